What follows belongs to an exercise in optimizing a design on an open flow for small area and a short achievable clock period; a production flow would make more cautious choices.
RTL that was checked went through simulation tests only; none was proved equivalent to the original.
Runs are listed by start time; runs that overlapped did not see each other's results, and the first one shown may already differ from the original design.
The series may have gaps, and a smaller design here may also do less where the tests do not look.
Only the layout flow was run in runs 3 to 10; the RTL was not checked for function there.
The clock cells of runs 11 to 15 come from the design's own scripts or RTL, not from TritonCTS.
The clock input has no modelled driver; a real chip could not lean on it and would need a root buffer or a full tree.

### flow/config.mk
export PLATFORM = sky130hd
export DESIGN_NAME = axis_dwidth_upsizer
export DESIGN_NICKNAME = axis_dwidth_upsizer
export VERILOG_FILES = /design/flow/design.v
export SDC_FILE = /design/flow/constraint.sdc
export NUM_CORES = 4
export LEC_CHECK = 0
export CAP_MARGIN = 20
export CORE_MARGIN = 2
export CORE_UTILIZATION = 40
export SLEW_MARGIN = 20
### flow/design.v
module axis_dwidth_upsizer #(
  parameter WIDTH      = 32,  
  parameter NUM_REG    =  4  
)(
    input  logic aclk,                     
    input  logic aresetn,               
    input  logic s_axis_tvalid,   
    output logic s_axis_tready,   
    input  logic [WIDTH-1:0] s_axis_tdata,     
    input  logic s_axis_tlast,   
    output logic m_axis_tvalid,   
    input  logic m_axis_tready,   
    output logic [WIDTH*NUM_REG-1:0] m_axis_tdata,     
    output logic m_axis_tlast
);
    localparam READY = 0;
    localparam LOAD = 1;
    localparam WRTARRAY = 2;
  logic [NUM_REG*WIDTH - 1:0] s_reg;
  logic [32:0] cnt;
  logic [1:0] state_reg;
  logic m_axis_tlast_local;
  always @(posedge aclk) begin
    if (aresetn == 0) begin
      state_reg       <= READY;
      cnt             <=  0;
      s_axis_tready   <=  1;
      m_axis_tvalid   <=  0;
      m_axis_tlast    <=  0;
      m_axis_tlast_local <= 0;
      s_reg           <= '0;
    end else begin
      m_axis_tdata    <= s_reg;
      if (s_axis_tlast == 1) m_axis_tlast_local <= 1;
      case (state_reg)
        READY:
          begin
            cnt <=  0;
            if (s_axis_tvalid == 1) begin
              s_reg[WIDTH-1:0] <= s_axis_tdata;
              state_reg   <= LOAD;
              cnt           <= cnt + 1;
            end
          end
        LOAD:
          begin
            if (cnt < NUM_REG & m_axis_tlast_local == 1) begin
              s_reg <= (s_reg << WIDTH);
              cnt            <= cnt + 1;
              state_reg      <= LOAD;
            end else if (cnt < NUM_REG  & s_axis_tvalid == 1) begin
              s_reg <= (s_reg << WIDTH) | s_axis_tdata;
              cnt            <= cnt + 1;
              state_reg      <= LOAD;
            end else if (cnt < NUM_REG & s_axis_tvalid == 0) 
              state_reg <= LOAD;
            else begin
              state_reg       <= WRTARRAY;
              s_axis_tready   <= 0;
              m_axis_tvalid   <= 1;
              m_axis_tlast    <= m_axis_tlast_local;
              cnt <= 0;
            end
          end
        WRTARRAY:
          begin
            if (m_axis_tready == 1) begin
              state_reg       <= READY;
              m_axis_tvalid <= 0;
              s_axis_tready   <= 1;
              m_axis_tlast    <= 0;
              m_axis_tlast_local <= 0;
            end
          end
      endcase
    end
  end
endmodule
### flow/run.sh
#!/bin/bash
# synth_recipe.tcl (not shown) runs the flow's synth.tcl, then flattens the netlist and writes it again
# the make line also repeats each setting of config.mk as NAME=value (left out here)
make -C /OpenROAD-flow-scripts/flow DESIGN_CONFIG=/design/flow/config.mk WORK_HOME=/design/flow/orfs CLKGATE_MAP_FILE= SYNTH_SCRIPT=/design/flow/synth_recipe.tcl finish
### flow/constraint.sdc
create_clock -name core_clock -period 3.5 [get_ports {aclk}]
set_input_delay 0.7000 -clock core_clock [delete_from_list [all_inputs] [get_ports {aclk}]]
set_output_delay 0.7000 -clock core_clock [all_outputs]
set_load 0.01 [all_outputs]
==> flow_summary.json, run 1 <==
{
  "whs_path_depth": 0,
  "synth.cell_area_um2": 10400,
  "status": "no timing/DRC/antenna violations",
  "cp.required_ps": 3880,
  "setup_viol": 0,
  "drive_gt1_share_pct": 5.22,
  "hp-start": "s_reg[118]",
  "synth-compound-area-share_pct": 5.83,
  "synth_ff_type": "dfxtp_1",
  "fin_skew_ps": 6.77,
  "reg2reg_setup_slack_ps": 750,
  "clk_pin_slew_worst_paths_ps": 60,
  "grt_antenna_before_repair": 0,
  "drc": 0,
  "synth.most_common_cell": "nand2_1",
  "syn-num-nets": 957,
  "insertion_delay_ps": 530,
  "ant_nets": 0,
  "synth_top_family_by_area": "simple AND/OR/NAND/NOR gates",
  "crit_path_end_kind": "register",
  "relSlewSlack_pct": 40.2,
  "synthArstFlopShare_pct": 0,
  "cp_max_fo": 52,
  "period_minus_slack_ps": 2750,
  "max_cap_violations": 0,
  "grt_max_degree": 164,
  "cts_root_buf": "clkbuf_16",
  "path_cells": "nor4_1 > nand4_1 > or4_4 > buf_12 > nand2_1 > a21oi_1",
  "die_w_um": 165,
  "r2r-end": "s_reg[50]",
  "worst-path-buf-inv": 1,
  "synth_cell_types": 40,
  "slew_viol_final": 0,
  "synthXorXnorAreaFrac_pct": 2.62,
  "tns_ps": 0,
  "startpoint": "cnt[6]",
  "grt_pass1_wl_um": 35000,
  "avgSynthCellArea_um2": 11.3,
  "fmaxAchievable_mhz": 364,
  "yosys_warnings": 1,
  "post_drt_wl_per_cell_um": 15.9,
  "grt_overflow": 0,
  "synth-edff-count": 128,
  "io_pins": 168,
  "syn_to_final_growth_pct": 27.4,
  "hold_buffers": 0,
  "coreArea_um2": 25300,
  "htree_levels": 1,
  "ys_top_cells_by_area": "edfxtp_1 (37%), dfxtp_1 (32%), nand2_1 (9.6%)",
  "numCtsBuffers": 29,
  "rsz0062_at_grt": "false",
  "synth-adder-area-share_pct": 0.604,
  "reg2regPathDepth": 6,
  "core.rowCount": 58,
  "crit_slowest_cell": "or4_4",
  "dr.pass1.iters": 5,
  "crit_type": "register to register",
  "via_per_inst": 4.82,
  "port_buffers": 167,
  "start_util_pct": 40.9,
  "cp.arrival_ps": 3130,
  "grt_pass1_vias": 6321,
  "totalWireLength_um": 22600,
  "clock-sinks": 295,
  "max_slew.worst_pin.slew_ps": 890,
  "fill_cells": 2267,
  "slowest_delay_ps": 900,
  "postCtsSetupBuffers": 0,
  "track_usage_pct": 16.3,
  "clockBufferDepth": 3,
  "antennaDiodeCount": 0,
  "finalHoldViolations": 0,
  "critPathTopFamily": "simple AND/OR/NAND/NOR gates",
  "r2r-start": "cnt[6]",
  "ys_seq_elements": 295,
  "cts_tree": "built",
  "die_h_um": 165,
  "hp-class": "register to register",
  "synth.mux.area_fraction_pct": 3.19,
  "cp-start-kind": "register",
  "die_area_um2": 27200,
  "hpwl_um": 14300,
  "gp_congestion": 0.819,
  "dr_total_vias": 6860,
  "cts_resized": 0,
  "nets": 1113,
  "synth.top_cell.area_share_pct": 37.1,
  "period_share_pct": 78.6,
  "hold_path_end": "m_axis_tdata[118]",
  "synth_commonest_cells": "nand2_1 (266), dfxtp_1 (167), edfxtp_1 (128)",
  "synthSimpleGateAreaFrac_pct": 15.7,
  "synth_cells": 915,
  "drt-initial-drc-count": 443,
  "yosysTopAreaCell": "edfxtp_1",
  "ys_seq_area_share_pct": 69.4
}
==> layout by cell type, fill, tap and decap left out, types with 2 or more instances in the layout <==
cell type,n
a211oi_1,2
a21oi_1,98
and3_1,6
and4_1,7
buf_12,4
buf_4,2
buf_6,2
clkbuf_1,12
clkbuf_16,29
clkbuf_8,3
clkdlybuf4s50_1,166
clkinv_1,2
clkinv_2,7
dfxtp_1,167
edfxtp_1,128
ha_1,5
inv_1,6
mux2i_1,33
nand2_1,266
nand3_1,9
nand3b_1,2
nand4_1,14
nor2_1,44
nor2b_1,3
nor3_1,9
nor3b_1,2
nor4_1,9
nor4_2,2
o21ai_0,4
or2_2,2
or3_1,2
xnor2_1,19
xor2_1,12
==> layout make-up <==
class	count	area [um2]	area share, %
clock buffer	44	812	6.15
timing repair buffer	174	1780	13.5
tap	330	413	3.13
clock inverter	9	45.0	0.341
sequential	295	7190	54.4
inverter	7	27.5	0.209
multi-input combinational	564	2940	22.2
==> metal layers <==
layer	routed length (um)	up-vias	share of wire (%)	global-route usage, %
li1	-	3449	-	-
met1	10900	3209	48	24.3
met2	10100	173	45	24.8
met3	1240	29	5.5	2.84
met4	391	0	1.7	3.95
met5	0	-	0	0
==> per-stage QoR <==
step / setup slack [ps] / cells / instance area [um2] / hold WS [ps] / util (%)
2_1_floorplan: 1470 / 915 / 10400 / 408 / -
3_3_place_gp: 661 / 1369 / 12300 / 412 / 48.6
3_5_place_dp: 589 / 1369 / 12300 / 418 / 48.6
4_1_cts: 743 / 1422 / 13200 / 428 / 52.0
5_1_grt: 585 / 1423 / 13200 / 440 / 52.1
6_report: 750 / 1423 / 13200 / 429 / 52.1
==> worst register-to-register path: stages (launching register included) <==
cell	delay (ps)
dfxtp_1	370
nor4_1	470
nand4_1	350
or4_4	900
buf_12	310
nand2_1	120
a21oi_1	70
==> worst max-delay path by stage <==
stage                            end  cells past startpoint
after floorplan           s_reg[100]                      8
after global placement    s_reg[113]                      5
after detailed placement   s_reg[50]                      5
after CTS                 s_reg[118]                      5
after global routing       s_reg[45]                      6
final                      s_reg[50]                      6
==> logic make-up after synthesis <==
kind of cell | count (synthesis)
buf+inv | 56
flops | 295
mux | 33
simple gates | 381
compound gates | 114
fa+ha+maj | 5
xor+xnor | 31
Power of run 1 is not shown: the default activity estimate is doubtful for this run.
==> inputs of run 2 (changes only) <==
==> flow/design.v (replaced) <==
module axis_dwidth_upsizer #(
  parameter WIDTH      = 32,  
  parameter NUM_REG    =  4  
)(
    input  logic aclk,
    input  logic aresetn,
    input  logic s_axis_tvalid,
    output logic s_axis_tready,
    input  logic [WIDTH-1:0] s_axis_tdata,
    input  logic s_axis_tlast,
    output logic m_axis_tvalid,
    input  logic m_axis_tready,
    output logic [WIDTH*NUM_REG-1:0] m_axis_tdata,
    output logic m_axis_tlast
);
  logic [NUM_REG*WIDTH-1:0] s_reg;
  logic [2:0] cnt;
  logic       vld;
  logic       tl;    
  wire idle    = (cnt == 0) & ~vld;
  wire full    = (cnt == NUM_REG);
  wire loading = (cnt != 0) & ~full;
  wire fill    = loading & tl;
  wire shift   = (idle & s_axis_tvalid) | (loading & (tl | s_axis_tvalid));
  always @(posedge aclk) begin
    if (shift)
      s_reg <= {s_reg[(NUM_REG-1)*WIDTH-1:0], fill ? {WIDTH{1'b0}} : s_axis_tdata};
  end
  always @(posedge aclk) begin
    if (aresetn == 0) begin
      cnt <= 0;
      vld <= 0;
      tl  <= 0;
    end else begin
      if (vld) begin
        if (m_axis_tready) begin
          vld <= 0;
          tl  <= 0;
        end
      end else if (full) begin
        vld <= 1;
        cnt <= 0;
      end else begin
        if (s_axis_tlast) tl <= 1;
        if (shift) cnt <= cnt + 1;
      end
    end
  end
  assign s_axis_tready = ~vld;
  assign m_axis_tvalid = vld;
  assign m_axis_tdata  = s_reg;
  assign m_axis_tlast  = tl;
endmodule
==> run 2 against run 1 <==
Effect of this change: synthesized area is 58% lower; maximum frequency is 20% higher; clock-buffer cell count is 27 lower; largest cell class unchanged; critical path type is now register to primary output; flip-flop and latch count is 162 lower; register-to-register slack better by 910 ps; global-route usage is 2.2 points lower; synthesized cell count is 78% lower; highest routed layer unchanged; non-clock buffer count is 6 lower.
==> flow_summary.json, run 2 <==
{
  "yosys_warnings": 1,
  "ys_top_cells_by_area": "edfxtp_1 (88%), and2_1 (4.4%), dfxtp_1 (2.3%)",
  "final_common_cell": "clkdlybuf4s50_1",
  "finalHoldViolations": 0,
  "fill_cells": 834,
  "hpwl_um": 5610,
  "cts_resized": 0,
  "via_per_inst": 4.39,
  "max_cap_violations": 0,
  "drc": 0,
  "syn-num-nets": 236,
  "rsz0062_at_grt": "false",
  "hp-class": "register to register",
  "port_buffers": 167,
  "start_util_pct": 40.7,
  "final_area_um2": 6790,
  "die_h_um": 109,
  "coreArea_um2": 10700,
  "clk_pin_slew_worst_paths_ps": 60,
  "antennaDiodeCount": 0,
  "nets": 420,
  "totalWireLength_um": 8220,
  "drive_gt1_share_pct": 9.14,
  "status": "no timing/DRC/antenna violations",
  "clock-sinks": 133,
  "die_w_um": 109,
  "period_share_pct": 65.7,
  "syn_to_final_growth_pct": 55.3,
  "gp_congestion": 0.706,
  "crit_path_end_kind": "primary output",
  "setup_viol": 0,
  "cp-start-kind": "register",
  "hold_buffers": 0,
  "htree_levels": 4,
  "dr_total_vias": 2344,
  "post_drt_wl_per_cell_um": 15.4,
  "insertion_delay_ps": 500,
  "largest_reg_flops": 128,
  "cts_root_buf": "clkbuf_8",
  "fin_skew_ps": 5.24,
  "synth.top_cell.area_share_pct": 87.9,
  "synth_cell_types": 20,
  "grt_max_degree": 129,
  "final_cell_mix": "clkdlybuf4s50_1 (167), edfxtp_1 (128), and2_1 (31)",
  "track_usage_pct": 14.1,
  "synth.most_common_cell": "edfxtp_1",
  "dpl-instance-area_um2": 6230,
  "avgSynthCellArea_um2": 22.2,
  "worst_hold_slack_ps": 443,
  "cp_max_fo": 5,
  "numCtsBuffers": 17,
  "synthArstFlopShare_pct": 0,
  "ys_seq_area_share_pct": 90.2,
  "synth.cell_area_um2": 4370,
  "cp.required_ps": 2800,
  "drt-initial-drc-count": 111,
  "synth_cells": 197,
  "ys_seq_elements": 133,
  "io_pins": 168,
  "die_area_um2": 11800,
  "relSlewSlack_pct": 56.4,
  "ant_nets": 0,
  "slew_viol_final": 0,
  "cts_tree": "built",
  "clockBufferDepth": 2,
  "crit_type": "register to primary output",
  "synth_commonest_cells": "edfxtp_1 (128), and2_1 (31), dfxtp_1 (5)",
  "grt_pass1_vias": 2213,
  "dr.pass1.iters": 4,
  "synth-edff-count": 128,
  "tns_ps": 0,
  "max_slew.worst_pin.slew_ps": 654,
  "grt_pass1_wl_um": 11800,
  "grt_overflow": 0,
  "core.rowCount": 38,
  "synth_ff_type": "edfxtp_1",
  "postCtsSetupBuffers": 0,
  "period_minus_slack_ps": 2300,
  "cp.arrival_ps": 1600,
  "yosysTopAreaCell": "edfxtp_1",
  "grt_antenna_before_repair": 0,
  "fmaxAchievable_mhz": 435
}
[run 2: stage by stage]
stage	cells	util (%)	setup slack [ps]
after global placement	502	58.0	1040
after floorplan	197	-	229
after global routing	534	63.2	1120
after detailed placement	502	58.0	1000
after CTS	534	63.2	1160
final	534	63.2	1200
[run 2: kinds of logic after synthesis]
group	count (synthesis)	share of synthesized area (%)
muxes	2	0.458
and+or+nand+nor	44	6.18
DFF	133	90.2
AOI/OAI and AO/OA	9	1.86
adders and majority gates	2	0.572
buffers and inverters	7	0.687
[run 2: final cells by class]
cell class,count,area (um2),area share (%)
repair buffers,168,1690,24.9
flip-flops and latches,133,3940,58.1
clock inverters,15,139,2.05
multi-input cells,57,408,6.01
inverters,4,15.0,0.221
clock buffers,17,414,6.10
well taps,140,175,2.58
[run 2: critical path: stages (launching register included)]
cell             delay [ps]
dfxtp_1                 360
inv_1                   170
clkdlybuf4s50_1         560
[run 2: metal layers]
| layer | GRT usage, % | vias to the layer above | part of all wire, % |
|---|---|---|---|
| li1 | - | 1116 | - |
| met1 | 16.6 | 1106 | 41 |
| met2 | 21.7 | 109 | 48 |
| met3 | 6.15 | 13 | 8.9 |
| met4 | 7.97 | 0 | 2.1 |
| met5 | 0 | - | 0 |
[run 2: path summary, 6_finish.rpt]
kind	slack, ps	to	cells past startpoint	start
worst min register to register	440	s_reg[94]	0	s_reg[62]
worst min-delay path	440	s_reg[94]	0	s_reg[62]
worst max register to register	1660	s_reg[104]	4	cnt[0]
worst max-delay path	1200	s_axis_tready	2	vld
Power of run 2 is not shown: the default activity estimate is doubtful for this run.
==> inputs of run 3 (changes only) <==
==> flow/design.v (replaced) <==
module axis_dwidth_upsizer #(
  parameter WIDTH      = 32,  
  parameter NUM_REG    =  4  
)(
    input  logic aclk,
    input  logic aresetn,
    input  logic s_axis_tvalid,
    output logic s_axis_tready,
    input  logic [WIDTH-1:0] s_axis_tdata,
    input  logic s_axis_tlast,
    output logic m_axis_tvalid,
    input  logic m_axis_tready,
    output logic [WIDTH*NUM_REG-1:0] m_axis_tdata,
    output logic m_axis_tlast
);
  logic [NUM_REG*WIDTH-1:0] s_reg;
  logic [2:0] cnt;
  logic       vld;    
  logic       rdy;    
  logic       tl;     
  logic       fill;   
  wire full  = (cnt == NUM_REG);
  wire acc   = ~vld & ~full;           
  wire shift = (acc & s_axis_tvalid) | fill;
  always @(posedge aclk) begin
    if (shift)
      s_reg <= {s_reg[(NUM_REG-1)*WIDTH-1:0], s_axis_tdata & {WIDTH{~fill}}};
  end
  logic [2:0] cnt_n;
  logic       vld_n, tl_n;
  always @* begin
    cnt_n = cnt;
    vld_n = vld;
    tl_n  = tl;
    if (vld) begin
      if (m_axis_tready) begin
        vld_n = 0;
        tl_n  = 0;
      end
    end else if (full) begin
      vld_n = 1;
      cnt_n = 0;
    end else begin
      if (s_axis_tlast) tl_n = 1;
      if (shift) cnt_n = cnt + 1;
    end
  end
  always @(posedge aclk) begin
    if (aresetn == 0) begin
      cnt  <= 0;
      vld  <= 0;
      rdy  <= 1;
      tl   <= 0;
      fill <= 0;
    end else begin
      cnt  <= cnt_n;
      vld  <= vld_n;
      rdy  <= ~vld_n;
      tl   <= tl_n;
      fill <= tl_n & (cnt_n != 0) & (cnt_n != NUM_REG) & ~vld_n;
    end
  end
  assign s_axis_tready = rdy;
  assign m_axis_tvalid = vld;
  assign m_axis_tdata  = s_reg;
  assign m_axis_tlast  = tl;
endmodule
==> flow/flow/run.sh (new file) <==
#!/bin/bash
# Standard ORFS layout, with the port buffers made of the smallest buffer cell
# (buffer_ports otherwise picks a clock delay buffer for every port).
set -euo pipefail
bash standard.sh BUFFER_PORTS_ARGS="-buffer_cell sky130_fd_sc_hd__buf_1" finish > orfs_make.log 2>&1
==> flow/standard.sh (new file) <==
#!/bin/bash
# synth_recipe.tcl (not shown) runs the flow's synth.tcl, then flattens the netlist and writes it again
# the make line also repeats each setting of config.mk as NAME=value (left out here)
make -C /OpenROAD-flow-scripts/flow DESIGN_CONFIG=/design/flow/config.mk WORK_HOME=/design/flow/orfs CLKGATE_MAP_FILE= SYNTH_SCRIPT=/design/flow/synth_recipe.tcl "${@:-finish}"
removed: flow/run.sh
==> run 3 against run 2 <==
Effect of this change: still clean; highest routed layer unchanged; synthesized area up 0.77%; synthesized cell count grew 3.0%; global-route usage is 0.29 points lower; first-iteration DRC count down 9.9%; largest cell class unchanged; critical path depth up 3; clock skew increased by 3.2 ps; maximum frequency fell by 3.3%.
==> flow_summary.json, run 3 <==
{
  "insertion_delay_ps": 500,
  "grt_antenna_before_repair": 0,
  "relSlewSlack_pct": 64.2,
  "grt_overflow": 0,
  "fin_util_pct": 53.5,
  "crit_type": "register to register",
  "fmaxAchievable_mhz": 421,
  "drive_gt1_share_pct": 9.25,
  "crit_path_end_kind": "register",
  "core.rowCount": 38,
  "slew_viol_final": 0,
  "synth_ff_type": "edfxtp_1",
  "cts_root_buf": "clkbuf_8",
  "die_w_um": 109,
  "gp_congestion": 0.726,
  "hold_buffers": 0,
  "dr_wl_met2_um": 4100,
  "fin_skew_ps": 8.42,
  "synth.most_common_cell": "edfxtp_1",
  "io_pins": 168,
  "avgSynthCellArea_um2": 21.7,
  "dr_total_vias": 2424,
  "largest_reg_flops": 128,
  "yosys_warnings": 1,
  "nets": 427,
  "max_slew.worst_pin.slew_ps": 537,
  "htree_levels": 4,
  "setup_viol": 0,
  "clk_pin_slew_worst_paths_ps": 60,
  "final_cell_mix": "buf_1 (167), edfxtp_1 (128), nor2b_1 (29)",
  "totalWireLength_um": 7970,
  "synth.top_cell.area_share_pct": 87.3,
  "grt_max_degree": 61,
  "rsz0062_at_grt": "false",
  "coreArea_um2": 10800,
  "ys_seq_elements": 135,
  "antennaDiodeCount": 0,
  "ant_nets": 0,
  "yosysTopAreaCell": "edfxtp_1",
  "max_cap_violations": 0,
  "synth_cell_types": 24,
  "fill_cells": 897,
  "final_common_cell": "buf_1",
  "die_area_um2": 11900,
  "hpwl_um": 5560,
  "synth_commonest_cells": "edfxtp_1 (128), nor2b_1 (29), dfxtp_1 (7)",
  "cts_resized": 0,
  "post_drt_wl_per_cell_um": 14.8,
  "dr.pass1.iters": 4,
  "path_cells": "inv_1 > ha_1 > a21oi_1 > a21o_4 > buf_4",
  "status": "no timing/DRC/antenna violations",
  "worst-path-buf-inv": 2,
  "drt-met1-wl_um": 3160,
  "cp.arrival_ps": 2540,
  "cp.required_ps": 3660,
  "cp_max_fo": 41,
  "cts_tree": "built",
  "hp-class": "register to register",
  "start_util_pct": 40.8,
  "tns_ps": 0,
  "critPathTopFamily": "compound AO/OA/AOI/OAI gates",
  "syn-num-nets": 242,
  "grt_pass1_wl_um": 11800,
  "clock-sinks": 135,
  "ys_seq_area_share_pct": 90.5,
  "die_h_um": 109,
  "ys_top_cells_by_area": "edfxtp_1 (87%), nor2b_1 (4.1%), dfxtp_1 (3.2%)",
  "via_per_inst": 4.49,
  "slowest_delay_ps": 520,
  "synthArstFlopShare_pct": 0,
  "postCtsSetupBuffers": 0,
  "top_layer": "met4",
  "synth-edff-count": 128,
  "dr_wl_met3_um": 618,
  "cp-start-kind": "register",
  "drt-initial-drc-count": 100,
  "period_minus_slack_ps": 2380,
  "syn_to_final_growth_pct": 31.1,
  "port_buffers": 167,
  "drc": 0,
  "crit_slowest_cell": "a21o_4",
  "grt_pass1_vias": 2305,
  "clockBufferDepth": 2,
  "finalHoldViolations": 0,
  "period_share_pct": 67.9,
  "synth.cell_area_um2": 4400,
  "track_usage_pct": 13.8,
  "synth_cells": 203,
  "numCtsBuffers": 17
}
[run 3: changes by cell type after synthesis, sizes merged, moves of 2 or more]
cell | previous run | this run
a21oi | 0 | 2
and2 | 33 | 1
and2b | 0 | 3
dfxtp | 5 | 7
nand2 | 4 | 6
nor2b | 3 | 29
nor3 | 0 | 2
o21a | 2 | 0
[run 3: final timing paths]
path                            startpoint    endpoint  slack (ps)  depth (start not counted)
worst max-delay path                cnt[0]  s_reg[118]        1120                          5
worst min-delay path             s_reg[20]   s_reg[52]         440                          0
worst max register to register      cnt[0]  s_reg[118]        1120                          5
worst min register to register   s_reg[20]   s_reg[52]         440                          0
[run 3: layout make-up]
cell class / count / area (um2) / area share, %
sequential: 135 / 3980 / 69.0
timing repair buffer: 170 / 662 / 11.5
clock buffer: 17 / 414 / 7.17
multi-input combinational: 60 / 390 / 6.76
tap: 140 / 175 / 3.03
clock inverter: 14 / 133 / 2.30
inverter: 4 / 15.0 / 0.260
[run 3: metal layers]
metal | up-vias | track usage, %
li1 | 1148 | -
met1 | 1161 | 16.0
met2 | 107 | 22.4
met3 | 8 | 5.68
met4 | 0 | 6.50
met5 | - | 0
[run 3: cells by family after synthesis]
| group | share of synthesized area, % |
|---|---|
| flip-flops | 90.5 |
| multiplexers | 0.227 |
| adder cells (fa/ha/maj) | 0.568 |
| AO/OA/AOI/OAI | 1.82 |
| AND/OR/NAND/NOR | 6.08 |
| buffers and inverters | 0.852 |
[run 3: metrics by stage]
stage                     worst slack [ps]  hold WS (ps)  cell area [um2]  std cells
after floorplan                        680           476             4410        203
after global placement                1300           429             5230        509
after detailed placement              1140           432             5230        509
after CTS                             1120           434             5770        540
after global routing                   958           429             5770        540
final                                 1120           442             5770        540
Power of run 3 is not shown: the default activity estimate is doubtful for this run.
==> inputs of run 4 (changes only) <==
--- a/flow/config.mk
+++ b/flow/config.mk
@@ -8,4 +8,5 @@
 export CAP_MARGIN = 20
 export CORE_MARGIN = 2
-export CORE_UTILIZATION = 40
+export CORE_UTILIZATION = 60
+export CTS_BUF_LIST = sky130_fd_sc_hd__clkbuf_4 sky130_fd_sc_hd__clkbuf_8
 export SLEW_MARGIN = 20
==> run 4 against run 3 <==
Effect of this change: clock-buffer cell count rose by 1; worst setup slack better by 86 ps; core utilization up 25 points; global-route usage is 4.3 points higher; maximum frequency grew 3.7%; cell area decreased by 3.0%; flip-flop and latch count unchanged; wire length fell by 8.4%; die area decreased by 32%; non-clock buffer count up 1; critical path type unchanged; critical endpoint is now s_reg[117].
==> flow_summary.json, run 4 <==
{
  "numCtsBuffers": 17,
  "max_cap_violations": 0,
  "clock-sinks": 135,
  "start_util_pct": 61.4,
  "port_buffers": 167,
  "synth.cell_area_um2": 4400,
  "crit_slowest_cell": "a21o_4",
  "cp-start-kind": "register",
  "synth_cells": 203,
  "totalWireLength_um": 7300,
  "antennaDiodeCount": 0,
  "multi_input_area_um2": 390,
  "cp.required_ps": 3590,
  "cts_resized": 0,
  "cp.depth": 5,
  "core.rowCount": 31,
  "cts_root_buf": "clkbuf_8",
  "ys_seq_elements": 135,
  "cts_tree": "built",
  "grt_antenna_before_repair": 0,
  "die_w_um": 89.7,
  "clockBufferDepth": 2,
  "cp.arrival_ps": 2380,
  "post_drt_wl_per_cell_um": 14.6,
  "crit_type": "register to register",
  "nets": 428,
  "status": "no timing/DRC/antenna violations",
  "seqCellArea_um2": 3980,
  "cp_max_fo": 53,
  "crit_path_end_kind": "register",
  "fin_util_pct": 78.0,
  "layout_setup_ws_ps": 1210,
  "fill_cells": 425,
  "post-place-ws_ps": 1200,
  "relSlewSlack_pct": 57.2,
  "worst-path-buf-inv": 2,
  "slew_viol_final": 0,
  "track_usage_pct": 18.1,
  "grt_max_degree": 54,
  "hold_buffers": 0,
  "max_slew.worst_pin.slew_ps": 643,
  "synth.top_cell.area_share_pct": 87.3,
  "drt-initial-drc-count": 160,
  "hpwl_um": 5120,
  "yosysTopAreaCell": "edfxtp_1",
  "synth-edff-count": 128,
  "fin_skew_ps": 7.79,
  "htree_levels": 4,
  "final_cell_mix": "buf_1 (167), edfxtp_1 (128), nor2b_1 (29)",
  "slowest_delay_ps": 580,
  "synth_ff_type": "edfxtp_1",
  "clk_pin_slew_worst_paths_ps": 70,
  "insertion_delay_ps": 410,
  "die_area_um2": 8040,
  "drive_gt1_share_pct": 9.95,
  "gp_congestion": 0.714,
  "critPathTopFamily": "compound AO/OA/AOI/OAI gates",
  "period_minus_slack_ps": 2290,
  "period_share_pct": 65.5,
  "yosys_warnings": 1,
  "rsz0062_at_grt": "false",
  "whs_path_depth": 0,
  "syn-num-nets": 242,
  "ys_seq_area_share_pct": 90.5,
  "dr_total_vias": 2396,
  "setup_viol": 0,
  "synth.most_common_cell": "edfxtp_1",
  "grt_overflow": 0,
  "synthArstFlopShare_pct": 0,
  "r2r-start": "cnt[0]",
  "reg2reg_setup_slack_ps": 1210,
  "syn_to_final_growth_pct": 27.1,
  "final_common_cell": "buf_1",
  "r2r-end": "s_reg[117]",
  "tns_ps": 0,
  "fmaxAchievable_mhz": 436,
  "die_h_um": 89.7,
  "coreArea_um2": 7180,
  "synth_commonest_cells": "edfxtp_1 (128), nor2b_1 (29), dfxtp_1 (7)",
  "ant_nets": 0,
  "dr.pass1.iters": 5,
  "io_pins": 168,
  "reg2regPathDepth": 5,
  "postCtsSetupBuffers": 0,
  "hold_path_end": "s_reg[114]",
  "grt_pass1_vias": 2147,
  "avgSynthCellArea_um2": 21.7,
  "path_cells": "inv_1 > ha_1 > a21oi_1 > a21o_4 > buf_4",
  "largest_reg_flops": 128,
  "hp-start": "s_reg[82]",
  "startpoint": "cnt[0]",
  "grt_pass1_wl_um": 10300,
  "ys_top_cells_by_area": "edfxtp_1 (87%), nor2b_1 (4.1%), dfxtp_1 (3.2%)",
  "finalHoldViolations": 0,
  "via_per_inst": 4.78,
  "hp-class": "register to register",
  "drc": 0,
  "synth_cell_types": 24
}
==> run 4: worst max-delay path by stage <==
| stage | endpoint | slack, ps |
|---|---|---|
| after floorplan | s_reg[0] | 680 |
| after global placement | s_reg[14] | 1240 |
| after detailed placement | s_reg[14] | 1200 |
| after CTS | s_reg[81] | 1200 |
| after global routing | s_reg[81] | 1000 |
| final | s_reg[117] | 1210 |
==> run 4: worst reg2reg max path, delay by kind of cell, from the launching register on <==
family          cells  cell delay [ps]
compound gates      2              820
buf+inv             2              540
flops               1              370
fa+ha+maj           1              230
==> run 4: layer usage <==
metal	global-route usage (%)	vias up	part of all wire (%)
li1	-	1146	-
met5	0	-	0
met2	28.3	107	51
met3	9.51	10	9.6
met4	8.96	0	1.5
met1	20.6	1133	38
==> run 4: stage by stage <==
stage | hold slack (ps) | instance area, um2 | std cells
CTS | 443 | 5600 | 501
finish | 447 | 5600 | 501
global placement | 426 | 5180 | 469
floorplan | 476 | 4410 | 203
global route | 450 | 5600 | 501
detailed placement | 430 | 5180 | 469
==> run 4: layout make-up <==
class	count	share of cell area, %
clock inverters	14	3.11
clock buffers	18	4.31
multi-input cells	60	6.97
well taps	99	2.21
flip-flops and latches	135	71.2
inverters	4	0.268
repair buffers	171	12.0
==> run 4: cells by family after synthesis <==
kind of cell	count (synthesis)	synth area share (%)
adders and majority gates	2	0.568
DFF	135	90.5
buffers and inverters	8	0.852
and+or+nand+nor	45	6.08
muxes	1	0.227
AOI/OAI and AO/OA	12	1.82
Power of run 4 is not shown: the default activity estimate is doubtful for this run.
==> inputs of run 5 (changes only) <==
==> flow/design.v (replaced) <==
module axis_dwidth_upsizer #(
  parameter WIDTH      = 32,  
  parameter NUM_REG    =  4  
)(
    input  logic aclk,
    input  logic aresetn,
    input  logic s_axis_tvalid,
    output logic s_axis_tready,
    input  logic [WIDTH-1:0] s_axis_tdata,
    input  logic s_axis_tlast,
    output logic m_axis_tvalid,
    input  logic m_axis_tready,
    output logic [WIDTH*NUM_REG-1:0] m_axis_tdata,
    output logic m_axis_tlast
);
  localparam CW = $clog2(NUM_REG);
  logic [NUM_REG*WIDTH-1:0] s_reg;
  logic [CW-1:0] cnt;    
  logic       acc;       
  logic       full;      
  logic       vld;       
  logic       rdy;       
  logic       tl;        
  logic       fill;      
  wire shift = (acc & s_axis_tvalid) | fill;
  wire last  = shift & (cnt == NUM_REG - 1);
  always @(posedge aclk) begin
    if (shift)
      s_reg <= {s_reg[(NUM_REG-1)*WIDTH-1:0], s_axis_tdata & {WIDTH{~fill}}};
  end
  logic [CW-1:0] cnt_n;
  logic acc_n, full_n, vld_n, tl_n;
  always @* begin
    cnt_n  = shift ? cnt + 1'b1 : cnt;
    acc_n  = acc ? ~last : (vld & m_axis_tready);
    full_n = acc & last;
    vld_n  = full | (vld & ~m_axis_tready);
    if (acc)
      tl_n = tl | s_axis_tlast;
    else if (vld & m_axis_tready)
      tl_n = 0;
    else
      tl_n = tl;
  end
  always @(posedge aclk) begin
    if (aresetn == 0) begin
      cnt  <= 0;
      acc  <= 1;
      full <= 0;
      vld  <= 0;
      rdy  <= 1;
      tl   <= 0;
      fill <= 0;
    end else begin
      cnt  <= cnt_n;
      acc  <= acc_n;
      full <= full_n;
      vld  <= vld_n;
      rdy  <= ~vld_n;
      tl   <= tl_n;
      fill <= tl_n & acc_n & (cnt_n != 0);
    end
  end
  assign s_axis_tready = rdy;
  assign m_axis_tvalid = vld;
  assign m_axis_tdata  = s_reg;
  assign m_axis_tlast  = tl;
endmodule
--- a/flow/config.mk
+++ b/flow/config.mk
@@ -9,4 +9,4 @@
 export CORE_MARGIN = 2
 export CORE_UTILIZATION = 60
-export CTS_BUF_LIST = sky130_fd_sc_hd__clkbuf_4 sky130_fd_sc_hd__clkbuf_8
+export CTS_BUF_LIST = sky130_fd_sc_hd__clkbuf_8
 export SLEW_MARGIN = 20
==> run 5 against run 4 <==
Effect of this change: via count is 3.8% lower; hold slack about the same; synthesized cell count is 4.4% lower; flip-flop and latch count grew 1; register-to-register slack better by 540 ps; first-iteration DRC count is 16% lower; final cell count is 2.2% lower; critical endpoint is now s_reg[9]; highest routed layer unchanged; clock-buffer cell count fell by 1; still clean; wire length shrank 2.7%; worst setup slack better by 540 ps; global-route usage fell by 0.51 points.
==> flow_summary.json, run 5 <==
{
  "cts_tree": "built",
  "setup_viol": 0,
  "dr_total_vias": 2305,
  "numCtsBuffers": 17,
  "largest_reg_flops": 128,
  "gp_congestion": 0.811,
  "port_buffers": 167,
  "track_usage_pct": 17.6,
  "seqCellArea_um2": 4000,
  "final_cell_mix": "buf_1 (167), edfxtp_1 (128), nor2b_1 (34)",
  "period_minus_slack_ps": 1760,
  "synth_cell_types": 19,
  "drt-initial-drc-count": 135,
  "fmaxAchievable_mhz": 570,
  "fin_skew_ps": 8.60,
  "die_area_um2": 7990,
  "multi_input_area_um2": 348,
  "clockBufferDepth": 2,
  "max_slew.worst_pin.slew_ps": 634,
  "antennaDiodeCount": 0,
  "cp-start-kind": "register",
  "ys_seq_area_share_pct": 91.5,
  "synth_cells": 194,
  "cp.arrival_ps": 1790,
  "slowest_delay_ps": 490,
  "die_w_um": 89.4,
  "insertion_delay_ps": 410,
  "crit_type": "register to register",
  "grt_overflow": 0,
  "hpwl_um": 4730,
  "synth.cell_area_um2": 4370,
  "final_common_cell": "buf_1",
  "synth_commonest_cells": "edfxtp_1 (128), nor2b_1 (34), dfxtp_1 (8)",
  "synthArstFlopShare_pct": 0,
  "htree_levels": 4,
  "drc": 0,
  "die_h_um": 89.4,
  "drive_gt1_share_pct": 8.70,
  "grt_antenna_before_repair": 0,
  "avgSynthCellArea_um2": 22.5,
  "ant_nets": 0,
  "syn-num-nets": 232,
  "crit_slowest_cell": "buf_12",
  "grt_max_degree": 129,
  "path_cells": "buf_4 > a21oi_4 > clkinvlp_4 > buf_12",
  "cp.required_ps": 3540,
  "start_util_pct": 61.3,
  "dr.pass1.iters": 4,
  "tns_ps": 0,
  "cts_resized": 0,
  "max_cap_violations": 0,
  "post_drt_wl_per_cell_um": 14.5,
  "io_pins": 168,
  "yosys_warnings": 1,
  "synth.top_cell.area_share_pct": 87.9,
  "hold_buffers": 0,
  "yosysTopAreaCell": "edfxtp_1",
  "cp_max_fo": 128,
  "syn_to_final_growth_pct": 27.6,
  "hp-class": "register to register",
  "grt_pass1_vias": 2148,
  "coreArea_um2": 7140,
  "postCtsSetupBuffers": 0,
  "fill_cells": 423,
  "crit_path_end_kind": "register",
  "via_per_inst": 4.70,
  "synth_ff_type": "edfxtp_1",
  "totalWireLength_um": 7110,
  "final_area_um2": 5580,
  "clock-sinks": 136,
  "status": "no timing/DRC/antenna violations",
  "slew_viol_final": 0,
  "ys_top_cells_by_area": "edfxtp_1 (88%), nor2b_1 (4.9%), dfxtp_1 (3.7%)",
  "clk_pin_slew_worst_paths_ps": 70,
  "ys_seq_elements": 136,
  "finalHoldViolations": 0,
  "nets": 417,
  "core.rowCount": 31,
  "synth.most_common_cell": "edfxtp_1",
  "grt_pass1_wl_um": 10100,
  "dpl-instance-area_um2": 5140,
  "synth-edff-count": 128,
  "period_share_pct": 50.2,
  "cts_root_buf": "clkbuf_8",
  "rsz0062_at_grt": "false",
  "relSlewSlack_pct": 57.7
}
run 5: final timing paths:
check                           slack, ps  depth (start not counted)      start        end
worst min-delay path                  450                          0  s_reg[59]  s_reg[91]
worst min register to register        450                          0  s_reg[59]  s_reg[91]
worst max-delay path                 1740                          4       fill   s_reg[9]
worst max register to register       1740                          4       fill   s_reg[9]
run 5: routing by layer:
layer / GRT usage [%] / up-vias / wire [um]
li1: - / 1108 / -
met1: 19.8 / 1073 / 2660
met2: 27.7 / 111 / 3640
met3: 9.14 / 13 / 657
met4: 8.68 / 0 / 150
met5: 0 / - / 0
run 5: metrics by stage:
step	worst slack, ps	hold WS (ps)	util [%]	cells
2_1_floorplan	251	431	-	194
3_3_place_gp	1540	426	72.0	459
3_5_place_dp	1520	431	72.0	459
4_1_cts	1740	445	78.2	490
5_1_grt	1620	455	78.2	490
6_report	1740	447	78.2	490
run 5: layout make-up:
class,count,share of cell area [%]
clock inverters,14,3.70
flip-flops and latches,136,71.7
repair buffers,169,11.7
inverters,2,0.202
well taps,99,2.22
multi-input cells,53,6.23
clock buffers,17,4.19
run 5: critical path: cells and delay by family (launching register included):
kind / cells / cell delay [ps]
buffers and inverters: 3 / 920
DFF: 1 / 310
AOI/OAI and AO/OA: 1 / 110
run 5: cells by family after synthesis:
family,count (synthesis),share of synthesized area [%]
flops,136,91.5
simple gates,42,5.63
compound gates,8,1.60
buf+inv,5,0.515
xor+xnor,1,0.200
mux,1,0.229
fa+ha+maj,1,0.286
Power of run 5 is not shown: the default activity estimate is doubtful for this run.
==> inputs of run 6 (changes only) <==
--- a/flow/config.mk
+++ b/flow/config.mk
@@ -10,3 +10,4 @@
 export CORE_UTILIZATION = 60
 export CTS_BUF_LIST = sky130_fd_sc_hd__clkbuf_8
+export SETUP_SLACK_MARGIN = 2.0
 export SLEW_MARGIN = 20
==> run 6 against run 5 <==
Effect of this change: still clean on timing, DRC and antenna; non-clock buffer count increased by 62; synthesized area unchanged; clock-buffer cell count unchanged; die area unchanged; largest cell class unchanged; highest routed layer unchanged.
==> flow_summary.json, run 6 <==
{
  "max_slew.worst_pin.slew_ps": 364,
  "synth_commonest_cells": "edfxtp_1 (128), nor2b_1 (34), dfxtp_1 (8)",
  "crit_path_end_kind": "primary output",
  "synth.cell_area_um2": 4370,
  "cp.arrival_ps": 1010,
  "hp-class": "register to register",
  "drive_gt1_share_pct": 49.3,
  "fmaxAchievable_mhz": 586,
  "ys_seq_elements": 136,
  "reg2reg_setup_slack_ps": 2060,
  "grt_max_degree": 100,
  "syn_to_final_growth_pct": 41.1,
  "via_per_inst": 4.75,
  "nets": 479,
  "port_buffers": 167,
  "grt_pass1_vias": 2213,
  "antennaDiodeCount": 0,
  "totalWireLength_um": 8580,
  "synth_top_family_by_area": "simple AND/OR/NAND/NOR gates",
  "ys_seq_area_share_pct": 91.5,
  "ant_nets": 0,
  "yosys_warnings": 1,
  "period_share_pct": 48.7,
  "tns_ps": 0,
  "dr_total_vias": 2620,
  "final_common_cell": "edfxtp_1",
  "grt_pass1_wl_um": 10400,
  "die_w_um": 89.4,
  "synthXorXnorAreaFrac_pct": 0.200,
  "core.rowCount": 31,
  "crit_slowest_cell": "edfxtp_1",
  "setup_viol": 0,
  "numCtsBuffers": 17,
  "start_util_pct": 61.3,
  "gp_congestion": 0.778,
  "dr.pass1.iters": 4,
  "fill_cells": 367,
  "slew_viol_final": 0,
  "status": "no timing/DRC/antenna violations",
  "track_usage_pct": 18.7,
  "avgSynthCellArea_um2": 22.5,
  "die_h_um": 89.4,
  "syn-num-nets": 232,
  "largest_reg_flops": 128,
  "synth_ff_type": "edfxtp_1",
  "max_cap_violations": 0,
  "synth-edff-count": 128,
  "crit_type": "register to primary output",
  "grt_antenna_before_repair": 0,
  "cp.required_ps": 2800,
  "synthSimpleGateAreaFrac_pct": 5.64,
  "critPathTopFamily": "flip-flops",
  "fin_skew_ps": 7.15,
  "drc": 0,
  "synth-compound-area-share_pct": 1.60,
  "final_cell_mix": "edfxtp_1 (128), clkbuf_2 (99), buf_4 (62)",
  "ys_top_cells_by_area": "edfxtp_1 (88%), nor2b_1 (4.9%), dfxtp_1 (3.7%)",
  "relSlewSlack_pct": 75.7,
  "cp_max_fo": 2,
  "period_minus_slack_ps": 1710,
  "synth-adder-area-share_pct": 0.286,
  "synth.most_common_cell": "edfxtp_1",
  "seqCellArea_um2": 4010,
  "rsz0062_at_grt": "true",
  "hold_buffers": 0,
  "multi_input_area_um2": 348,
  "yosysTopAreaCell": "edfxtp_1",
  "synth.top_cell.area_share_pct": 87.9,
  "cp-start-kind": "register",
  "grt_overflow": 0,
  "cts_root_buf": "clkbuf_8",
  "clockBufferDepth": 2,
  "synth_cell_types": 19,
  "slowest_delay_ps": 420,
  "finalHoldViolations": 0,
  "cts_tree": "built",
  "coreArea_um2": 7140,
  "insertion_delay_ps": 420,
  "htree_levels": 4,
  "synth_cells": 194,
  "path_cells": "clkbuf_2",
  "clk_pin_slew_worst_paths_ps": 70,
  "post_drt_wl_per_cell_um": 15.6,
  "die_area_um2": 7990,
  "synthArstFlopShare_pct": 0,
  "drt-initial-drc-count": 159,
  "io_pins": 168,
  "clock-sinks": 136,
  "synth.mux.area_fraction_pct": 0.229,
  "worst-path-buf-inv": 1
}
[run 6: cell counts after synthesis]
No cell type changed its count.
[run 6: timing repair]
item / CTS / global route
cloned: 0 / 1
setup endpoints to repair: 131 / 230
endpoints found under the hold margin: 0 / 0
setup buffers: 28 / 32
resized for setup: 32 / 104
pin swaps: 0 / 1
[run 6: logic make-up (layout without fill, tap and decap cells)]
group,Yosys count,in the layout
AO/OA/AOI/OAI,8,8
XOR/XNOR,1,1
adder cells (fa/ha/maj),1,1
buffers and inverters,5,263
flip-flops,136,136
multiplexers,1,1
AND/OR/NAND/NOR,42,42
[run 6: worst paths after layout]
path | to | from | cells past startpoint
setup / recovery | m_axis_tdata[53] | s_reg[53] | 1
hold / removal | s_reg[123] | s_reg[91] | 0
setup reg to reg | s_reg[3] | acc | 3
hold reg to reg | s_reg[123] | s_reg[91] | 0
[run 6: per-stage QoR]
stage | instance area, um2 | std cells | hold slack (ps) | util, % | worst slack, ps
6_report | 6170 | 551 | 442 | 86.5 | 1790
5_1_grt | 6170 | 551 | 456 | 86.5 | 1760
4_1_cts | 5760 | 518 | 445 | 80.7 | 1790
3_5_place_dp | 5150 | 460 | 430 | 72.1 | 1600
3_3_place_gp | 5150 | 460 | 427 | 72.1 | 1630
2_1_floorplan | 4380 | 194 | 431 | - | 251
[run 6: cell type report]
| class | instances | area share (%) |
|---|---|---|
| inverter | 2 | 0.182 |
| sequential | 136 | 64.9 |
| clock inverter | 13 | 1.74 |
| clock buffer | 17 | 3.79 |
| timing repair buffer | 231 | 21.7 |
| tap | 99 | 2.01 |
| multi-input combinational | 53 | 5.64 |
[run 6: layer usage]
layer  global-route usage (%)  up-vias  part of all wire (%)
met5                        0        -                     0
met4                     9.63        0                   2.1
met3                     9.14       16                   7.4
met2                     30.5      115                    55
met1                     20.2     1258                    35
li1                         -     1231                     -
[run 6: worst reg2reg max path, cell delays in order (launching register included)]
cell and delay (ps):
dfxtp_1 440, a21oi_4 120, clkinvlp_4 160, buf_4 370
Power of run 6 is not shown: the default activity estimate is doubtful for this run.
==> inputs of run 7 (changes only) <==
==> flow/design.v (replaced) <==
module axis_dwidth_upsizer #(
  parameter WIDTH      = 32,  
  parameter NUM_REG    =  4  
)(
    input  logic aclk,
    input  logic aresetn,
    input  logic s_axis_tvalid,
    output logic s_axis_tready,
    input  logic [WIDTH-1:0] s_axis_tdata,
    input  logic s_axis_tlast,
    output logic m_axis_tvalid,
    input  logic m_axis_tready,
    output logic [WIDTH*NUM_REG-1:0] m_axis_tdata,
    output logic m_axis_tlast
);
  logic [NUM_REG*WIDTH-1:0] s_reg;
  logic [NUM_REG-1:0] pos;    
  logic       full;           
  logic       vld;            
  logic       rdy;            
  logic       tl;             
  logic       fill;           
  wire acc   = |pos;
  wire shift = (acc & s_axis_tvalid) | fill;    
  wire [WIDTH-1:0] din = s_axis_tdata & {WIDTH{~fill}};
  genvar k;
  generate
    for (k = 0; k < NUM_REG; k = k + 1) begin : g_slot
      always @(posedge aclk) begin
        if (pos[k] & (s_axis_tvalid | fill))
          s_reg[(NUM_REG-k)*WIDTH-1 -: WIDTH] <= din;
      end
    end
  endgenerate
  logic [NUM_REG-1:0] pos_n;
  logic full_n, vld_n, tl_n;
  always @* begin
    pos_n  = shift ? {pos[NUM_REG-2:0], 1'b0} : pos;
    pos_n[0] = pos_n[0] | (vld & m_axis_tready);
    full_n = pos[NUM_REG-1] & shift;
    vld_n  = full | (vld & ~m_axis_tready);
    if (acc)
      tl_n = tl | s_axis_tlast;
    else if (vld & m_axis_tready)
      tl_n = 0;
    else
      tl_n = tl;
  end
  always @(posedge aclk) begin
    if (aresetn == 0) begin
      pos  <= 1;
      full <= 0;
      vld  <= 0;
      rdy  <= 1;
      tl   <= 0;
      fill <= 0;
    end else begin
      pos  <= pos_n;
      full <= full_n;
      vld  <= vld_n;
      rdy  <= ~vld_n;
      tl   <= tl_n;
      fill <= tl_n & |pos_n[NUM_REG-1:1];
    end
  end
  assign s_axis_tready = rdy;
  assign m_axis_tvalid = vld;
  assign m_axis_tdata  = s_reg;
  assign m_axis_tlast  = tl;
endmodule
--- a/flow/config.mk
+++ b/flow/config.mk
@@ -10,4 +10,3 @@
 export CORE_UTILIZATION = 60
 export CTS_BUF_LIST = sky130_fd_sc_hd__clkbuf_8
-export SETUP_SLACK_MARGIN = 2.0
 export SLEW_MARGIN = 20
==> run 7 against run 6 <==
Effect of this change: global-route usage increased by 1.3 points; synthesized cell count increased by 1.0%; critical path depth increased by 2; critical path type is now register to register; highest routed layer unchanged.
==> flow_summary.json, run 7 <==
{
  "status": "no timing/DRC/antenna violations",
  "yosysTopAreaCell": "edfxtp_1",
  "hold_buffers": 0,
  "crit_path_end_kind": "register",
  "max_slew.worst_pin.slew_ps": 1030,
  "finalHoldViolations": 0,
  "clock-sinks": 137,
  "ys_seq_elements": 137,
  "via_per_inst": 4.88,
  "cp-start-kind": "register",
  "port_buffers": 167,
  "synthXorXnorAreaFrac_pct": 0,
  "antennaDiodeCount": 0,
  "drt-initial-drc-count": 188,
  "dr_total_vias": 2404,
  "start_util_pct": 61.0,
  "drc": 0,
  "die_w_um": 89.4,
  "gp_congestion": 0.793,
  "synth.most_common_cell": "edfxtp_1",
  "drt-met1-wl_um": 3230,
  "fin_skew_ps": 8.87,
  "final_cell_mix": "buf_1 (167), edfxtp_1 (128), nor2b_1 (34)",
  "synth_cells": 196,
  "ys_seq_area_share_pct": 91.9,
  "clockBufferDepth": 2,
  "postCtsSetupBuffers": 0,
  "tns_ps": 0,
  "max_cap_violations": 0,
  "period_minus_slack_ps": 2200,
  "relSlewSlack_pct": 31.2,
  "final_cells": 493,
  "slew_viol_final": 0,
  "yosys_warnings": 1,
  "die_h_um": 89.4,
  "nets": 419,
  "largest_reg_flops": 128,
  "core.rowCount": 31,
  "period_share_pct": 62.8,
  "synthArstFlopShare_pct": 0,
  "crit_type": "register to register",
  "final_common_cell": "buf_1",
  "fin_util_pct": 78.1,
  "cts_resized": 0,
  "synth.mux.area_fraction_pct": 0,
  "fmaxAchievable_mhz": 455,
  "synth_cell_types": 17,
  "post_drt_wl_per_cell_um": 16.4,
  "cp.required_ps": 3540,
  "fill_cells": 421,
  "htree_levels": 4,
  "cts_root_buf": "clkbuf_8",
  "numCtsBuffers": 17,
  "synth.top_cell.area_share_pct": 87.8,
  "die_area_um2": 8000,
  "totalWireLength_um": 8080,
  "grt_max_degree": 36,
  "synth.cell_area_um2": 4380,
  "dp_cells": 462,
  "grt_pass1_wl_um": 11000,
  "insertion_delay_ps": 430,
  "track_usage_pct": 20.0,
  "cts_tree": "built",
  "syn-num-nets": 233,
  "synth-compound-area-share_pct": 1.06,
  "cp.arrival_ps": 2240,
  "coreArea_um2": 7180,
  "hp-class": "register to register",
  "cp_max_fo": 35,
  "top_layer": "met4",
  "grt_pass1_vias": 2179,
  "synth_top_family_by_area": "simple AND/OR/NAND/NOR gates",
  "dr_wl_met3_um": 698,
  "grt_antenna_before_repair": 0,
  "drive_gt1_share_pct": 9.39,
  "synth_commonest_cells": "edfxtp_1 (128), nor2b_1 (37), dfxtp_1 (9)",
  "clk_pin_slew_worst_paths_ps": 70,
  "dr_wl_met2_um": 3960,
  "ant_nets": 0,
  "synth-edff-count": 128,
  "synth_ff_type": "edfxtp_1",
  "dr.pass1.iters": 4,
  "hpwl_um": 5200,
  "avgSynthCellArea_um2": 22.3,
  "grt_overflow": 0,
  "ys_top_cells_by_area": "edfxtp_1 (88%), nor2b_1 (5.3%), dfxtp_1 (4.1%)",
  "io_pins": 168,
  "synthSimpleGateAreaFrac_pct": 6.71,
  "syn_to_final_growth_pct": 27.9,
  "rsz0062_at_grt": "false",
  "synth-adder-area-share_pct": 0,
  "setup_viol": 0
}
[run 7: changes by cell type after synthesis, sizes merged, moves of 3 or more]
cell / delta
buf: -3
clkbuf: +3
nor2b: +3
o21a: +3
[run 7: kinds of logic (layout without fill, tap and decap cells)]
group                  count (synthesis)  in the layout
flip-flops                           137            137
AND/OR/NAND/NOR                       48             48
AO/OA/AOI/OAI                          7              7
buffers and inverters                  4            202
[run 7: critical path: stages (launching register included)]
cell and delay (ps):
dfxtp_1 310, buf_4 360, nor2_1 270, nor2b_4 860
[run 7: routing by layer]
layer,GRT usage [%],up-vias
li1,-,1113
met1,25.7,1136
met2,30.6,136
met3,8.40,19
met4,8.14,0
met5,0,-
[run 7: path summary, 6_finish.rpt]
check | from | to | slack (ps) | cells past startpoint
worst max-delay path | fill | s_reg[23] | 1300 | 3
worst min-delay path | full | rdy | 470 | 1
worst max register to register | fill | s_reg[23] | 1300 | 3
worst min register to register | full | rdy | 470 | 1
[run 7: cell type report]
type / instances / area [um2] / area share, %
clock buffers: 17 / 234 / 4.18
clock inverters: 14 / 205 / 3.66
inverters: 1 / 3.75 / 0.0670
multi-input cells: 55 / 363 / 6.48
flip-flops and latches: 137 / 4020 / 71.8
well taps: 99 / 124 / 2.21
repair buffers: 170 / 649 / 11.6
[run 7: per-stage QoR]
stage	setup slack, ps	instance area [um2]	hold WS (ps)
2_1_floorplan	805	4380	431
4_1_cts	1280	5600	483
3_5_place_dp	1230	5160	469
3_3_place_gp	1220	5160	465
6_report	1300	5600	475
5_1_grt	1150	5600	515
Power of run 7 is not shown: the default activity estimate is doubtful for this run.
==> inputs of run 8 (changes only) <==
--- a/flow/config.mk
+++ b/flow/config.mk
@@ -9,4 +9,6 @@
 export CORE_MARGIN = 2
 export CORE_UTILIZATION = 60
-export CTS_BUF_LIST = sky130_fd_sc_hd__clkbuf_8
+export CTS_BUF_LIST = sky130_fd_sc_hd__clkbuf_16
+export CTS_CLUSTER_DIAMETER = 100
+export CTS_CLUSTER_SIZE = 40
 export SLEW_MARGIN = 20
==> run 8 against run 7 <==
Effect of this change: still clean on timing, DRC and antenna; via count is 1.0% higher; worst setup slack better by 1.2 ps; core utilization is 2.7 points higher; non-clock buffer count stayed put; hold slack worse by 3.5 ps; synthesized area stayed put; maximum frequency hardly changed; flip-flop and latch count stayed put; critical endpoint is now s_reg[5].
==> flow_summary.json, run 8 <==
{
  "ys_top_cells_by_area": "edfxtp_1 (88%), nor2b_1 (5.3%), dfxtp_1 (4.1%)",
  "drc": 0,
  "fmaxAchievable_mhz": 455,
  "final_cell_mix": "buf_1 (167), edfxtp_1 (128), nor2b_1 (34)",
  "ant_nets": 0,
  "synth_cell_types": 17,
  "antennaDiodeCount": 0,
  "grt_antenna_before_repair": 0,
  "cts_root_buf": "clkbuf_16",
  "htree_levels": 4,
  "synth_cells": 196,
  "max_slew.worst_pin.slew_ps": 1020,
  "reg2regPathDepth": 3,
  "clockBufferDepth": 2,
  "grt_pass1_wl_um": 12000,
  "crit_path_end_kind": "register",
  "grt_pass1_vias": 2304,
  "hpwl_um": 5200,
  "slowest_delay_ps": 860,
  "synthArstFlopShare_pct": 0,
  "cp_max_fo": 35,
  "insertion_delay_ps": 410,
  "rsz0062_at_grt": "false",
  "critPathTopFamily": "simple AND/OR/NAND/NOR gates",
  "drt-initial-drc-count": 140,
  "gp_congestion": 0.793,
  "largest_reg_flops": 128,
  "nets": 419,
  "layout_setup_ws_ps": 1300,
  "startpoint": "fill",
  "postCtsSetupBuffers": 0,
  "syn_to_final_growth_pct": 32.3,
  "critPathCapture": "s_reg[5]",
  "cp.arrival_ps": 2220,
  "io_pins": 168,
  "die_h_um": 89.4,
  "grt_overflow": 0,
  "track_usage_pct": 22.3,
  "post-place-ws_ps": 1230,
  "core.rowCount": 31,
  "die_w_um": 89.4,
  "yosysTopAreaCell": "edfxtp_1",
  "syn-num-nets": 233,
  "cp.required_ps": 3520,
  "period_share_pct": 62.7,
  "avgSynthCellArea_um2": 22.3,
  "path_cells": "buf_4 > nor2_1 > nor2b_4",
  "final_common_cell": "buf_1",
  "grt_max_degree": 36,
  "r2r-start": "fill",
  "crit_type": "register to register",
  "reg2reg_setup_slack_ps": 1300,
  "synth-edff-count": 128,
  "start_util_pct": 61.0,
  "synth_ff_type": "edfxtp_1",
  "finalHoldViolations": 0,
  "cp-start-kind": "register",
  "post_drt_wl_per_cell_um": 17.6,
  "hp-class": "register to register",
  "synth.top_cell.area_share_pct": 87.8,
  "hold_buffers": 0,
  "clk_pin_slew_worst_paths_ps": 60,
  "relSlewSlack_pct": 31.8,
  "crit_slowest_cell": "nor2b_4",
  "clock-sinks": 137,
  "status": "no timing/DRC/antenna violations",
  "drive_gt1_share_pct": 9.39,
  "die_area_um2": 8000,
  "synth.cell_area_um2": 4380,
  "dr_total_vias": 2428,
  "synth_commonest_cells": "edfxtp_1 (128), nor2b_1 (37), dfxtp_1 (9)",
  "totalWireLength_um": 8690,
  "port_buffers": 167,
  "cp.depth": 3,
  "ys_seq_area_share_pct": 91.9,
  "tns_ps": 0,
  "worst-path-buf-inv": 1,
  "ys_seq_elements": 137,
  "dr.pass1.iters": 4,
  "slew_viol_final": 0,
  "cts_resized": 0,
  "yosys_warnings": 1,
  "numCtsBuffers": 17,
  "synth.most_common_cell": "edfxtp_1",
  "via_per_inst": 4.92,
  "cts_tree": "built",
  "period_minus_slack_ps": 2200,
  "setup_viol": 0,
  "max_cap_violations": 0,
  "fin_skew_ps": 8.71,
  "r2r-end": "s_reg[5]",
  "coreArea_um2": 7180
}
-- run 8: cells by family (layout without fill, tap and decap cells) --
group | after synthesis | in the layout | share of synthesized area (%)
buffers and inverters | 4 | 202 | 0.343
AND/OR/NAND/NOR | 48 | 48 | 6.71
AO/OA/AOI/OAI | 7 | 7 | 1.06
flip-flops | 137 | 137 | 91.9
-- run 8: metrics by stage --
step | cells | hold WS (ps) | instance area [um2] | util [%]
floorplan | 196 | 431 | 4380 | -
global placement | 462 | 465 | 5160 | 72.0
detailed placement | 462 | 469 | 5160 | 72.0
CTS | 493 | 480 | 5790 | 80.7
global route | 493 | 539 | 5790 | 80.7
finish | 493 | 471 | 5790 | 80.7
-- run 8: area by class of cell --
class | instances | area [um2]
Clock buffer | 17 | 425
Clock inverter | 14 | 205
Fill cell | 385 | 1380
Inverter | 1 | 3.75
Multi-Input combinational cell | 55 | 363
Sequential cell | 137 | 4020
Tap cell | 99 | 124
Timing Repair Buffer | 170 | 649
-- run 8: worst min path at each step --
stage / startpoint / end / slack (ps) / depth (start not counted)
after floorplan: full / rdy / 430 / 1
after global placement: full / rdy / 460 / 1
after detailed placement: full / rdy / 470 / 1
after CTS: full / rdy / 480 / 1
after global routing: full / rdy / 540 / 1
final: full / rdy / 470 / 1
-- run 8: worst reg2reg max path: cells and delay by family (launching register included) --
family | cells | cell delay [ps]
simple gates | 2 | 1140
buf+inv | 1 | 360
flops | 1 | 300
-- run 8: layer usage --
metal / GRT usage [%] / vias up / part of all wire [%]
met2: 33.9 / 152 / 49
met5: 0 / - / 0
met3: 8.49 / 20 / 8.9
li1: - / 1123 / -
met4: 14.4 / 0 / 2.8
met1: 27.1 / 1133 / 39
Power of run 8 is not shown: the default activity estimate is doubtful for this run.
==> inputs of run 9 (changes only) <==
==> flow/flow/run.sh (replaced) <==
#!/bin/bash
# Standard ORFS layout with: the smallest buffer cell for the port buffers
# (buffer_ports otherwise picks a clock delay buffer), and a shallow clock tree
# of large clock buffers without dummy loads.
set -euo pipefail
CTS="-sink_clustering_enable -repair_clock_nets -dont_use_dummy_load -sink_clustering_size 36 -sink_clustering_max_diameter 100 -buf_list sky130_fd_sc_hd__clkbuf_16 -root_buf sky130_fd_sc_hd__clkbuf_16"
bash standard.sh BUFFER_PORTS_ARGS="-buffer_cell sky130_fd_sc_hd__buf_1" CTS_ARGS="$CTS" finish > orfs_make.log 2>&1
--- a/flow/config.mk
+++ b/flow/config.mk
@@ -9,6 +9,3 @@
 export CORE_MARGIN = 2
 export CORE_UTILIZATION = 60
-export CTS_BUF_LIST = sky130_fd_sc_hd__clkbuf_16
-export CTS_CLUSTER_DIAMETER = 100
-export CTS_CLUSTER_SIZE = 40
 export SLEW_MARGIN = 20
==> run 9 against run 8 <==
Effect of this change: clock-buffer cell count did not move; sequential share of layout area rose by 2.5 points; critical path depth did not move; via count fell by 1.8%; global-route usage fell by 2.0 points; synthesized cell count did not move; register-to-register slack barely moved; first-iteration DRC count rose by 15%; synthesized area did not move; core utilization fell by 2.9 points; non-clock buffer count did not move; worst setup slack got worse by 7.0 ps; critical path type unchanged.
==> flow_summary.json, run 9 <==
{
  "via_per_inst": 4.98,
  "synth.top_cell.area_share_pct": 87.8,
  "period_share_pct": 62.9,
  "synth_commonest_cells": "edfxtp_1 (128), nor2b_1 (37), dfxtp_1 (9)",
  "drc": 0,
  "syn-num-nets": 233,
  "cp-start-kind": "register",
  "cts_tree": "built",
  "max_cap_violations": 0,
  "numCtsBuffers": 17,
  "die_area_um2": 8000,
  "post_drt_wl_per_cell_um": 16.9,
  "ys_top_cells_by_area": "edfxtp_1 (88%), nor2b_1 (5.3%), dfxtp_1 (4.1%)",
  "die_h_um": 89.4,
  "finalHoldViolations": 0,
  "io_pins": 168,
  "period_minus_slack_ps": 2200,
  "synth_cells": 196,
  "nets": 419,
  "grt_pass1_wl_um": 11200,
  "worst-path-buf-inv": 1,
  "port_buffers": 167,
  "max_slew.worst_pin.slew_ps": 1040,
  "track_usage_pct": 20.3,
  "fmaxAchievable_mhz": 454,
  "synth_cell_types": 17,
  "ant_nets": 0,
  "cp.required_ps": 3490,
  "grt_antenna_before_repair": 0,
  "postCtsSetupBuffers": 0,
  "drive_gt1_share_pct": 6.58,
  "dr_total_vias": 2384,
  "hold_buffers": 0,
  "start_util_pct": 61.0,
  "ys_seq_elements": 137,
  "drt-initial-drc-count": 161,
  "hold_path_end": "rdy",
  "yosys_warnings": 1,
  "relSlewSlack_pct": 30.8,
  "die_w_um": 89.4,
  "synth-edff-count": 128,
  "crit_slowest_cell": "nor2b_4",
  "crit_type": "register to register",
  "synth.cell_area_um2": 4380,
  "synthArstFlopShare_pct": 0,
  "dr.pass1.iters": 4,
  "gp_congestion": 0.793,
  "clockBufferDepth": 2,
  "core.rowCount": 31,
  "slowest_delay_ps": 860,
  "coreArea_um2": 7180,
  "cp_max_fo": 35,
  "avgSynthCellArea_um2": 22.3,
  "clk_pin_slew_worst_paths_ps": 50,
  "crit_path_end_kind": "register",
  "final_cell_mix": "buf_1 (167), edfxtp_1 (128), nor2b_1 (34)",
  "largest_reg_flops": 128,
  "synth.most_common_cell": "edfxtp_1",
  "grt_pass1_vias": 2194,
  "syn_to_final_growth_pct": 27.6,
  "hp-class": "register to register",
  "clock-sinks": 137,
  "path_cells": "buf_4 > nor2_1 > nor2b_4",
  "reg2regPathDepth": 3,
  "grt_overflow": 0,
  "cp.arrival_ps": 2200,
  "setup_viol": 0,
  "cts_resized": 0,
  "htree_levels": 4,
  "r2r-start": "fill",
  "status": "no timing/DRC/antenna violations",
  "reg2reg_setup_slack_ps": 1300,
  "slew_viol_final": 0,
  "critPathTopFamily": "simple AND/OR/NAND/NOR gates",
  "cp.depth": 3,
  "rsz0062_at_grt": "false",
  "ys_seq_area_share_pct": 91.9,
  "insertion_delay_ps": 390,
  "r2r-end": "s_reg[23]",
  "fin_skew_ps": 14.5,
  "yosysTopAreaCell": "edfxtp_1",
  "grt_max_degree": 36,
  "final_common_cell": "buf_1",
  "synth_ff_type": "edfxtp_1",
  "totalWireLength_um": 8090,
  "tns_ps": 0,
  "hpwl_um": 5200,
  "hp-start": "full",
  "cts_root_buf": "clkbuf_16",
  "antennaDiodeCount": 0,
  "whs_path_depth": 1
}
run 9: layout make-up:
| cell class | instances | area [um2] |
|---|---|---|
| flip-flops and latches | 137 | 4020 |
| fillers | 433 | 1590 |
| repair buffers | 170 | 649 |
| clock buffers | 17 | 425 |
| multi-input cells | 55 | 363 |
| well taps | 99 | 124 |
| inverters | 1 | 3.75 |
run 9: kinds of logic after synthesis:
family                 share of synthesized area (%)
buffers and inverters                          0.343
flip-flops                                      91.9
AO/OA/AOI/OAI                                   1.06
AND/OR/NAND/NOR                                 6.71
run 9: worst max path at each step:
stage,start,end
floorplan,s_axis_tvalid,s_reg[32]
finish,fill,s_reg[23]
global route,fill,s_reg[23]
CTS,fill,s_reg[23]
detailed placement,s_axis_tvalid,s_reg[24]
global placement,s_axis_tvalid,s_reg[30]
run 9: stage by stage:
step	instances	area [um2]	hold slack (ps)	utilization [%]	setup WS [ps]
6_report	479	5590	471	77.9	1300
5_1_grt	479	5590	538	77.9	1170
4_1_cts	479	5590	480	77.9	1270
3_5_place_dp	462	5160	469	72.0	1230
3_3_place_gp	462	5160	465	72.0	1220
2_1_floorplan	196	4380	431	-	805
run 9: metal layers:
layer | global-route usage (%) | share of wire, %
met1 | 26.2 | 40
met2 | 31.5 | 50
met3 | 8.68 | 9.6
met4 | 7.06 | 0.67
met5 | 0 | 0
Power of run 9 is not shown: the default activity estimate is doubtful for this run.
==> inputs of run 10 (changes only) <==
==> flow/flow/run.sh (replaced) <==
#!/bin/bash
# Standard ORFS layout with: the smallest buffer cell for the port buffers
# (buffer_ports otherwise picks a clock delay buffer), and a shallow clock tree
# of large clock buffers without dummy loads.
set -euo pipefail
CTS="-sink_clustering_enable -repair_clock_nets -dont_use_dummy_load -sink_clustering_size 20 -sink_clustering_max_diameter 60 -buf_list sky130_fd_sc_hd__clkbuf_8"
bash standard.sh BUFFER_PORTS_ARGS="-buffer_cell sky130_fd_sc_hd__buf_1" CTS_ARGS="$CTS" finish > orfs_make.log 2>&1
==> run 10 against run 9 <==
Effect of this change: worst setup slack improved by 24 ps; flip-flop and latch count unchanged; via count is 1.7% lower; register-to-register slack better by 20 ps; final cell count is the same; cell area is 3.4% lower; critical path depth unchanged; critical path type unchanged.
==> flow_summary.json, run 10 <==
{
  "synth.most_common_cell": "edfxtp_1",
  "core.rowCount": 31,
  "drive_gt1_share_pct": 6.58,
  "synth_cells": 196,
  "die_area_um2": 8000,
  "cp.required_ps": 3500,
  "coreArea_um2": 7180,
  "setup_viol": 0,
  "ys_seq_area_share_pct": 91.9,
  "synth.top_cell.area_share_pct": 87.8,
  "tns_ps": 0,
  "totalWireLength_um": 7940,
  "crit_type": "register to register",
  "grt_max_degree": 36,
  "hold_buffers": 0,
  "cp_max_fo": 35,
  "largest_reg_flops": 128,
  "fin_skew_ps": 24.0,
  "fin_util_pct": 75.2,
  "synth_ff_type": "edfxtp_1",
  "yosys_warnings": 1,
  "track_usage_pct": 19.9,
  "yosysTopAreaCell": "edfxtp_1",
  "max_cap_violations": 0,
  "cts_tree": "built",
  "hpwl_um": 5200,
  "grt_overflow": 0,
  "antennaDiodeCount": 0,
  "syn_to_final_growth_pct": 23.3,
  "clock-sinks": 137,
  "fill_cells": 450,
  "finalHoldViolations": 0,
  "nets": 419,
  "drt-initial-drc-count": 181,
  "grt_antenna_before_repair": 0,
  "via_per_inst": 4.89,
  "io_pins": 168,
  "cp.arrival_ps": 2180,
  "ys_seq_elements": 137,
  "seqCellArea_um2": 4020,
  "die_w_um": 89.4,
  "dr.pass1.iters": 4,
  "numCtsBuffers": 17,
  "insertion_delay_ps": 410,
  "gp_congestion": 0.793,
  "synth.cell_area_um2": 4380,
  "clockBufferDepth": 2,
  "synth_commonest_cells": "edfxtp_1 (128), nor2b_1 (37), dfxtp_1 (9)",
  "status": "no timing/DRC/antenna violations",
  "grt_pass1_vias": 2159,
  "rsz0062_at_grt": "false",
  "post_drt_wl_per_cell_um": 16.6,
  "ys_top_cells_by_area": "edfxtp_1 (88%), nor2b_1 (5.3%), dfxtp_1 (4.1%)",
  "clk_pin_slew_worst_paths_ps": 70,
  "cp-start-kind": "register",
  "relSlewSlack_pct": 31.1,
  "synth-edff-count": 128,
  "die_h_um": 89.4,
  "cts_resized": 0,
  "htree_levels": 4,
  "multi_input_area_um2": 363,
  "drc": 0,
  "port_buffers": 167,
  "cts_root_buf": "clkbuf_8",
  "grt_pass1_wl_um": 10900,
  "start_util_pct": 61.0,
  "max_slew.worst_pin.slew_ps": 1030,
  "avgSynthCellArea_um2": 22.3,
  "fmaxAchievable_mhz": 459,
  "crit_path_end_kind": "register",
  "postCtsSetupBuffers": 0,
  "synth_cell_types": 17,
  "syn-num-nets": 233,
  "hp-class": "register to register",
  "slew_viol_final": 0,
  "dr_total_vias": 2343,
  "period_share_pct": 62.2,
  "period_minus_slack_ps": 2180,
  "synthArstFlopShare_pct": 0,
  "final_cell_mix": "buf_1 (167), edfxtp_1 (128), nor2b_1 (34)",
  "ant_nets": 0,
  "final_common_cell": "buf_1"
}
==> run 10: cell types whose count changed in the layout (fill, tap and decap cells not counted) <==
cell and delta:
clkbuf_16 -17, clkbuf_8 +17
==> run 10: critical path: stages (launching register included) <==
cell and delay (ps):
dfxtp_1 300, buf_4 350, nor2_1 260, nor2b_4 860
==> run 10: per-stage QoR <==
stage	instances	hold slack [ps]	instance area [um2]	setup WS [ps]
after global placement	462	465	5160	1220
after CTS	479	482	5400	1280
after global routing	479	518	5400	1170
after floorplan	196	431	4380	805
after detailed placement	462	469	5160	1230
final	479	473	5400	1320
==> run 10: cell families (layout without fill, tap and decap cells) <==
logic type	after synthesis	count (layout)	synth area share (%)
compound gates	7	7	1.06
flops	137	137	91.9
buf+inv	4	188	0.343
simple gates	48	48	6.71
==> run 10: cell type report <==
class / instances / share of cell area [%]
Tap cell: 99 / 2.29
Sequential cell: 137 / 74.5
Timing Repair Buffer: 170 / 12.0
Multi-Input combinational cell: 55 / 6.72
Clock buffer: 17 / 4.33
Inverter: 1 / 0.0695
==> run 10: final timing paths <==
| path | from | endpoint | slack, ps | depth (start not counted) |
|---|---|---|---|---|
| setup reg to reg | fill | s_reg[28] | 1320 | 3 |
| hold reg to reg | full | rdy | 470 | 1 |
| hold / removal | full | rdy | 470 | 1 |
| setup / recovery | fill | s_reg[28] | 1320 | 3 |
==> run 10: layer usage <==
metal	global-route usage, %	vias to the layer above	wire length [um]
met5	0	-	0
met4	8.01	0	91
met3	8.96	8	690
met2	30.0	125	3970
met1	25.6	1113	3180
li1	-	1097	-
Power of run 10 is not shown: the default activity estimate is doubtful for this run.
==> inputs of run 11 (changes only) <==
--- a/flow/design.v
+++ b/flow/design.v
@@ -20,13 +20,13 @@
   logic       rdy;            
   logic       tl;             
-  logic       fill;           
-  wire acc   = |pos;
-  wire shift = (acc & s_axis_tvalid) | fill;    
-  wire [WIDTH-1:0] din = s_axis_tdata & {WIDTH{~fill}};
+  wire acc   = ~(full | vld);
+  wire zero  = tl & ~pos[0];
+  wire shift = acc & (s_axis_tvalid | zero);     
+  wire [WIDTH-1:0] din = s_axis_tdata & {WIDTH{~zero}};
   genvar k;
   generate
     for (k = 0; k < NUM_REG; k = k + 1) begin : g_slot
       always @(posedge aclk) begin
-        if (pos[k] & (s_axis_tvalid | fill))
+        if (pos[k])
           s_reg[(NUM_REG-k)*WIDTH-1 -: WIDTH] <= din;
       end
@@ -40,10 +40,5 @@
     full_n = pos[NUM_REG-1] & shift;
     vld_n  = full | (vld & ~m_axis_tready);
-    if (acc)
-      tl_n = tl | s_axis_tlast;
-    else if (vld & m_axis_tready)
-      tl_n = 0;
-    else
-      tl_n = tl;
+    tl_n   = (acc & s_axis_tlast) | (tl & ~(vld & m_axis_tready));
   end
   always @(posedge aclk) begin
@@ -54,5 +49,4 @@
       rdy  <= 1;
       tl   <= 0;
-      fill <= 0;
     end else begin
       pos  <= pos_n;
@@ -61,5 +55,4 @@
       rdy  <= ~vld_n;
       tl   <= tl_n;
-      fill <= tl_n & |pos_n[NUM_REG-1:1];
     end
   end
==> flow/flow/run.sh (replaced) <==
#!/bin/bash
# Standard ORFS layout with: the smallest buffer cell for the port buffers
# (buffer_ports otherwise picks a clock delay buffer), a one-level clock tree of
# four clock buffers fed by the clock port (flow/clock_tree.tcl, run at the end
# of the CTS step), and a setup repair there aimed at FLOW_REPAIR_MARGIN.
set -euo pipefail
F=$(cd "$(dirname "$0")" && pwd)
export FLOW_REPAIR_MARGIN=${FLOW_REPAIR_MARGIN:-2.05}
export FLOW_REPAIR_ARGS=${FLOW_REPAIR_ARGS:-}
CTS="-sink_clustering_enable -dont_use_dummy_load -buf_list sky130_fd_sc_hd__clkbuf_16"
bash standard.sh BUFFER_PORTS_ARGS="-buffer_cell sky130_fd_sc_hd__buf_1" CTS_ARGS="$CTS" \
  POST_CTS_TCL="$F/post_cts.tcl" finish > orfs_make.log 2>&1
==> flow/flow/clock_tree.tcl (new file) <==
# Replaces the clock tree that CTS built with a single level of clock buffers:
# the clock port drives NLEAF buffers, each placed at the middle of a balanced
# geometric cluster of the registers and driving that cluster's clock pins.
proc my_clock_tree { nleaf master } {
  set block [ord::get_db_block]
  set root [$block findNet aclk]
  set mbuf [[ord::get_db] findMaster $master]

  # Walk the old tree from the port: buffers and inverters, and the register clock pins.
  set sinks {}
  set old_insts {}
  set old_nets {}
  set todo [list $root]
  while { [llength $todo] } {
    set net [lindex $todo 0]
    set todo [lrange $todo 1 end]
    foreach it [$net getITerms] {
      if { ![$it isInputSignal] && [$it getIoType] ne "INPUT" } { continue }
      set inst [$it getInst]
      set m [$inst getMaster]
      if { [$m isSequential] } {
        lappend sinks $it
      } else {
        lappend old_insts $inst
        foreach o [$inst getITerms] {
          if { [$o isOutputSignal] && [$o getNet] ne "NULL" } {
            lappend old_nets [$o getNet]
            lappend todo [$o getNet]
          }
        }
      }
    }
  }
  puts "clock_tree: [llength $sinks] sinks, removing [llength $old_insts] old clock cells"
  foreach it $sinks { $it disconnect }
  foreach inst $old_insts { odb::dbInst_destroy $inst }
  foreach net $old_nets { odb::dbNet_destroy $net }

  # Balanced split into nleaf groups (nleaf a power of 2): alternately by x and by y.
  set pts {}
  foreach it $sinks {
    set box [[$it getInst] getBBox]
    lappend pts [list [expr {([$box xMin] + [$box xMax]) / 2}] [expr {([$box yMin] + [$box yMax]) / 2}] $it]
  }
  set groups [list $pts]
  set axis 0
  while { [llength $groups] < $nleaf } {
    set next {}
    foreach g $groups {
      set s [lsort -integer -index $axis $g]
      set h [expr {[llength $s] / 2}]
      lappend next [lrange $s 0 [expr {$h - 1}]] [lrange $s $h end]
    }
    set groups $next
    set axis [expr {1 - $axis}]
  }

  set i 0
  foreach g $groups {
    set sx 0; set sy 0
    foreach p $g { incr sx [lindex $p 0]; incr sy [lindex $p 1] }
    set cx [expr {$sx / [llength $g]}]
    set cy [expr {$sy / [llength $g]}]
    set buf [odb::dbInst_create $block $mbuf "clkbuf_leaf_${i}_aclk"]
    $buf setSourceType TIMING
    $buf setLocation $cx $cy
    $buf setPlacementStatus PLACED
    set net [odb::dbNet_create $block "clknet_leaf_${i}_aclk"]
    $net setSigType CLOCK
    foreach it [$buf getITerms] {
      if { [$it isInputSignal] } { $it connect $root }
      if { [$it isOutputSignal] } { $it connect $net }
    }
    foreach p $g { [lindex $p 2] connect $net }
    puts "clock_tree: leaf $i at ($cx, $cy) drives [llength $g] sinks"
    incr i
  }
}
==> flow/flow/post_cts.tcl (new file) <==
# Run at the end of ORFS's CTS step (POST_CTS_TCL), before the step saves its results.
source [file join [file dirname [info script]] clock_tree.tcl]
my_clock_tree 4 sky130_fd_sc_hd__clkbuf_16
detailed_placement
estimate_parasitics -placement
if { [info exists ::env(FLOW_REPAIR_MARGIN)] } {
  repair_timing -setup -setup_margin $::env(FLOW_REPAIR_MARGIN) {*}$::env(FLOW_REPAIR_ARGS) -verbose
  detailed_placement
  estimate_parasitics -placement
}
report_clock_latency
report_checks -format end -group_path_count 5
--- a/flow/config.mk
+++ b/flow/config.mk
@@ -9,3 +9,4 @@
 export CORE_MARGIN = 2
 export CORE_UTILIZATION = 60
+export CTS_BUF_LIST = sky130_fd_sc_hd__clkbuf_8
 export SLEW_MARGIN = 20
==> run 11 against run 10 <==
Effect of this change: register-to-register slack improved by 790 ps; die area decreased by 0.40%; synthesized cell count fell by 1.0%; wire length rose by 0.96%; sequential share of layout area is 2.0 points higher; clock skew fell by 16 ps; global-route usage about the same; final cell count shrank 2.9%; maximum frequency grew 51%; via count down 3.8%; first-iteration DRC count decreased by 22%; synthesized area is 0.43% lower; largest cell class unchanged.
==> flow_summary.json, run 11 <==
{
  "reg2reg_setup_slack_ps": 2110,
  "seqCellArea_um2": 4020,
  "max_slew.worst_pin.slew_ps": 526,
  "fill_cells": 455,
  "synth.cell_area_um2": 4360,
  "clock-sinks": 136,
  "fin_skew_ps": 8.00,
  "crit_path_end_kind": "primary output",
  "drive_gt1_share_pct": 4.10,
  "synth_commonest_cells": "edfxtp_1 (128), and2_1 (32), dfxtp_1 (8)",
  "ys_seq_area_share_pct": 91.8,
  "grt_pass1_vias": 2066,
  "avgSynthCellArea_um2": 22.5,
  "antennaDiodeCount": 0,
  "crit_slowest_cell": "dfxtp_2",
  "synth_cells": 194,
  "port_buffers": 167,
  "synth_cell_types": 18,
  "cp_max_fo": 7,
  "yosysTopAreaCell": "edfxtp_1",
  "fmaxAchievable_mhz": 694,
  "tns_ps": 0,
  "reg2regPathDepth": 3,
  "io_pins": 168,
  "drt-initial-drc-count": 142,
  "hp-start": "vld",
  "dr.pass1.iters": 4,
  "relSlewSlack_pct": 64.9,
  "worst-path-buf-inv": 1,
  "critPathTopFamily": "flip-flops",
  "start_util_pct": 61.1,
  "path_cells": "buf_1",
  "synth.top_cell.area_share_pct": 88.1,
  "synth.most_common_cell": "edfxtp_1",
  "syn_to_final_growth_pct": 20.3,
  "synth-adder-area-share_pct": 0,
  "max_cap_violations": 0,
  "synth.mux.area_fraction_pct": 0.459,
  "totalWireLength_um": 8020,
  "whs_path_depth": 1,
  "synthArstFlopShare_pct": 0,
  "synth_top_family_by_area": "simple AND/OR/NAND/NOR gates",
  "cp.arrival_ps": 740,
  "die_h_um": 89.3,
  "ant_nets": 0,
  "ys_top_cells_by_area": "edfxtp_1 (88%), and2_1 (4.6%), dfxtp_1 (3.7%)",
  "setup_viol": 0,
  "multi_input_area_um2": 343,
  "dr_total_vias": 2253,
  "grt_overflow": 0,
  "synthXorXnorAreaFrac_pct": 0,
  "track_usage_pct": 19.9,
  "r2r-end": "pos[0]",
  "r2r-start": "pos[0]",
  "period_minus_slack_ps": 1440,
  "synthSimpleGateAreaFrac_pct": 5.97,
  "syn-num-nets": 231,
  "crit_type": "register to primary output",
  "synth-compound-area-share_pct": 1.23,
  "synth-edff-count": 128,
  "yosys_warnings": 1,
  "status": "no timing/DRC/antenna violations",
  "final_common_cell": "buf_1",
  "finalHoldViolations": 0,
  "largest_reg_flops": 128,
  "grt_pass1_wl_um": 11300,
  "coreArea_um2": 7140,
  "hpwl_um": 5100,
  "core.rowCount": 31,
  "worst_hold_slack_ps": 578,
  "final_cell_mix": "buf_1 (166), edfxtp_1 (128), and2_1 (32)",
  "slowest_delay_ps": 400,
  "clk_pin_slew_worst_paths_ps": 110,
  "ys_seq_elements": 136,
  "layout_setup_ws_ps": 2060,
  "cp.required_ps": 2800,
  "rsz0062_at_grt": "false",
  "die_w_um": 89.3,
  "grt_max_degree": 36,
  "drc": 0,
  "hp-class": "register to register",
  "insertion_delay_ps": 170,
  "die_area_um2": 7970,
  "nets": 405,
  "gp_congestion": 0.734,
  "cp-start-kind": "register",
  "slew_viol_final": 0,
  "via_per_inst": 4.85,
  "post-place-ws_ps": 1890,
  "post_drt_wl_per_cell_um": 17.2,
  "fin_util_pct": 73.5,
  "hold_path_end": "pos[0]",
  "period_share_pct": 41.2,
  "grt_antenna_before_repair": 0,
  "synth_ff_type": "edfxtp_1"
}
## run 11: logic make-up after synthesis
logic type / after synthesis
AOI/OAI and AO/OA: 8
and+or+nand+nor: 42
buffers and inverters: 6
DFF: 136
muxes: 2
## run 11: area by class of cell, clock buffers not listed
cell class / instances / share of cell area (%)
Timing Repair Buffer: 170 / 12.4
Tap cell: 99 / 2.36
Sequential cell: 136 / 76.6
Inverter: 3 / 0.215
Multi-Input combinational cell: 53 / 6.54
## run 11: worst max path at each step
stage	start	to	slack (ps)	cells past startpoint
3_5_place_dp	s_axis_tvalid	pos[0]	1890	4
3_3_place_gp	pos[3]	pos[3]	1890	3
5_1_grt	vld	m_axis_tvalid	2020	1
2_1_floorplan	pos[0]	s_reg[0]	1650	3
6_report	vld	m_axis_tvalid	2060	1
## run 11: routing by layer
| metal | share of wire [%] | global-route usage, % | vias to the layer above |
|---|---|---|---|
| met5 | 0 | 0 | - |
| met4 | 1.8 | 4.88 | 0 |
| met3 | 8.7 | 6.83 | 12 |
| met2 | 49 | 32.3 | 114 |
| met1 | 41 | 26.6 | 1055 |
| li1 | - | - | 1072 |
## run 11: metrics by stage
| stage | area [um2] | std cells |
|---|---|---|
| final | 5240 | 465 |
| after global routing | 5240 | 465 |
| after detailed placement | 5120 | 460 |
| after global placement | 5120 | 460 |
| after floorplan | 4360 | 194 |
Power of run 11 is not shown: the default activity estimate is doubtful for this run.
==> inputs of run 12 (changes only) <==
--- a/flow/design.v
+++ b/flow/design.v
@@ -22,5 +22,4 @@
   wire acc   = ~(full | vld);
   wire zero  = tl & ~pos[0];
-  wire shift = acc & (s_axis_tvalid | zero);     
   wire [WIDTH-1:0] din = s_axis_tdata & {WIDTH{~zero}};
   genvar k;
@@ -33,10 +32,13 @@
     end
   endgenerate
+  wire step = s_axis_tvalid | tl;
   logic [NUM_REG-1:0] pos_n;
   logic full_n, vld_n, tl_n;
   always @* begin
-    pos_n  = shift ? {pos[NUM_REG-2:0], 1'b0} : pos;
-    pos_n[0] = pos_n[0] | (vld & m_axis_tready);
-    full_n = pos[NUM_REG-1] & shift;
+    pos_n[0] = (pos[0] & ~s_axis_tvalid) | (vld & m_axis_tready);
+    pos_n[1] = (pos[1] & ~step) | (pos[0] & s_axis_tvalid);
+    for (int i = 2; i < NUM_REG; i++)
+      pos_n[i] = (pos[i] & ~step) | (pos[i-1] & step);
+    full_n = pos[NUM_REG-1] & step;
     vld_n  = full | (vld & ~m_axis_tready);
     tl_n   = (acc & s_axis_tlast) | (tl & ~(vld & m_axis_tready));
--- a/flow/flow/run.sh
+++ b/flow/flow/run.sh
@@ -6,5 +6,5 @@
 set -euo pipefail
 F=$(cd "$(dirname "$0")" && pwd)
-export FLOW_REPAIR_MARGIN=${FLOW_REPAIR_MARGIN:-2.05}
+export FLOW_REPAIR_MARGIN=${FLOW_REPAIR_MARGIN:-2.1}
 export FLOW_REPAIR_ARGS=${FLOW_REPAIR_ARGS:-}
 CTS="-sink_clustering_enable -dont_use_dummy_load -buf_list sky130_fd_sc_hd__clkbuf_16"
--- a/flow/flow/post_cts.tcl
+++ b/flow/flow/post_cts.tcl
@@ -1,5 +1,7 @@
 # Run at the end of ORFS's CTS step (POST_CTS_TCL), before the step saves its results.
 source [file join [file dirname [info script]] clock_tree.tcl]
-my_clock_tree 4 sky130_fd_sc_hd__clkbuf_16
+set clk_master sky130_fd_sc_hd__buf_16
+if { [info exists ::env(FLOW_CLK_MASTER)] } { set clk_master $::env(FLOW_CLK_MASTER) }
+my_clock_tree 4 $clk_master
 detailed_placement
 estimate_parasitics -placement
==> run 12 against run 11 <==
Effect of this change: still clean on timing, DRC and antenna; register-to-register slack gained 120 ps; hold slack lost 49 ps; flip-flop and latch count is the same; worst setup slack gained 37 ps; sequential share of layout area is essentially flat; via count grew 1.9%; clock skew shrank 3.2 ps; largest cell class unchanged.
==> flow_summary.json, run 12 <==
{
  "die_w_um": 89.2,
  "rsz0062_at_grt": "false",
  "hold_path_end": "rdy",
  "setup_viol": 0,
  "r2r-end": "s_reg[67]",
  "synth_top_family_by_area": "simple AND/OR/NAND/NOR gates",
  "synth_cells": 190,
  "drt-initial-drc-count": 162,
  "avgSynthCellArea_um2": 22.9,
  "synth.mux.area_fraction_pct": 0.460,
  "crit_type": "register to primary output",
  "dp_cells": 457,
  "synth_commonest_cells": "edfxtp_1 (128), and2_1 (32), dfxtp_1 (8)",
  "synthArstFlopShare_pct": 0,
  "post_drt_wl_per_cell_um": 17.7,
  "synth.most_common_cell": "edfxtp_1",
  "ys_seq_elements": 136,
  "period_minus_slack_ps": 1410,
  "synth_ff_type": "edfxtp_1",
  "whs_path_depth": 1,
  "critPathTopFamily": "flip-flops",
  "track_usage_pct": 20.1,
  "cp.arrival_ps": 710,
  "final_common_cell": "buf_1",
  "status": "no timing/DRC/antenna violations",
  "hp-start": "full",
  "clk_pin_slew_worst_paths_ps": 110,
  "period_share_pct": 40.1,
  "hpwl_um": 5410,
  "worst-path-buf-inv": 1,
  "nets": 401,
  "slowest_delay_ps": 410,
  "insertion_delay_ps": 140,
  "grt_pass1_vias": 2180,
  "r2r-start": "pos[1]",
  "grt_pass1_wl_um": 11500,
  "final_cell_mix": "buf_1 (167), edfxtp_1 (128), and2_1 (32)",
  "cp.required_ps": 2800,
  "synthXorXnorAreaFrac_pct": 0,
  "via_per_inst": 4.98,
  "core.rowCount": 31,
  "die_area_um2": 7950,
  "finalHoldViolations": 0,
  "syn_to_final_growth_pct": 20.3,
  "startpoint": "s_reg[122]",
  "grt_overflow": 0,
  "dr.pass1.iters": 4,
  "port_buffers": 167,
  "coreArea_um2": 7140,
  "synth-compound-area-share_pct": 0.690,
  "largest_reg_flops": 128,
  "max_slew.worst_pin.slew_ps": 508,
  "fill_cells": 453,
  "gp_congestion": 0.785,
  "clock-sinks": 136,
  "synth.top_cell.area_share_pct": 88.3,
  "crit_slowest_cell": "edfxtp_1",
  "slew_viol_final": 0,
  "synth-adder-area-share_pct": 0,
  "yosysTopAreaCell": "edfxtp_1",
  "relSlewSlack_pct": 66.1,
  "path_cells": "buf_1",
  "synthSimpleGateAreaFrac_pct": 6.35,
  "syn-num-nets": 227,
  "cp-start-kind": "register",
  "reg2regPathDepth": 1,
  "crit_path_end_kind": "primary output",
  "final_cells": 461,
  "max_cap_violations": 0,
  "totalWireLength_um": 8140,
  "reg2reg_setup_slack_ps": 2230,
  "tns_ps": 0,
  "yosys_warnings": 1,
  "cp_max_fo": 1,
  "ys_seq_area_share_pct": 92.0,
  "synth-edff-count": 128,
  "start_util_pct": 61.0,
  "ys_top_cells_by_area": "edfxtp_1 (88%), and2_1 (4.6%), dfxtp_1 (3.7%)",
  "drc": 0,
  "grt_max_degree": 35,
  "die_h_um": 89.2,
  "drive_gt1_share_pct": 4.42,
  "antennaDiodeCount": 0,
  "hp-class": "register to register",
  "fin_util_pct": 73.4,
  "fmaxAchievable_mhz": 712,
  "dr_total_vias": 2295,
  "fin_skew_ps": 4.80,
  "io_pins": 168,
  "ant_nets": 0,
  "grt_antenna_before_repair": 0,
  "synth_cell_types": 18,
  "synth.cell_area_um2": 4350
}
run 12: cell count changes in the layout (fill, tap and decap cells not counted), moves of 2 or more:
cell	change
clkbuf_16	-4
inv_1	-3
buf_16	+4
buf_4	+2
a21oi_1	-2
run 12: how the worst max path moves through the flow:
stage | end | slack (ps) | cells past startpoint
after floorplan | s_reg[0] | 1720 | 3
after global placement | s_reg[3] | 1970 | 1
after detailed placement | s_reg[19] | 1950 | 1
after global routing | m_axis_tvalid | 2050 | 1
final | m_axis_tdata[122] | 2090 | 1
run 12: cells by family after synthesis:
group | Yosys count
multiplexers | 2
buffers and inverters | 4
AND/OR/NAND/NOR | 44
flip-flops | 136
AO/OA/AOI/OAI | 4
run 12: area by class of cell, clock buffers not listed:
class                      instances  area [um2]  area share [%]
multi-input combinational         50         327            6.24
tap                               99         124            2.37
sequential                       136        4010            76.6
timing repair buffer             172         664            12.7
run 12: routing by layer:
| layer | GRT usage, % | vias to the layer above | part of all wire [%] |
|---|---|---|---|
| met3 | 6.83 | 6 | 7.9 |
| met1 | 25.0 | 1114 | 40 |
| met2 | 34.3 | 110 | 50 |
| met4 | 5.29 | 0 | 1.3 |
| li1 | - | 1065 | - |
| met5 | 0 | - | 0 |
run 12: stage by stage:
step | cell area, um2 | setup WS, ps | hold slack (ps)
finish | 5240 | 2090 | 529
global placement | 5120 | 1970 | 516
detailed placement | 5120 | 1950 | 511
global route | 5240 | 2050 | 558
floorplan | 4350 | 1720 | 448
Power of run 12 is not shown: the default activity estimate is doubtful for this run.
==> inputs of run 13 (changes only) <==
--- a/flow/design.v
+++ b/flow/design.v
@@ -1,2 +1,11 @@
+module axis_upsizer_slot_bit (
+    input  logic d,
+    input  logic w,
+    input  logic q,
+    input  logic h,
+    output logic y
+);
+  assign y = (d & w) | (q & h);
+endmodule
 module axis_dwidth_upsizer #(
   parameter WIDTH      = 32,  
@@ -23,13 +32,18 @@
   wire zero  = tl & ~pos[0];
   wire [WIDTH-1:0] din = s_axis_tdata & {WIDTH{~zero}};
-  genvar k;
+  logic [NUM_REG*WIDTH-1:0] s_next;
+  genvar k, b;
   generate
     for (k = 0; k < NUM_REG; k = k + 1) begin : g_slot
-      always @(posedge aclk) begin
-        if (pos[k])
-          s_reg[(NUM_REG-k)*WIDTH-1 -: WIDTH] <= din;
+      wire hold = ~pos[k];
+      for (b = 0; b < WIDTH; b = b + 1) begin : g_bit
+        axis_upsizer_slot_bit u_bit (
+          .d(din[b]), .w(pos[k]), .q(s_reg[(NUM_REG-1-k)*WIDTH+b]), .h(hold),
+          .y(s_next[(NUM_REG-1-k)*WIDTH+b]));
       end
     end
   endgenerate
+  always @(posedge aclk)
+    s_reg <= s_next;
   wire step = s_axis_tvalid | tl;
   logic [NUM_REG-1:0] pos_n;
@@ -38,7 +52,7 @@
     pos_n[0] = (pos[0] & ~s_axis_tvalid) | (vld & m_axis_tready);
     pos_n[1] = (pos[1] & ~step) | (pos[0] & s_axis_tvalid);
-    for (int i = 2; i < NUM_REG; i++)
-      pos_n[i] = (pos[i] & ~step) | (pos[i-1] & step);
-    full_n = pos[NUM_REG-1] & step;
+    pos_n[2] = (pos[2] & ~step) | (pos[1] & step);
+    pos_n[3] = (pos[3] & ~step) | (pos[2] & step);
+    full_n = pos[3] & step;
     vld_n  = full | (vld & ~m_axis_tready);
     tl_n   = (acc & s_axis_tlast) | (tl & ~(vld & m_axis_tready));
==> flow/flow/run.sh (replaced) <==
#!/bin/bash
# Standard ORFS layout with:
# - the smallest buffer cell for the port buffers (buffer_ports otherwise picks
#   a clock delay buffer);
# - every pin placed by flow/io_pins.tcl, a data bit's pins together, and each
#   bit's cells moved next to its pins before detailed placement
#   (flow/bit_place.tcl);
# - a one-level clock tree of four buffers fed by the clock port
#   (flow/clock_tree.tcl), then a setup repair aimed at FLOW_REPAIR_MARGIN, a
#   downsizing of cells with slack to spare, and a second repair, all at the end
#   of the CTS step (flow/post_cts.tcl).
# ORFS's own output goes to orfs_make.log; each tool's log stays in orfs/logs/.
set -euo pipefail
F=$(cd "$(dirname "$0")" && pwd)
export FLOW_REPAIR_MARGIN=${FLOW_REPAIR_MARGIN:-2.12}
export FLOW_RECOVER=${FLOW_RECOVER:-100}
export FLOW_REPAIR_ARGS=${FLOW_REPAIR_ARGS:-}
CTS="-sink_clustering_enable -dont_use_dummy_load -buf_list sky130_fd_sc_hd__clkbuf_16"
bash standard.sh BUFFER_PORTS_ARGS="-buffer_cell sky130_fd_sc_hd__buf_1" CTS_ARGS="$CTS" \
  PRE_IO_PLACEMENT_TCL="$F/io_pins.tcl" PRE_DETAIL_PLACE_TCL="$F/bit_place.tcl" POST_CTS_TCL="$F/post_cts.tcl" finish > orfs_make.log 2>&1
==> flow/flow/bit_place.tcl (new file) <==
# Run before ORFS's detailed placement (PRE_DETAIL_PLACE_TCL): moves each data
# bit's cells next to its pins (flow/io_pins.tcl puts a bit's pins together):
# the port buffers by the pin, each output's register and the gate that feeds
# it behind its buffer, the input's gate behind the input buffer. Detailed
# placement then makes the placement legal.
proc my_net_driver { net } {
  foreach it [$net getITerms] {
    if { [$it isOutputSignal] } { return [$it getInst] }
  }
  return "NULL"
}
proc my_net_loads { net } {
  set r {}
  foreach it [$net getITerms] {
    if { [$it isInputSignal] } { lappend r [$it getInst] }
  }
  return $r
}
proc my_inst_pin_net { inst pin } {
  foreach it [$inst getITerms] {
    if { [[$it getMTerm] getName] eq $pin } { return [$it getNet] }
  }
  return "NULL"
}
proc my_put { inst px py nx ny depth } {
  if { $inst eq "NULL" } { return }
  if { [$inst isFixed] } { return }
  set m [$inst getMaster]
  set w [$m getWidth]
  set h [$m getHeight]
  # Centre the cell on the point depth inside the pin, along the inward normal.
  set x [expr {int($px + $nx * $depth - $w / 2)}]
  set y [expr {int($py + $ny * $depth - $h / 2)}]
  $inst setLocation $x $y
  $inst setPlacementStatus PLACED
}
proc my_bit_place { } {
  set block [ord::get_db_block]
  set dbu [$block getDbUnitsPerMicron]
  set die [$block getDieArea]
  set W [$die xMax]
  set H [$die yMax]
  set um [expr {double($dbu)}]
  foreach bt [$block getBTerms] {
    set name [$bt getName]
    if { ![string match "*_tdata*" $name] } { continue }
    set bb [$bt getBBox]
    set px [expr {([$bb xMin] + [$bb xMax]) / 2}]
    set py [expr {([$bb yMin] + [$bb yMax]) / 2}]
    if { $py <= [expr {$um}] } { set nx 0; set ny 1
    } elseif { $py >= $H - $um } { set nx 0; set ny -1
    } elseif { $px <= [expr {$um}] } { set nx 1; set ny 0
    } else { set nx -1; set ny 0 }
    set net [$bt getNet]
    if { [string match "m_axis_tdata*" $name] } {
      set buf [my_net_driver $net]
      if { $buf eq "NULL" } { continue }
      my_put $buf $px $py $nx $ny [expr {4 * $um}]
      set reg [my_net_driver [my_inst_pin_net $buf A]]
      if { $reg eq "NULL" } { continue }
      my_put $reg $px $py $nx $ny [expr {8 * $um}]
      set dnet [my_inst_pin_net $reg D]
      if { $dnet ne "NULL" } {
        my_put [my_net_driver $dnet] $px $py $nx $ny [expr {12 * $um}]
      }
    } else {
      foreach buf [my_net_loads $net] {
        my_put $buf $px $py $nx $ny [expr {4 * $um}]
        set onet [my_inst_pin_net $buf X]
        if { $onet eq "NULL" } { continue }
        foreach g [my_net_loads $onet] {
          my_put $g $px $py $nx $ny [expr {14 * $um}]
        }
      }
    }
  }
}
my_bit_place
==> flow/flow/io_pins.tcl (new file) <==
# Run before ORFS's pin placement (PRE_IO_PLACEMENT_TCL): places every pin along
# the die edge in a fixed order, so that each data bit's pins sit together: for
# bit b the four output bits that can hold input bit b (one per slot) with
# s_axis_tdata[b] in their middle, and the control pins together.
proc my_place_pins { } {
  set block [ord::get_db_block]
  set die [$block getDieArea]
  set W [$die xMax]
  set H [$die yMax]
  set n 4
  set w 32
  set seq {}
  for { set b 0 } { $b < $w } { incr b } {
    if { $b == $w / 2 } {
      lappend seq s_axis_tvalid s_axis_tready s_axis_tlast aresetn aclk m_axis_tvalid m_axis_tready m_axis_tlast
    }
    lappend seq "m_axis_tdata\[[expr {3 * $w + $b}]\]" "m_axis_tdata\[[expr {2 * $w + $b}]\]" \
      "s_axis_tdata\[$b\]" "m_axis_tdata\[[expr {$w + $b}]\]" "m_axis_tdata\[$b\]"
  }
  set npins [llength $seq]
  # Walk the edge counterclockwise from the bottom left corner, keeping clear of corners.
  set corner 3000
  set eh [expr {$W - 2 * $corner}]
  set ev [expr {$H - 2 * $corner}]
  set perim [expr {2 * ($eh + $ev)}]
  set step [expr {double($perim) / $npins}]
  set i 0
  foreach name $seq {
    set d [expr {($i + 0.5) * $step}]
    if { $d < $eh } {
      set x [expr {$corner + $d}]; set y 0; set layer $::env(IO_PLACER_V); set size {0.14 0.485}
    } elseif { $d < $eh + $ev } {
      set x $W; set y [expr {$corner + $d - $eh}]; set layer $::env(IO_PLACER_H); set size {0.8 0.3}
    } elseif { $d < 2 * $eh + $ev } {
      set x [expr {$W - $corner - ($d - $eh - $ev)}]; set y $H; set layer $::env(IO_PLACER_V); set size {0.14 0.485}
    } else {
      set x 0; set y [expr {$H - $corner - ($d - 2 * $eh - $ev)}]; set layer $::env(IO_PLACER_H); set size {0.8 0.3}
    }
    set dbu [$block getDbUnitsPerMicron]
    place_pin -pin_name $name -layer $layer -location [list [expr {double($x) / $dbu}] [expr {double($y) / $dbu}]] \
      -pin_size $size -force_to_die_boundary
    incr i
  }
}
my_place_pins
--- a/flow/flow/post_cts.tcl
+++ b/flow/flow/post_cts.tcl
@@ -8,4 +8,8 @@
 if { [info exists ::env(FLOW_REPAIR_MARGIN)] } {
   repair_timing -setup -setup_margin $::env(FLOW_REPAIR_MARGIN) {*}$::env(FLOW_REPAIR_ARGS) -verbose
+  if { [info exists ::env(FLOW_RECOVER)] } {
+    repair_timing -recover_power $::env(FLOW_RECOVER) -setup_margin $::env(FLOW_REPAIR_MARGIN) -verbose
+    repair_timing -setup -setup_margin $::env(FLOW_REPAIR_MARGIN) {*}$::env(FLOW_REPAIR_ARGS) -verbose
+  }
   detailed_placement
   estimate_parasitics -placement
--- a/flow/config.mk
+++ b/flow/config.mk
@@ -8,5 +8,6 @@
 export CAP_MARGIN = 20
 export CORE_MARGIN = 2
-export CORE_UTILIZATION = 60
-export CTS_BUF_LIST = sky130_fd_sc_hd__clkbuf_8
+export CORE_UTILIZATION = 40
 export SLEW_MARGIN = 20
+export SYNTH_HIERARCHICAL = 1
+export SYNTH_MINIMUM_KEEP_SIZE = 0
==> run 13 against run 12 <==
Effect of this change: synthesized cell count rose by 69%; synthesized area fell by 1.4%; via count rose by 56%; flip-flop and latch count did not move; die area rose by 45%; clock skew barely moved; hold slack got worse by 45 ps; sequential share of layout area fell by 24 points; register-to-register slack got worse by 120 ps; critical endpoint is now s_reg[61].
==> flow_summary.json, run 13 <==
{
  "grt_overflow": 0,
  "synth-adder-area-share_pct": 0,
  "synth_top_family_by_area": "compound AO/OA/AOI/OAI gates",
  "nets": 540,
  "period_minus_slack_ps": 1390,
  "port_buffers": 167,
  "synth.cell_area_um2": 4290,
  "ys_seq_area_share_pct": 63.5,
  "insertion_delay_ps": 150,
  "hp-start": "s_reg[86]",
  "coreArea_um2": 10400,
  "r2r-start": "pos[0]",
  "cp_max_fo": 19,
  "max_cap_violations": 0,
  "dpl-instance-area_um2": 5100,
  "fin_util_pct": 50.3,
  "cp.arrival_ps": 1440,
  "grt_pass1_wl_um": 18200,
  "ys_seq_elements": 136,
  "cp-start-kind": "register",
  "synth.mux.area_fraction_pct": 0.467,
  "ant_nets": 0,
  "grt_antenna_before_repair": 0,
  "syn_to_final_growth_pct": 21.6,
  "synth_ff_type": "dfxtp_1",
  "crit_type": "register to register",
  "dr.pass1.iters": 5,
  "synth_cells": 322,
  "syn-num-nets": 359,
  "ys_top_cells_by_area": "dfxtp_1 (63%), a22o_1 (26%), and2_4 (4.1%)",
  "synth.most_common_cell": "dfxtp_1",
  "synth-edff-count": 0,
  "final_area_um2": 5220,
  "grt_max_degree": 35,
  "max_slew.worst_pin.slew_ps": 515,
  "status": "no timing/DRC/antenna violations",
  "antennaDiodeCount": 0,
  "synth.top_cell.area_share_pct": 63.5,
  "post_drt_wl_per_cell_um": 18.9,
  "drc": 0,
  "drt-initial-drc-count": 270,
  "yosys_warnings": 7,
  "tns_ps": 0,
  "largest_reg_flops": 128,
  "fin_skew_ps": 4.66,
  "totalWireLength_um": 12000,
  "startpoint": "pos[0]",
  "slew_viol_final": 0,
  "die_w_um": 108,
  "hp-class": "register to register",
  "final_common_cell": "buf_1",
  "finalHoldViolations": 0,
  "start_util_pct": 41.4,
  "hpwl_um": 7360,
  "fill_cells": 955,
  "rsz0062_at_grt": "false",
  "setup_viol": 0,
  "fmaxAchievable_mhz": 721,
  "relSlewSlack_pct": 65.6,
  "grt_pass1_vias": 3358,
  "io_pins": 0,
  "track_usage_pct": 20.4,
  "die_area_um2": 11600,
  "avgSynthCellArea_um2": 13.3,
  "synthSimpleGateAreaFrac_pct": 7.58,
  "dr_total_vias": 3571,
  "core.rowCount": 37,
  "seqCellArea_um2": 2740,
  "cp.required_ps": 3550,
  "worst_hold_slack_ps": 484,
  "multi_input_area_um2": 1460,
  "die_h_um": 108,
  "clk_pin_slew_worst_paths_ps": 120,
  "yosysTopAreaCell": "dfxtp_1",
  "synth_cell_types": 19,
  "synth_commonest_cells": "dfxtp_1 (136), a22o_1 (128), and2_4 (20)",
  "clock-sinks": 136,
  "gp_congestion": 0.728,
  "final_cell_mix": "buf_1 (151), dfxtp_1 (128), a22o_1 (128)",
  "synthArstFlopShare_pct": 0,
  "synth-compound-area-share_pct": 27.0,
  "drive_gt1_share_pct": 8.18,
  "via_per_inst": 5.61,
  "crit_path_end_kind": "register",
  "synthXorXnorAreaFrac_pct": 0,
  "period_share_pct": 39.6
}
[run 13: cell count changes after synthesis, sizes merged, moves of 3 or more]
cell	delta
buf	+3
a22o	+128
dfxtp	+128
clkbuf	-3
inv	+5
edfxtp	-128
[run 13: logic make-up (layout without fill, tap and decap cells)]
group | after synthesis | count (layout)
flops | 136 | 136
compound gates | 133 | 133
simple gates | 42 | 44
buf+inv | 9 | 186
mux | 2 | 2
[run 13: through the flow]
step                instances  setup slack (ps)
global placement          629              1770
finish                    637              2110
global route              637              2010
detailed placement        629              1670
floorplan                 322              1640
[run 13: final timing paths]
check | end | slack [ps] | cells past startpoint
hold reg to reg | s_reg[86] | 480 | 1
setup / recovery | s_reg[61] | 2110 | 3
setup reg to reg | s_reg[61] | 2110 | 3
hold / removal | s_reg[86] | 480 | 1
[run 13: cell type report, clock buffers not listed]
class,instances,share of cell area [%]
Sequential cell,136,52.5
Multi-Input combinational cell,179,28.0
Timing Repair Buffer,177,13.8
Tap cell,136,3.26
Inverter,5,0.432
[run 13: critical path: stages, from the launching register on]
cell and delay (ps):
dfxtp_4 450, nand2b_2 310, and2_0 270, a22o_1 260
[run 13: per-module statistics from Yosys, one instance, submodules excluded]
module	copies in the design	cell area, um2	cells
axis_upsizer_slot_bit	128	8.76	1
axis_dwidth_upsizer	1	3170	194
[run 13: per-layer routing]
layer / up-vias / routed length [um] / GRT usage (%)
met2: 258 / 5490 / 32.1
met5: - / 0 / 0
met4: 0 / 347 / 6.87
met3: 30 / 1180 / 5.69
li1: 1600 / - / -
met1: 1683 / 5010 / 26.9
Power of run 13 is not shown: the default activity estimate is doubtful for this run.
==> inputs of run 14 (changes only) <==
--- a/flow/design.v
+++ b/flow/design.v
@@ -1,10 +1,9 @@
 module axis_upsizer_slot_bit (
-    input  logic d,
-    input  logic w,
+    input  logic dn,
     input  logic q,
     input  logic h,
     output logic y
 );
-  assign y = (d & w) | (q & h);
+  assign y = (~dn & ~h) | (q & h);
 endmodule
 module axis_dwidth_upsizer #(
@@ -29,15 +28,15 @@
   logic       rdy;            
   logic       tl;             
+  logic       zero_n;         
+  logic [NUM_REG-1:0] hold;   
   wire acc   = ~(full | vld);
-  wire zero  = tl & ~pos[0];
-  wire [WIDTH-1:0] din = s_axis_tdata & {WIDTH{~zero}};
+  wire [WIDTH-1:0] din_n = ~(s_axis_tdata & {WIDTH{zero_n}});
   logic [NUM_REG*WIDTH-1:0] s_next;
   genvar k, b;
   generate
     for (k = 0; k < NUM_REG; k = k + 1) begin : g_slot
-      wire hold = ~pos[k];
       for (b = 0; b < WIDTH; b = b + 1) begin : g_bit
         axis_upsizer_slot_bit u_bit (
-          .d(din[b]), .w(pos[k]), .q(s_reg[(NUM_REG-1-k)*WIDTH+b]), .h(hold),
+          .dn(din_n[b]), .q(s_reg[(NUM_REG-1-k)*WIDTH+b]), .h(hold[k]),
           .y(s_next[(NUM_REG-1-k)*WIDTH+b]));
       end
@@ -65,4 +64,6 @@
       rdy  <= 1;
       tl   <= 0;
+      zero_n <= 1;
+      hold <= ~1;
     end else begin
       pos  <= pos_n;
@@ -71,4 +72,6 @@
       rdy  <= ~vld_n;
       tl   <= tl_n;
+      zero_n <= ~(tl_n & ~pos_n[0]);
+      hold <= ~pos_n;
     end
   end
--- a/flow/flow/clock_tree.tcl
+++ b/flow/flow/clock_tree.tcl
@@ -45,4 +45,18 @@
   set groups [list $pts]
   set axis 0
+  if { [info exists ::env(FLOW_CLK_SPLIT)] && $::env(FLOW_CLK_SPLIT) eq "edge" && $nleaf == 4 } {
+    # One group per die edge: each register goes with the edge nearest to it.
+    set die [$block getDieArea]
+    set W [$die xMax]
+    set H [$die yMax]
+    set groups [list {} {} {} {}]
+    foreach p $pts {
+      set x [lindex $p 0]
+      set y [lindex $p 1]
+      set d [list $y [expr {$W - $x}] [expr {$H - $y}] $x]
+      set e [lsearch -exact $d [tcl::mathfunc::min {*}$d]]
+      lset groups $e [concat [lindex $groups $e] [list $p]]
+    }
+  }
   while { [llength $groups] < $nleaf } {
     set next {}
==> run 14 against run 13 <==
Effect of this change: first-iteration DRC count fell by 30%; hold slack worse by 17 ps; clock skew rose by 0.80 ps; synthesized area down 0.50%; global-route usage fell by 2.1 points.
==> flow_summary.json, run 14 <==
{
  "totalWireLength_um": 10700,
  "io_pins": 0,
  "r2r-end": "s_reg[31]",
  "max_slew.worst_pin.slew_ps": 588,
  "fmaxAchievable_mhz": 715,
  "grt_antenna_before_repair": 0,
  "slew_viol_final": 0,
  "ant_nets": 0,
  "synth-edff-count": 0,
  "synth_ff_type": "dfxtp_1",
  "hold_path_end": "s_reg[45]",
  "fin_skew_ps": 5.46,
  "coreArea_um2": 10300,
  "synthXorXnorAreaFrac_pct": 0,
  "die_h_um": 107,
  "busiest_layer": "met2",
  "final_cell_mix": "nand2_1 (161), buf_1 (147), dfxtp_1 (134)",
  "dp_cells": 761,
  "synth_top_family_by_area": "compound AO/OA/AOI/OAI gates",
  "finalHoldViolations": 0,
  "core.rowCount": 37,
  "r2r-start": "hold[3]",
  "ys_top_cells_by_area": "dfxtp_1 (66%), o21ai_1 (15%), nand2_1 (14%)",
  "syn_to_final_growth_pct": 22.6,
  "clk_pin_slew_worst_paths_ps": 120,
  "start_util_pct": 41.4,
  "tns_ps": 0,
  "cp.depth": 1,
  "via_per_inst": 4.97,
  "yosys_warnings": 7,
  "grt_max_degree": 59,
  "drc": 0,
  "track_usage_pct": 18.3,
  "ys_seq_elements": 141,
  "avgSynthCellArea_um2": 9.32,
  "max_cap_violations": 0,
  "reg2reg_setup_slack_ps": 2200,
  "status": "no timing/DRC/antenna violations",
  "grt_pass1_wl_um": 16700,
  "synth.top_cell.area_share_pct": 66.1,
  "whs_path_depth": 2,
  "dr_total_vias": 3814,
  "drive_gt1_share_pct": 5.55,
  "gp_congestion": 0.759,
  "post_drt_wl_per_cell_um": 13.9,
  "synthArstFlopShare_pct": 0,
  "crit_type": "register to primary output",
  "synthSimpleGateAreaFrac_pct": 15.8,
  "synth-compound-area-share_pct": 17.3,
  "synth.cell_area_um2": 4270,
  "final_common_cell": "nand2_1",
  "grtUsageMet2_pct": 32.7,
  "synth.mux.area_fraction_pct": 0,
  "syn-num-nets": 495,
  "synth-adder-area-share_pct": 0,
  "die_area_um2": 11500,
  "relSlewSlack_pct": 60.8,
  "worst-path-buf-inv": 1,
  "antennaDiodeCount": 0,
  "insertion_delay_ps": 150,
  "slowest_delay_ps": 380,
  "yosysTopAreaCell": "dfxtp_1",
  "dr.pass1.iters": 5,
  "grt_overflow": 0,
  "hp-class": "register to register",
  "largest_reg_flops": 128,
  "die_w_um": 107,
  "cp_max_fo": 2,
  "hpwl_um": 7290,
  "ys_seq_area_share_pct": 66.1,
  "final_area_um2": 5230,
  "rsz0062_at_grt": "false",
  "drt-initial-drc-count": 188,
  "cp-start-kind": "register",
  "layout_setup_ws_ps": 2100,
  "period_share_pct": 40.0,
  "crit_path_end_kind": "primary output",
  "critPathTopFamily": "flip-flops",
  "reg2regPathDepth": 3,
  "clock-sinks": 141,
  "path_cells": "buf_1",
  "crit_slowest_cell": "dfxtp_1",
  "grt_pass1_vias": 3511,
  "gr-usage-met3_pct": 2.91,
  "port_buffers": 167,
  "hp-start": "s_reg[45]",
  "synth_commonest_cells": "nand2_1 (161), dfxtp_1 (141), o21ai_1 (130)",
  "final_cells": 767,
  "cp.required_ps": 2800,
  "post-place-ws_ps": 1880,
  "period_minus_slack_ps": 1400,
  "nets": 670,
  "synth_cell_types": 17,
  "synth_cells": 458,
  "dpl-instance-area_um2": 5080,
  "setup_viol": 0,
  "synth.most_common_cell": "nand2_1",
  "met1_usage_pct": 22.2,
  "cp.arrival_ps": 700
}
## run 14: area by class of cell, clock buffers not listed
class / count / area, um2
Timing Repair Buffer: 174 / 698
Multi-Input combinational cell: 312 / 1410
Fill cell: 961 / 5090
Sequential cell: 141 / 2840
Tap cell: 136 / 170
## run 14: logic make-up after synthesis
group / after synthesis
simple gates: 170
flops: 141
compound gates: 142
buf+inv: 5
## run 14: metal layers
layer | wire length [um] | share of wire (%) | vias up
li1 | - | - | 1884
met3 | 695 | 6.5 | 14
met2 | 5360 | 50 | 156
met4 | 178 | 1.7 | 0
met1 | 4460 | 42 | 1760
met5 | 0 | 0 | -
## run 14: per-module statistics from Yosys, one instance, submodules excluded
module / cells inside / flops+latches
axis_dwidth_upsizer: 202 / 141
axis_upsizer_slot_bit: 2 / 0
## run 14: metrics by stage
step / hold slack [ps] / util, %
finish: 466 / 50.7
global route: 488 / 50.7
detailed placement: 440 / 49.2
global placement: 434 / 49.2
floorplan: 439 / -
## run 14: worst max path at each step
stage               start                 to  slack [ps]
2_1_floorplan     hold[3]           s_reg[0]        1900
3_3_place_gp      hold[2]          s_reg[32]        1960
3_5_place_dp      hold[0]         s_reg[115]        1880
5_1_grt        s_reg[127]  m_axis_tdata[127]        2070
6_report       s_reg[127]  m_axis_tdata[127]        2100
Power of run 14 is not shown: the default activity estimate is doubtful for this run.
==> inputs of run 15 (changes only) <==
--- a/flow/design.v
+++ b/flow/design.v
@@ -23,5 +23,4 @@
 );
   logic [NUM_REG*WIDTH-1:0] s_reg;
-  logic [NUM_REG-1:0] pos;    
   logic       full;           
   logic       vld;            
@@ -30,4 +29,5 @@
   logic       zero_n;         
   logic [NUM_REG-1:0] hold;   
+  wire  [NUM_REG-1:0] pos = ~hold;   
   wire acc   = ~(full | vld);
   wire [WIDTH-1:0] din_n = ~(s_axis_tdata & {WIDTH{zero_n}});
@@ -59,5 +59,4 @@
   always @(posedge aclk) begin
     if (aresetn == 0) begin
-      pos  <= 1;
       full <= 0;
       vld  <= 0;
@@ -67,5 +66,4 @@
       hold <= ~1;
     end else begin
-      pos  <= pos_n;
       full <= full_n;
       vld  <= vld_n;
==> run 15 against run 14 <==
Effect of this change: largest cell class unchanged; sequential share of layout area grew 0.46 points; hold slack lost 5.0 ps; highest routed layer unchanged; wire length is 5.1% lower; die area decreased by 3.5%; final cell count shrank 1.6%.
==> flow_summary.json, run 15 <==
{
  "status": "no timing/DRC/antenna violations",
  "cp.required_ps": 2800,
  "clock-sinks": 137,
  "cp.arrival_ps": 700,
  "syn-num-nets": 486,
  "hp-class": "register to register",
  "io_pins": 0,
  "final_area_um2": 5050,
  "synth_ff_type": "dfxtp_1",
  "synth.top_cell.area_share_pct": 66.7,
  "antennaDiodeCount": 0,
  "slowest_delay_ps": 390,
  "path_cells": "buf_1",
  "via_per_inst": 4.91,
  "synth.most_common_cell": "nand2_1",
  "grt_antenna_before_repair": 0,
  "hp-start": "s_reg[17]",
  "final_cell_mix": "nand2_1 (163), buf_1 (158), dfxtp_1 (128)",
  "synth_commonest_cells": "nand2_1 (163), dfxtp_1 (137), o21ai_1 (131)",
  "period_share_pct": 39.9,
  "tns_ps": 0,
  "synth_cells": 449,
  "yosysTopAreaCell": "dfxtp_1",
  "nets": 658,
  "synth-edff-count": 0,
  "ys_seq_elements": 137,
  "synth.cell_area_um2": 4110,
  "relSlewSlack_pct": 56.5,
  "post_drt_wl_per_cell_um": 13.4,
  "rsz0062_at_grt": "false",
  "reg2regPathDepth": 3,
  "whs_path_depth": 2,
  "reg2reg_setup_slack_ps": 2130,
  "crit_path_end_kind": "primary output",
  "coreArea_um2": 10100,
  "die_w_um": 105,
  "largest_reg_flops": 128,
  "critPathTopFamily": "flip-flops",
  "cp_max_fo": 2,
  "max_cap_violations": 0,
  "avgSynthCellArea_um2": 9.16,
  "grt_pass1_wl_um": 16400,
  "port_buffers": 167,
  "max_slew.worst_pin.slew_ps": 653,
  "synth-compound-area-share_pct": 16.8,
  "dpl-instance-area_um2": 4910,
  "slew_viol_final": 0,
  "synthXorXnorAreaFrac_pct": 0,
  "synthArstFlopShare_pct": 0,
  "drive_gt1_share_pct": 3.39,
  "start_util_pct": 40.6,
  "startpoint": "s_reg[95]",
  "dr.pass1.iters": 4,
  "final_common_cell": "nand2_1",
  "r2r-start": "zero_n",
  "worst-path-buf-inv": 1,
  "synth.mux.area_fraction_pct": 0,
  "yosys_warnings": 7,
  "track_usage_pct": 18.0,
  "grt_pass1_vias": 3451,
  "synthSimpleGateAreaFrac_pct": 16.1,
  "fin_skew_ps": 12.6,
  "r2r-end": "s_reg[97]",
  "drt-initial-drc-count": 147,
  "synth_cell_types": 16,
  "crit_slowest_cell": "dfxtp_1",
  "totalWireLength_um": 10100,
  "ys_seq_area_share_pct": 66.7,
  "synth-adder-area-share_pct": 0,
  "dr_total_vias": 3710,
  "insertion_delay_ps": 150,
  "grt_overflow": 0,
  "finalHoldViolations": 0,
  "ys_top_cells_by_area": "dfxtp_1 (67%), o21ai_1 (16%), nand2_1 (15%)",
  "fmaxAchievable_mhz": 715,
  "critPathCapture": "m_axis_tdata[95]",
  "setup_viol": 0,
  "grt_max_degree": 67,
  "syn_to_final_growth_pct": 22.7,
  "ant_nets": 0,
  "core.rowCount": 37,
  "period_minus_slack_ps": 1400,
  "crit_type": "register to primary output",
  "cp.depth": 1,
  "die_area_um2": 11100,
  "synth_top_family_by_area": "compound AO/OA/AOI/OAI gates",
  "gp_congestion": 0.722,
  "clk_pin_slew_worst_paths_ps": 120,
  "hpwl_um": 6940,
  "die_h_um": 105,
  "cp-start-kind": "register",
  "drc": 0
}
==> run 15: layer usage <==
metal,vias to the layer above,GRT usage [%],wire length (um)
met1,1695,22.1,4410
met5,-,0,0
met2,157,31.2,4870
met4,0,7.62,261
li1,1838,-,-
met3,20,2.97,600
==> run 15: how the worst min path moves through the flow <==
stage / to / slack, ps
3_5_place_dp: s_reg[12] / 440
6_report: s_reg[17] / 460
2_1_floorplan: rdy / 440
3_3_place_gp: s_reg[44] / 440
5_1_grt: s_reg[11] / 480
==> run 15: area by class of cell, clock buffers not listed <==
type                            instances  area, um2
Fill cell                             954       5090
Inverter                                1       3.75
Multi-Input combinational cell        308       1350
Sequential cell                       137       2770
Tap cell                              136        170
Timing Repair Buffer                  169        648
==> run 15: logic make-up (layout without fill, tap and decap cells) <==
family,after synthesis,count (layout)
AO/OA/AOI/OAI,136,136
AND/OR/NAND/NOR,172,172
flip-flops,137,137
buffers and inverters,4,174
==> run 15: Yosys stat by module, one instance, submodules excluded <==
| module | cells | flops+latches | area, um2 |
|---|---|---|---|
| axis_dwidth_upsizer | 193 | 137 | 2990 |
| axis_upsizer_slot_bit | 2 | 0 | 8.76 |
==> run 15: stage by stage <==
step	hold WS, ps	std cells	setup slack, ps	utilization (%)
after global routing	480	755	2060	49.8
after floorplan	441	449	1720	-
final	461	755	2100	49.8
after detailed placement	442	750	1880	48.4
after global placement	435	750	1970	48.4
Power of run 15 is not shown: the default activity estimate is doubtful for this run.
==> inputs of run 16 (changes only) <==
--- a/flow/flow/run.sh
+++ b/flow/flow/run.sh
@@ -6,6 +6,6 @@
 #   bit's cells moved next to its pins before detailed placement
 #   (flow/bit_place.tcl);
-# - a one-level clock tree of four buffers fed by the clock port
-#   (flow/clock_tree.tcl), then a setup repair aimed at FLOW_REPAIR_MARGIN, a
+# - a two-level clock tree of inverters, four fed by the clock port and eight
+#   driving the registers (flow/clock_tree.tcl), then a setup repair aimed at FLOW_REPAIR_MARGIN, a
 #   downsizing of cells with slack to spare, and a second repair, all at the end
 #   of the CTS step (flow/post_cts.tcl).
--- a/flow/flow/clock_tree.tcl
+++ b/flow/flow/clock_tree.tcl
@@ -91,2 +91,99 @@
   }
 }
+
+# Two-level version: the clock port drives NROOT cells (ROOT_MASTER), each
+# driving NLEAF / NROOT leaf cells (LEAF_MASTER) that drive the registers. With
+# inverters at both levels the registers see the clock's own polarity.
+proc my_clock_tree2 { nroot nleaf root_master leaf_master } {
+  set block [ord::get_db_block]
+  set root [$block findNet aclk]
+  set mroot [[ord::get_db] findMaster $root_master]
+  set mleaf [[ord::get_db] findMaster $leaf_master]
+
+  set sinks {}
+  set old_insts {}
+  set old_nets {}
+  set todo [list $root]
+  while { [llength $todo] } {
+    set net [lindex $todo 0]
+    set todo [lrange $todo 1 end]
+    foreach it [$net getITerms] {
+      if { ![$it isInputSignal] && [$it getIoType] ne "INPUT" } { continue }
+      set inst [$it getInst]
+      if { [[$inst getMaster] isSequential] } {
+        lappend sinks $it
+      } else {
+        lappend old_insts $inst
+        foreach o [$inst getITerms] {
+          if { [$o isOutputSignal] && [$o getNet] ne "NULL" } {
+            lappend old_nets [$o getNet]
+            lappend todo [$o getNet]
+          }
+        }
+      }
+    }
+  }
+  puts "clock_tree: [llength $sinks] sinks, removing [llength $old_insts] old clock cells"
+  foreach it $sinks { $it disconnect }
+  foreach inst $old_insts { odb::dbInst_destroy $inst }
+  foreach net $old_nets { odb::dbNet_destroy $net }
+
+  # Balanced split into nleaf groups, alternately by x and by y; groups 2i and
+  # 2i+1 (and so on up) come from the same parent, so they lie side by side.
+  set pts {}
+  foreach it $sinks {
+    set box [[$it getInst] getBBox]
+    lappend pts [list [expr {([$box xMin] + [$box xMax]) / 2}] [expr {([$box yMin] + [$box yMax]) / 2}] $it]
+  }
+  set groups [list $pts]
+  set axis 0
+  while { [llength $groups] < $nleaf } {
+    set next {}
+    foreach g $groups {
+      set s [lsort -integer -index $axis $g]
+      set h [expr {[llength $s] / 2}]
+      lappend next [lrange $s 0 [expr {$h - 1}]] [lrange $s $h end]
+    }
+    set groups $next
+    set axis [expr {1 - $axis}]
+  }
+
+  set per [expr {$nleaf / $nroot}]
+  for { set r 0 } { $r < $nroot } { incr r } {
+    set mine [lrange $groups [expr {$r * $per}] [expr {($r + 1) * $per - 1}]]
+    set rnet [odb::dbNet_create $block "clknet_root_${r}_aclk"]
+    $rnet setSigType CLOCK
+    set lx {}; set ly {}
+    foreach g $mine {
+      set i [expr {$r * $per + [lsearch -exact $mine $g]}]
+      set sx 0; set sy 0
+      foreach p $g { incr sx [lindex $p 0]; incr sy [lindex $p 1] }
+      set cx [expr {$sx / [llength $g]}]
+      set cy [expr {$sy / [llength $g]}]
+      lappend lx $cx; lappend ly $cy
+      set buf [odb::dbInst_create $block $mleaf "clkbuf_leaf_${i}_aclk"]
+      $buf setSourceType TIMING
+      $buf setLocation $cx $cy
+      $buf setPlacementStatus PLACED
+      set net [odb::dbNet_create $block "clknet_leaf_${i}_aclk"]
+      $net setSigType CLOCK
+      foreach it [$buf getITerms] {
+        if { [$it isInputSignal] } { $it connect $rnet }
+        if { [$it isOutputSignal] } { $it connect $net }
+      }
+      foreach p $g { [lindex $p 2] connect $net }
+      puts "clock_tree: leaf $i at ($cx, $cy) drives [llength $g] sinks"
+    }
+    set rx [expr {int([tcl::mathop::+ {*}$lx] / [llength $lx])}]
+    set ry [expr {int([tcl::mathop::+ {*}$ly] / [llength $ly])}]
+    set rb [odb::dbInst_create $block $mroot "clkbuf_root_${r}_aclk"]
+    $rb setSourceType TIMING
+    $rb setLocation $rx $ry
+    $rb setPlacementStatus PLACED
+    foreach it [$rb getITerms] {
+      if { [$it isInputSignal] } { $it connect $root }
+      if { [$it isOutputSignal] } { $it connect $rnet }
+    }
+    puts "clock_tree: root $r at ($rx, $ry)"
+  }
+}
--- a/flow/flow/post_cts.tcl
+++ b/flow/flow/post_cts.tcl
@@ -1,7 +1,13 @@
 # Run at the end of ORFS's CTS step (POST_CTS_TCL), before the step saves its results.
 source [file join [file dirname [info script]] clock_tree.tcl]
-set clk_master sky130_fd_sc_hd__buf_16
-if { [info exists ::env(FLOW_CLK_MASTER)] } { set clk_master $::env(FLOW_CLK_MASTER) }
-my_clock_tree 4 $clk_master
+# The clock port drives four inverters, each driving two inverters that drive
+# an eighth of the registers.
+set clk_cells {sky130_fd_sc_hd__inv_8 sky130_fd_sc_hd__inv_12}
+if { [info exists ::env(FLOW_CLK_TWO)] } { set clk_cells $::env(FLOW_CLK_TWO) }
+if { [info exists ::env(FLOW_CLK_MASTER)] } {
+  my_clock_tree 4 $::env(FLOW_CLK_MASTER)
+} else {
+  my_clock_tree2 4 8 {*}$clk_cells
+}
 detailed_placement
 estimate_parasitics -placement
==> run 16 against run 15 <==
Effect of this change: critical path depth unchanged; clock skew decreased by 9.5 ps; flip-flop and latch count unchanged; maximum frequency increased by 2.6%; first-iteration DRC count increased by 3.4%; register-to-register slack improved by 90 ps; wire length increased by 0.12%.
==> flow_summary.json, run 16 <==
{
  "r2r-end": "s_reg[64]",
  "setup_viol": 0,
  "fin_skew_ps": 3.13,
  "final_area_um2": 5100,
  "grt_overflow": 0,
  "synth-edff-count": 0,
  "synth_cell_types": 16,
  "final_cell_mix": "buf_1 (164), nand2_1 (163), dfxtp_1 (130)",
  "nets": 665,
  "worst-path-buf-inv": 1,
  "syn_to_final_growth_pct": 23.9,
  "cp.arrival_ps": 660,
  "crit_path_end_kind": "primary output",
  "antennaDiodeCount": 0,
  "port_buffers": 167,
  "slew_viol_final": 0,
  "synth.cell_area_um2": 4110,
  "hp-class": "register to register",
  "post-place-ws_ps": 1880,
  "yosys_warnings": 7,
  "grt_max_degree": 67,
  "final_common_cell": "buf_1",
  "critPathCapture": "m_axis_tlast",
  "ant_nets": 0,
  "period_minus_slack_ps": 1360,
  "grt_antenna_before_repair": 0,
  "die_w_um": 105,
  "tns_ps": 0,
  "relSlewSlack_pct": 56.7,
  "period_share_pct": 38.9,
  "max_cap_violations": 0,
  "die_h_um": 105,
  "drive_gt1_share_pct": 3.51,
  "crit_type": "register to primary output",
  "dr_total_vias": 3762,
  "finalHoldViolations": 0,
  "post_drt_wl_per_cell_um": 13.3,
  "insertion_delay_ps": 110,
  "avgSynthCellArea_um2": 9.16,
  "hpwl_um": 6940,
  "synth.top_cell.area_share_pct": 66.7,
  "reg2reg_setup_slack_ps": 2220,
  "coreArea_um2": 10100,
  "top_layer": "met4",
  "gp_congestion": 0.722,
  "cp.required_ps": 2800,
  "track_usage_pct": 18.3,
  "clk_pin_slew_worst_paths_ps": 60,
  "cp-start-kind": "register",
  "synth_commonest_cells": "nand2_1 (163), dfxtp_1 (137), o21ai_1 (131)",
  "totalWireLength_um": 10200,
  "dr_wl_met2_um": 4940,
  "status": "no timing/DRC/antenna violations",
  "core.rowCount": 37,
  "io_pins": 0,
  "ys_top_cells_by_area": "dfxtp_1 (67%), o21ai_1 (16%), nand2_1 (15%)",
  "startpoint": "tl",
  "dr_wl_met3_um": 693,
  "cp_max_fo": 6,
  "clock-sinks": 137,
  "slowest_delay_ps": 390,
  "grt_pass1_vias": 3564,
  "start_util_pct": 40.6,
  "yosysTopAreaCell": "dfxtp_1",
  "path_cells": "clkbuf_2",
  "dr.pass1.iters": 5,
  "synthArstFlopShare_pct": 0,
  "fmaxAchievable_mhz": 734,
  "syn-num-nets": 486,
  "max_slew.worst_pin.slew_ps": 650,
  "drc": 0,
  "die_area_um2": 11100,
  "cp.depth": 1,
  "drt-initial-drc-count": 152,
  "reg2regPathDepth": 3,
  "drt-met1-wl_um": 4260,
  "crit_slowest_cell": "dfxtp_2",
  "ys_seq_area_share_pct": 66.7,
  "largest_reg_flops": 128,
  "dpl-instance-area_um2": 4910,
  "rsz0062_at_grt": "false",
  "critPathTopFamily": "flip-flops",
  "synth_ff_type": "dfxtp_1",
  "synth.most_common_cell": "nand2_1",
  "layout_setup_ws_ps": 2140,
  "synth_cells": 449,
  "grt_pass1_wl_um": 16600,
  "via_per_inst": 4.94,
  "r2r-start": "zero_n",
  "ys_seq_elements": 137
}
run 16: modules after synthesis, one instance, submodules excluded:
module,copies in the design,cells,area [um2]
axis_dwidth_upsizer,1,193,2990
axis_upsizer_slot_bit,128,2,8.76
run 16: how the worst min path moves through the flow:
stage,from,cells past startpoint,endpoint
5_1_grt,s_reg[11],2,s_reg[11]
3_5_place_dp,s_reg[12],2,s_reg[12]
6_report,s_reg[17],2,s_reg[17]
2_1_floorplan,full,1,rdy
3_3_place_gp,s_reg[44],2,s_reg[44]
run 16: logic make-up after synthesis:
group	after synthesis	synth area share (%)
flip-flops	137	66.7
AO/OA/AOI/OAI	136	16.8
buffers and inverters	4	0.456
AND/OR/NAND/NOR	172	16.1
run 16: metrics by stage:
| stage | utilization, % | hold slack [ps] | cells |
|---|---|---|---|
| after detailed placement | 48.4 | 442 | 750 |
| final | 50.3 | 449 | 762 |
| after global placement | 48.4 | 435 | 750 |
| after floorplan | - | 441 | 449 |
| after global routing | 50.3 | 466 | 762 |
run 16: final cells by class:
| cell class | instances | area, um2 |
|---|---|---|
| sequential | 137 | 2760 |
| tap | 136 | 170 |
| clock inverter | 12 | 175 |
| timing repair buffer | 168 | 636 |
| inverter | 1 | 3.75 |
| fill | 946 | 5040 |
| multi-input combinational | 308 | 1350 |
run 16: routing by layer:
| layer | global-route usage (%) | vias up |
|---|---|---|
| met5 | 0 | - |
| met2 | 31.4 | 183 |
| met3 | 3.83 | 25 |
| met4 | 8.48 | 0 |
| li1 | - | 1869 |
| met1 | 21.9 | 1685 |
Power of run 16 is not shown: the default activity estimate is doubtful for this run.
==> inputs of run 17 (changes only) <==
--- a/flow/flow/run.sh
+++ b/flow/flow/run.sh
@@ -7,11 +7,11 @@
 #   (flow/bit_place.tcl);
 # - a two-level clock tree of inverters, four fed by the clock port and eight
-#   driving the registers (flow/clock_tree.tcl), then a setup repair aimed at FLOW_REPAIR_MARGIN, a
-#   downsizing of cells with slack to spare, and a second repair, all at the end
-#   of the CTS step (flow/post_cts.tcl).
+#   driving the registers (flow/clock_tree.tcl), then a setup repair aimed at
+#   FLOW_REPAIR_MARGIN, a downsizing of cells with slack to spare, and a
+#   second repair, all at the end of the CTS step (flow/post_cts.tcl).
 # ORFS's own output goes to orfs_make.log; each tool's log stays in orfs/logs/.
 set -euo pipefail
 F=$(cd "$(dirname "$0")" && pwd)
-export FLOW_REPAIR_MARGIN=${FLOW_REPAIR_MARGIN:-2.12}
+export FLOW_REPAIR_MARGIN=${FLOW_REPAIR_MARGIN:-2.17}
 export FLOW_RECOVER=${FLOW_RECOVER:-100}
 export FLOW_REPAIR_ARGS=${FLOW_REPAIR_ARGS:-}
==> run 17 against run 16 <==
Effect of this change: final cell count rose by 0.13%; flip-flop and latch count unchanged; worst setup slack gained 25 ps; critical path depth up 3; cell area grew 0.29%; die area unchanged; clock skew is 0.70 ps higher; register-to-register slack hardly changed; synthesized area stayed put; sequential share of layout area is 0.061 points lower; first-iteration DRC count is 24% higher; synthesized cell count unchanged; highest routed layer unchanged.
==> flow_summary.json, run 17 <==
{
  "status": "no timing/DRC/antenna violations",
  "fin_skew_ps": 3.83,
  "synth-compound-area-share_pct": 16.8,
  "clk_pin_slew_worst_paths_ps": 60,
  "start_util_pct": 40.6,
  "synth.top_cell.area_share_pct": 66.7,
  "synthSimpleGateAreaFrac_pct": 16.1,
  "final_cell_mix": "nand2_1 (163), buf_1 (161), dfxtp_1 (130)",
  "via_per_inst": 4.96,
  "nets": 666,
  "dr.pass1.iters": 5,
  "antennaDiodeCount": 0,
  "grt_max_degree": 67,
  "slew_viol_final": 0,
  "finalHoldViolations": 0,
  "relSlewSlack_pct": 55.5,
  "period_share_pct": 38.2,
  "cp.required_ps": 3500,
  "drc": 0,
  "reg2regPathDepth": 3,
  "totalWireLength_um": 10300,
  "port_buffers": 167,
  "crit_type": "input pin to register",
  "synth_ff_type": "dfxtp_1",
  "fill_cells": 946,
  "track_usage_pct": 18.4,
  "tns_ps": 0,
  "synthXorXnorAreaFrac_pct": 0,
  "drt-initial-drc-count": 189,
  "insertion_delay_ps": 110,
  "grt_antenna_before_repair": 0,
  "cp_max_fo": 7,
  "grt_pass1_wl_um": 16700,
  "post_drt_wl_per_cell_um": 13.5,
  "synth.most_common_cell": "nand2_1",
  "synth_cell_types": 16,
  "syn_to_final_growth_pct": 24.3,
  "synthArstFlopShare_pct": 0,
  "dr_total_vias": 3788,
  "coreArea_um2": 10100,
  "ys_top_cells_by_area": "dfxtp_1 (67%), o21ai_1 (16%), nand2_1 (15%)",
  "max_slew.worst_pin.slew_ps": 667,
  "core.rowCount": 37,
  "io_pins": 0,
  "die_h_um": 105,
  "whs_path_depth": 2,
  "cp-start-kind": "input pin",
  "cp.arrival_ps": 1340,
  "avgSynthCellArea_um2": 9.16,
  "yosys_warnings": 7,
  "crit_path_end_kind": "register",
  "gp_congestion": 0.722,
  "clock-sinks": 137,
  "yosysTopAreaCell": "dfxtp_1",
  "synth_commonest_cells": "nand2_1 (163), dfxtp_1 (137), o21ai_1 (131)",
  "synth.mux.area_fraction_pct": 0,
  "hp-class": "register to register",
  "syn-num-nets": 486,
  "synth_cells": 449,
  "grt_overflow": 0,
  "synth.cell_area_um2": 4110,
  "ant_nets": 0,
  "final_common_cell": "nand2_1",
  "ys_seq_area_share_pct": 66.7,
  "die_w_um": 105,
  "synth-edff-count": 0,
  "hpwl_um": 6940,
  "synth-adder-area-share_pct": 0,
  "fmaxAchievable_mhz": 748,
  "grt_pass1_vias": 3559,
  "rsz0062_at_grt": "false",
  "largest_reg_flops": 128,
  "ys_seq_elements": 137,
  "synth_top_family_by_area": "compound AO/OA/AOI/OAI gates",
  "max_cap_violations": 0,
  "die_area_um2": 11100,
  "period_minus_slack_ps": 1340,
  "drive_gt1_share_pct": 3.99,
  "setup_viol": 0
}
## run 17: cell count changes in the layout (fill, tap and decap cells not counted), sizes merged
cell,change
clkbuf,+3
buf,-2
## run 17: critical path, stage by stage
cell and delay, ps:
clkbuf_1 270, o21ai_0 140, a21oi_1 160, nand2_1 60
## run 17: layout make-up
| cell class | count | area (um2) | share of cell area, % |
|---|---|---|---|
| repair buffers | 169 | 646 | 12.6 |
| flip-flops and latches | 137 | 2770 | 54.2 |
| well taps | 136 | 170 | 3.33 |
| inverters | 1 | 3.75 | 0.0734 |
| clock inverters | 12 | 175 | 3.43 |
| multi-input cells | 308 | 1350 | 26.4 |
## run 17: cells by family after synthesis
kind of cell,count (synthesis)
and+or+nand+nor,172
DFF,137
AOI/OAI and AO/OA,136
buffers and inverters,4
## run 17: modules after synthesis, one instance, submodules excluded
module | cells | copies in the design | flip-flops and latches | cell area (um2)
axis_upsizer_slot_bit | 2 | 128 | 0 | 8.76
axis_dwidth_upsizer | 193 | 1 | 137 | 2990
## run 17: metrics by stage
stage	instance area [um2]	utilization, %	worst slack [ps]	cells	hold WS [ps]
after floorplan	4110	-	1720	449	441
after global placement	4910	48.4	1970	750	435
after detailed placement	4910	48.4	1880	750	442
after global routing	5110	50.4	2060	763	466
final	5110	50.4	2160	763	449
## run 17: final timing paths
check | from | end | slack (ps)
setup reg to reg | zero_n | s_reg[64] | 2230
hold reg to reg | s_reg[17] | s_reg[17] | 450
setup / recovery | aresetn | zero_n | 2160
hold / removal | s_reg[17] | s_reg[17] | 450
## run 17: metal layers
metal	part of all wire (%)	track usage (%)	up-vias	routed length (um)
met4	2.1	8.00	0	214
met3	6.9	3.77	19	708
met1	42	22.2	1729	4300
met5	0	0	-	0
li1	-	-	1866	-
met2	49	31.8	174	5050
Power of run 17 is not shown: the default activity estimate is doubtful for this run.
==> inputs of run 18 (changes only) <==
--- a/flow/flow/post_cts.tcl
+++ b/flow/flow/post_cts.tcl
@@ -18,7 +18,16 @@
     repair_timing -setup -setup_margin $::env(FLOW_REPAIR_MARGIN) {*}$::env(FLOW_REPAIR_ARGS) -verbose
   }
-  detailed_placement
-  estimate_parasitics -placement
 }
+# The control inputs each feed several gates: give them a stronger port buffer
+# than the repair, working from estimated wires, sees a need for.
+foreach port {aresetn s_axis_tvalid s_axis_tlast m_axis_tready} {
+  foreach it [[[[ord::get_db_block] findBTerm $port] getNet] getITerms] {
+    if { [$it isInputSignal] } {
+      replace_cell [[$it getInst] getName] sky130_fd_sc_hd__buf_4
+    }
+  }
+}
+detailed_placement
+estimate_parasitics -placement
 report_clock_latency
 report_checks -format end -group_path_count 5
==> run 18 against run 17 <==
Effect of this change: still clean; wire length grew 0.13%; flip-flop and latch count is the same; register-to-register slack is essentially flat; final cell count is the same; maximum frequency is essentially flat; largest cell class unchanged.
==> flow_summary.json, run 18 <==
{
  "relSlewSlack_pct": 55.6,
  "period_minus_slack_ps": 1340,
  "period_share_pct": 38.2,
  "grt_pass1_wl_um": 16700,
  "synth_ff_type": "dfxtp_1",
  "fmaxAchievable_mhz": 748,
  "synth_cell_types": 16,
  "top_layer": "met4",
  "insertion_delay_ps": 110,
  "critPathTopFamily": "flip-flops",
  "r2r-start": "zero_n",
  "final_common_cell": "nand2_1",
  "port_buffers": 167,
  "slew_viol_final": 0,
  "setup_viol": 0,
  "synth-edff-count": 0,
  "synth_commonest_cells": "nand2_1 (163), dfxtp_1 (137), o21ai_1 (131)",
  "die_area_um2": 11100,
  "finalHoldViolations": 0,
  "synth-adder-area-share_pct": 0,
  "ys_top_cells_by_area": "dfxtp_1 (67%), o21ai_1 (16%), nand2_1 (15%)",
  "status": "no timing/DRC/antenna violations",
  "hold_path_end": "s_reg[17]",
  "synth.mux.area_fraction_pct": 0,
  "dp_cells": 750,
  "cp-start-kind": "register",
  "slowest_delay_ps": 350,
  "synthXorXnorAreaFrac_pct": 0,
  "clk_pin_slew_worst_paths_ps": 60,
  "antennaDiodeCount": 0,
  "yosysTopAreaCell": "dfxtp_1",
  "totalWireLength_um": 10300,
  "avgSynthCellArea_um2": 9.16,
  "grt_max_degree": 67,
  "whs_path_depth": 2,
  "hpwl_um": 6940,
  "synth.most_common_cell": "nand2_1",
  "dr_wl_met3_um": 712,
  "crit_slowest_cell": "dfxtp_1",
  "start_util_pct": 40.6,
  "crit_path_end_kind": "primary output",
  "io_pins": 0,
  "fin_skew_ps": 4.41,
  "nets": 666,
  "track_usage_pct": 18.4,
  "dr_total_vias": 3781,
  "hp-start": "s_reg[17]",
  "rsz0062_at_grt": "false",
  "dr_wl_met2_um": 5050,
  "synth_top_family_by_area": "compound AO/OA/AOI/OAI gates",
  "cp.arrival_ps": 640,
  "yosys_warnings": 7,
  "cp.required_ps": 2800,
  "dr.pass1.iters": 5,
  "final_cell_mix": "nand2_1 (163), buf_1 (159), dfxtp_1 (130)",
  "path_cells": "buf_1",
  "core.rowCount": 37,
  "crit_type": "register to primary output",
  "dpl-instance-area_um2": 4910,
  "synth_cells": 449,
  "grt_pass1_vias": 3561,
  "max_slew.worst_pin.slew_ps": 666,
  "syn_to_final_growth_pct": 24.6,
  "drc": 0,
  "drt-initial-drc-count": 168,
  "tns_ps": 0,
  "die_w_um": 105,
  "synth.cell_area_um2": 4110,
  "cp_max_fo": 2,
  "reg2regPathDepth": 3,
  "gp_congestion": 0.722,
  "fill_cells": 945,
  "synthArstFlopShare_pct": 0,
  "grt_antenna_before_repair": 0,
  "hp-class": "register to register",
  "via_per_inst": 4.96,
  "coreArea_um2": 10100,
  "final_area_um2": 5130,
  "die_h_um": 105,
  "post_drt_wl_per_cell_um": 13.5,
  "final_cells": 763,
  "grt_overflow": 0,
  "ant_nets": 0,
  "clock-sinks": 137,
  "drt-met1-wl_um": 4330,
  "synth.top_cell.area_share_pct": 66.7,
  "r2r-end": "s_reg[64]",
  "max_cap_violations": 0,
  "drive_gt1_share_pct": 4.63,
  "ys_seq_elements": 137,
  "synth-compound-area-share_pct": 16.8,
  "largest_reg_flops": 128,
  "worst_hold_slack_ps": 449,
  "reg2reg_setup_slack_ps": 2220,
  "ys_seq_area_share_pct": 66.7,
  "syn-num-nets": 486,
  "synthSimpleGateAreaFrac_pct": 16.1,
  "worst-path-buf-inv": 1
}
## run 18: cell types whose count changed in the layout (fill, tap and decap cells not counted)
cell	before	now
buf_4	2	6
buf_1	161	159
clkbuf_1	3	1
## run 18: Yosys stat by module (local to each module, per instance)
module | cell area (um2) | times used
axis_dwidth_upsizer | 2990 | 1
axis_upsizer_slot_bit | 8.76 | 128
## run 18: metrics by stage
step | worst slack [ps] | util [%]
final | 2160 | 50.6
after floorplan | 1720 | -
after global routing | 2070 | 50.6
after global placement | 1970 | 48.4
after detailed placement | 1880 | 48.4
## run 18: cells by family after synthesis
family | after synthesis
simple gates | 172
compound gates | 136
buf+inv | 4
flops | 137
## run 18: layout make-up
type | count | area (um2) | share of cell area, %
timing repair buffer | 169 | 661 | 12.9
multi-input combinational | 308 | 1350 | 26.3
clock inverter | 12 | 175 | 3.42
tap | 136 | 170 | 3.32
inverter | 1 | 3.75 | 0.0732
sequential | 137 | 2770 | 54.0
## run 18: how the worst max path moves through the flow
stage,cells past startpoint,slack [ps],startpoint,end
final,1,2160,s_reg[127],m_axis_tdata[127]
after global routing,3,2070,hold[0],zero_n
after detailed placement,3,1880,hold[0],zero_n
after global placement,3,1970,hold[0],zero_n
after floorplan,3,1720,hold[0],zero_n
## run 18: routing by layer
layer / up-vias / GRT usage (%)
li1: 1864 / -
met1: 1723 / 22.2
met2: 179 / 31.8
met3: 15 / 3.77
met4: 0 / 8.00
met5: - / 0
Power of run 18 is not shown: the default activity estimate is doubtful for this run.
==> inputs of run 19 (changes only) <==
==> flow/flow/bit_place.tcl (replaced) <==
# Run before ORFS's detailed placement (PRE_DETAIL_PLACE_TCL): moves each data
# bit's cells next to its pins (flow/io_pins.tcl puts a bit's pins together).
# Each output's port buffer goes in the row or column of cells next to the die
# edge at its pin; the register driving it, with the gates that make the
# register's next value, goes just inside: along a left or right edge in the
# buffer's row, along a bottom or top edge in its own row (one per slot) above
# or below the buffers. The input's port buffer and the gate it feeds go next
# to the input pin. Detailed placement then makes the placement legal.
proc my_net_driver { net } {
  foreach it [$net getITerms] {
    if { [$it isOutputSignal] } { return [$it getInst] }
  }
  return "NULL"
}
proc my_net_loads { net } {
  set r {}
  foreach it [$net getITerms] {
    if { [$it isInputSignal] } { lappend r [$it getInst] }
  }
  return $r
}
proc my_inst_pin_net { inst pin } {
  foreach it [$inst getITerms] {
    if { [[$it getMTerm] getName] eq $pin } { return [$it getNet] }
  }
  return "NULL"
}
proc my_at { inst x y } {
  if { $inst eq "NULL" || [$inst isFixed] } { return }
  $inst setLocation [expr {int($x)}] [expr {int($y)}]
  $inst setPlacementStatus PLACED
}
proc my_width { inst } { return [[$inst getMaster] getWidth] }
# The register's next-value cells: the driver of D and, among that driver's
# inputs, the ones driven by a cell that feeds nothing else.
proc my_next_cells { reg } {
  set r {}
  set dnet [my_inst_pin_net $reg D]
  if { $dnet eq "NULL" } { return $r }
  set g [my_net_driver $dnet]
  if { $g eq "NULL" } { return $r }
  lappend r $g
  foreach it [$g getITerms] {
    if { ![$it isInputSignal] || [$it getNet] eq "NULL" } { continue }
    set n [$it getNet]
    set d [my_net_driver $n]
    if { $d ne "NULL" && [llength [my_net_loads $n]] == 1 && ![[$d getMaster] isSequential] } {
      lappend r $d
    }
  }
  return $r
}
proc my_bit_place { } {
  set block [ord::get_db_block]
  set core [$block getCoreArea]
  set cx0 [$core xMin]; set cy0 [$core yMin]; set cx1 [$core xMax]; set cy1 [$core yMax]
  set die [$block getDieArea]
  set W [$die xMax]; set H [$die yMax]
  set rowh 2720
  foreach row [$block getRows] { set rowh [[$row getSite] getHeight]; break }
  # Slot index of each output bit.
  foreach bt [$block getBTerms] {
    set name [$bt getName]
    if { ![regexp {^(m|s)_axis_tdata\[(\d+)\]$} $name -> dir idx] } { continue }
    set bb [$bt getBBox]
    set px [expr {([$bb xMin] + [$bb xMax]) / 2}]
    set py [expr {([$bb yMin] + [$bb yMax]) / 2}]
    if { $py < $cy0 } { set edge b } elseif { $py > $cy1 } { set edge t } elseif { $px < $cx0 } { set edge l } else { set edge r }
    set net [$bt getNet]
    if { $dir eq "m" } {
      set buf [my_net_driver $net]
      if { $buf eq "NULL" } { continue }
      set reg [my_net_driver [my_inst_pin_net $buf A]]
      set chain [list $buf]
      if { $reg ne "NULL" } { lappend chain $reg {*}[my_next_cells $reg] }
      set slot [expr {3 - $idx / 32}]
    } else {
      set chain {}
      foreach buf [my_net_loads $net] {
        lappend chain $buf
        set onet [my_inst_pin_net $buf X]
        if { $onet ne "NULL" } { lappend chain {*}[my_net_loads $onet] }
      }
      set slot -1
    }
    switch $edge {
      l - r {
        # The pin's row; the cells in a line going inward from the edge.
        set y [expr {$cy0 + int(($py - $cy0) / $rowh) * $rowh}]
        if { $y > $cy1 - $rowh } { set y [expr {$cy1 - $rowh}] }
        set x [expr {$edge eq "l" ? $cx0 : $cx1}]
        foreach c $chain {
          set w [my_width $c]
          if { $edge eq "l" } { my_at $c $x $y; set x [expr {$x + $w}] } else { set x [expr {$x - $w}]; my_at $c $x $y }
        }
      }
      b - t {
        # The buffer in the edge row under the pin; the rest in a row of their
        # own, one per slot (the input's in the row after the four slots).
        set c0 [lindex $chain 0]
        set x [expr {$px - [my_width $c0] / 2}]
        set r0 [expr {$edge eq "b" ? $cy0 : $cy1 - $rowh}]
        my_at $c0 $x $r0
        set k [expr {$slot < 0 ? 5 : $slot + 1}]
        set y [expr {$edge eq "b" ? $cy0 + $k * $rowh : $cy1 - ($k + 1) * $rowh}]
        set rest [lrange $chain 1 end]
        set tw 0
        foreach c $rest { incr tw [my_width $c] }
        # Line the group's cells up centred on the group: the pins of one bit
        # span about the width of one register and its gates.
        set x [expr {$px - $tw / 2}]
        foreach c $rest { my_at $c $x $y; set x [expr {$x + [my_width $c]}] }
      }
    }
  }
}
my_bit_place
==> run 19 against run 18 <==
Effect of this change: maximum frequency is 0.42% higher; flip-flop and latch count stayed put; core utilization hardly changed; hold slack better by 2.6 ps; final cell count stayed put; cell area hardly changed; global-route usage is 1.2 points lower; wire length is 7.9% lower; clock skew is 1.9 ps higher.
==> flow_summary.json, run 19 <==
{
  "status": "no timing/DRC/antenna violations",
  "synth_cells": 449,
  "fill_cells": 855,
  "synthArstFlopShare_pct": 0,
  "r2r-start": "zero_n",
  "die_area_um2": 11100,
  "period_minus_slack_ps": 1330,
  "final_common_cell": "nand2_1",
  "multi_input_area_um2": 1350,
  "fmaxAchievable_mhz": 751,
  "crit_path_end_kind": "primary output",
  "synth.top_cell.area_share_pct": 66.7,
  "hp-class": "register to register",
  "max_slew.worst_pin.slew_ps": 628,
  "synth_ff_type": "dfxtp_1",
  "hpwl_um": 6410,
  "ys_top_cells_by_area": "dfxtp_1 (67%), o21ai_1 (16%), nand2_1 (15%)",
  "yosys_warnings": 7,
  "ys_seq_elements": 137,
  "grt_pass1_vias": 3278,
  "finalHoldViolations": 0,
  "critPathTopFamily": "flip-flops",
  "track_usage_pct": 17.3,
  "layout_setup_ws_ps": 2170,
  "totalWireLength_um": 9480,
  "startpoint": "s_reg[22]",
  "syn_to_final_growth_pct": 24.6,
  "crit_slowest_cell": "dfxtp_1",
  "synth_cell_types": 16,
  "grt_overflow": 0,
  "grt_pass1_wl_um": 15600,
  "die_w_um": 105,
  "final_cell_mix": "nand2_1 (163), buf_1 (159), dfxtp_1 (130)",
  "fin_util_pct": 50.5,
  "coreArea_um2": 10100,
  "cp-start-kind": "register",
  "period_share_pct": 38.1,
  "grt_max_degree": 67,
  "ant_nets": 0,
  "syn-num-nets": 486,
  "hp-start": "s_reg[110]",
  "post_drt_wl_per_cell_um": 12.4,
  "fin_skew_ps": 6.35,
  "io_pins": 0,
  "post-place-ws_ps": 1910,
  "max_cap_violations": 0,
  "insertion_delay_ps": 110,
  "dr.pass1.iters": 7,
  "synth_commonest_cells": "nand2_1 (163), dfxtp_1 (137), o21ai_1 (131)",
  "dr_total_vias": 3524,
  "path_cells": "buf_1",
  "worst-path-buf-inv": 1,
  "drc": 0,
  "cp.required_ps": 2800,
  "core.rowCount": 37,
  "slew_viol_final": 0,
  "start_util_pct": 40.6,
  "yosysTopAreaCell": "dfxtp_1",
  "slowest_delay_ps": 360,
  "ys_seq_area_share_pct": 66.7,
  "largest_reg_flops": 128,
  "final_area_um2": 5120,
  "drt-initial-drc-count": 235,
  "clk_pin_slew_worst_paths_ps": 60,
  "cp.arrival_ps": 630,
  "nets": 666,
  "relSlewSlack_pct": 58.1,
  "drive_gt1_share_pct": 4.63,
  "setup_viol": 0,
  "rsz0062_at_grt": "false",
  "synth.most_common_cell": "nand2_1",
  "clock-sinks": 137,
  "via_per_inst": 4.62,
  "avgSynthCellArea_um2": 9.16,
  "crit_type": "register to primary output",
  "synth.cell_area_um2": 4110,
  "tns_ps": 0,
  "dpl-instance-area_um2": 4910,
  "gp_congestion": 0.722,
  "antennaDiodeCount": 0,
  "die_h_um": 105,
  "port_buffers": 167,
  "seqCellArea_um2": 2770,
  "grt_antenna_before_repair": 0,
  "synth-edff-count": 0,
  "cp_max_fo": 2
}
## run 19: final cells by class
type | count | area share (%)
tap | 136 | 3.32
multi-input combinational | 308 | 26.3
timing repair buffer | 169 | 12.9
sequential | 137 | 54.0
clock inverter | 12 | 3.42
inverter | 1 | 0.0732
## run 19: tightest hold or removal path: stages (launching register included)
cell	delay, ps
dfxtp_1	320
nand2_1	40
o21ai_0	50
## run 19: stage by stage
stage	instances	hold slack, ps
3_3_place_gp	750	435
3_5_place_dp	750	441
2_1_floorplan	449	441
6_report	763	451
5_1_grt	763	466
## run 19: cell families (layout without fill, tap and decap cells)
logic type	count (synthesis)	in the layout	synth area share, %
buffers and inverters	4	182	0.456
flip-flops	137	137	66.7
AO/OA/AOI/OAI	136	136	16.8
AND/OR/NAND/NOR	172	172	16.1
## run 19: per-layer routing
layer | vias up | global-route usage, % | share of wire, %
li1 | 1863 | - | -
met1 | 1477 | 22.0 | 45
met2 | 157 | 28.6 | 47
met3 | 27 | 3.46 | 6.1
met4 | 0 | 7.05 | 2.3
met5 | - | 0 | 0
## run 19: final timing paths
| kind | end | slack, ps | depth (start not counted) |
|---|---|---|---|
| min reg2reg | s_reg[110] | 450 | 2 |
| max | m_axis_tdata[22] | 2170 | 1 |
| min | s_reg[110] | 450 | 2 |
| max reg2reg | s_reg[72] | 2210 | 3 |
## run 19: Yosys stat by module, one instance, submodules excluded
| module | flops+latches | cell area [um2] |
|---|---|---|
| axis_dwidth_upsizer | 137 | 2990 |
| axis_upsizer_slot_bit | 0 | 8.76 |
Power of run 19 is not shown: the default activity estimate is doubtful for this run.
==> inputs of run 20 (changes only) <==
==> flow/flow/io_pins.tcl (replaced) <==
# Run before ORFS's pin placement (PRE_IO_PLACEMENT_TCL): places every pin along
# the die edge in a fixed order, so that each data bit's pins sit together: for
# bit b the four output bits that can hold input bit b (one per slot) with
# s_axis_tdata[b] in their middle, and the control pins together.
proc my_place_pins { } {
  set block [ord::get_db_block]
  set die [$block getDieArea]
  set W [$die xMax]
  set H [$die yMax]
  set n 4
  set w 32
  set seq {}
  for { set b 0 } { $b < $w } { incr b } {
    if { $b == $w / 2 } {
      lappend seq s_axis_tvalid s_axis_tready s_axis_tlast aresetn aclk m_axis_tvalid m_axis_tready m_axis_tlast
    }
    lappend seq "m_axis_tdata\[[expr {3 * $w + $b}]\]" "m_axis_tdata\[[expr {2 * $w + $b}]\]" \
      "s_axis_tdata\[$b\]" "m_axis_tdata\[[expr {$w + $b}]\]" "m_axis_tdata\[$b\]"
  }
  set npins [llength $seq]
  # Pins on the left and right edges sit at row centres, one per row, so that
  # each gets a row of its own for its cells; the rest share the bottom and top
  # edges evenly. Corners are kept clear.
  set corner 3000
  if { [info exists ::env(FLOW_PIN_CORNER)] } { set corner $::env(FLOW_PIN_CORNER) }
  set core [$block getCoreArea]
  set rowh 2720
  foreach row [$block getRows] { set rowh [[$row getSite] getHeight]; break }
  set ys {}
  for { set y [expr {[$core yMin] + $rowh / 2}] } { $y < [$core yMax] } { incr y $rowh } {
    if { $y >= $corner && $y <= $H - $corner } { lappend ys $y }
  }
  set nlr [llength $ys]
  set ntb [expr {($npins - 2 * $nlr + 1) / 2}]
  set nb $ntb
  set nt [expr {$npins - 2 * $nlr - $nb}]
  set locs {}
  set span [expr {$W - 2 * $corner}]
  for { set i 0 } { $i < $nb } { incr i } {
    lappend locs [list [expr {$corner + ($i + 0.5) * $span / $nb}] 0 $::env(IO_PLACER_V) {0.14 0.485}]
  }
  foreach y $ys { lappend locs [list $W $y $::env(IO_PLACER_H) {0.8 0.3}] }
  for { set i 0 } { $i < $nt } { incr i } {
    lappend locs [list [expr {$W - $corner - ($i + 0.5) * $span / $nt}] $H $::env(IO_PLACER_V) {0.14 0.485}]
  }
  foreach y [lreverse $ys] { lappend locs [list 0 $y $::env(IO_PLACER_H) {0.8 0.3}] }
  set i 0
  foreach name $seq {
    lassign [lindex $locs $i] x y layer size
    set dbu [$block getDbUnitsPerMicron]
    place_pin -pin_name $name -layer $layer -location [list [expr {double($x) / $dbu}] [expr {double($y) / $dbu}]] \
      -pin_size $size -force_to_die_boundary
    incr i
  }
}
my_place_pins
==> run 20 against run 19 <==
Effect of this change: still clean on timing, DRC and antenna; maximum frequency up 0.24%; register-to-register slack improved by 20 ps; final cell count shrank 0.13%; cell area unchanged; via count down 0.94%; clock skew about the same; wire length is 0.56% higher; sequential share of layout area is 0.098 points higher; flip-flop and latch count stayed put; critical endpoint is now m_axis_tdata[122]; highest routed layer unchanged.
==> flow_summary.json, run 20 <==
{
  "tns_ps": 0,
  "reg2reg_setup_slack_ps": 2230,
  "drt-initial-drc-count": 273,
  "synthArstFlopShare_pct": 0,
  "r2r-start": "zero_n",
  "fill_cells": 862,
  "yosysTopAreaCell": "dfxtp_1",
  "hpwl_um": 6480,
  "synth.most_common_cell": "nand2_1",
  "final_cell_mix": "nand2_1 (163), buf_1 (158), o21ai_0 (130)",
  "dr_total_vias": 3491,
  "hold_path_end": "s_reg[117]",
  "avgSynthCellArea_um2": 9.16,
  "post_drt_wl_per_cell_um": 12.5,
  "clock-sinks": 137,
  "critPathTopFamily": "flip-flops",
  "grt_antenna_before_repair": 0,
  "grt_pass1_wl_um": 15400,
  "finalHoldViolations": 0,
  "ys_top_cells_by_area": "dfxtp_1 (67%), o21ai_1 (16%), nand2_1 (15%)",
  "die_area_um2": 11100,
  "ys_seq_area_share_pct": 66.7,
  "synth_commonest_cells": "nand2_1 (163), dfxtp_1 (137), o21ai_1 (131)",
  "via_per_inst": 4.58,
  "cp_max_fo": 2,
  "clk_pin_slew_worst_paths_ps": 60,
  "cp.required_ps": 2800,
  "slew_viol_final": 0,
  "largest_reg_flops": 128,
  "hp-class": "register to register",
  "ant_nets": 0,
  "nets": 665,
  "reg2regPathDepth": 3,
  "cp.arrival_ps": 630,
  "totalWireLength_um": 9530,
  "die_w_um": 105,
  "period_minus_slack_ps": 1330,
  "die_h_um": 105,
  "track_usage_pct": 17.2,
  "hp-start": "s_reg[117]",
  "max_slew.worst_pin.slew_ps": 624,
  "antennaDiodeCount": 0,
  "status": "no timing/DRC/antenna violations",
  "synth_ff_type": "dfxtp_1",
  "multi_input_area_um2": 1350,
  "rsz0062_at_grt": "false",
  "start_util_pct": 40.6,
  "relSlewSlack_pct": 58.4,
  "seqCellArea_um2": 2770,
  "syn_to_final_growth_pct": 24.6,
  "grt_pass1_vias": 3166,
  "ys_seq_elements": 137,
  "final_common_cell": "nand2_1",
  "coreArea_um2": 10100,
  "yosys_warnings": 7,
  "fin_skew_ps": 6.48,
  "path_cells": "buf_1",
  "io_pins": 0,
  "drc": 0,
  "max_cap_violations": 0,
  "synth.cell_area_um2": 4110,
  "synth.top_cell.area_share_pct": 66.7,
  "period_share_pct": 38.0,
  "r2r-end": "s_reg[104]",
  "grt_overflow": 0,
  "dr.pass1.iters": 4,
  "worst-path-buf-inv": 1,
  "synth-edff-count": 0,
  "drive_gt1_share_pct": 5.11,
  "whs_path_depth": 2,
  "crit_path_end_kind": "primary output",
  "synth_cells": 449,
  "port_buffers": 167,
  "slowest_delay_ps": 350,
  "grt_max_degree": 67,
  "synth_cell_types": 16,
  "setup_viol": 0,
  "crit_slowest_cell": "dfxtp_1",
  "crit_type": "register to primary output",
  "core.rowCount": 37,
  "cp-start-kind": "register",
  "gp_congestion": 0.759,
  "fmaxAchievable_mhz": 753,
  "syn-num-nets": 486,
  "insertion_delay_ps": 110
}
-- run 20: worst min-delay path, stage by stage, from the launching register on --
cell and delay [ps]:
dfxtp_1 310, nand2_1 50, o21ai_1 50
-- run 20: final cells by class --
cell class	instances	share of cell area, %
clock inverters	12	3.42
multi-input cells	308	26.3
inverters	1	0.0732
well taps	136	3.32
repair buffers	168	12.8
flip-flops and latches	137	54.1
-- run 20: per-layer routing --
layer | vias to the layer above | track usage [%] | wire length (um)
met5 | - | 0 | 0
met4 | 0 | 5.52 | 162
met3 | 13 | 5.19 | 551
met2 | 129 | 29.1 | 4570
met1 | 1482 | 20.9 | 4250
li1 | 1867 | - | -
-- run 20: worst max-delay path by stage --
stage	startpoint	to	slack (ps)	depth (start not counted)
2_1_floorplan	hold[0]	zero_n	1720	3
3_3_place_gp	hold[0]	zero_n	1970	3
3_5_place_dp	hold[0]	zero_n	1880	3
5_1_grt	hold[0]	zero_n	1980	3
6_report	s_reg[122]	m_axis_tdata[122]	2170	1
-- run 20: cells by family after synthesis --
group / after synthesis / synth area share (%)
DFF: 137 / 66.7
and+or+nand+nor: 172 / 16.1
buffers and inverters: 4 / 0.456
AOI/OAI and AO/OA: 136 / 16.8
-- run 20: metrics by stage --
step	setup slack, ps	instance area [um2]	hold slack (ps)	util (%)	std cells
floorplan	1720	4110	441	-	449
global placement	1970	4910	435	48.4	750
detailed placement	1880	4910	442	48.4	750
global route	1980	5120	471	50.5	762
finish	2170	5120	451	50.5	762
-- run 20: per-module statistics from Yosys (local to each module, per instance) --
module / cell area [um2] / copies in the design / cells inside / flip-flops and latches
axis_dwidth_upsizer: 2990 / 1 / 193 / 137
axis_upsizer_slot_bit: 8.76 / 128 / 2 / 0
Power of run 20 is not shown: the default activity estimate is doubtful for this run.

==> what the ideal ports hide <==
The results above use ideal ports. As a check the final layouts listed here were re-extracted and re-timed, cells and wires unchanged.
Step 1: set_driving_cell puts a clkbuf_16 on aclk and a buf_2 on each other input, an assumption about the parent block.
Step 2 moves the port delays by t, midway between the first and last clock arrival at a register: inputs arrive t later, outputs are due t later. That takes back most of the time a late clock gives input paths.
Three values: ideal ports, drivers, drivers and shift; two values: the first two.
run	shift t [ns]	setup slack, ns	clock arrival spread, ns	cell pins on the clock port's net
run 1	0.571	0.750 / 0.750 / 0.668	0.008 / 0.008	1
run 2	0.533	1.200 / 1.167 / 0.978	0.006 / 0.006	1
run 3	0.528	1.122 / 1.122 / 1.122	0.008 / 0.009	1
run 4	0.437	1.208 / 1.208 / 1.208	0.009 / 0.008	1
run 5	0.431	1.744 / 1.744 / 1.479	0.010 / 0.010	1
run 6	0.445	1.795 / 1.765 / 1.574	0.008 / 0.008	1
run 7	0.447	1.303 / 1.303 / 1.221	0.010 / 0.011	1
run 8	0.437	1.304 / 1.304 / 1.206	0.010 / 0.010	1
run 9	0.412	1.297 / 1.297 / 1.212	0.016 / 0.016	1
run 10	0.425	1.321 / 1.321 / 1.204	0.028 / 0.028	1
run 11	0.243	2.058 / 1.984 / 1.887	0.008 / 0.008	4
run 12	0.241	2.095 / 1.996 / 1.996	0.006 / 0.007	4
run 13	0.252	2.112 / 2.014 / 1.980	0.008 / 0.007	4
run 14	0.251	2.101 / 2.000 / 2.039	0.007 / 0.007	4
run 15	0.252	2.102 / 1.998 / 2.050	0.015 / 0.015	4
run 16	0.240	2.138 / 2.006 / 2.044	0.006 / 0.006	4
run 17	0.240	2.163 / 2.032 / 2.032	0.005 / 0.006	4
run 18	0.240	2.162 / 2.031 / 2.189	0.005 / 0.006	4
run 19	0.232	2.168 / 2.045 / 2.187	0.008 / 0.008	4
run 20	0.236	2.171 / 2.043 / 2.168	0.008 / 0.009	4
After both steps setup and hold are still met in every run listed. For run 5, which loses most, drivers alone change the setup slack by 0.000 ns; drivers and shift together by -0.265 ns.
